This design comes from an exercise in tuning for small area on the open sky130 flow, not from production work. The RTL was checked by simulation tests, not by an equivalence proof against the original design. Runs are listed by start time; runs that overlapped did not see each other's results, and the first one shown may already differ from the original design. Some runs may be left out. An edit can pass the tests and still lose a function that they never use. No activity file was given, so power comes from the tool's default toggle rates.

## flow/config.mk

```make
export PLATFORM = sky130hd
export DESIGN_NAME = ADD_Final_Project
export DESIGN_NICKNAME = ADD_Final_Project
export VERILOG_FILES = /design/flow/design.v
export SDC_FILE = /design/flow/constraint.sdc
export NUM_CORES = 4
export LEC_CHECK = 0
export CAP_MARGIN = 20
export CORE_MARGIN = 2
export CORE_UTILIZATION = 40
export SLEW_MARGIN = 20
```

## flow/constraint.sdc

```tcl
create_clock -name core_clock -period 10.0 [get_ports {clk}]
set_input_delay 2.0000 -clock core_clock [delete_from_list [all_inputs] [get_ports {clk}]]
set_output_delay 2.0000 -clock core_clock [all_outputs]
set_load 0.01 [all_outputs]
```

## flow/design.v

```verilog
module Authentication(clk, rst, UserDigit, UserLoad, LoggedIn, PlayerID_internal_from_pswd, logout_from_gamectrl, isGuest_from_PSWD, LoggedInLED, IDCorrect);
   input clk, rst, UserLoad; 
   input [3:0] UserDigit;
   output LoggedIn; 
   output [2:0] PlayerID_internal_from_pswd;
   input logout_from_gamectrl; 
   output isGuest_from_PSWD, LoggedInLED; 
	output IDCorrect; 
   wire matchedID;
   wire [2:0] PlayerID_internal_from_authentication; 
   wire logout;  
   wire isGuest_from_IDCheck;  
   PlayerID_Authentication PlayerID_Authentication1(clk, rst, UserDigit, UserLoad, matchedID, PlayerID_internal_from_authentication, logout, isGuest_from_IDCheck);
   PSWD_Authentication Pswd_authentication1(clk, rst, matchedID, PlayerID_internal_from_authentication, logout, isGuest_from_IDCheck, UserLoad, UserDigit, LoggedIn, PlayerID_internal_from_pswd, logout_from_gamectrl, isGuest_from_PSWD, LoggedInLED);
   assign IDCorrect = matchedID; 
endmodule
module Countto10(clk, rst, HundredmsTimeOut, OneSecTimeOut); 
   input clk, rst, HundredmsTimeOut; 
   output OneSecTimeOut; 
   reg OneSecTimeOut; 
   reg [3:0] count;
   always @ (posedge clk)
      begin
         if (rst == 1'b0) begin
            count <= 4'd0;
            OneSecTimeOut <= 1'b0;   
         end
         else begin
            if (HundredmsTimeOut == 1'b1) begin
                  count <= count + 1;
                  OneSecTimeOut <= 1'b0;
            end
            if (count == 4'b1010) begin   
               count <= 4'b0000;
               OneSecTimeOut <= 1'b1; 
            end       
            else begin
               OneSecTimeOut <= 1'b0; 
            end
         end
      end
endmodule 
module Countto100(clk, rst, enable, OnemsTimeOut, HundredmsTimeOut); 
   input clk, rst, enable, OnemsTimeOut; 
   output HundredmsTimeOut; 
   reg HundredmsTimeOut; 
   reg [6:0] count; 
   always @ (posedge clk)
      begin
         if (rst == 1'b0 || enable == 1'b0) begin
            count <= 7'd0; 
            HundredmsTimeOut <= 1'b0;
         end
         else begin
            if (OnemsTimeOut == 1'b1) begin 
                  count <= count + 1; 
                  HundredmsTimeOut <= 1'b0;
            end
            if (count == 7'd100) begin     
                  count <= 7'd0;
                  HundredmsTimeOut <= 1'b1; 
            end
            else begin
               HundredmsTimeOut <= 1'b0; 
            end
         end
      end
endmodule 
module Countto3(clk, rst, HundredmsTimeOut, ThreeSecTimeOut);  
   input clk, rst, HundredmsTimeOut; 
   output ThreeSecTimeOut; 
   reg ThreeSecTimeOut; 
   reg [3:0] count;
   always @ (posedge clk)
      begin
         if (rst == 1'b0) begin
            count <= 4'd0;
            ThreeSecTimeOut <= 1'b0;  
         end
         else begin
            if (HundredmsTimeOut == 1'b1) begin
                  count <= count + 1;
                  ThreeSecTimeOut <= 1'b0;
            end
            if (count == 4'd3) begin  
               count <= 4'b0000;
               ThreeSecTimeOut <= 1'b1; 
            end       
            else begin
               ThreeSecTimeOut <= 1'b0; 
            end
         end
      end
endmodule 
module Countto5(clk, rst, HundredmsTimeOut, FiveSecTimeOut); 
   input clk, rst, HundredmsTimeOut; 
   output FiveSecTimeOut; 
   reg FiveSecTimeOut; 
   reg [3:0] count;
   always @ (posedge clk)
      begin
         if (rst == 1'b0) begin
            count <= 4'd0;
            FiveSecTimeOut <= 1'b0;  
         end
         else begin
            if (HundredmsTimeOut == 1'b1) begin
                  count <= count + 1;
                  FiveSecTimeOut <= 1'b0;
            end
            if (count == 4'b0101) begin  
               count <= 4'b0000;
               FiveSecTimeOut <= 1'b1; 
            end       
            else begin
               FiveSecTimeOut <= 1'b0; 
            end
         end
      end
endmodule 
module DigitTimer(clk, rst, reconfig, number, BorrowUp, BorrowDn, NoBorrowUp, NoBorrowDn);
   input clk, rst, reconfig, BorrowDn, NoBorrowUp;
   output BorrowUp, NoBorrowDn; 
   reg BorrowUp, NoBorrowDn; 
   output [3:0] number; 
   reg [3:0] number; 
   always @ (posedge clk) begin
      if (rst == 1'b0) begin
         number <= 4'b0000; 
         BorrowUp <= 1'b0; 
         NoBorrowDn <= 1'b0; 
      end
      else begin
         BorrowUp <= 1'b0; 
         if (reconfig == 1'b1) begin
            number <= 4'b1010; 
            BorrowUp <= 1'b0; 
            NoBorrowDn <= 1'b0; 
         end
         else begin
            BorrowUp <= 1'b0; 
            if (BorrowDn == 1'b1) begin
               if (number == 4'b0000) begin
                  if (NoBorrowUp == 1'b0) begin
                     number <= 4'b1001;
                     BorrowUp <= 1'b1;    
                  end
                  else begin
                     NoBorrowDn <= 1'b1;
                  end
               end
               else if (number == 4'b0001) begin
                  if (NoBorrowUp == 1'b1) begin
                     NoBorrowDn <= 1'b1; 
                  end
                  number <= number - 1;
               end
               else begin
                  number <= number - 1;
               end
            end
         end
      end
  end
endmodule
module DigitTimer120(clk, rst, reconfig, number, BorrowUp, BorrowDn, NoBorrowUp, NoBorrowDn);
   input clk, rst, reconfig, BorrowDn, NoBorrowUp;
   output BorrowUp, NoBorrowDn; 
   reg BorrowUp, NoBorrowDn; 
   output [3:0] number; 
   reg [3:0] number; 
   always @ (posedge clk) begin
      if (rst == 1'b0) begin
         number <= 4'b0000; 
         BorrowUp <= 1'b0; 
         NoBorrowDn <= 1'b0; 
      end
      else begin
         BorrowUp <= 1'b0; 
         if (reconfig == 1'b1) begin
            number <= 4'b1100; 
            BorrowUp <= 1'b0; 
            NoBorrowDn <= 1'b0; 
         end
         else begin
            BorrowUp <= 1'b0; 
            if (BorrowDn == 1'b1) begin
               if (number == 4'b0000) begin
                  if (NoBorrowUp == 1'b0) begin
                     number <= 4'b1001;
                     BorrowUp <= 1'b1;    
                  end
                  else begin
                     NoBorrowDn <= 1'b1;
                  end
               end
               else if (number == 4'b0001) begin
                  if (NoBorrowUp == 1'b1) begin
                     NoBorrowDn <= 1'b1; 
                  end
                  number <= number - 1;
               end
               else begin
                  number <= number - 1;
               end
            end
         end
      end
  end
endmodule
module FiveSecTimer(clk, rst, enable, FiveSecTimeOut);
   input clk, rst, enable;
   output FiveSecTimeOut; 
   wire HundredmsTimeOut;
   wire OnemsTimeOut; 
   wire OneSec;
   wire FiveSec; 
   OnemsTimer_lfsr OnemsTimer1(clk, rst, enable, OnemsTimeOut); 
   Countto100 Countto100one(clk, rst, enable, OnemsTimeOut, HundredmsTimeOut);
   Countto10 Countto10one(clk, rst, HundredmsTimeOut, OneSec); 
   Countto5 Countto5one(clk, rst, OneSec, FiveSec); 
   assign FiveSecTimeOut = FiveSec; 
endmodule
module LFSR_number_generator(clk, rst, q); 
   input clk, rst; 
   output [3:0] q; 
   reg [3:0] q; 
   reg [15:0] LFSR;
   wire feedback = LFSR[15];
   always @(posedge clk)
   begin
      if (rst == 1'b0) begin
         LFSR <= 16'b1111111111111111; 
         q <= 4'b0000; 
      end
      else begin 
         LFSR[0] <= feedback;
         LFSR[1] <= LFSR[0];
         LFSR[2] <= LFSR[1] ^ feedback;
         LFSR[3] <= LFSR[2] ^ feedback;
         LFSR[4] <= LFSR[3];
         LFSR[5] <= LFSR[4] ^ feedback;
         LFSR[6] <= LFSR[5];
         LFSR[7] <= LFSR[6];
         LFSR[8] <= LFSR[7];
         LFSR[9] <= LFSR[8];
         LFSR[10] <= LFSR[9];
         LFSR[11] <= LFSR[10];
         LFSR[12] <= LFSR[11];
         LFSR[13] <= LFSR[12];
         LFSR[14] <= LFSR[13];
         LFSR[15] <= LFSR[14];
         q <= {LFSR[6], LFSR[8], LFSR[11], LFSR[14]};
      end  
   end
endmodule
module My7seg(num_input, num_output);
   input [3:0] num_input; 
   output [6:0] num_output; 
   reg [6:0] num_output; 
   always @ (num_input)
      begin
         case(num_input)
            4'b0000: begin num_output = 7'b1000000 ; end
            4'b0001: begin num_output = 7'b1111001 ; end
            4'b0010: begin num_output = 7'b0100100 ; end
            4'b0011: begin num_output = 7'b0110000 ; end
            4'b0100: begin num_output = 7'b0011001 ; end
            4'b0101: begin num_output = 7'b0010010 ; end
            4'b0110: begin num_output = 7'b0000010 ; end
            4'b0111: begin num_output = 7'b1111000 ; end
            4'b1000: begin num_output = 7'b0000000 ; end
            4'b1001: begin num_output = 7'b0011000 ; end
            4'b1010: begin num_output = 7'b0001000 ; end 
            4'b1011: begin num_output = 7'b0000011 ; end
            4'b1100: begin num_output = 7'b1000110 ; end
            4'b1101: begin num_output = 7'b0100001 ; end
            4'b1110: begin num_output = 7'b0000110 ; end
            4'b1111: begin num_output = 7'b0001110 ; end
            default: begin num_output = 7'b1111111 ; end
         endcase
      end
endmodule
module OnemsTimer_lfsr(clk, rst, enable, OnemsTimeOut);
   input clk, rst, enable;
   output OnemsTimeOut;
   reg OnemsTimeOut;
   reg [15:0] LFSR;
   wire feedback = LFSR[15];
   always @ (posedge clk)
      begin 
         if (rst == 1'b0 || enable == 1'b0) begin
            LFSR <= 16'd65535; 
            OnemsTimeOut <= 1'b0; 
         end
         else begin
            if (LFSR == 16'd65419) begin
               LFSR <= 16'd65535; 
               OnemsTimeOut <= 1'b1; 
            end
            else begin
               LFSR[0] <= feedback;
               LFSR[1] <= LFSR[0];
               LFSR[2] <= LFSR[1] ^ feedback;
               LFSR[3] <= LFSR[2] ^ feedback;
               LFSR[4] <= LFSR[3];
               LFSR[5] <= LFSR[4] ^ feedback;
               LFSR[6] <= LFSR[5];
               LFSR[7] <= LFSR[6];
               LFSR[8] <= LFSR[7];
               LFSR[9] <= LFSR[8];
               LFSR[10] <= LFSR[9];
               LFSR[11] <= LFSR[10];
               LFSR[12] <= LFSR[11];
               LFSR[13] <= LFSR[12];
               LFSR[14] <= LFSR[13];
               LFSR[15] <= LFSR[14];
               OnemsTimeOut <= 1'b0; 
            end
         end
      end
endmodule 
module PSWD(clk, rst, matchedID, ID_internal_from_ID, logout, isGuest_from_ID, UserLoad, UserDigit, addr, data_rom_PSWD, LoggedIn, PlayerID_internal, logout_from_gamectrl, isGuest_from_PSWD, LoggedInLED);
   input clk, rst; 
   input matchedID; 
   input [2:0] ID_internal_from_ID;
   output logout;
   input isGuest_from_ID;
   input UserLoad; 
   input [3:0] UserDigit; 
   output [4:0] addr; 
   input [23:0] data_rom_PSWD; 
   output LoggedIn; 
   output [2:0] PlayerID_internal;
   input logout_from_gamectrl; 
   output isGuest_from_PSWD;  
   output LoggedInLED; 
   reg logout;
   reg [4:0] addr;
   reg LoggedIn; 
   reg [2:0] PlayerID_internal;
   reg isGuest_from_PSWD; 
   reg [23:0] EnteredPSWD;
   reg [23:0] PSWD_from_ROM;
   reg LoggedInLED; 
   parameter INITIAL = 0, DIGIT_ONE = 1, DIGIT_TWO = 2, DIGIT_THREE = 3, DIGIT_FOUR = 4, DIGIT_FIVE = 5, DIGIT_SIX = 6,
             FETCHROM = 7, ROMCYC1 = 8, ROMCYC2 = 9, ROMCATCH = 10, COMPARE = 11, PASSED = 12, WAIT1 = 13, WAIT2 = 14;  
   reg [3:0] state;
   reg [2:0] count2; 
   reg [1:0] count3; 
   always @ (posedge clk) begin
      if (rst == 1'b0) begin
         logout <= 1'b0;
         addr <= 5'b00000;
         LoggedIn <= 1'b0;
         PlayerID_internal <= 3'b000;
         isGuest_from_PSWD <= 1'b0;
         EnteredPSWD <= 24'd0; 
         PSWD_from_ROM <= 24'd0; 
         LoggedInLED <= 1'b0; 
         count2 <= 3'b000;
         count3 <= 2'b00;
         state <= INITIAL; 
      end
      else begin
         case(state) 
            INITIAL: begin
               logout <= 1'b0;
               addr <= 5'b00000;
               LoggedIn <= 1'b0;
               PlayerID_internal <= 3'b000;
               isGuest_from_PSWD <= 1'b0;
               EnteredPSWD <= 24'd0; 
               PSWD_from_ROM <= 24'd0; 
               LoggedInLED <= 1'b0;
               count2 <= 3'b000;
               count3 <= 2'b00; 
               if (matchedID == 1'b1) begin 
                  state <= DIGIT_ONE;
               end
            end
            DIGIT_ONE: begin
               if (UserLoad == 1'b1) begin
                  EnteredPSWD[23:20] <= UserDigit;
                  state <= DIGIT_TWO;   
               end
               else begin
                  state <= DIGIT_ONE; 
               end
            end
            DIGIT_TWO: begin
               if (UserLoad == 1'b1) begin
                  EnteredPSWD[19:16] <= UserDigit;
                  state <= DIGIT_THREE;   
               end
               else begin
                  state <= DIGIT_TWO; 
               end  
            end
            DIGIT_THREE: begin
               if (UserLoad == 1'b1) begin
                  EnteredPSWD[15:12] <= UserDigit;
                  state <= DIGIT_FOUR;   
               end
               else begin
                  state <= DIGIT_THREE; 
               end  
            end
            DIGIT_FOUR: begin
               if (UserLoad == 1'b1) begin
                  EnteredPSWD[11:8] <= UserDigit;
                  state <= DIGIT_FIVE;   
               end
               else begin
                  state <= DIGIT_FOUR; 
               end  
            end
            DIGIT_FIVE: begin
               if (UserLoad == 1'b1) begin
                  EnteredPSWD[7:4] <= UserDigit;
                  state <= DIGIT_SIX;   
               end
               else begin
                  state <= DIGIT_FIVE; 
               end  
            end
            DIGIT_SIX: begin
               if (UserLoad == 1'b1) begin
                  EnteredPSWD[3:0] <= UserDigit;
                  state <= FETCHROM;   
               end
               else begin
                  state <= DIGIT_SIX; 
               end   
            end
            FETCHROM: begin
               addr <= {2'b00, ID_internal_from_ID}; 
               state <= ROMCYC1; 
            end
            ROMCYC1: begin
               state <= ROMCYC2; 
            end
            ROMCYC2: begin
               state <= ROMCATCH; 
            end
            ROMCATCH: begin
               PSWD_from_ROM <= data_rom_PSWD;
               count3 <= count3 + 1; 
               if (count3 == 2'b11) begin 
                  state <= COMPARE; 
               end
               end
            COMPARE: begin
               if (EnteredPSWD == PSWD_from_ROM) begin
                  state <= PASSED; 
               end
               else begin
                  state <= DIGIT_ONE; 
               end
            end
            PASSED: begin
               LoggedIn <= 1'b1;
               LoggedInLED <= 1'b1;  
               PlayerID_internal <= ID_internal_from_ID; 
               if (isGuest_from_ID == 1'b1) begin
                  isGuest_from_PSWD <= 1'b1; 
               end
               if (logout_from_gamectrl == 1'b1) begin
                  state <= WAIT1;
               end
               else begin 
                  state <= PASSED;
               end
            end
            WAIT1: begin
               logout <= 1'b1;
               LoggedIn <= 1'b0;
               LoggedInLED <= 1'b0;  
               state <= WAIT2; 
            end
            WAIT2: begin
               logout <= 1'b0;
               count2 <= count2 + 1;       
               if (count2 == 3'b101) begin
                  state <= INITIAL;   
               end 
            end
            default: begin
               logout <= 1'b0;
               addr <= 5'b00000;
               LoggedIn <= 1'b0;
               PlayerID_internal <= 3'b000;
               isGuest_from_PSWD <= 1'b0;
               EnteredPSWD <= 24'd0; 
               PSWD_from_ROM <= 24'd0; 
               LoggedInLED <= 1'b0;
               count2 <= 3'b000;
               state <= INITIAL;
            end
         endcase
      end
   end
endmodule
module PSWD_Authentication(clk, rst, matchedID, ID_internal_from_ID, logout, isGuest_from_ID, UserLoad, UserDigit, LoggedIn, PlayerID_internal, logout_from_gamectrl, isGuest_from_PSWD, LoggedInLED);
   input clk, rst; 
   input matchedID; 
   input [2:0] ID_internal_from_ID;
   output logout;
   input isGuest_from_ID;
   input UserLoad; 
   input [3:0] UserDigit; 
   output LoggedIn; 
   output [2:0] PlayerID_internal;
   input logout_from_gamectrl; 
   output isGuest_from_PSWD;  
   output LoggedInLED; 
   wire [4:0] addr; 
   wire [23:0] data_rom_PSWD; 
   ROM_PSWD ROM_PSWD1(addr, clk, data_rom_PSWD); 
   PSWD PSWD1(clk, rst, matchedID, ID_internal_from_ID, logout, isGuest_from_ID, UserLoad, UserDigit, addr, data_rom_PSWD, LoggedIn, PlayerID_internal, logout_from_gamectrl, isGuest_from_PSWD, LoggedInLED); 
endmodule 
module PlayerID(clk, rst, UserDigit, UserLoad, addr, data_rom_ID, matchedID, PlayerID_internal, logout, isGuest_from_IDCheck);
   input clk, rst, UserLoad;
   input [3:0] UserDigit; 
   output [4:0] addr; 
   input [15:0] data_rom_ID;
   output matchedID;
   output [2:0] PlayerID_internal; 
   input logout; 
   output isGuest_from_IDCheck; 
   reg [4:0] addr;
   reg matchedID; 
   reg [2:0] PlayerID_internal;
   reg isGuest_from_IDCheck; 
   reg [15:0] EnteredID; 
   reg [15:0] ID_from_ROM; 
   parameter INITIAL = 0, DIGIT_ONE = 1, DIGIT_TWO = 2, DIGIT_THREE = 3, DIGIT_FOUR = 4, FETCHROM = 5, ROMCYC1 = 6, ROMCYC2 = 7, 
             ROMCATCH = 8, COMPARE = 9, STATUS_CHK = 10, GUEST_CHK = 11; 
   reg [3:0] state; 
   always @ (posedge clk) begin
      if (rst == 1'b0) begin
         addr <= 5'b00000;   
         matchedID <= 1'b0;
         PlayerID_internal <= 3'b000; 
         isGuest_from_IDCheck <= 1'b0;  
         EnteredID <= 16'd0; 
         ID_from_ROM <= 16'd0; 
         state <= INITIAL; 
      end
      else begin
         case(state)
            INITIAL: begin
               addr <= 5'b00000;   
               matchedID <= 1'b0;
               PlayerID_internal <= 3'b000; 
               isGuest_from_IDCheck <= 1'b0;  
               EnteredID <= 16'd0;
               ID_from_ROM <= 16'd0;  
               state <= DIGIT_ONE;
            end
            DIGIT_ONE: begin
               if (UserLoad == 1'b1) begin
                  EnteredID[15:12] <= UserDigit;
                  state <= DIGIT_TWO;   
               end
               else begin
                  state <= DIGIT_ONE; 
               end          
            end
            DIGIT_TWO: begin
               if (UserLoad == 1'b1) begin
                  EnteredID[11:8] <= UserDigit;
                  state <= DIGIT_THREE;   
               end
               else begin
                  state <= DIGIT_TWO; 
               end  
            end
            DIGIT_THREE: begin
               if (UserLoad == 1'b1) begin
                  EnteredID[7:4] <= UserDigit;
                  state <= DIGIT_FOUR;   
               end
               else begin
                  state <= DIGIT_THREE; 
               end  
            end
            DIGIT_FOUR: begin
               if (UserLoad == 1'b1) begin
                  EnteredID[3:0] <= UserDigit;
                  state <= FETCHROM;   
               end
               else begin
                  state <= DIGIT_FOUR; 
               end  
            end
            FETCHROM: begin
               state <= ROMCYC1; 
            end
            ROMCYC1: begin
               state <= ROMCYC2; 
            end
            ROMCYC2: begin
               state <= ROMCATCH; 
            end
            ROMCATCH: begin
               ID_from_ROM <= data_rom_ID; 
               state <= COMPARE; 
            end
            COMPARE: begin
               if (EnteredID == ID_from_ROM) begin
                  state <= GUEST_CHK; 
                  matchedID <= 1'b1;
                  PlayerID_internal <= addr; 
               end
               else begin
                  state <= STATUS_CHK; 
               end
            end
            STATUS_CHK: begin
               if (ID_from_ROM == 16'b1111111111111111) begin
                  state <= INITIAL; 
               end
               else begin
                  addr <= addr + 1;
                  state <= FETCHROM;           
               end
            end
            GUEST_CHK: begin
               if (ID_from_ROM == 16'b0101100101110011) begin
                  isGuest_from_IDCheck <= 1'b1;  
               end
               if (logout == 1'b1) begin
                  state <= INITIAL;
               end
               else begin
                  state <= GUEST_CHK;
               end
            end
            default: begin
               addr <= 5'b00000;   
               matchedID <= 1'b0;
               PlayerID_internal <= 3'b000; 
               isGuest_from_IDCheck <= 1'b0;  
               EnteredID <= 16'd0; 
               ID_from_ROM <= 16'd0; 
               state <= INITIAL;   
            end
         endcase
      end
   end
endmodule
module PlayerID_Authentication(clk, rst, UserDigit, UserLoad, matchedID, PlayerID_internal_from_authentication, logout, isGuest_from_IDCheck);
   input clk, rst, UserLoad;
   input [3:0] UserDigit;  
   output matchedID;
   output [2:0] PlayerID_internal_from_authentication; 
   input logout; 
   output isGuest_from_IDCheck; 
   wire [4:0] addr; 
   wire [15:0] data_rom_ID;
   PlayerID PlayerID1(clk, rst, UserDigit, UserLoad, addr, data_rom_ID, matchedID, PlayerID_internal_from_authentication, logout, isGuest_from_IDCheck); 
   ROM_PlayerID ROM_PlayerID1(addr, clk, data_rom_ID); 
endmodule
module ROM_PSWD(address, clock, q);
   input [4:0] address;
   input clock;
   output [23:0] q;
   reg [23:0] q;
   reg [4:0] address_reg;
   reg [23:0] mem [0:31];
   initial $readmemh("PSWD_ROM_mem.hex", mem);
   always @ (posedge clock) begin
      address_reg <= address;
      q <= mem[address_reg];
   end
endmodule
module ROM_PlayerID(address, clock, q);
   input [4:0] address;
   input clock;
   output [15:0] q;
   reg [15:0] q;
   reg [4:0] address_reg;
   reg [15:0] mem [0:31];
   initial $readmemh("PlayerID_ROM_mem.hex", mem);
   always @ (posedge clock) begin
      address_reg <= address;
      q <= mem[address_reg];
   end
endmodule
module TenSecTimer(clk, rst, enable, TenSecTimeOut);
   input clk, rst, enable;
   output TenSecTimeOut; 
   wire HundredmsTimeOut; 
   wire OnemsTimeOut; 
   wire OneSec;
   wire TenSec; 
   OnemsTimer_lfsr OnemsTimer1(clk, rst, enable, OnemsTimeOut); 
   Countto100 Countto100one(clk, rst, enable, OnemsTimeOut, HundredmsTimeOut);
   Countto10 Countto10one(clk, rst, HundredmsTimeOut, OneSec); 
   Countto10 Countto10two(clk, rst, OneSec, TenSec); 
   assign TenSecTimeOut = TenSec; 
endmodule
module ThreeSecTimer(clk, rst, enable, ThreeSecTimeOut);
   input clk, rst, enable; 
   output ThreeSecTimeOut; 
   wire HundredmsTimeOut;
   wire OnemsTimeOut; 
   wire OneSec;
   wire ThreeSec; 
   OnemsTimer_lfsr OnemsTimer1(clk, rst, enable, OnemsTimeOut); 
   Countto100 Countto100one(clk, rst, enable, OnemsTimeOut, HundredmsTimeOut);
   Countto10 Countto10one(clk, rst, HundredmsTimeOut, OneSec); 
   Countto3 Countto3one(clk, rst, OneSec, ThreeSec); 
   assign ThreeSecTimeOut = ThreeSec; 
endmodule
module Timer(clk, rst, reconfig, ones, TenSecTimer, TimeOut); 
   input clk, rst, reconfig; 
   output [3:0] ones; 
   input TenSecTimer; 
   output TimeOut; 
   wire BorrowUpOnes; 
   DigitTimer Ones(clk, rst, reconfig, ones, BorrowUpOnes, TenSecTimer, 1'b1, TimeOut);
endmodule
module Timer100(clk, rst, enable, reconfig, TimeOut, ones);
   input clk, rst, enable, reconfig; 
   output TimeOut; 
   output [3:0] ones; 
   wire TenSecTimer; 
   TenSecTimer TenSecTimer1(clk, rst, enable, TenSecTimer); 
   Timer Timer1(clk, rst, reconfig, ones, TenSecTimer, TimeOut);    
endmodule
module Timer120(clk, rst, enable, reconfig, TimeOut, ones);
   input clk, rst, enable, reconfig; 
   output TimeOut; 
   output [3:0] ones; 
   wire TenSecTimer; 
   TenSecTimer TenSecTimer1(clk, rst, enable, TenSecTimer); 
   Timer_med Timer_med1(clk, rst, reconfig, ones, TenSecTimer, TimeOut);    
endmodule
module Timer_med(clk, rst, reconfig, ones, TenSecTimer, TimeOut); 
   input clk, rst, reconfig; 
   output [3:0] ones; 
   input TenSecTimer; 
   output TimeOut; 
   wire BorrowUpOnes; 
   DigitTimer120 Ones(clk, rst, reconfig, ones, BorrowUpOnes, TenSecTimer, 1'b1, TimeOut);
endmodule
module button_shaper(Button_in, Button_out, clk, rst);
   input Button_in; 
   output Button_out;
   input clk, rst; 
   reg Button_out;
   parameter INIT = 0, PULSE = 1, WAIT = 2;
   reg [1:0] State, StateNext; 
   always @ (State, Button_in) begin
      case(State)
         INIT: 
            begin
               Button_out = 1'b0;
               if (Button_in == 1'b0)
                  StateNext = PULSE;
               else
                  StateNext = INIT; 
            end
         PULSE: 
            begin
               Button_out = 1'b1; 
               StateNext = WAIT; 
            end
         WAIT: 
            begin
               Button_out = 1'b0; 
               if (Button_in == 1'b1)
                  StateNext = INIT; 
               else 
                  StateNext = WAIT; 
            end
         default: 
            begin 
               Button_out = 1'b0;
               StateNext = INIT; 
            end
      endcase
   end
   always @ (posedge clk) begin
      if (rst == 1'b0)
         State <= INIT; 
      else
         State <= StateNext; 
   end
endmodule
module difficulty_selector(LoggedIn, difficulty, LoggedIn_easy, LoggedIn_medium, LoggedIn_hard, rst, logout_easy, logout_med, logout_hard, logout, PlayerID_from_pswd);
   input LoggedIn, rst; 
   input [1:0] difficulty; 
   output LoggedIn_easy;  
   reg LoggedIn_easy; 
	output LoggedIn_medium; 
	reg LoggedIn_medium; 
	output LoggedIn_hard; 
	reg LoggedIn_hard; 
   input logout_easy;
	input logout_med;  
	input logout_hard; 
   output logout;
	input PlayerID_from_pswd;  
   reg logout;
   always @ (*) begin
      logout = 1'b0;
      if (rst == 1'b0 || LoggedIn == 1'b0) begin
         LoggedIn_easy = 1'b0; 
			LoggedIn_medium = 1'b0;
			LoggedIn_hard = 1'b0; 
      end
      else begin
            if (difficulty == 2'b00) begin
               LoggedIn_easy = 1'b0; 
					LoggedIn_medium = 1'b0; 
					LoggedIn_hard = 1'b0;
            end 
            else if (difficulty == 2'b01) begin
               LoggedIn_easy = 1'b1; 
					LoggedIn_medium = 1'b0; 
					LoggedIn_hard = 1'b0;
            end
            else if (difficulty == 2'b10) begin
               LoggedIn_easy = 1'b0;
				   LoggedIn_medium = 1'b1; 
				   LoggedIn_hard = 1'b0;	
            end
            else begin
               LoggedIn_easy = 1'b0; 
					LoggedIn_medium = 1'b0;
				   LoggedIn_hard = 1'b1;	
            end
         if (logout_easy == 1'b1 || logout_med == 1'b1 || logout_hard == 1'b1) begin
            logout = 1'b1;
         end
         else begin
            logout = 1'b0; 
         end
      end
   end
endmodule 
module gamecontrol(clk, rst, morse_number, LoggedIn, game_start, load, user_input, reconfig, enable, timeout, number, score_ones, score_tens, correct, logout, logout_from_gamecontrol); 
   input clk, rst;
   input [3:0] morse_number; 
   input LoggedIn, game_start;
   input load; 
   input [3:0] user_input;  
   output reconfig, enable;
   input timeout; 
   output [3:0] number; 
   output [3:0] score_ones; 
   output [3:0] score_tens;
   output correct; 
   input logout; 
   output logout_from_gamecontrol; 
   reg reconfig, enable; 
   reg [3:0] number; 
   reg [3:0] score_ones; 
   reg [3:0] score_tens;
   reg correct; 
   reg logout_from_gamecontrol; 
   parameter INITIAL = 0, RECONFIG = 1, WAIT1 = 2, START = 3, WAIT2 = 4, COMPARE = 5, GAME_OVER = 6;
   reg [2:0] state;
   reg [3:0] count_ones;
   reg [3:0] count_tens; 
   reg [3:0] user_entry; 
   always @ (posedge clk) begin
      if (rst == 1'b0) begin
         reconfig <= 1'b0;
         enable <= 1'b0; 
         number <= 4'b0000;
         score_ones <= 4'b0000;
         score_tens <= 4'b0000;  
         count_ones <= 4'b0000;
         count_tens <= 4'b0000;
         user_entry <= 4'b0000; 
         logout_from_gamecontrol <= 1'b0; 
         correct <= 1'b0; 
         state <= INITIAL; 
      end
      else begin
         case(state)
            INITIAL: begin
               reconfig <= 1'b0;
               enable <= 1'b0; 
               number <= 4'b0000;
               score_ones <= 4'b0000;
               score_tens <= 4'b0000;  
               count_ones <= 4'b0000;
               count_tens <= 4'b0000;
               logout_from_gamecontrol <= 1'b0; 
               correct <= 1'b0; 
               if (LoggedIn == 1'b1) begin
                   state <= RECONFIG; 
               end
               else begin
                  state <= INITIAL; 
               end
            end
            RECONFIG: begin
               reconfig <= 1'b1;
               state <= WAIT1; 
            end
            WAIT1: begin
               reconfig <= 1'b0;
               if (game_start == 1'b1) begin
                  state <= START;
               end
               else begin
                  state <= WAIT1; 
               end
            end
            START: begin
               enable <= 1'b1; 
               number <= morse_number;
               state <= WAIT2;  
            end
            WAIT2: begin
               if (timeout == 1'b1) begin
                  state <= GAME_OVER; 
               end
               if (load == 1'b1) begin
                  user_entry <= user_input; 
                  state <= COMPARE; 
               end
            end
            COMPARE: begin
               if (timeout == 1'b1) begin
                  state <= GAME_OVER; 
               end
               if (number == user_entry) begin
                  count_ones <= count_ones + 1;
                  correct <= 1'b1; 
                  if (count_ones == 4'b1010) begin
                      count_tens <= count_tens + 1;
                      count_ones <= 4'b0000; 
                  end
                  state <= START;
               end
               else begin
                  correct <= 1'b0; 
                  state <= START; 
               end
            end
            GAME_OVER: begin
               enable <= 1'b0; 
               number <= 4'b0000; 
               score_ones <= count_ones; 
               score_tens <= count_tens; 
               if (logout == 1'b1) begin
                  state <= INITIAL; 
                  logout_from_gamecontrol <= 1'b1; 
               end
               if (game_start == 1'b1) begin
                  state <= RECONFIG; 
               end
            end
            default: begin
               reconfig <= 1'b0;
               enable <= 1'b0; 
               number <= 4'b0000;
               score_ones <= 4'b0000;
               score_tens <= 4'b0000;  
               count_ones <= 4'b0000;
               count_tens <= 4'b0000;
               user_entry <= 4'b0000; 
               logout_from_gamecontrol <= 1'b0; 
               state <= INITIAL;
            end
         endcase
      end
   end
endmodule 
module gamecontrol2(clk, rst, morse_number, LoggedIn, game_start, load, user_input, reconfig, enable, timeout, number, score_ones, score_tens, correct, logout, logout_from_gamecontrol, enable5_1, enable5_2, FiveSecTimeout_1, FiveSecTimeout_2);
   input clk, rst; 
   input [3:0] morse_number;  
   input LoggedIn, game_start, load;
   input [3:0] user_input;  
   output reconfig, enable; 
   input timeout; 
   output [3:0] number; 
   output [3:0] score_ones; 
   output [3:0] score_tens;  
   output correct; 
   input logout; 
   output logout_from_gamecontrol; 
   output enable5_1, enable5_2; 
   input FiveSecTimeout_1, FiveSecTimeout_2;
   reg reconfig, enable; 
   reg [3:0] number; 
   reg [3:0] score_ones; 
   reg [3:0] score_tens; 
   reg correct; 
   reg logout_from_gamecontrol; 
   reg enable5_1, enable5_2;
   parameter INITIAL = 0, RECONFIG = 1, WAIT1 = 2, START1 = 3, BUFFER1 = 4, START2 = 5, BUFFER2 = 6, WAIT2 = 7, COMPARE1 = 8, WAIT3 = 9, COMPARE2 = 10, DECISION = 11, GAMEOVER = 12;
   reg [3:0] state;
   reg [3:0] count_ones;
   reg [3:0] count_tens; 
   reg [3:0] user_entry; 
   reg [3:0] temp1; 
   reg [3:0] temp2; 
   reg flag; 
   always @ (posedge clk) begin
      if (rst == 1'b0) begin
         reconfig <= 1'b0;
         enable <= 1'b0;
         number <= 4'b0000;
         score_ones <= 4'b0000;
         score_tens <= 4'b0000; 
         correct <= 1'b0;  
         logout_from_gamecontrol <= 1'b0; 
         enable5_1 <= 1'b0;
         enable5_2 <= 1'b0; 
         count_ones <= 4'b0000;
         count_tens <= 4'b0000;
         user_entry <= 4'b0000; 
         temp1 <= 4'b0000; 
         temp2 <= 4'b0000; 
         state <= INITIAL;  
         flag <= 1'b1;   
      end
      else begin
         case (state)
            INITIAL: begin
               reconfig <= 1'b0;
               enable <= 1'b0;
               number <= 4'b0000;
               score_ones <= 4'b0000;
               score_tens <= 4'b0000; 
               correct <= 1'b0;  
               logout_from_gamecontrol <= 1'b0; 
               enable5_1 <= 1'b0;
               enable5_2 <= 1'b0; 
               count_ones <= 4'b0000;
               count_tens <= 4'b0000;
               user_entry <= 4'b0000; 
               temp1 <= 4'b0000; 
               temp2 <= 4'b0000;  
               flag <= 1'b1;
				   if (LoggedIn == 1'b1) begin
				      state <= RECONFIG;
			      end	
            end
            RECONFIG: begin
               reconfig <= 1'b1; 
               state <= WAIT1;
            end
            WAIT1: begin
               reconfig <= 1'b0;
               if (game_start == 1'b1) begin
                  state <= START1; 
               end
               else begin 
                  state <= WAIT1; 
               end 
            end
            START1: begin
               flag <= 1'b1; 
               enable <= 1'b1; 
               enable5_1 <= 1'b1; 
               number <= morse_number; 
               temp1 <= morse_number; 
					state <= BUFFER1; 
               if (timeout == 1'b1) begin
                  state <= GAMEOVER;
               end
            end
            BUFFER1: begin
				   if (timeout == 1'b1) begin
                  state <= GAMEOVER;
               end
               if (FiveSecTimeout_1 == 1'b1) begin
					   enable5_1 <= 1'b0; 
                  state <= START2; 
               end 
               else begin
                  state <= BUFFER1; 
               end
				end
            START2: begin 
               enable5_2 <= 1'b1; 
               number <= morse_number; 
               temp2 <= morse_number; 
					state <= BUFFER2; 
               if (timeout == 1'b1) begin
                  state <= GAMEOVER;
               end
            end
            BUFFER2: begin
				   if (timeout == 1'b1) begin
                  state <= GAMEOVER;
               end
               if (FiveSecTimeout_2 == 1'b1) begin
					   enable5_2 <= 1'b0;
                  state <= WAIT2; 
               end 
               else begin
                  state <= BUFFER2; 
               end
            end
            WAIT2: begin  
				   number <= 4'b1111; 
               if (timeout == 1'b1) begin
                  state <= GAMEOVER;
               end
               if (load == 1'b1) begin
                  user_entry <= user_input; 
                  state <= COMPARE1; 
               end
            end
            COMPARE1: begin
               if (timeout == 1'b1) begin
                  state <= GAMEOVER;
               end 
               if (user_entry == temp1) begin
                  state <= WAIT3; 
               end
               else begin
                  flag <= 1'b0; 
                  state <= WAIT3; 
               end
            end
            WAIT3: begin
               if (timeout == 1'b1) begin
                  state <= GAMEOVER;
               end
               if (load == 1'b1) begin
                  user_entry <= user_input; 
                  state <= COMPARE2;  
               end
            end
            COMPARE2: begin
               if (timeout == 1'b1) begin
                  state <= GAMEOVER;
               end 
               if (user_entry == temp2) begin
                  state <= DECISION; 
               end
               else begin
                  flag <= 1'b0; 
                  state <= DECISION; 
               end
            end
            DECISION: begin
               if (timeout == 1'b1) begin
                  state <= GAMEOVER;
               end
               if (flag == 1'b1) begin
                  count_ones <= count_ones + 1; 
                  correct <= 1'b1; 
                  if (count_ones == 4'b1010) begin
                      count_tens <= count_tens + 1;
                      count_ones <= 4'b0000; 
                  end
                  state <= START1;
               end
               else begin
                  correct <= 1'b0; 
                  state <= START1; 
               end   
            end
            GAMEOVER: begin
               enable <= 1'b0; 
               number <= 4'b0000;
               temp1 <= 4'b0000;
               temp2 <= 4'b0000;  
               score_ones <= count_ones;
               score_tens <= score_tens; 
               if (game_start == 1'b1) begin
                  state <= RECONFIG; 
               end
					if (logout == 1'b1) begin
					   logout_from_gamecontrol <= 1'b1; 
						state <= INITIAL; 
					end
            end
            default: begin
               reconfig <= 1'b0;
               enable <= 1'b0;
               number <= 4'b0000;
               score_ones <= 4'b0000;
               score_tens <= 4'b0000; 
               correct <= 1'b0;  
               logout_from_gamecontrol <= 1'b0; 
               enable5_1 <= 1'b0;
               enable5_2 <= 1'b0; 
               count_ones <= 4'b0000;
               count_tens <= 4'b0000;
               user_entry <= 4'b0000; 
               temp1 <= 4'b0000; 
               temp2 <= 4'b0000; 
               state <= INITIAL;  
               flag <= 1'b1; 
            end
         endcase
      end
   end
endmodule 
module gamecontrol3(clk, rst, morse_number, LoggedIn, game_start, load, user_input, reconfig, enable, timeout, number, score_ones, score_tens, correct, logout, logout_from_gamecontrol, enable3_1, enable3_2, enable3_3, ThreeSecTimeout_1, ThreeSecTimeout_2, ThreeSecTimeout_3);
   input clk, rst;  
   input [3:0] morse_number;  
   input LoggedIn, game_start, load;
   input [3:0] user_input;  
   output reconfig, enable; 
   input timeout; 
   output [3:0] number; 
   output [3:0] score_ones; 
   output [3:0] score_tens; 
   output correct; 
   input logout; 
   output logout_from_gamecontrol; 
   output enable3_1, enable3_2, enable3_3; 
   input ThreeSecTimeout_1, ThreeSecTimeout_2, ThreeSecTimeout_3;
   reg reconfig, enable; 
   reg [3:0] number; 
   reg [3:0] score_ones; 
   reg [3:0] score_tens; 
   reg correct; 
   reg logout_from_gamecontrol; 
   reg enable3_1, enable3_2, enable3_3;
   parameter INITIAL = 0, RECONFIG = 1, WAIT1 = 2, START1 = 3, BUFFER1 = 4, START2 = 5, BUFFER2 = 6, START3 = 7, BUFFER3 = 8, WAIT2 = 9, COMPARE1 = 10, WAIT3 = 11, COMPARE2 = 12, WAIT4 = 13, COMPARE3 = 14, DECISION = 15, GAMEOVER = 16;
   reg [4:0] state;
   reg [3:0] count_ones;
   reg [3:0] count_tens; 
   reg [3:0] user_entry; 
   reg [3:0] temp1; 
   reg [3:0] temp2; 
   reg [3:0] temp3; 
   reg flag; 
   always @ (posedge clk) begin
      if (rst == 1'b0) begin
         reconfig <= 1'b0;
         enable <= 1'b0;
         number <= 4'b0000;
         score_ones <= 4'b0000;
         score_tens <= 4'b0000; 
         correct <= 1'b0;  
         logout_from_gamecontrol <= 1'b0; 
         enable3_1 <= 1'b0;
         enable3_2 <= 1'b0; 
         enable3_3 <= 1'b0; 
         count_ones <= 4'b0000;
         count_tens <= 4'b0000;
         user_entry <= 4'b0000; 
         temp1 <= 4'b0000; 
         temp2 <= 4'b0000; 
			temp3 <= 4'b0000; 
         state <= INITIAL;  
         flag <= 1'b1;   
      end
      else begin
         case (state)
            INITIAL: begin
               reconfig <= 1'b0;
               enable <= 1'b0;
               number <= 4'b0000;
               score_ones <= 4'b0000;
               score_tens <= 4'b0000; 
               correct <= 1'b0;  
               logout_from_gamecontrol <= 1'b0; 
               enable3_1 <= 1'b0;
               enable3_2 <= 1'b0; 
               count_ones <= 4'b0000;
               count_tens <= 4'b0000;
               user_entry <= 4'b0000; 
               temp1 <= 4'b0000; 
               temp2 <= 4'b0000;  
					temp3 <= 4'b0000; 
               flag <= 1'b1;
				   if (LoggedIn == 1'b1) begin
				      state <= RECONFIG;
			      end	
            end
            RECONFIG: begin
               reconfig <= 1'b1; 
               state <= WAIT1;
            end
            WAIT1: begin
               reconfig <= 1'b0;
               if (game_start == 1'b1) begin
                  state <= START1; 
               end
               else begin 
                  state <= WAIT1; 
               end 
            end
            START1: begin
               flag <= 1'b1; 
               enable <= 1'b1; 
               enable3_1 <= 1'b1; 
               number <= morse_number; 
               temp1 <= morse_number; 
					state <= BUFFER1; 
               if (timeout == 1'b1) begin
                  state <= GAMEOVER;
               end
            end
            BUFFER1: begin
				   if (timeout == 1'b1) begin
                  state <= GAMEOVER;
               end
               if (ThreeSecTimeout_1 == 1'b1) begin
					   enable3_1 <= 1'b0; 
                  state <= START2; 
               end 
               else begin
                  state <= BUFFER1; 
               end
				end
            START2: begin 
               enable3_2 <= 1'b1; 
               number <= morse_number; 
               temp2 <= morse_number; 
					state <= BUFFER2; 
               if (timeout == 1'b1) begin
                  state <= GAMEOVER;
               end
            end
            BUFFER2: begin
				   if (timeout == 1'b1) begin
                  state <= GAMEOVER;
               end
               if (ThreeSecTimeout_2 == 1'b1) begin
					   enable3_2 <= 1'b0;
                  state <= START3; 
               end 
               else begin
                  state <= BUFFER2; 
               end
            end
            START3: begin
               enable3_3 <= 1'b1; 
               number <= morse_number; 
               temp3 <= morse_number; 
					state <= BUFFER3;
               if (timeout == 1'b1) begin
                  state <= GAMEOVER;
               end
            end
            BUFFER3: begin
               if (timeout == 1'b1) begin
                  state <= GAMEOVER;
               end
               if (ThreeSecTimeout_3 == 1'b1) begin
					   enable3_3 <= 1'b0;
                  state <= WAIT2; 
               end 
               else begin
                  state <= BUFFER3; 
               end
            end
            WAIT2: begin  
				   number <= 4'b1111; 
               if (timeout == 1'b1) begin
                  state <= GAMEOVER;
               end
               if (load == 1'b1) begin
                  user_entry <= user_input; 
                  state <= COMPARE1; 
               end
            end
            COMPARE1: begin
               if (timeout == 1'b1) begin
                  state <= GAMEOVER;
               end 
               if (user_entry == temp1) begin
                  state <= WAIT3; 
               end
               else begin
                  flag <= 1'b0; 
                  state <= WAIT3; 
               end
            end
            WAIT3: begin
               if (timeout == 1'b1) begin
                  state <= GAMEOVER;
               end
               if (load == 1'b1) begin
                  user_entry <= user_input; 
                  state <= COMPARE2;  
               end
            end
            COMPARE2: begin
               if (timeout == 1'b1) begin
                  state <= GAMEOVER;
               end 
               if (user_entry == temp2) begin
                  state <= WAIT4; 
               end
               else begin
                  flag <= 1'b0; 
                  state <= WAIT4; 
               end
            end
            WAIT4: begin
               if (timeout == 1'b1) begin
                  state <= GAMEOVER;
               end
               if (load == 1'b1) begin
                  user_entry <= user_input; 
                  state <= COMPARE3;  
               end
            end
            COMPARE3: begin
               if (timeout == 1'b1) begin
                  state <= GAMEOVER;
               end 
               if (user_entry == temp3) begin
                  state <= DECISION; 
               end
               else begin
                  flag <= 1'b0; 
                  state <= DECISION; 
               end
            end
            DECISION: begin
               if (timeout == 1'b1) begin
                  state <= GAMEOVER;
               end
               if (flag == 1'b1) begin
                  count_ones <= count_ones + 1; 
                  correct <= 1'b1; 
                  if (count_ones == 4'b1010) begin
                      count_tens <= count_tens + 1;
                      count_ones <= 4'b0000; 
                  end
                  state <= START1;
               end
               else begin
                  correct <= 1'b0; 
                  state <= START1; 
               end   
            end
            GAMEOVER: begin
               enable <= 1'b0; 
               number <= 4'b0000;
               temp1 <= 4'b0000;
               temp2 <= 4'b0000; 
				   temp3 <= 4'b0000; 	
               score_ones <= count_ones;
               score_tens <= score_tens; 
               if (game_start == 1'b1) begin
                  state <= RECONFIG; 
               end
					if (logout == 1'b1) begin
					   logout_from_gamecontrol <= 1'b1; 
						state <= INITIAL; 
					end
            end
            default: begin
               reconfig <= 1'b0;
               enable <= 1'b0;
               number <= 4'b0000;
               score_ones <= 4'b0000;
               score_tens <= 4'b0000; 
               correct <= 1'b0;  
               logout_from_gamecontrol <= 1'b0; 
               enable3_1 <= 1'b0;
               enable3_2 <= 1'b0; 
               count_ones <= 4'b0000;
               count_tens <= 4'b0000;
               user_entry <= 4'b0000; 
               temp1 <= 4'b0000; 
               temp2 <= 4'b0000; 
               state <= INITIAL;  
               flag <= 1'b1; 
            end
         endcase
      end
   end
endmodule 
module gamecontrol_easy(clk, rst, LoggedIn_easy, game_start, load, user_input, reconfig, enable, timeout, number, score_ones, score_tens, correct, logout, logout_from_gamecontrol);
    input clk, rst, LoggedIn_easy, game_start, load; 
    input [3:0] user_input; 
    output reconfig, enable; 
    input timeout; 
    output [3:0] number; 
    output [3:0] score_ones;
    output [3:0] score_tens; 
    output correct; 
    input logout; 
    output logout_from_gamecontrol; 
    wire [3:0] morse_number;
    morse_number morse_number_easy(clk, rst, morse_number);
    gamecontrol gamecontrol1(clk, rst, morse_number, LoggedIn_easy, game_start, load, user_input, reconfig, enable, timeout, number, score_ones, score_tens, correct, logout, logout_from_gamecontrol); 
endmodule
module gamecontrol_hard(clk, rst, LoggedIn_hard, game_start, load, user_input, reconfig, enable, timeout, number, score_ones, score_tens, correct, logout, logout_hard);
   input clk, rst, LoggedIn_hard, game_start, load;
   input [3:0] user_input;  
   output reconfig, enable;  
   input timeout; 
   output [3:0] number; 
   output [3:0] score_ones; 
   output [3:0] score_tens; 
   output correct; 
   input logout; 
   output logout_hard; 
   wire [3:0] morse_number;
   wire enable3_1, ThreeSecTimeout_1, enable3_2, ThreeSecTimeout_2, enable3_3, ThreeSecTimeout_3; 
   morse_number_hard morse_number_hard(clk, rst, morse_number);
   ThreeSecTimer ThreeSecTimer1(clk, rst, enable3_1, ThreeSecTimeout_1); 
   ThreeSecTimer ThreeSecTimer2(clk, rst, enable3_2, ThreeSecTimeout_2); 
   ThreeSecTimer ThreeSecTimer3(clk, rst, enable3_3, ThreeSecTimeout_3); 
   gamecontrol3 gamecontrol_hard(clk, rst, morse_number, LoggedIn_hard, game_start, load, user_input, reconfig, enable, timeout, number, score_ones, score_tens, correct, logout, logout_hard, enable3_1, enable3_2, enable3_3, ThreeSecTimeout_1, ThreeSecTimeout_2, ThreeSecTimeout_3);
endmodule  
module gamecontrol_medium(clk, rst, LoggedIn_medium, game_start, load, user_input, reconfig, enable, timeout, number, score_ones, score_tens, correct, logout, logout_from_gamecontrol);
   input clk, rst, LoggedIn_medium, game_start, load;
   input [3:0] user_input;  
   output reconfig, enable; 
   input timeout;  
   output [3:0] number; 
   output [3:0] score_ones; 
   output [3:0] score_tens; 
   output correct; 
   input logout; 
   output logout_from_gamecontrol; 
   wire [3:0] morse_number;
   wire enable5_1, FiveSecTimeout_1, enable5_2, FiveSecTimeout_2; 
   morse_number morse_number_easy(clk, rst, morse_number);
   FiveSecTimer FiveSecTimer1(clk, rst, enable5_1, FiveSecTimeout_1); 
   FiveSecTimer FiveSecTimer2(clk, rst, enable5_2, FiveSecTimeout_2); 
   gamecontrol2 gamecontrol_med(clk, rst, morse_number, LoggedIn_medium, game_start, load, user_input, reconfig, enable, timeout, number, score_ones, score_tens, correct, logout, logout_from_gamecontrol, enable5_1, enable5_2, FiveSecTimeout_1, FiveSecTimeout_2);
endmodule  
module morse_number(clk, rst, morse_number);  
   input clk, rst;
   output [3:0] morse_number;
   wire [3:0] q;   
   LFSR_number_generator LFSR_number_generator1(clk, rst, q); 
   morse_number_decoder morse_number_decoder1(q, morse_number); 
endmodule 
module morse_number_decoder(q, morse_number);
   input [3:0] q;
   output [3:0] morse_number; 
   reg [3:0] morse_number;  
   always @ (q) begin
      case (q)
         4'b0000: begin morse_number = 4'b0000; end 
         4'b0001: begin morse_number = 4'b0001; end
         4'b0010: begin morse_number = 4'b0010; end 
         4'b0011: begin morse_number = 4'b0011; end
         4'b0100: begin morse_number = 4'b0100; end 
         4'b0101: begin morse_number = 4'b0101; end
         4'b0110: begin morse_number = 4'b0110; end 
         4'b0111: begin morse_number = 4'b0111; end
         4'b1000: begin morse_number = 4'b1000; end 
         4'b1001: begin morse_number = 4'b1001; end
         4'b1010: begin morse_number = 4'b0000; end 
         4'b1011: begin morse_number = 4'b0001; end
         4'b1100: begin morse_number = 4'b0010; end 
         4'b1101: begin morse_number = 4'b0011; end
         4'b1110: begin morse_number = 4'b0100; end 
         4'b1111: begin morse_number = 4'b0101; end
         default: begin morse_number = 4'b0000; end
      endcase
   end
endmodule
module morse_number_decoder_hard(q, morse_number); 
   input [3:0] q;
   output [3:0] morse_number; 
   reg [3:0] morse_number; 
   always @ (q) begin
      case (q)
         4'b0000: begin morse_number = 4'b0000; end 
         4'b0001: begin morse_number = 4'b0001; end
         4'b0010: begin morse_number = 4'b0010; end 
         4'b0011: begin morse_number = 4'b0011; end
         4'b0100: begin morse_number = 4'b0100; end 
         4'b0101: begin morse_number = 4'b0101; end
         4'b0110: begin morse_number = 4'b0110; end 
         4'b0111: begin morse_number = 4'b0111; end
         4'b1000: begin morse_number = 4'b1000; end 
         4'b1001: begin morse_number = 4'b1001; end
         4'b1010: begin morse_number = 4'b1010; end 
         4'b1011: begin morse_number = 4'b1011; end
         4'b1100: begin morse_number = 4'b1100; end 
         4'b1101: begin morse_number = 4'b1101; end
         4'b1110: begin morse_number = 4'b1110; end 
         4'b1111: begin morse_number = 4'b0000; end
         default: begin morse_number = 4'b0000; end
      endcase
   end
endmodule
module morse_number_hard(clk, rst, morse_number);  
   input clk, rst;
   output [3:0] morse_number;
   wire [3:0] q;   
   LFSR_number_generator LFSR_number_generator1(clk, rst, q); 
   morse_number_decoder_hard morse_number_decoder_hard1(q, morse_number); 
endmodule 
module number_morse_decoder(number, logout_from_gamecontrol, timeout, timeout_med, timeout_hard, rst, display0, display1, display2, display3, display4); 
   input [3:0] number;
   input logout_from_gamecontrol, timeout, timeout_med, timeout_hard, rst; 
   output [6:0] display0; 
   output [6:0] display1; 
   output [6:0] display2; 
   output [6:0] display3; 
   output [6:0] display4;  
   reg [6:0] display0; 
   reg [6:0] display1; 
   reg [6:0] display2; 
   reg [6:0] display3; 
   reg [6:0] display4;
always @ (number, logout_from_gamecontrol, timeout, timeout_med, timeout_hard, rst) begin 
      if (rst == 1'b0 || timeout == 1'b1 || timeout_med == 1'b1 || timeout_hard == 1'b1) begin 
         display0 = 7'b1111111;
         display1 = 7'b1111111;
         display2 = 7'b1111111;
         display3 = 7'b1111111;
         display4 = 7'b1111111;
      end
      else begin
         case (number)
            4'b0000: begin  
               display0 = 7'b1110111; display1 = 7'b1110111; display2 = 7'b1110111; display3 = 7'b1110111; display4 = 7'b1110111;
            end
            4'b0001: begin  
               display0 = 7'b1110111; display1 = 7'b1110111; display2 = 7'b1110111; display3 = 7'b1110111; display4 = 7'b0100011;
            end
            4'b0010: begin  
               display0 = 7'b1110111; display1 = 7'b1110111; display2 = 7'b1110111; display3 = 7'b0100011; display4 = 7'b0100011;
            end
            4'b0011: begin  
               display0 = 7'b1110111; display1 = 7'b1110111; display2 = 7'b0100011; display3 = 7'b0100011; display4 = 7'b0100011;
            end
            4'b0100: begin  
               display0 = 7'b1110111; display1 = 7'b0100011; display2 = 7'b0100011; display3 = 7'b0100011; display4 = 7'b0100011;
            end
            4'b0101: begin  
               display0 = 7'b0100011; display1 = 7'b0100011; display2 = 7'b0100011; display3 = 7'b0100011; display4 = 7'b0100011;
            end
            4'b0110: begin  
               display0 = 7'b0100011; display1 = 7'b0100011; display2 = 7'b0100011; display3 = 7'b0100011; display4 = 7'b1110111;
            end
            4'b0111: begin  
               display0 = 7'b0100011; display1 = 7'b0100011; display2 = 7'b0100011; display3 = 7'b1110111; display4 = 7'b1110111;
            end
            4'b1000: begin  
               display0 = 7'b0100011; display1 = 7'b0100011; display2 = 7'b1110111; display3 = 7'b1110111; display4 = 7'b1110111;
            end
            4'b1001: begin  
               display0 = 7'b0100011; display1 = 7'b1110111; display2 = 7'b1110111; display3 = 7'b1110111; display4 = 7'b1110111;
            end
            4'b1010: begin  
               display0 = 7'b1111111; display1 = 7'b1111111; display2 = 7'b1111111; display3 = 7'b1110111; display4 = 7'b0100011; 
            end
            4'b1011: begin  
               display0 = 7'b1111111; display1 = 7'b0100011; display2 = 7'b0100011; display3 = 7'b0100011; display4 = 7'b1110111;
            end
            4'b1100: begin  
               display0 = 7'b1111111; display1 = 7'b0100011; display2 = 7'b1110111; display3 = 7'b0100011; display4 = 7'b1110111;
            end
            4'b1101: begin  
               display0 = 7'b1111111; display1 = 7'b1111111; display2 = 7'b0100011; display3 = 7'b0100011; display4 = 7'b1110111;
            end
            4'b1110: begin  
               display0 = 7'b1111111; display1 = 7'b1111111; display2 = 7'b1111111; display3 = 7'b1111111; display4 = 7'b0100011;
            end
            4'b1111: begin  
               display0 = 7'b1111111; display1 = 7'b1111111; display2 = 7'b1111111; display3 = 7'b1111111; display4 = 7'b1111111;
            end
            default: begin
               display0 = 7'b1111111; display1 = 7'b1111111; display2 = 7'b1111111; display3 = 7'b1111111; display4 = 7'b1111111;
            end
         endcase
      end
   end
endmodule 
module signal_MUX(difficulty, signal1, signal2, signal3, signalout);
   input [1:0] difficulty; 
   input signal1, signal2, signal3; 
   output signalout; 
   reg signalout; 
   always @ (*) begin
      case (difficulty) 
         2'b00: begin
            signalout = 1'b0; 
         end
         2'b01: begin
            signalout = signal1; 
         end
         2'b10: begin
            signalout = signal2; 
         end
         2'b11: begin
            signalout = signal3; 
         end
         default: begin
            signalout = 1'b0; 
         end
      endcase 
   end
endmodule
module signal_MUX_4bit(difficulty, signal1, signal2, signal3, signalout);
   input [1:0] difficulty; 
   input [3:0] signal1;
   input [3:0] signal2;
	input [3:0] signal3; 
   output [3:0] signalout; 
   reg [3:0] signalout; 
   always @ (*) begin
      case (difficulty) 
         2'b00: begin 
            signalout = 4'b0000; 
         end
         2'b01: begin
            signalout = signal1; 
         end
         2'b10: begin
            signalout = signal2; 
         end
         2'b11: begin
            signalout = signal3; 
         end
         default: begin
            signalout = 4'b0000; 
         end
      endcase 
   end
endmodule
module ADD_Final_Project(clk, rst, UserDigit, UserLoad, LoggedInLED, difficulty, game_start, correct_final, 
logout, display0, display1, display2, display3, display4, ones_output, correctID);
   input clk, rst;
   input [3:0] UserDigit; 
   input UserLoad; 
   output LoggedInLED; 
   input [1:0] difficulty; 
   input game_start;
   output correct_final; 
   input logout; 
   output [6:0] display0; 
   output [6:0] display1; 
   output [6:0] display2;  
   output [6:0] display3; 
   output [6:0] display4; 
   output [6:0] ones_output;  
   output correctID; 
   wire LoggedIn;  
   wire [2:0] PlayerID_from_pswd;  
   wire logout_from_gamectrl;  
   wire isGuest_from_PSWD;  
   wire LoggedIn_easy;  
   wire LoggedIn_medium;  
   wire LoggedIn_hard;  
   wire logout_easy;  
   wire reconfig;  
   wire enable;  
   wire timeout;  
   wire [3:0] number;  
   wire [3:0] score_ones;  
   wire [3:0] score_tens;  
   wire [3:0] ones;  
	wire [3:0] ones_med;  
	wire [3:0] ones_hard; 
	wire [3:0] ones_final; 
	wire reconfig_med;  
	wire enable_med;  
	wire timeout_med;  
	wire logout_med;  
	wire [3:0] number_med;  
   wire [3:0] score_ones_med;  
   wire [3:0] score_tens_med;  
	wire [3:0] number_final; 
	wire correct;
	wire correct_med; 
	wire correct_hard; 
	wire reconfig_hard; 
	wire enable_hard; 
	wire timeout_hard;
	wire logout_hard; 
	wire [3:0] number_hard; 
   wire [3:0] score_ones_hard; 
   wire [3:0] score_tens_hard;
	wire timeout_final;
   button_shaper shaper1(UserLoad, Load_signal, clk, rst);
   button_shaper shaper2(game_start, start_signal, clk, rst);  
   button_shaper shaper3(logout, logout_signal, clk, rst); 	
   Authentication Authentication1(clk, rst, UserDigit, Load_signal, LoggedIn, PlayerID_from_pswd, 
	logout_from_difficulty_selector, isGuest_from_PSWD, LoggedInLED, correctID);
   difficulty_selector selector1(LoggedIn, difficulty, LoggedIn_easy, LoggedIn_medium, LoggedIn_hard, rst, 
	logout_easy, logout_med, logout_hard, logout_from_difficulty_selector, PlayerID_from_pswd);
   gamecontrol_easy gamecontrol1(clk, rst, LoggedIn_easy, start_signal, Load_signal, UserDigit, reconfig,
	enable, timeout, number, score_ones, score_tens, correct, logout_signal, logout_easy);
	gamecontrol_medium gamecontrol_med(clk, rst, LoggedIn_medium, start_signal, Load_signal, UserDigit,
	reconfig_med, enable_med, timeout_med, number_med, score_ones_med, score_tens_med, correct_med, logout_signal, logout_med);
	gamecontrol_hard gamecontrol_hard1(clk, rst, LoggedIn_hard, start_signal, Load_signal, UserDigit, reconfig_hard, 
	enable_hard, timeout_hard, number_hard, score_ones_hard, score_tens_hard, correct_hard, logout_signal, logout_hard);
   Timer100 Timer1(clk, rst, enable, reconfig, timeout, ones);
	Timer120 Timer2(clk, rst, enable_med, reconfig_med, timeout_med, ones_med); 
	Timer120 Timer3(clk, rst, enable_hard, reconfig_hard, timeout_hard, ones_hard);
	signal_MUX correct_select(difficulty, correct, correct_med, correct_hard, correct_final); 
	signal_MUX_4bit ones_select(difficulty, ones, ones_med, ones_hard, ones_final); 
	signal_MUX_4bit number_select(difficulty, number, number_med, number_hard, number_final); 
	signal_MUX timeout_select(difficulty, timeout, timeout_med, timeout_hard, timeout_final); 
   My7seg my7seg1(ones_final, ones_output); 
   number_morse_decoder decoder1(number_final, logout_easy, timeout, timeout_med, timeout_hard,
	rst, display0, display1, display2, display3, display4); 
endmodule
```

## flow/PSWD_ROM_mem.hex

```
C60E28
B70582
8957D1
59BF73
9A0C2E
A04A54
FFFFFF
FFFFFF
000000
000000
000000
000000
000000
000000
000000
000000
000000
000000
000000
000000
000000
000000
000000
000000
000000
000000
000000
000000
000000
000000
000000
000000
```

## flow/PlayerID_ROM_mem.hex

```
3848
0851
6197
6542
4565
5973
FFFF
FFFF
FFFF
FFFF
FFFF
FFFF
FFFF
FFFF
FFFF
FFFF
0000
0000
0000
0000
0000
0000
0000
0000
0000
0000
0000
0000
0000
0000
0000
0000
```

## flow/run.sh

```bash
#!/bin/bash
# synth_recipe.tcl (not shown) runs the flow's synth.tcl, then flattens the netlist and writes it again
# the make line also repeats each setting of config.mk as NAME=value (left out here)
make -C /OpenROAD-flow-scripts/flow DESIGN_CONFIG=/design/flow/config.mk WORK_HOME=/design/flow/orfs CLKGATE_MAP_FILE= SYNTH_SCRIPT=/design/flow/synth_recipe.tcl finish
```

==> key figures, run 1 <==
CTS
  • Hold Buf Count CTS: 0
  • Clk latency of the worst-skew pair: 610 ps
  • CTS tree: yes
  • CTS resizes: 0
  • CTS Sinks: 577
  • Number of CTS-inserted buffers: 59
  • CTS clock-pin slew for the worst setup and hold paths: 60 ps
  • Clock root buffer: clkbuf_16
  • Max Root-Sink Buffers: 3
  • Setup Buffers After CTS: 0
  • H-tree depth: 2

Critical path
  • CP required: 8000 ps
  • Arrival time at the worst endpoint: 5250 ps
  • Slowest-stage cell, CP: clkdlybuf4s50_1
  • Critical path buffers and inverters: 4
  • Worst path max stage delay: 790 ps
  • Startpoint Class: input pin
  • Critical path's top delay family: buffers and inverters
  • CP cell instances: clkdlybuf4s50_1, nor2b_1, a22o_1, inv_1, ha_1, inv_1, and2_1, nor2_1, o32ai_1, clkdlybuf4s50_1
  • CP endpoint kind: output port
  • CP Class: input pin to output port
  • Crit. Startpoint: difficulty[1]
  • Worst Path Max Fanout: 12

Floorplan
  • Starting Density: 40.3%
  • Die area: 61100 sq um
  • Core area: 58800 sq um
  • Row count: 89
  • Num ports: 56
  • Die X-Extent: 247 um
  • Die Ht: 247 um

Logic synthesis
  • Post-synthesis instance area: 23700 sq um
  • Cell variety after synth: 79
  • Synth top cells by count: dfxtp_1 (577), nor2_1 (343), nand2_1 (202), a21oi_1 (147), or3_1 (118)
  • Yosys reg bits: 577
  • Most common cell in the synthesized netlist: dfxtp_1
  • Synth warnings: 28
  • Post-synth EDFFs: 0
  • Leading area contributor after synthesis: dfxtp_1
  • Largest cells by area after synthesis: dfxtp_1 (49%), nor2_1 (5.4%), ha_1 (4.4%)
  • Cells after synthesis: 2590
  • Asr flop ratio synth: 0%
  • Main flop type after synthesis: dfxtp_1
  • Synth top area share: 48.8%
  • Avg Inst Size Synth: 9.14 sq um
  • Seq/Total Area, Yosys: 48.8%

STA
  • Final setup violation count: 0
  • Tightest hold margin: 357 ps
  • Final period util: 72.5%
  • Clock period minus final worst setup slack: 7250 ps
  • Fin. max-slew vios: 0
  • Final Hold Vio Count: 0
  • Layout Skew: 12.9 ps
  • Setup TNS: 0 ps
  • Slew margin rel.: 34.6%
  • Worst-Margin Slew: 980 ps
  • Max frequency: 138 MHz
  • RSZ-0062 raised after global routing: no

Place
  • Routability cong.: 0.845
  • Port bufs: 40
  • Detailed Place HPWL: 33100 um
  • Inst Count DP: 3283

Job
  • Maxcap violations: 0

Finish
  • Max reg flops: 24
  • Layout fillers: 5578
  • Final non-filler cell total: 3388
  • Area Growth Syn to Fin: 11.6%
  • Largest Register: Authentication1.Pswd_authentication1.PSWD1.EnteredPSWD
  • Largest regs: Authentication1.Pswd_authentication1.PSWD1.EnteredPSWD (24), Authentication1.Pswd_authentication1.PSWD1.PSWD_from_ROM (19), Authentication1.Pswd_authentication1.ROM_PSWD1.q (19)
  • Layout cells sized above 1: 5.66%
  • Antenna diodes: 0
  • Nets: 2665

Global route
  • Initial antenna violation count: 0
  • Vias in the first global route: 16800
  • Gr usage total: 16.2%
  • Pin count of the biggest net entering global routing: 84
  • Total gr overflow: 0
  • Global-route wire length before repair: 83000 um

Route
  • Vias post-DR: 17600
  • Met3 routed WL: 1900 um
  • Total routed wirelength: 49400 um
  • Pre-Repair DR Iteration Count: 5
  • Met1 wire length: 23500 um
  • DRT antenna net count: 0
  • Top Metal Used: met4
  • WL per Instance: 14.6 um
  • DR DRC count: 0
  • Drt via density: 5.20
  • Met2 WL: 23000 um
  • Drt first-iter violations: 973

Power
  • Leakage power: 9.44 nW
  • PD cells: 187 nW/um^2
  • Max VDD drop: 0.000136 V

Status
  • Status: no timing/DRC/antenna violations

Min path
  • Type of the tightest min-delay check: flop to flop
==> logic make-up after synthesis <==
kind of cell / after synthesis / share of synthesized area [%]
simple gates: 1030 / 21.8
compound gates: 450 / 12.2
other cells: 1 / 0.0158
flops: 577 / 48.8
xor+xnor: 201 / 7.44
buf+inv: 216 / 3.99
fa+ha+maj: 83 / 4.39
mux: 32 / 1.41
==> routing by layer <==
metal / vias up / GRT usage, %
met2: 321 / 27.2
met1: 8297 / 21.4
li1: 8906 / -
met4: 0 / 4.83
met3: 77 / 2.54
met5: - / 0
==> placed cells by master (no fill, tap or decap), types with 10 or more instances in the layout <==
cell type,count
o21ai_0,85
mux2i_1,22
a22oi_1,58
nand3b_1,12
a22o_1,13
nor2_1,343
nor4_1,16
or3_1,118
o211ai_1,12
xnor2_1,84
a21oi_1,147
clkbuf_1,18
xor2_1,117
a31oi_1,19
clkdlybuf4s50_1,39
ha_1,83
clkbuf_16,60
nand4_1,62
mux2_2,10
conb_1,15
a211oi_1,20
nand2b_1,60
and2_1,14
nand2_1,202
dfxtp_1,577
nor3_1,38
nor2b_1,21
or2_2,17
o2111ai_1,20
nand3_1,65
and3_1,13
inv_1,73
==> path summary, 6_finish.rpt <==
path               endpoint  slack (ps)  depth (start not counted)
max          ones_output[1]        2750                         10
min                    flop         360                          0
min reg2reg            flop         360                          0
max reg2reg            flop        7530                          4
==> layout make-up <==
| cell class | count | area (sq um) | area share [%] |
|---|---|---|---|
| Clock buffer | 87 | 1690 | 6.41 |
| Clock inverter | 18 | 238 | 0.900 |
| Inverter | 75 | 284 | 1.08 |
| Multi-Input combinational cell | 1811 | 11200 | 42.5 |
| Sequential cell | 577 | 11600 | 43.7 |
| Tap cell | 773 | 967 | 3.66 |
| Timing Repair Buffer | 47 | 450 | 1.71 |
==> metrics by stage <==
step	utilization [%]	area [sq um]	setup slack (ps)	power (W)
2_1_floorplan	-	23700	4140	0.00271
3_3_place_gp	41.6	24500	2960	0.00280
3_5_place_dp	41.6	24500	2770	0.00281
4_1_cts	44.9	26400	2760	0.00501
5_1_grt	44.9	26400	2490	0.00516
6_report	44.9	26400	2750	0.00495
==> worst register-to-register path: cells and delay by family, from the launching register on <==
kind               cells  cell delay, ps
AOI/OAI and AO/OA      2             610
and+or+nand+nor        2             850
DFF                    1             940
==> power breakdown <==
part / switching (W) / internal [W] / leakage [nW]
Combinational: 0.000234 / 0.000138 / 3.84
Sequential: 0.0000611 / 0.00233 / 4.66
Clock: 0.000886 / 0.00129 / 0.939
==> run 2: changes to the inputs <==
==> flow/design.v (replaced) <==
module button_shaper(Button_in, Button_out, clk, rst);
   input Button_in, clk, rst;
   output Button_out;
   reg [1:0] s;
   assign Button_out = s[0];
   always @(posedge clk) begin
      if (rst == 1'b0)
         s <= 2'b00;
      else begin
         s[0] <= ~s[0] & ~s[1] & ~Button_in;
         s[1] <= s[0] | (s[1] & ~Button_in);
      end
   end
endmodule
module ms100(clk, rst, en, tick);
   input clk, rst, en;
   output tick;
   reg [8:0] n;
   assign tick = (n == 9'd302);
   always @(posedge clk) begin
      if (rst == 1'b0 || en == 1'b0)
         n <= 9'd0;
      else if (n == 9'd302)
         n <= 9'd3;
      else
         n <= n + 9'd1;
   end
endmodule
module cnt_p(clk, rst, inc, pulse);
   parameter W = 4;
   parameter LAST = 10;
   input clk, rst, inc;
   output pulse;
   reg [W-1:0] c;
   assign pulse = (c == LAST + 1);
   always @(posedge clk) begin
      if (rst == 1'b0)
         c <= 0;
      else if (c == LAST)
         c <= LAST + 1;
      else if (inc)
         c <= pulse ? 1 : c + 1;
      else if (pulse)
         c <= 0;
   end
endmodule
module sec_timer(clk, rst, en, timeout);
   parameter W = 4;
   parameter LAST = 10;
   input clk, rst, en;
   output timeout;
   wire t100, t1s;
   ms100 m(clk, rst, en, t100);
   cnt_p #(4, 10) c1(clk, rst, t100, t1s);
   cnt_p #(W, LAST) c2(clk, rst, t1s, timeout);
endmodule
module cdown(clk, rst, reconfig, dec, d, timeout);
   parameter INIT = 10;
   input clk, rst, reconfig, dec;
   output [3:0] d;
   output timeout;
   reg [3:0] d;
   assign timeout = (d == 4'd0);
   always @(posedge clk) begin
      if (rst == 1'b0)
         d <= 4'd15;
      else if (reconfig)
         d <= INIT;
      else if (dec) begin
         if (d == 4'd15 || d == 4'd0 || d == 4'd1)
            d <= 4'd0;
         else
            d <= d - 4'd1;
      end
   end
endmodule
module ctl_easy(clk, rst, morse, LoggedIn, gs, load, uin, reconfig, enable, timeout, number, correct, logout, lo);
   input clk, rst, LoggedIn, gs, load, timeout, logout;
   input [3:0] morse, uin;
   output reconfig, enable, correct, lo;
   output [3:0] number;
   reg enable, correct, lo, match;
   reg [3:0] number;
   reg [2:0] st;
   localparam INITIAL = 0, RECONFIG = 1, WAIT1A = 2, WAIT1 = 3, START = 4, WAIT2 = 5, COMPARE = 6, GAME_OVER = 7;
   assign reconfig = (st == WAIT1A);
   always @(posedge clk) begin
      if (rst == 1'b0) begin
         st <= INITIAL; enable <= 1'b0; number <= 4'd0; correct <= 1'b0; lo <= 1'b0;
      end
      else begin
         case (st)
            INITIAL: begin
               enable <= 1'b0; number <= 4'd0; correct <= 1'b0; lo <= 1'b0;
               if (LoggedIn) st <= RECONFIG;
            end
            RECONFIG: st <= WAIT1A;
            WAIT1A, WAIT1: st <= gs ? START : WAIT1;
            START: begin
               enable <= 1'b1; number <= morse; st <= WAIT2;
            end
            WAIT2: begin
               if (load) begin
                  match <= (uin == number); st <= COMPARE;
               end
               else if (timeout) st <= GAME_OVER;
            end
            COMPARE: begin
               correct <= match; st <= START;
            end
            default: begin  
               enable <= 1'b0; number <= 4'd0;
               if (logout) lo <= 1'b1;
               if (gs) st <= RECONFIG;
               else if (logout) st <= INITIAL;
            end
         endcase
      end
   end
endmodule
module ctl_med(clk, rst, morse, LoggedIn, gs, load, uin, reconfig, enable, timeout, number, correct, logout, lo, e1, e2, f1, f2);
   input clk, rst, LoggedIn, gs, load, timeout, logout, f1, f2;
   input [3:0] morse, uin;
   output reconfig, enable, correct, lo, e1, e2;
   output [3:0] number;
   reg enable, correct, lo, e1, e2, flag;
   reg [3:0] t1, t2;
   reg [3:0] number;
   reg [3:0] st;
   localparam INITIAL = 0, RECONFIG = 1, WAIT1A = 2, WAIT1 = 3, START1 = 4, BUFFER1 = 5, START2 = 6, BUFFER2 = 7,
              WAIT2A = 8, WAIT2 = 9, COMPARE1 = 10, WAIT3 = 11, COMPARE2 = 12, DECISION = 13, GAMEOVER = 14;
   assign reconfig = (st == WAIT1A);
   always @(*) begin
      case (st)
         START1: number = enable ? 4'hF : 4'h0;
         BUFFER1, START2: number = t1;
         BUFFER2, WAIT2A: number = t2;
         WAIT2, COMPARE1, WAIT3, COMPARE2, DECISION, GAMEOVER: number = 4'hF;
         default: number = 4'h0;
      endcase
   end
   always @(posedge clk) begin
      if (rst == 1'b0) begin
         st <= INITIAL; enable <= 1'b0; correct <= 1'b0; lo <= 1'b0; e1 <= 1'b0; e2 <= 1'b0;
      end
      else begin
         case (st)
            INITIAL: begin
               enable <= 1'b0; correct <= 1'b0; lo <= 1'b0; e1 <= 1'b0; e2 <= 1'b0;
               if (LoggedIn) st <= RECONFIG;
            end
            RECONFIG: st <= WAIT1A;
            WAIT1A, WAIT1: st <= gs ? START1 : WAIT1;
            START1: begin
               enable <= 1'b1; e1 <= 1'b1; t1 <= morse;
               st <= timeout ? GAMEOVER : BUFFER1;
            end
            BUFFER1: if (f1) begin e1 <= 1'b0; st <= START2; end
            START2: begin
               e2 <= 1'b1; t2 <= morse;
               st <= timeout ? GAMEOVER : BUFFER2;
            end
            BUFFER2: if (f2) begin e2 <= 1'b0; st <= WAIT2A; end
            WAIT2A, WAIT2: begin
               if (load) begin flag <= (uin == t1); st <= COMPARE1; end
               else if (timeout) st <= GAMEOVER;
               else st <= WAIT2;
            end
            COMPARE1: st <= WAIT3;
            WAIT3: begin
               if (load) begin flag <= flag & (uin == t2); st <= COMPARE2; end
               else if (timeout) st <= GAMEOVER;
            end
            COMPARE2: st <= DECISION;
            DECISION: begin correct <= flag; st <= START1; end
            default: begin  
               enable <= 1'b0;
               if (logout) begin lo <= 1'b1; st <= INITIAL; end
               else if (gs) st <= RECONFIG;
            end
         endcase
      end
   end
endmodule
module ctl_hard(clk, rst, morse, LoggedIn, gs, load, uin, reconfig, enable, timeout, number, correct, logout, lo, e1, e2, e3, f1, f2, f3);
   input clk, rst, LoggedIn, gs, load, timeout, logout, f1, f2, f3;
   input [3:0] morse, uin;
   output reconfig, enable, correct, lo, e1, e2, e3;
   output [3:0] number;
   reg enable, correct, lo, e1, e2, e3, flag;
   reg [3:0] t1, t2, t3;
   reg [3:0] number;
   reg [4:0] st;
   localparam INITIAL = 0, RECONFIG = 1, WAIT1A = 2, WAIT1 = 3, START1 = 4, BUFFER1 = 5, START2 = 6, BUFFER2 = 7,
              START3 = 8, BUFFER3 = 9, WAIT2A = 10, WAIT2 = 11, COMPARE1 = 12, WAIT3 = 13, COMPARE2 = 14,
              WAIT4 = 15, COMPARE3 = 16, DECISION = 17, GAMEOVER = 18;
   assign reconfig = (st == WAIT1A);
   always @(*) begin
      case (st)
         START1: number = enable ? 4'hF : 4'h0;
         BUFFER1, START2: number = t1;
         BUFFER2, START3: number = t2;
         BUFFER3, WAIT2A: number = t3;
         WAIT2, COMPARE1, WAIT3, COMPARE2, WAIT4, COMPARE3, DECISION, GAMEOVER: number = 4'hF;
         default: number = 4'h0;
      endcase
   end
   always @(posedge clk) begin
      if (rst == 1'b0) begin
         st <= INITIAL; enable <= 1'b0; correct <= 1'b0; lo <= 1'b0; e1 <= 1'b0; e2 <= 1'b0; e3 <= 1'b0;
      end
      else begin
         case (st)
            INITIAL: begin
               enable <= 1'b0; correct <= 1'b0; lo <= 1'b0; e1 <= 1'b0; e2 <= 1'b0;
               if (LoggedIn) st <= RECONFIG;
            end
            RECONFIG: st <= WAIT1A;
            WAIT1A, WAIT1: st <= gs ? START1 : WAIT1;
            START1: begin
               enable <= 1'b1; e1 <= 1'b1; t1 <= morse;
               st <= timeout ? GAMEOVER : BUFFER1;
            end
            BUFFER1: if (f1) begin e1 <= 1'b0; st <= START2; end
            START2: begin
               e2 <= 1'b1; t2 <= morse;
               st <= timeout ? GAMEOVER : BUFFER2;
            end
            BUFFER2: if (f2) begin e2 <= 1'b0; st <= START3; end
            START3: begin
               e3 <= 1'b1; t3 <= morse;
               st <= timeout ? GAMEOVER : BUFFER3;
            end
            BUFFER3: if (f3) begin e3 <= 1'b0; st <= WAIT2A; end
            WAIT2A, WAIT2: begin
               if (load) begin flag <= (uin == t1); st <= COMPARE1; end
               else if (timeout) st <= GAMEOVER;
               else st <= WAIT2;
            end
            COMPARE1: st <= WAIT3;
            WAIT3: begin
               if (load) begin flag <= flag & (uin == t2); st <= COMPARE2; end
               else if (timeout) st <= GAMEOVER;
            end
            COMPARE2: st <= WAIT4;
            WAIT4: begin
               if (load) begin flag <= flag & (uin == t3); st <= COMPARE3; end
               else if (timeout) st <= GAMEOVER;
            end
            COMPARE3: st <= DECISION;
            DECISION: begin correct <= flag; st <= START1; end
            default: begin  
               enable <= 1'b0;
               if (logout) begin lo <= 1'b1; st <= INITIAL; end
               else if (gs) st <= RECONFIG;
            end
         endcase
      end
   end
endmodule
module player_id(clk, rst, d, load, logout, matchedID, k);
   input clk, rst, load, logout;
   input [3:0] d;
   output matchedID;
   output [2:0] k;
   reg [3:0] st;
   reg [2:0] addr, code;
   localparam INIT = 0, INIT_G = 1, D1 = 2, D2 = 3, D3 = 4, D4 = 5, FETCH = 6, CYC1 = 7, CYC2 = 8,
              CATCH = 9, CMP = 10, STAT = 11, GUEST = 12;
   assign matchedID = (st == GUEST) || (st == INIT_G);
   assign k = addr;
   function [3:0] idg;   
      input [2:0] i;
      input [1:0] j;
      reg [15:0] e;
      begin
         case (i)
            3'd0: e = 16'h3848;
            3'd1: e = 16'h0851;
            3'd2: e = 16'h6197;
            3'd3: e = 16'h6542;
            3'd4: e = 16'h4565;
            3'd5: e = 16'h5973;
            default: e = 16'hFFFF;
         endcase
         case (j)
            2'd0: idg = e[15:12];
            2'd1: idg = e[11:8];
            2'd2: idg = e[7:4];
            default: idg = e[3:0];
         endcase
      end
   endfunction
   always @(posedge clk) begin
      if (rst == 1'b0) begin
         st <= INIT; addr <= 3'd0;
      end
      else begin
         case (st)
            INIT, INIT_G: begin addr <= 3'd0; st <= D1; end
            D1: if (load) begin
               case (d)
                  4'h3: code <= 3'd0;
                  4'h0: code <= 3'd1;
                  4'h6: code <= 3'd2;   
                  4'h4: code <= 3'd4;
                  4'h5: code <= 3'd5;
                  4'hF: code <= 3'd6;
                  default: code <= 3'd7;
               endcase
               st <= D2;
            end
            D2: if (load) begin
               if (code == 3'd2 && d == 4'h5) code <= 3'd3;
               else if (code == 3'd7 || d != idg(code, 2'd1)) code <= 3'd7;
               st <= D3;
            end
            D3: if (load) begin
               if (code == 3'd7 || d != idg(code, 2'd2)) code <= 3'd7;
               st <= D4;
            end
            D4: if (load) begin
               if (code == 3'd7 || d != idg(code, 2'd3)) code <= 3'd7;
               st <= FETCH;
            end
            FETCH: st <= CYC1;
            CYC1: st <= CYC2;
            CYC2: st <= CATCH;
            CATCH: st <= CMP;
            CMP: st <= (code == addr) ? GUEST : STAT;
            STAT: begin
               if (addr == 3'd6) st <= INIT;
               else begin addr <= addr + 3'd1; st <= FETCH; end
            end
            GUEST: if (logout) st <= INIT_G;
            default: st <= INIT;
         endcase
      end
   end
endmodule
module pswd(clk, rst, matchedID, k, d, load, logout_gc, LoggedIn, logout);
   input clk, rst, matchedID, load, logout_gc;
   input [2:0] k;
   input [3:0] d;
   output LoggedIn, logout;
   reg [4:0] st;
   reg pf;
   localparam INIT = 0, P1 = 1, P6 = 6, FETCH = 7, CATCH3 = 13, CMP = 14, PASS0 = 15, PASS = 16, W1 = 17,
              W2_0 = 18, W2_5 = 23;
   assign LoggedIn = (st == PASS) || (st == W1);
   assign logout = (st == W2_0);
   reg [23:0] pw;
   reg [3:0] pd;
   always @(*) begin
      case (k)
         3'd0: pw = 24'hC60E28;
         3'd1: pw = 24'hB70582;
         3'd2: pw = 24'h8957D1;
         3'd3: pw = 24'h59BF73;
         3'd4: pw = 24'h9A0C2E;
         3'd5: pw = 24'hA04A54;
         default: pw = 24'hFFFFFF;
      endcase
      case (st[2:0])
         3'd1: pd = pw[23:20];
         3'd2: pd = pw[19:16];
         3'd3: pd = pw[15:12];
         3'd4: pd = pw[11:8];
         3'd5: pd = pw[7:4];
         default: pd = pw[3:0];
      endcase
   end
   always @(posedge clk) begin
      if (rst == 1'b0)
         st <= INIT;
      else begin
         if (st == INIT) begin
            if (matchedID) st <= P1;
         end
         else if (st <= P6) begin
            if (load) begin
               pf <= (st == P1 || pf) && (d == pd);
               st <= st + 5'd1;
            end
         end
         else if (st == CMP)
            st <= pf ? PASS0 : P1;
         else if (st == PASS) begin
            if (logout_gc) st <= W1;
         end
         else if (st == W2_5)
            st <= INIT;
         else
            st <= st + 5'd1;
      end
   end
endmodule
module ADD_Final_Project(clk, rst, UserDigit, UserLoad, LoggedInLED, difficulty, game_start, correct_final,
logout, display0, display1, display2, display3, display4, ones_output, correctID);
   input clk, rst;
   input [3:0] UserDigit;
   input UserLoad;
   output LoggedInLED;
   input [1:0] difficulty;
   input game_start;
   output correct_final;
   input logout;
   output [6:0] display0;
   output [6:0] display1;
   output [6:0] display2;
   output [6:0] display3;
   output [6:0] display4;
   output [6:0] ones_output;
   output correctID;
   wire Load_signal, start_signal, logout_signal;
   button_shaper shaper1(UserLoad, Load_signal, clk, rst);
   button_shaper shaper2(game_start, start_signal, clk, rst);
   button_shaper shaper3(logout, logout_signal, clk, rst);
   wire matchedID, LoggedIn, pswd_logout;
   wire [2:0] k;
   wire lo_e, lo_m, lo_h;
   player_id pid(clk, rst, UserDigit, Load_signal, pswd_logout, matchedID, k);
   pswd pw(clk, rst, matchedID, k, UserDigit, Load_signal, lo_e | lo_m | lo_h, LoggedIn, pswd_logout);
   assign correctID = matchedID;
   assign LoggedInLED = LoggedIn;
   reg [15:0] L;
   wire fb = L[15];
   always @(posedge clk) begin
      if (rst == 1'b0)
         L <= 16'hFFFF;
      else
         L <= {L[14:6], L[5] , L[4] ^ fb, L[3], L[2] ^ fb, L[1] ^ fb, L[0], fb};
   end
   wire [3:0] q = {L[7], L[9], L[12], L[15]};
   wire [3:0] morse_m = (q >= 4'd10) ? q - 4'd10 : q;
   wire [3:0] morse_h = (q == 4'd15) ? 4'd0 : q;
   wire LI_e = LoggedIn & (difficulty == 2'b01);
   wire LI_m = LoggedIn & (difficulty == 2'b10);
   wire LI_h = LoggedIn & (difficulty == 2'b11);
   wire rc_e, en_e, to_e, c_e, ts_e;
   wire [3:0] n_e, d_e;
   ctl_easy ce(clk, rst, morse_m, LI_e, start_signal, Load_signal, UserDigit, rc_e, en_e, to_e, n_e, c_e, logout_signal, lo_e);
   sec_timer #(4, 10) te(clk, rst, en_e, ts_e);
   cdown #(10) de(clk, rst, rc_e, ts_e, d_e, to_e);
   wire rc_m, en_m, to_m, c_m, ts_m, e1_m, e2_m, f1_m, f2_m;
   wire [3:0] n_m, d_m;
   ctl_med cm(clk, rst, morse_m, LI_m, start_signal, Load_signal, UserDigit, rc_m, en_m, to_m, n_m, c_m, logout_signal, lo_m,
              e1_m, e2_m, f1_m, f2_m);
   sec_timer #(4, 10) tm(clk, rst, en_m, ts_m);
   cdown #(12) dm(clk, rst, rc_m, ts_m, d_m, to_m);
   sec_timer #(3, 5) fm1(clk, rst, e1_m, f1_m);
   sec_timer #(3, 5) fm2(clk, rst, e2_m, f2_m);
   wire rc_h, en_h, to_h, c_h, ts_h, e1_h, e2_h, e3_h, f1_h, f2_h, f3_h;
   wire [3:0] n_h, d_h;
   ctl_hard ch(clk, rst, morse_h, LI_h, start_signal, Load_signal, UserDigit, rc_h, en_h, to_h, n_h, c_h, logout_signal, lo_h,
               e1_h, e2_h, e3_h, f1_h, f2_h, f3_h);
   sec_timer #(4, 10) th(clk, rst, en_h, ts_h);
   cdown #(12) dh(clk, rst, rc_h, ts_h, d_h, to_h);
   sec_timer #(3, 3) fh1(clk, rst, e1_h, f1_h);
   sec_timer #(3, 3) fh2(clk, rst, e2_h, f2_h);
   sec_timer #(3, 3) fh3(clk, rst, e3_h, f3_h);
   reg correct_final;
   reg [3:0] ones, num;
   always @(*) begin
      case (difficulty)
         2'b01: begin correct_final = c_e; ones = d_e; num = n_e; end
         2'b10: begin correct_final = c_m; ones = d_m; num = n_m; end
         2'b11: begin correct_final = c_h; ones = d_h; num = n_h; end
         default: begin correct_final = 1'b0; ones = 4'd0; num = 4'd0; end
      endcase
   end
   reg [6:0] ones_output;
   always @(*) begin
      case (ones)
         4'd0: ones_output = 7'b1000000;
         4'd1: ones_output = 7'b1111001;
         4'd2: ones_output = 7'b0100100;
         4'd3: ones_output = 7'b0110000;
         4'd4: ones_output = 7'b0011001;
         4'd5: ones_output = 7'b0010010;
         4'd6: ones_output = 7'b0000010;
         4'd7: ones_output = 7'b1111000;
         4'd8: ones_output = 7'b0000000;
         4'd9: ones_output = 7'b0011000;
         4'd10: ones_output = 7'b0001000;
         4'd11: ones_output = 7'b0000011;
         4'd12: ones_output = 7'b1000110;
         4'd13: ones_output = 7'b0100001;
         4'd14: ones_output = 7'b0000110;
         default: ones_output = 7'b1000000;  
      endcase
   end
   localparam [6:0] DA = 7'b1110111, DO = 7'b0100011, DB = 7'b1111111;
   reg [34:0] disp;
   always @(*) begin
      if (rst == 1'b0 || to_e || to_m || to_h)
         disp = {DB, DB, DB, DB, DB};
      else begin
         case (num)
            4'h0: disp = {DA, DA, DA, DA, DA};
            4'h1: disp = {DA, DA, DA, DA, DO};
            4'h2: disp = {DA, DA, DA, DO, DO};
            4'h3: disp = {DA, DA, DO, DO, DO};
            4'h4: disp = {DA, DO, DO, DO, DO};
            4'h5: disp = {DO, DO, DO, DO, DO};
            4'h6: disp = {DO, DO, DO, DO, DA};
            4'h7: disp = {DO, DO, DO, DA, DA};
            4'h8: disp = {DO, DO, DA, DA, DA};
            4'h9: disp = {DO, DA, DA, DA, DA};
            4'hA: disp = {DB, DB, DB, DA, DO};
            4'hB: disp = {DB, DO, DO, DO, DA};
            4'hC: disp = {DB, DO, DA, DO, DA};
            4'hD: disp = {DB, DB, DO, DO, DA};
            4'hE: disp = {DB, DB, DB, DB, DO};
            default: disp = {DB, DB, DB, DB, DB};
         endcase
      end
   end
   assign {display0, display1, display2, display3, display4} = disp;
endmodule
removed: flow/PSWD_ROM_mem.hex
removed: flow/PlayerID_ROM_mem.hex
==> run 2 against run 1 <==
Effect of this change:
- still clean
- synthesized cell count is 36% lower
- sequential share of layout area is 11 points lower
- hold slack better by 42 ps
- first-iteration DRC count is 33% lower
- global-route usage is 0.91 points higher
- die area is 41% lower
- worst setup slack worse by 170 ps
- combinational power is 8.6% lower
- flip-flop and latch count is 343 lower
- clock power is 55% lower
- sequential power is 57% lower
- critical path type unchanged
==> key figures, run 2 <==
Status
  • Status: no timing/DRC/antenna violations

Logic synthesis
  • Synth warnings: 13 (-54%)
  • Main flop type after synthesis: dfxtp_1
  • Largest cells by area after synthesis: dfxtp_1 (30%), ha_1 (7.7%), edfxtp_1 (5.9%)
  • Post-synthesis mux area share: 2.14% (+0.74 points)
  • Synth top area share: 30.2% (-19 points)
  • Synth top cells by count: nor2_1 (213), dfxtp_1 (207), nand2_1 (139), a21oi_1 (105)
  • Seq/Total Area, Yosys: 36.1% (-13 points)
  • Leading area contributor after synthesis: dfxtp_1
  • Yosys reg bits: 234 (-59%)
  • Post-synthesis instance area: 13700 sq um (-42%)
  • Cells after synthesis: 1670 (-36%)
  • Most common cell in the synthesized netlist: nor2_1
  • Post-Synth Adder-Cell Area: 7.66% (+3.3 points)
  • Simple-gate share of the synthesized area: 23.8% (+2.1 points)
  • Post-synth EDFFs: 27 (+27)
  • Largest family of logic cells by synthesized area: simple AND/OR/NAND/NOR gates
  • Compound-Gate Fraction of Synth Area: 17.5% (+5.3 points)
  • Avg Inst Size Synth: 8.21 sq um (-10%)
  • Xor and xnor area share after synthesis: 6.71% (-0.73 points)
  • Asr flop ratio synth: 0% (unchanged)
  • Cell variety after synth: 88 (+11%)

STA
  • Fin. max-slew vios: 0 (unchanged)
  • RSZ-0062 raised after global routing: no
  • Final Hold Vio Count: 0 (unchanged)
  • Worst-Margin Slew: 1050 ps (+65.6 ps)
  • Slew margin rel.: 30.3% (-4.3 points)
  • Final period util: 74.3% (+1.7 points)
  • Clock period minus final worst setup slack: 7430 ps (+173 ps)
  • Max frequency: 135 MHz (-2.3%)
  • Final setup violation count: 0 (unchanged)
  • Setup TNS: 0 ps (unchanged)
  • Layout Skew: 20.5 ps (+7.54 ps)

CTS
  • Setup Buffers After CTS: 0 (unchanged)
  • Max Root-Sink Buffers: 3 (unchanged)
  • CTS tree: yes
  • CTS Sinks: 234 (-59%)
  • Clock root buffer: clkbuf_16
  • Hold Buf Count CTS: 0 (unchanged)
  • CTS clock-pin slew for the worst setup and hold paths: 70 ps (about the same)
  • CTS resizes: 0 (unchanged)
  • H-tree depth: 1 (-1)
  • Number of CTS-inserted buffers: 27 (-54%)
  • Clk latency of the worst-skew pair: 550 ps (-60 ps)

Critical path
  • Worst R2R Start: ch.st[0]
  • Arrival time at the worst endpoint: 5430 ps (+180 ps)
  • Worst path max stage delay: 720 ps (-70 ps)
  • CP endpoint kind: output port
  • Crit. Startpoint: difficulty[0]
  • Slowest-stage cell, CP: nor2b_1
  • Most used cell, CP: clkdlybuf4s50_1
  • Reg2reg setup slack: 7250 ps (-280 ps)
  • CP required: 8000 ps (about the same)
  • Reg2Reg Depth: 7 (+3)
  • Worst Path Max Fanout: 13 (+1)
  • CP cell instances: clkdlybuf4s50_1, nor2b_1, and2_1, nand2_1, nand4_2, inv_1, ha_1, o21a_1, o21ai_1, clkdlybuf4s50_1
  • Critical R2R Capture: ch.flag
  • Startpoint Class: input pin
  • CP Class: input pin to output port

Finish
  • Antenna diodes: 0 (unchanged)
  • Max reg flops: 16 (-33%)
  • Most common cell after layout, fill and taps aside: nor2_1
  • Area Growth Syn to Fin: 10.4%
  • Nets: 1752 (-34%)
  • Layout cells sized above 1: 4.95% (-0.71 points)
  • Final non-filler cell total: 2125 (-37%)
  • Design area: 15100 sq um (-43%)
  • Fin util: 45.1% (+0.13 points)
  • Layout fillers: 3308 (-41%)
  • Commonest cells after routing, fill and taps aside: nor2_1 (213), dfxtp_1 (207), nand2_1 (139), a21oi_1 (105)
  • Largest Register: L

Place
  • Port bufs: 40 (unchanged)
  • Detailed Place HPWL: 21900 um (-34%)
  • Placed Area: 14300 sq um (-42%)
  • Routability cong.: 0.894 (+5.8%)
  • Inst Count DP: 2076 (-37%)

Route
  • WL per Instance: 14.6 um (about the same)
  • Total routed wirelength: 30900 um (-37%)
  • Vias post-DR: 11500 (-35%)
  • Drt first-iter violations: 650 (-33%)
  • DRT antenna net count: 0 (unchanged)
  • Drt via density: 5.40 (+3.9%)
  • DR DRC count: 0 (unchanged)
  • Pre-Repair DR Iteration Count: 5 (unchanged)

Min path
  • Worst hold endpoint: L[15]
  • Hold path startpoint: L[14]
  • Type of the tightest min-delay check: flop to flop
  • Hold depth: 1 (+1)

Floorplan
  • Row count: 67 (-25%)
  • Core area: 33600 sq um (-43%)
  • Die area: 35800 sq um (-41%)
  • Starting Density: 40.8% (+0.53 points)
  • Num ports: 56 (unchanged)
  • Die X-Extent: 189 um (-24%)
  • Die Ht: 189 um (-24%)

Global route
  • Gr usage total: 17.1% (+0.91 points)
  • Global-route wire length before repair: 52000 um (-37%)
  • Total gr overflow: 0 (unchanged)
  • Vias in the first global route: 10600 (-37%)
  • Pin count of the biggest net entering global routing: 90 (+7.1%)
  • Initial antenna violation count: 0 (unchanged)

Power
  • PD cells: 156 nW/um^2 (-17%)
  • Leakage power: 5.52 nW (-42%)
  • Max VDD drop: 0.000115 V (-15%)
  • Total Power: 0.00236 W (-52%)

Job
  • Maxcap violations: 0 (unchanged)
## run 2: cell types whose count changed after synthesis, moves of 23 or more
cell | previous run | this run
edfxtp_1 | 0 | 27
xnor2_1 | 84 | 40
nand4_1 | 62 | 28
nor2_1 | 343 | 213
a22oi_1 | 58 | 14
a21oi_1 | 147 | 105
nand2_1 | 202 | 139
or3_1 | 118 | 14
xor2_1 | 117 | 65
buf_2 | 31 | 6
nand2b_1 | 60 | 37
dfxtp_1 | 577 | 207
## run 2: metrics by stage
stage / hold slack (ps) / setup WS, ps
3_3_place_gp: 388 / 2690
5_1_grt: 429 / 2250
6_report: 399 / 2580
3_5_place_dp: 391 / 2590
4_1_cts: 406 / 2600
2_1_floorplan: 386 / 4250
## run 2: critical path: cells and delay by family
kind,cells,cell delay (ps)
compound gates,2,470
fa+ha+maj,1,210
buf+inv,3,1400
simple gates,4,1350
## run 2: routing by layer
layer  part of all wire, %  global-route usage (%)  wire length (um)
met1                    48                    23.3             14800
met4                   2.3                    4.60               697
met5                     0                       0                 0
met2                    45                    28.5             14100
met3                   4.3                    2.19              1340
## run 2: cell type report
| type | instances | area (sq um) | area share (%) |
|---|---|---|---|
| timing repair buffer | 45 | 433 | 2.86 |
| multi-input combinational | 1261 | 7990 | 52.7 |
| clock inverter | 14 | 165 | 1.09 |
| sequential | 234 | 4950 | 32.7 |
| clock buffer | 35 | 716 | 4.73 |
| inverter | 88 | 330 | 2.18 |
| tap | 448 | 561 | 3.70 |
## run 2: where the power goes
group	total, W	internal, W	leakage (nW)	switching [W]
Clock	0.000988	0.000585	0.428	0.000403
Combinational	0.000341	0.000138	3.18	0.000203
Sequential	0.00103	0.000973	1.92	0.0000589
Total	0.00236	0.00170	5.52	0.000665
## run 2: worst max path at each step
| stage | end | slack [ps] | cells past startpoint |
|---|---|---|---|
| after floorplan | display1[4] | 4250 | 9 |
| after global placement | display1[2] | 2690 | 10 |
| after detailed placement | display1[2] | 2590 | 10 |
| after CTS | display1[2] | 2600 | 10 |
| after global routing | display1[4] | 2250 | 10 |
| final | display1[2] | 2580 | 10 |
## run 2: logic make-up after synthesis
| family | Yosys count |
|---|---|
| XOR/XNOR | 105 |
| buffers and inverters | 189 |
| AND/OR/NAND/NOR | 658 |
| adder cells (fa/ha/maj) | 84 |
| multiplexers | 29 |
| AO/OA/AOI/OAI | 370 |
| flip-flops | 234 |
| other | 1 |
==> run 3: changes to the inputs <==
--- a/flow/design.v
+++ b/flow/design.v
@@ -17,29 +17,52 @@
    output tick;
-   reg [8:0] n;
-   assign tick = (n == 9'd302);
+   reg [8:0] L;
+   assign tick = L[0] & L[1] & ~L[2] & L[3] & ~L[4] & L[6] & ~L[7];
    always @(posedge clk) begin
       if (rst == 1'b0 || en == 1'b0)
-         n <= 9'd0;
-      else if (n == 9'd302)
-         n <= 9'd3;
+         L <= 9'b010010010;
       else
-         n <= n + 9'd1;
+         L <= {L[7:2], L[1] & ~tick, L[0], L[8] ^ L[3]};
    end
 endmodule
-module cnt_p(clk, rst, inc, pulse);
-   parameter W = 4;
-   parameter LAST = 10;
+module cnt10(clk, rst, inc, pulse);
    input clk, rst, inc;
    output pulse;
-   reg [W-1:0] c;
-   assign pulse = (c == LAST + 1);
+   reg [3:0] c;
+   wire adv = inc | (c[3] & c[1]);      
+   wire a0 = adv & c[0];
+   wire a1 = a0 & c[1];
+   assign pulse = c[3] & c[1] & c[0];   
    always @(posedge clk) begin
       if (rst == 1'b0)
-         c <= 0;
-      else if (c == LAST)
-         c <= LAST + 1;
-      else if (inc)
-         c <= pulse ? 1 : c + 1;
-      else if (pulse)
-         c <= 0;
+         c <= 4'd0;
+      else
+         c <= {c[3] ^ (a1 & (c[2] | c[3])), c[2] ^ (a1 & ~c[3]), c[1] ^ a0, c[0] ^ adv};
+   end
+endmodule
+module cnt5(clk, rst, inc, pulse);
+   input clk, rst, inc;
+   output pulse;
+   reg [2:0] c;
+   wire z = c[2] & c[1];                
+   wire adv = inc | (c[2] & c[0]);      
+   wire a0 = adv & c[0];
+   assign pulse = z;
+   always @(posedge clk) begin
+      if (rst == 1'b0)
+         c <= 3'd0;
+      else
+         c <= {(c[2] | (a0 & c[1])) & ~z, (c[1] ^ a0) & ~z, (c[0] ^ adv) & ~z};
+   end
+endmodule
+module cnt3(clk, rst, inc, pulse);
+   input clk, rst, inc;
+   output pulse;
+   reg [2:0] c;
+   wire adv = inc | (c[1] & c[0]);      
+   assign pulse = c[2];                 
+   always @(posedge clk) begin
+      if (rst == 1'b0)
+         c <= 3'd0;
+      else
+         c <= {c[1] & c[0], (c[1] ^ (adv & c[0])) & ~c[2], (c[0] ^ adv) & ~c[2]};
    end
@@ -47,4 +70,3 @@
 module sec_timer(clk, rst, en, timeout);
-   parameter W = 4;
-   parameter LAST = 10;
+   parameter N = 10;
    input clk, rst, en;
@@ -53,4 +75,14 @@
    ms100 m(clk, rst, en, t100);
-   cnt_p #(4, 10) c1(clk, rst, t100, t1s);
-   cnt_p #(W, LAST) c2(clk, rst, t1s, timeout);
+   cnt10 c1(clk, rst, t100, t1s);
+   generate
+      if (N == 10) begin : g10
+         cnt10 c2(clk, rst, t1s, timeout);
+      end
+      else if (N == 5) begin : g5
+         cnt5 c2(clk, rst, t1s, timeout);
+      end
+      else begin : g3
+         cnt3 c2(clk, rst, t1s, timeout);
+      end
+   endgenerate
 endmodule
@@ -81,10 +113,17 @@
    output [3:0] number;
-   reg enable, correct, lo, match;
-   reg [3:0] number;
-   reg [2:0] st;
-   localparam INITIAL = 0, RECONFIG = 1, WAIT1A = 2, WAIT1 = 3, START = 4, WAIT2 = 5, COMPARE = 6, GAME_OVER = 7;
+   reg correct, lo;
+   reg [3:0] num;
+   reg [3:0] st;
+   localparam INITIAL = 0, RECONFIG = 1, WAIT1A = 2, WAIT1 = 3, START_F = 4, START_N = 5, WAIT2 = 6,
+              COMPARE_T = 7, COMPARE_F = 8, GAME_OVER_A = 9, GAME_OVER = 10;
    assign reconfig = (st == WAIT1A);
+   assign enable = (st == START_N) || (st == WAIT2) || (st == COMPARE_T) || (st == COMPARE_F) || (st == GAME_OVER_A);
+   assign number = enable ? num : 4'd0;
+   always @(posedge clk) begin
+      if (st == START_F || st == START_N)
+         num <= morse;
+   end
    always @(posedge clk) begin
       if (rst == 1'b0) begin
-         st <= INITIAL; enable <= 1'b0; number <= 4'd0; correct <= 1'b0; lo <= 1'b0;
+         st <= INITIAL; correct <= 1'b0; lo <= 1'b0;
       end
@@ -93,3 +132,3 @@
             INITIAL: begin
-               enable <= 1'b0; number <= 4'd0; correct <= 1'b0; lo <= 1'b0;
+               correct <= 1'b0; lo <= 1'b0;
                if (LoggedIn) st <= RECONFIG;
@@ -97,17 +136,11 @@
             RECONFIG: st <= WAIT1A;
-            WAIT1A, WAIT1: st <= gs ? START : WAIT1;
-            START: begin
-               enable <= 1'b1; number <= morse; st <= WAIT2;
-            end
+            WAIT1A, WAIT1: st <= gs ? START_F : WAIT1;
+            START_F, START_N: st <= WAIT2;
             WAIT2: begin
-               if (load) begin
-                  match <= (uin == number); st <= COMPARE;
-               end
-               else if (timeout) st <= GAME_OVER;
-            end
-            COMPARE: begin
-               correct <= match; st <= START;
+               if (load) st <= (uin == num) ? COMPARE_T : COMPARE_F;
+               else if (timeout) st <= GAME_OVER_A;
             end
-            default: begin  
-               enable <= 1'b0; number <= 4'd0;
+            COMPARE_T: begin correct <= 1'b1; st <= START_N; end
+            COMPARE_F: begin correct <= 1'b0; st <= START_N; end
+            GAME_OVER_A, GAME_OVER: begin
                if (logout) lo <= 1'b1;
@@ -115,3 +148,5 @@
                else if (logout) st <= INITIAL;
+               else st <= GAME_OVER;
             end
+            default: st <= INITIAL;
          endcase
@@ -125,15 +160,18 @@
    output [3:0] number;
-   reg enable, correct, lo, e1, e2, flag;
-   reg [3:0] t1, t2;
+   reg correct, e1, e2, flag;
+   reg [3:0] A, B;
    reg [3:0] number;
-   reg [3:0] st;
-   localparam INITIAL = 0, RECONFIG = 1, WAIT1A = 2, WAIT1 = 3, START1 = 4, BUFFER1 = 5, START2 = 6, BUFFER2 = 7,
-              WAIT2A = 8, WAIT2 = 9, COMPARE1 = 10, WAIT3 = 11, COMPARE2 = 12, DECISION = 13, GAMEOVER = 14;
+   reg [4:0] st;
+   localparam INITIAL = 0, INITIAL_L = 1, RECONFIG = 2, WAIT1A = 3, WAIT1 = 4, START1F = 5, START1N = 6,
+              BUFFER1 = 7, START2 = 8, BUFFER2 = 9, WAIT2A = 10, WAIT2 = 11, COMPARE1 = 12, WAIT3 = 13,
+              COMPARE2 = 14, DECISION = 15, GAMEOVER_A = 16, GAMEOVER = 17;
    assign reconfig = (st == WAIT1A);
+   assign lo = (st == INITIAL_L);
+   assign enable = (st >= START1N && st <= GAMEOVER_A);
+   wire waitld = (st == WAIT2A || st == WAIT2 || st == WAIT3) && load;
+   wire sh = (st == START1F || st == START1N || st == START2 || waitld);
    always @(*) begin
       case (st)
-         START1: number = enable ? 4'hF : 4'h0;
-         BUFFER1, START2: number = t1;
-         BUFFER2, WAIT2A: number = t2;
-         WAIT2, COMPARE1, WAIT3, COMPARE2, DECISION, GAMEOVER: number = 4'hF;
+         START1N, WAIT2, COMPARE1, WAIT3, COMPARE2, DECISION, GAMEOVER_A, GAMEOVER: number = 4'hF;
+         BUFFER1, START2, BUFFER2, WAIT2A: number = A;
          default: number = 4'h0;
@@ -142,4 +180,8 @@
    always @(posedge clk) begin
+      if (sh) begin A <= morse; B <= A; end
+      if (waitld) flag <= (st == WAIT3 ? flag : 1'b1) & (uin == B);
+   end
+   always @(posedge clk) begin
       if (rst == 1'b0) begin
-         st <= INITIAL; enable <= 1'b0; correct <= 1'b0; lo <= 1'b0; e1 <= 1'b0; e2 <= 1'b0;
+         st <= INITIAL; correct <= 1'b0; e1 <= 1'b0; e2 <= 1'b0;
       end
@@ -147,11 +189,11 @@
          case (st)
-            INITIAL: begin
-               enable <= 1'b0; correct <= 1'b0; lo <= 1'b0; e1 <= 1'b0; e2 <= 1'b0;
-               if (LoggedIn) st <= RECONFIG;
+            INITIAL, INITIAL_L: begin
+               correct <= 1'b0; e1 <= 1'b0; e2 <= 1'b0;
+               st <= LoggedIn ? RECONFIG : INITIAL;
             end
             RECONFIG: st <= WAIT1A;
-            WAIT1A, WAIT1: st <= gs ? START1 : WAIT1;
-            START1: begin
-               enable <= 1'b1; e1 <= 1'b1; t1 <= morse;
-               st <= timeout ? GAMEOVER : BUFFER1;
+            WAIT1A, WAIT1: st <= gs ? START1F : WAIT1;
+            START1F, START1N: begin
+               e1 <= 1'b1;
+               st <= timeout ? GAMEOVER_A : BUFFER1;
             end
@@ -159,23 +201,13 @@
             START2: begin
-               e2 <= 1'b1; t2 <= morse;
-               st <= timeout ? GAMEOVER : BUFFER2;
+               e2 <= 1'b1;
+               st <= timeout ? GAMEOVER_A : BUFFER2;
             end
             BUFFER2: if (f2) begin e2 <= 1'b0; st <= WAIT2A; end
-            WAIT2A, WAIT2: begin
-               if (load) begin flag <= (uin == t1); st <= COMPARE1; end
-               else if (timeout) st <= GAMEOVER;
-               else st <= WAIT2;
-            end
+            WAIT2A, WAIT2: st <= load ? COMPARE1 : timeout ? GAMEOVER_A : WAIT2;
             COMPARE1: st <= WAIT3;
-            WAIT3: begin
-               if (load) begin flag <= flag & (uin == t2); st <= COMPARE2; end
-               else if (timeout) st <= GAMEOVER;
-            end
+            WAIT3: st <= load ? COMPARE2 : timeout ? GAMEOVER_A : WAIT3;
             COMPARE2: st <= DECISION;
-            DECISION: begin correct <= flag; st <= START1; end
-            default: begin  
-               enable <= 1'b0;
-               if (logout) begin lo <= 1'b1; st <= INITIAL; end
-               else if (gs) st <= RECONFIG;
-            end
+            DECISION: begin correct <= flag; st <= START1N; end
+            GAMEOVER_A, GAMEOVER: st <= logout ? INITIAL_L : gs ? RECONFIG : GAMEOVER;
+            default: st <= INITIAL;
          endcase
@@ -189,17 +221,19 @@
    output [3:0] number;
-   reg enable, correct, lo, e1, e2, e3, flag;
-   reg [3:0] t1, t2, t3;
+   reg correct, e1, e2, e3, flag;
+   reg [3:0] A, B, C;
    reg [3:0] number;
    reg [4:0] st;
-   localparam INITIAL = 0, RECONFIG = 1, WAIT1A = 2, WAIT1 = 3, START1 = 4, BUFFER1 = 5, START2 = 6, BUFFER2 = 7,
-              START3 = 8, BUFFER3 = 9, WAIT2A = 10, WAIT2 = 11, COMPARE1 = 12, WAIT3 = 13, COMPARE2 = 14,
-              WAIT4 = 15, COMPARE3 = 16, DECISION = 17, GAMEOVER = 18;
+   localparam INITIAL = 0, INITIAL_L = 1, RECONFIG = 2, WAIT1A = 3, WAIT1 = 4, START1F = 5, START1N = 6,
+              BUFFER1 = 7, START2 = 8, BUFFER2 = 9, START3 = 10, BUFFER3 = 11, WAIT2A = 12, WAIT2 = 13,
+              COMPARE1 = 14, WAIT3 = 15, COMPARE2 = 16, WAIT4 = 17, COMPARE3 = 18, DECISION = 19,
+              GAMEOVER_A = 20, GAMEOVER = 21;
    assign reconfig = (st == WAIT1A);
+   assign lo = (st == INITIAL_L);
+   assign enable = (st >= START1N && st <= GAMEOVER_A);
+   wire waitld = (st == WAIT2A || st == WAIT2 || st == WAIT3 || st == WAIT4) && load;
+   wire sh = (st == START1F || st == START1N || st == START2 || st == START3 || waitld);
    always @(*) begin
       case (st)
-         START1: number = enable ? 4'hF : 4'h0;
-         BUFFER1, START2: number = t1;
-         BUFFER2, START3: number = t2;
-         BUFFER3, WAIT2A: number = t3;
-         WAIT2, COMPARE1, WAIT3, COMPARE2, WAIT4, COMPARE3, DECISION, GAMEOVER: number = 4'hF;
+         START1N, WAIT2, COMPARE1, WAIT3, COMPARE2, WAIT4, COMPARE3, DECISION, GAMEOVER_A, GAMEOVER: number = 4'hF;
+         BUFFER1, START2, BUFFER2, START3, BUFFER3, WAIT2A: number = A;
          default: number = 4'h0;
@@ -208,4 +242,8 @@
    always @(posedge clk) begin
+      if (sh) begin A <= morse; B <= A; C <= B; end
+      if (waitld) flag <= ((st == WAIT3 || st == WAIT4) ? flag : 1'b1) & (uin == C);
+   end
+   always @(posedge clk) begin
       if (rst == 1'b0) begin
-         st <= INITIAL; enable <= 1'b0; correct <= 1'b0; lo <= 1'b0; e1 <= 1'b0; e2 <= 1'b0; e3 <= 1'b0;
+         st <= INITIAL; correct <= 1'b0; e1 <= 1'b0; e2 <= 1'b0; e3 <= 1'b0;
       end
@@ -213,11 +251,11 @@
          case (st)
-            INITIAL: begin
-               enable <= 1'b0; correct <= 1'b0; lo <= 1'b0; e1 <= 1'b0; e2 <= 1'b0;
-               if (LoggedIn) st <= RECONFIG;
+            INITIAL, INITIAL_L: begin
+               correct <= 1'b0; e1 <= 1'b0; e2 <= 1'b0;
+               st <= LoggedIn ? RECONFIG : INITIAL;
             end
             RECONFIG: st <= WAIT1A;
-            WAIT1A, WAIT1: st <= gs ? START1 : WAIT1;
-            START1: begin
-               enable <= 1'b1; e1 <= 1'b1; t1 <= morse;
-               st <= timeout ? GAMEOVER : BUFFER1;
+            WAIT1A, WAIT1: st <= gs ? START1F : WAIT1;
+            START1F, START1N: begin
+               e1 <= 1'b1;
+               st <= timeout ? GAMEOVER_A : BUFFER1;
             end
@@ -225,4 +263,4 @@
             START2: begin
-               e2 <= 1'b1; t2 <= morse;
-               st <= timeout ? GAMEOVER : BUFFER2;
+               e2 <= 1'b1;
+               st <= timeout ? GAMEOVER_A : BUFFER2;
             end
@@ -230,28 +268,15 @@
             START3: begin
-               e3 <= 1'b1; t3 <= morse;
-               st <= timeout ? GAMEOVER : BUFFER3;
+               e3 <= 1'b1;
+               st <= timeout ? GAMEOVER_A : BUFFER3;
             end
             BUFFER3: if (f3) begin e3 <= 1'b0; st <= WAIT2A; end
-            WAIT2A, WAIT2: begin
-               if (load) begin flag <= (uin == t1); st <= COMPARE1; end
-               else if (timeout) st <= GAMEOVER;
-               else st <= WAIT2;
-            end
+            WAIT2A, WAIT2: st <= load ? COMPARE1 : timeout ? GAMEOVER_A : WAIT2;
             COMPARE1: st <= WAIT3;
-            WAIT3: begin
-               if (load) begin flag <= flag & (uin == t2); st <= COMPARE2; end
-               else if (timeout) st <= GAMEOVER;
-            end
+            WAIT3: st <= load ? COMPARE2 : timeout ? GAMEOVER_A : WAIT3;
             COMPARE2: st <= WAIT4;
-            WAIT4: begin
-               if (load) begin flag <= flag & (uin == t3); st <= COMPARE3; end
-               else if (timeout) st <= GAMEOVER;
-            end
+            WAIT4: st <= load ? COMPARE3 : timeout ? GAMEOVER_A : WAIT4;
             COMPARE3: st <= DECISION;
-            DECISION: begin correct <= flag; st <= START1; end
-            default: begin  
-               enable <= 1'b0;
-               if (logout) begin lo <= 1'b1; st <= INITIAL; end
-               else if (gs) st <= RECONFIG;
-            end
+            DECISION: begin correct <= flag; st <= START1N; end
+            GAMEOVER_A, GAMEOVER: st <= logout ? INITIAL_L : gs ? RECONFIG : GAMEOVER;
+            default: st <= INITIAL;
          endcase
@@ -442,3 +467,3 @@
    ctl_easy ce(clk, rst, morse_m, LI_e, start_signal, Load_signal, UserDigit, rc_e, en_e, to_e, n_e, c_e, logout_signal, lo_e);
-   sec_timer #(4, 10) te(clk, rst, en_e, ts_e);
+   sec_timer #(10) te(clk, rst, en_e, ts_e);
    cdown #(10) de(clk, rst, rc_e, ts_e, d_e, to_e);
@@ -448,6 +473,6 @@
               e1_m, e2_m, f1_m, f2_m);
-   sec_timer #(4, 10) tm(clk, rst, en_m, ts_m);
+   sec_timer #(10) tm(clk, rst, en_m, ts_m);
    cdown #(12) dm(clk, rst, rc_m, ts_m, d_m, to_m);
-   sec_timer #(3, 5) fm1(clk, rst, e1_m, f1_m);
-   sec_timer #(3, 5) fm2(clk, rst, e2_m, f2_m);
+   sec_timer #(5) fm1(clk, rst, e1_m, f1_m);
+   sec_timer #(5) fm2(clk, rst, e2_m, f2_m);
    wire rc_h, en_h, to_h, c_h, ts_h, e1_h, e2_h, e3_h, f1_h, f2_h, f3_h;
@@ -456,7 +481,7 @@
                e1_h, e2_h, e3_h, f1_h, f2_h, f3_h);
-   sec_timer #(4, 10) th(clk, rst, en_h, ts_h);
+   sec_timer #(10) th(clk, rst, en_h, ts_h);
    cdown #(12) dh(clk, rst, rc_h, ts_h, d_h, to_h);
-   sec_timer #(3, 3) fh1(clk, rst, e1_h, f1_h);
-   sec_timer #(3, 3) fh2(clk, rst, e2_h, f2_h);
-   sec_timer #(3, 3) fh3(clk, rst, e3_h, f3_h);
+   sec_timer #(3) fh1(clk, rst, e1_h, f1_h);
+   sec_timer #(3) fh2(clk, rst, e2_h, f2_h);
+   sec_timer #(3) fh3(clk, rst, e3_h, f3_h);
    reg correct_final;
==> run 3 against run 2 <==
Effect of this change:
- hold slack better by 6.3 ps
- area after synthesis fell by 11%
- design area down 11%
- clock-buffer cell count unchanged
- combinational power is 19% higher
- clock power down 4.3%
- non-clock buffer count rose by 3
- register-to-register slack got worse by 30 ps
- first-iteration DRC count is 1.8% lower
==> key figures, run 3 <==
Status
  • Status: no timing/DRC/antenna violations

Logic synthesis
  • Avg Inst Size Synth: 8.83 sq um (+7.5%)
  • Synth top cells by count: dfxtp_1 (200), nor2_1 (126), a21oi_1 (86), o21ai_0 (71), ha_1 (67)
  • Asr flop ratio synth: 0% (unchanged)
  • Most common cell in the synthesized netlist: dfxtp_1
  • Seq/Total Area, Yosys: 40.4% (+4.2 points)
  • Cells after synthesis: 1376 (-18%)
  • Post-synth EDFFs: 30 (+11%)
  • Leading area contributor after synthesis: dfxtp_1
  • Synth warnings: 13 (unchanged)
  • Cell variety after synth: 98 (+11%)
  • Synth top area share: 33.0% (+2.7 points)
  • Post-synthesis instance area: 12100 sq um (-11%)
  • Yosys reg bits: 230 (-1.7%)
  • Largest cells by area after synthesis: dfxtp_1 (33%), edfxtp_1 (7.4%), ha_1 (6.9%)
  • Main flop type after synthesis: dfxtp_1

CTS
  • CTS clock-pin slew for the worst setup and hold paths: 60 ps (about the same)
  • CTS resizes: 0 (unchanged)
  • Number of CTS-inserted buffers: 27 (unchanged)
  • Setup Buffers After CTS: 0 (unchanged)
  • CTS tree: yes
  • Clk latency of the worst-skew pair: 530 ps (-20 ps)
  • CTS Sinks: 230 (-1.7%)
  • Max Root-Sink Buffers: 3 (unchanged)
  • Hold Buf Count CTS: 0 (unchanged)
  • H-tree depth: 1 (unchanged)
  • Clock root buffer: clkbuf_16

Floorplan
  • Row count: 63 (-6.0%)
  • Num ports: 56 (unchanged)
  • Die X-Extent: 178 um (-5.8%)
  • Die area: 31800 sq um (-11%)
  • Die Ht: 178 um (-5.8%)
  • Core area: 29800 sq um (-11%)
  • Starting Density: 40.8% (about the same)

Global route
  • Total gr overflow: 0 (unchanged)
  • Initial antenna violation count: 0 (unchanged)
  • Gr usage total: 16.5% (-0.64 points)
  • Pin count of the biggest net entering global routing: 67 (-26%)
  • Vias in the first global route: 8865 (-17%)
  • Global-route wire length before repair: 43800 um (-16%)

Critical path
  • Worst path max stage delay: 670 ps (-50 ps)
  • CP required: 8000 ps (about the same)
  • CP cell instances: clkdlybuf4s50_1, buf_4, nor2b_2, nor3b_1, a222oi_1, nor2b_1, ha_1, mux2_4, a211o_1, clkdlybuf4s50_1
  • CP Class: input pin to output port
  • Slowest-stage cell, CP: nor3b_1
  • Critical path buffers and inverters: 3 (unchanged)
  • Arrival time at the worst endpoint: 5590 ps (+160 ps)
  • Worst Path Max Fanout: 13 (unchanged)
  • CP endpoint kind: output port
  • Most used cell, CP: clkdlybuf4s50_1
  • Startpoint Class: input pin
  • Critical path's top delay family: simple AND/OR/NAND/NOR gates

Finish
  • Area Growth Syn to Fin: 11.0%
  • Nets: 1440 (-18%)
  • Max reg flops: 16 (unchanged)
  • Most common cell after layout, fill and taps aside: dfxtp_1
  • Commonest cells after routing, fill and taps aside: dfxtp_1 (200), nor2_1 (126), a21oi_1 (86), o21ai_0 (71), ha_1 (67)
  • Antenna diodes: 0 (unchanged)
  • Layout cells sized above 1: 7.23% (+2.3 points)
  • Largest Register: L

Route
  • Top Metal Used: met4
  • Drt via density: 5.37 (-0.61%)
  • Vias post-DR: 9516 (-17%)
  • Met2 WL: 11200 um (-20%)
  • Met1 wire length: 12700 um (-14%)
  • Total routed wirelength: 26000 um (-16%)
  • Pre-Repair DR Iteration Count: 7 (+2)
  • WL per Instance: 14.7 um (+0.60%)
  • DR DRC count: 0 (unchanged)
  • Met3 routed WL: 1180 um (-12%)
  • DRT antenna net count: 0 (unchanged)
  • Drt first-iter violations: 638 (-1.8%)

Power
  • PD cells: 177 nW/um^2 (+13%)
  • Max VDD drop: 0.000128 V (+11%)
  • Leakage power: 5.36 nW (-2.9%)

STA
  • Layout Skew: 12.3 ps (-8.12 ps)
  • Tightest hold margin: 406 ps (+6.30 ps)
  • Fin. max-slew vios: 0 (unchanged)
  • Setup TNS: 0 ps (unchanged)
  • Final period util: 75.9% (+1.6 points)
  • RSZ-0062 raised after global routing: no
  • Clock period minus final worst setup slack: 7590 ps (+164 ps)
  • Slew margin rel.: 42.0% (+12 points)
  • Final Hold Vio Count: 0 (unchanged)
  • Worst-Margin Slew: 863 ps (-183 ps)
  • Final setup violation count: 0 (unchanged)
  • Max frequency: 132 MHz (-2.2%)

Job
  • Maxcap violations: 0 (unchanged)

Place
  • Routability cong.: 0.869 (-2.8%)
  • Port bufs: 40 (unchanged)
  • Detailed Place HPWL: 18100 um (-18%)

Min path
  • Type of the tightest min-delay check: flop to flop
[run 3: stage by stage]
step	power (W)	setup slack (ps)	util, %	area, sq um	cells
final	0.00238	2410	45.3	13500	1773
after global routing	0.00250	2240	45.3	13500	1773
after floorplan	0.00136	4000	-	12200	1390
after detailed placement	0.00145	2430	42.3	12600	1723
after global placement	0.00145	2560	42.3	12600	1723
after CTS	0.00241	2430	45.3	13500	1773
[run 3: where the power goes]
group	switching, W	total, W	internal [W]
Combinational	0.000227	0.000405	0.000178
Sequential	0.0000696	0.00103	0.000962
Clock	0.000381	0.000946	0.000565
[run 3: final timing paths]
check / cells after the start / slack, ps / to / start
max reg2reg: 8 / 7220 / pw.pf / pid.addr[2]
min reg2reg: 1 / 410 / L[6] / L[5]
min: 1 / 410 / L[6] / L[5]
max: 10 / 2410 / display4[6] / difficulty[1]
[run 3: logic make-up after synthesis]
group           share of synthesized area (%)
compound gates                           17.6
xor+xnor                                 3.60
fa+ha+maj                                6.90
buf+inv                                  5.91
flops                                    40.4
mux                                      2.00
other cells                            0.0309
simple gates                             23.6
[run 3: final cells by class]
type / instances / area (sq um)
Clock buffer: 35 / 767
Clock inverter: 15 / 106
Fill cell: 2847 / 16300
Inverter: 48 / 185
Multi-Input combinational cell: 1007 / 6580
Sequential cell: 230 / 4900
Tap cell: 390 / 488
Timing Repair Buffer: 48 / 455
[run 3: metal layers]
layer	vias up	GRT usage, %
met2	210	25.3
met1	4417	23.6
met4	0	5.35
met3	49	2.54
met5	-	0
li1	4840	-
==> run 4: changes to the inputs <==
--- a/flow/design.v
+++ b/flow/design.v
@@ -17,9 +17,9 @@
    output tick;
-   reg [8:0] L;
-   assign tick = L[0] & L[1] & ~L[2] & L[3] & ~L[4] & L[6] & ~L[7];
+   reg [8:0] y;
+   assign tick = y[0] & ~y[1] & ~y[2] & ~y[3] & ~y[4] & y[6] & y[7];
    always @(posedge clk) begin
       if (rst == 1'b0 || en == 1'b0)
-         L <= 9'b010010010;
+         y <= 9'b000111000;
       else
-         L <= {L[7:2], L[1] & ~tick, L[0], L[8] ^ L[3]};
+         y <= {~y[7:3], ~y[2], ~y[1] & ~tick, ~y[0], ~(y[8] ^ y[3])};
    end
--- a/flow/config.mk
+++ b/flow/config.mk
@@ -10,2 +10,5 @@
 export CORE_UTILIZATION = 40
+export CTS_BUF_LIST = sky130_fd_sc_hd__clkbuf_8
+export CTS_CLUSTER_DIAMETER = 60
+export CTS_CLUSTER_SIZE = 16
 export SLEW_MARGIN = 20
==> run 4 against run 3 <==
Effect of this change:
- flip-flop and latch count stayed put
- critical path depth unchanged
- routed wire length decreased by 1.5%
- clock power decreased by 33%
- largest cell class unchanged
- design area fell by 4.2%
- clock skew grew 23 ps
- power decreased by 20%
- largest power group unchanged
==> key figures, run 4 <==
Min path
  • Type of the tightest min-delay check: flop to flop
  • Hold path startpoint: fh1.m.y[5]

Finish
  • Layout cells sized above 1: 4.82% (-2.4 points)
  • Design area: 12900 sq um (-4.2%)
  • Antenna diodes: 0 (unchanged)
  • Max reg flops: 16 (unchanged)
  • Most common cell after layout, fill and taps aside: dfxtp_1
  • Fin util: 43.8% (-1.4 points)
  • Commonest cells after routing, fill and taps aside: dfxtp_1 (200), nor2_1 (139), nand2_1 (104), a21oi_1 (75), o21ai_0 (67)
  • Area Growth Syn to Fin: 8.53%
  • Nets: 1426 (-0.97%)
  • Largest Register: L

Route
  • Met3 routed WL: 1050 um (-11%)
  • Total routed wirelength: 25600 um (-1.5%)
  • Vias post-DR: 9475 (-0.43%)
  • Met2 WL: 11100 um (-1.7%)
  • Pre-Repair DR Iteration Count: 4 (-3)
  • Top Metal Used: met4
  • Drt via density: 5.39 (+0.42%)
  • Met1 wire length: 12900 um (+0.87%)
  • DR DRC count: 0 (unchanged)
  • WL per Instance: 14.6 um (-0.62%)
  • DRT antenna net count: 0 (unchanged)
  • Drt first-iter violations: 639 (+0.16%)

Logic synthesis
  • Most common cell in the synthesized netlist: dfxtp_1
  • Synth top area share: 33.6% (+0.68 points)
  • Synth top cells by count: dfxtp_1 (200), nor2_1 (139), nand2_1 (104), a21oi_1 (75), o21ai_0 (67)
  • Avg Inst Size Synth: 8.72 sq um (-1.3%)
  • Asr flop ratio synth: 0% (unchanged)
  • Largest cells by area after synthesis: dfxtp_1 (34%), edfxtp_1 (7.6%), ha_1 (6.6%)
  • Leading area contributor after synthesis: dfxtp_1
  • Post-synthesis instance area: 11900 sq um (-2.0%)
  • Cells after synthesis: 1366 (-0.73%)
  • Seq/Total Area, Yosys: 41.2% (+0.83 points)
  • Post-synth EDFFs: 30 (unchanged)
  • Yosys reg bits: 230 (unchanged)
  • Main flop type after synthesis: dfxtp_1
  • Cell variety after synth: 78 (-20%)
  • Synth warnings: 13 (unchanged)

Critical path
  • Arrival time at the worst endpoint: 5220 ps (-370 ps)
  • CP endpoint kind: output port
  • Slowest-stage cell, CP: clkdlybuf4s50_1
  • CP Class: input pin to output port
  • CP required: 8000 ps (about the same)
  • Worst path max stage delay: 690 ps (+20 ps)
  • Critical path buffers and inverters: 3 (unchanged)
  • Reg2reg setup slack: 7000 ps (-220 ps)
  • Startpoint Class: input pin
  • Critical path's top delay family: compound AO/OA/AOI/OAI gates
  • Worst Path Max Fanout: 15 (+2)
  • Worst R2R Start: pid.addr[2]
  • CP cell instances: clkdlybuf4s50_1, a21o_1, a221oi_2, a21oi_1, a22oi_2, inv_1, ha_1, o211ai_1, o2111ai_1, clkdlybuf4s50_1
  • Crit. Startpoint: difficulty[0]
  • Most used cell, CP: clkdlybuf4s50_1

Place
  • DP Worst Slack: 2780 ps (+347 ps)
  • Placed Area: 12400 sq um (-1.6%)
  • Detailed Place HPWL: 17700 um (-2.2%)
  • Port bufs: 40 (unchanged)
  • Routability cong.: 0.827 (-4.8%)

Power
  • Max VDD drop: 0.0000809 V (-37%)
  • PD cells: 148 nW/um^2 (-16%)
  • Leakage power: 5.06 nW (-5.6%)
  • Total Power: 0.00192 W (-20%)

Global route
  • Pin count of the biggest net entering global routing: 77 (+15%)
  • Gr usage total: 16.2% (-0.22 points)
  • Total gr overflow: 0 (unchanged)
  • Vias in the first global route: 8733 (-1.5%)
  • Initial antenna violation count: 0 (unchanged)
  • Global-route wire length before repair: 42600 um (-2.6%)

CTS
  • Hold Buf Count CTS: 0 (unchanged)
  • CTS Sinks: 230 (unchanged)
  • Clock root buffer: clkbuf_8
  • CTS resizes: 0 (unchanged)
  • Clk latency of the worst-skew pair: 560 ps (+30 ps)
  • CTS tree: yes
  • Max Root-Sink Buffers: 3 (unchanged)
  • Number of CTS-inserted buffers: 24 (-11%)
  • CTS clock-pin slew for the worst setup and hold paths: 90 ps (+30 ps)
  • H-tree depth: 1 (unchanged)
  • Setup Buffers After CTS: 0 (unchanged)

STA
  • Final Hold Vio Count: 0 (unchanged)
  • Worst setup margin: 2780 ps (+364 ps)
  • RSZ-0062 raised after global routing: no
  • Setup TNS: 0 ps (unchanged)
  • Layout Skew: 35.7 ps (+23.4 ps)
  • Slew margin rel.: 28.0% (-14 points)
  • Final period util: 72.2% (-3.6 points)
  • Max frequency: 138 MHz (+5.0%)
  • Worst-Margin Slew: 1070 ps (+210 ps)
  • Fin. max-slew vios: 0 (unchanged)
  • Final setup violation count: 0 (unchanged)
  • Clock period minus final worst setup slack: 7220 ps (-364 ps)

Floorplan
  • Die area: 31200 sq um (-2.0%)
  • Row count: 63 (unchanged)
  • Core area: 29500 sq um (-1.1%)
  • Die Ht: 177 um (-0.99%)
  • Num ports: 56 (unchanged)
  • Die X-Extent: 177 um (-0.99%)
  • Starting Density: 40.4% (-0.39 points)

Job
  • Maxcap violations: 0 (unchanged)

Status
  • Status: no timing/DRC/antenna violations
run 4: changes by cell type after synthesis, moves of 11 or more:
cell      previous run  this run
xnor2_1             41        17
a21oi_1             86        75
xor2_1               9        30
nand2b_1            43        29
a21boi_0             2        16
and3_1              47        17
and2_1              37        49
nand2_1             65       104
nor2_1             126       139
or2_2               21         5
run 4: power by group:
group / leakage, nW / internal [W] / switching, W
clock: 0.269 / 0.000263 / 0.000368
sequential: 1.88 / 0.000953 / 0.0000408
combinational: 2.91 / 0.000129 / 0.000164
run 4: final timing paths:
kind / cells past startpoint / to
worst max-delay path: 10 / display3[6]
worst min-delay path: 1 / fh1.m.y[6]
worst max register to register: 8 / pw.pf
worst min register to register: 1 / fh1.m.y[6]
run 4: per-stage QoR:
step | std cells | hold slack (ps)
2_1_floorplan | 1380 | 358
5_1_grt | 1758 | 397
3_5_place_dp | 1716 | 372
4_1_cts | 1758 | 380
3_3_place_gp | 1716 | 365
6_report | 1758 | 379
run 4: cell type report:
cell class | count | area [sq um]
Sequential cell | 230 | 4900
Fill cell | 2922 | 16600
Inverter | 44 | 165
Multi-Input combinational cell | 1006 | 6410
Clock buffer | 26 | 358
Clock inverter | 16 | 150
Timing Repair Buffer | 46 | 443
Tap cell | 390 | 488
run 4: cell families (layout without fill, tap and decap cells):
family | after synthesis | count (layout) | share of synthesized area, %
xor gates and xnor gates | 47 | 47 | 3.46
and+or+nand+nor | 534 | 534 | 23.2
AOI/OAI and AO/OA | 332 | 332 | 18.8
other | 1 | 15 | 0.0315
DFF | 230 | 230 | 41.2
buffers and inverters | 144 | 132 | 5.38
adders and majority gates | 63 | 63 | 6.62
muxes | 15 | 15 | 1.31
run 4: layer usage:
| metal | track usage, % | up-vias |
|---|---|---|
| li1 | - | 4814 |
| met1 | 23.1 | 4446 |
| met2 | 25.7 | 174 |
| met3 | 2.37 | 41 |
| met4 | 4.34 | 0 |
| met5 | 0 | - |
==> run 5: changes to the inputs <==
--- a/flow/config.mk
+++ b/flow/config.mk
@@ -10,5 +10,5 @@
 export CORE_UTILIZATION = 40
-export CTS_BUF_LIST = sky130_fd_sc_hd__clkbuf_8
-export CTS_CLUSTER_DIAMETER = 60
-export CTS_CLUSTER_SIZE = 16
+export CTS_BUF_LIST = sky130_fd_sc_hd__clkbuf_4
+export CTS_CLUSTER_DIAMETER = 50
+export CTS_CLUSTER_SIZE = 10
 export SLEW_MARGIN = 20
==> run 5 against run 4 <==
Effect of this change:
- critical endpoint unchanged
- register-to-register slack lost 20 ps
- power shrank 2.1%
- global-route usage grew 0.15 points
- worst setup slack gained 6.5 ps
- hold slack gained 6.7 ps
- critical path depth is the same
- first-iteration DRC count grew 5.6%
- via count grew 0.35%
- sequential power is essentially flat
==> key figures, run 5 <==
STA
  • Final period util: 72.2% (about the same)
  • Worst-Margin Slew: 1050 ps (-22.8 ps)
  • Worst setup margin: 2780 ps (+6.48 ps)
  • Setup TNS: 0 ps (unchanged)
  • Layout Skew: 38.7 ps (+3.03 ps)
  • RSZ-0062 raised after global routing: no
  • Max frequency: 139 MHz (about the same)
  • Final setup violation count: 0 (unchanged)
  • Fin. max-slew vios: 0 (unchanged)
  • Slew margin rel.: 28.2% (+0.26 points)
  • Final Hold Vio Count: 0 (unchanged)
  • Clock period minus final worst setup slack: 7220 ps (-6.48 ps)

Critical path
  • CP endpoint kind: output port
  • Worst Path Max Fanout: 15 (unchanged)
  • Arrival time at the worst endpoint: 5220 ps (about the same)
  • Worst path max stage delay: 680 ps (about the same)
  • CP cell instances: clkdlybuf4s50_1, a21o_1, a221oi_2, a21oi_1, a22oi_2, inv_1, ha_1, o211ai_1, o2111ai_1, clkdlybuf4s50_1
  • Most used cell, CP: clkdlybuf4s50_1
  • CP Class: input pin to output port
  • Slowest-stage cell, CP: clkdlybuf4s50_1
  • Startpoint Class: input pin
  • CP required: 8000 ps (about the same)

Logic synthesis
  • Yosys reg bits: 230 (unchanged)
  • Synth warnings: 13 (unchanged)
  • Synth top area share: 33.6% (unchanged)
  • Seq/Total Area, Yosys: 41.2% (unchanged)
  • Largest cells by area after synthesis: dfxtp_1 (34%), edfxtp_1 (7.6%), ha_1 (6.6%)
  • Post-synthesis instance area: 11900 sq um (unchanged)
  • Asr flop ratio synth: 0% (unchanged)
  • Most common cell in the synthesized netlist: dfxtp_1
  • Post-synth EDFFs: 30 (unchanged)
  • Avg Inst Size Synth: 8.72 sq um (unchanged)
  • Cell variety after synth: 78 (unchanged)
  • Leading area contributor after synthesis: dfxtp_1
  • Main flop type after synthesis: dfxtp_1
  • Synth top cells by count: dfxtp_1 (200), nor2_1 (139), nand2_1 (104), a21oi_1 (75), o21ai_0 (67)
  • Cells after synthesis: 1366 (unchanged)

Floorplan
  • Core area: 29500 sq um (unchanged)
  • Num ports: 56 (unchanged)
  • Starting Density: 40.4% (unchanged)
  • Die area: 31200 sq um (unchanged)
  • Row count: 63 (unchanged)
  • Die Ht: 177 um (unchanged)
  • Die X-Extent: 177 um (unchanged)

Route
  • DRT antenna net count: 0 (unchanged)
  • Vias post-DR: 9508 (+0.35%)
  • Drt first-iter violations: 675 (+5.6%)
  • WL per Instance: 14.5 um (-0.26%)
  • Pre-Repair DR Iteration Count: 6 (+2)
  • Total routed wirelength: 25700 um (+0.25%)
  • DR DRC count: 0 (unchanged)
  • Drt via density: 5.38 (-0.16%)

Power
  • Leakage power: 5.03 nW (-0.46%)
  • PD cells: 146 nW/um^2 (-1.5%)
  • Max VDD drop: 0.0000654 V (-19%)

Finish
  • Commonest cells after routing, fill and taps aside: dfxtp_1 (200), nor2_1 (139), nand2_1 (104), a21oi_1 (75), o21ai_0 (67)
  • Most common cell after layout, fill and taps aside: dfxtp_1
  • Area Growth Syn to Fin: 7.88%
  • Layout fillers: 2937 (+0.51%)
  • Layout cells sized above 1: 5.45% (+0.63 points)
  • Max reg flops: 16 (unchanged)
  • Largest Register: L
  • Nets: 1433 (+0.49%)
  • Final non-filler cell total: 1767 (+0.51%)

Min path
  • Type of the tightest min-delay check: flop to flop

Global route
  • Total gr overflow: 0 (unchanged)
  • Vias in the first global route: 8774 (+0.47%)
  • Gr usage total: 16.4% (+0.15 points)
  • Initial antenna violation count: 1 (+1)
  • Global-route wire length before repair: 42900 um (+0.60%)
  • Pin count of the biggest net entering global routing: 77 (unchanged)

CTS
  • H-tree depth: 1 (unchanged)
  • Number of CTS-inserted buffers: 31 (+29%)
  • CTS Sinks: 230 (unchanged)
  • CTS resizes: 0 (unchanged)
  • Clk latency of the worst-skew pair: 700 ps (+140 ps)
  • Clock root buffer: clkbuf_4
  • Setup Buffers After CTS: 0 (unchanged)
  • Max Root-Sink Buffers: 3 (unchanged)
  • Hold Buf Count CTS: 0 (unchanged)
  • CTS tree: yes
  • CTS clock-pin slew for the worst setup and hold paths: 100 ps (about the same)

Place
  • Port bufs: 40 (unchanged)
  • DP Worst Slack: 2780 ps (unchanged)
  • Routability cong.: 0.827 (unchanged)
  • Detailed Place HPWL: 17700 um (unchanged)
  • Inst Count DP: 1716 (unchanged)

Status
  • Status: no timing/DRC/antenna violations

Job
  • Maxcap violations: 0 (unchanged)
-- run 5: worst paths after layout --
| kind | start | slack [ps] | end | cells past startpoint |
|---|---|---|---|---|
| max | difficulty[0] | 2780 | display3[6] | 10 |
| min | fh1.m.y[5] | 390 | fh1.m.y[6] | 1 |
| max reg2reg | pid.addr[2] | 6980 | pw.pf | 8 |
| min reg2reg | fh1.m.y[5] | 390 | fh1.m.y[6] | 1 |
-- run 5: cells by family (layout without fill, tap and decap cells) --
| group | count (synthesis) | count (layout) | synth area share, % |
|---|---|---|---|
| AO/OA/AOI/OAI | 332 | 332 | 18.8 |
| XOR/XNOR | 47 | 47 | 3.46 |
| adder cells (fa/ha/maj) | 63 | 63 | 6.62 |
| buffers and inverters | 144 | 140 | 5.38 |
| flip-flops | 230 | 230 | 41.2 |
| multiplexers | 15 | 15 | 1.31 |
| other | 1 | 16 | 0.0315 |
| AND/OR/NAND/NOR | 534 | 534 | 23.2 |
-- run 5: metal layers --
metal	wire [um]	up-vias	track usage (%)
met1	12700	4452	23.2
met4	592	0	4.65
met5	0	-	0
met3	1220	38	2.63
li1	-	4824	-
met2	11100	194	25.8
-- run 5: critical path, delay by kind of cell --
| kind | cells | cell delay [ps] |
|---|---|---|
| AOI/OAI and AO/OA | 6 | 1500 |
| adders and majority gates | 1 | 240 |
| buffers and inverters | 3 | 1480 |
-- run 5: where the power goes --
part / total [W] / leakage, nW / internal (W) / switching (W)
Sequential: 0.000994 / 1.88 / 0.000953 / 0.0000406
Combinational: 0.000293 / 2.91 / 0.000129 / 0.000164
Clock: 0.000589 / 0.245 / 0.000261 / 0.000329
Total: 0.00188 / 5.03 / 0.00134 / 0.000533
-- run 5: layout make-up --
class                      count  area (sq um)  share of cell area, %
timing repair buffer          46           443                   3.45
clock buffer                  38           285                   2.22
inverter                      44           165                   1.29
tap                          390           488                   3.80
sequential                   230          4900                   38.2
antenna                        1          2.50                 0.0195
multi-input combinational   1006          6410                   49.9
clock inverter                12           143                   1.11
-- run 5: stage by stage --
step	hold slack, ps	util, %	total power [W]	cell area (sq um)
after floorplan	358	-	0.00123	12000
after global placement	365	42.1	0.00130	12400
after detailed placement	372	42.1	0.00130	12400
after CTS	391	43.6	0.00190	12800
after global routing	399	43.6	0.00198	12800
final	386	43.6	0.00188	12800
==> run 6: changes to the inputs <==
==> flow/flow/run.sh (new file) <==
#!/bin/bash
set -e
cp standard.sh standard_sh.copy.log
export BUFFER_PORTS_ARGS="-buffer_cell sky130_fd_sc_hd__buf_1"
export CTS_ARGS="-sink_clustering_enable -repair_clock_nets -dont_use_dummy_load -buf_list sky130_fd_sc_hd__clkbuf_4 -sink_clustering_size 10 -sink_clustering_max_diameter 50"
bash standard.sh > standard_flow.log 2>&1
==> flow/standard.sh (new file) <==
#!/bin/bash
# synth_recipe.tcl (not shown) runs the flow's synth.tcl, then flattens the netlist and writes it again
# the make line also repeats each setting of config.mk as NAME=value (left out here)
make -C /OpenROAD-flow-scripts/flow DESIGN_CONFIG=/design/flow/config.mk WORK_HOME=/design/flow/orfs CLKGATE_MAP_FILE= SYNTH_SCRIPT=/design/flow/synth_recipe.tcl "${@:-finish}"
--- a/flow/config.mk
+++ b/flow/config.mk
@@ -10,5 +10,2 @@
 export CORE_UTILIZATION = 40
-export CTS_BUF_LIST = sky130_fd_sc_hd__clkbuf_4
-export CTS_CLUSTER_DIAMETER = 50
-export CTS_CLUSTER_SIZE = 10
 export SLEW_MARGIN = 20
removed: flow/run.sh
==> run 6 against run 5 <==
Effect of this change:
- largest cell class unchanged
- clock power fell by 29%
- worst setup slack improved by 670 ps
- still clean on timing, DRC and antenna
- clock-buffer cell count fell by 9
- via count fell by 0.49%
==> key figures, run 6 <==
Status
  • Status: no timing/DRC/antenna violations

Route
  • Pre-Repair DR Iteration Count: 5 (-1)
  • DRT antenna net count: 0 (unchanged)
  • Drt first-iter violations: 736 (+9.0%)
  • WL per Instance: 14.6 um (+0.35%)
  • Vias post-DR: 9461 (-0.49%)
  • Drt via density: 5.41 (+0.59%)
  • Total routed wirelength: 25500 um (-0.73%)
  • DR DRC count: 0 (unchanged)

CTS
  • Max Root-Sink Buffers: 3 (unchanged)
  • CTS tree: yes
  • Number of CTS-inserted buffers: 29 (-6.5%)
  • CTS clock-pin slew for the worst setup and hold paths: 100 ps (about the same)
  • Setup Buffers After CTS: 0 (unchanged)
  • CTS resizes: 0 (unchanged)
  • H-tree depth: 1 (unchanged)
  • Clock root buffer: clkbuf_4
  • Clk latency of the worst-skew pair: 680 ps (-20 ps)
  • Hold Buf Count CTS: 0 (unchanged)
  • CTS Sinks: 230 (unchanged)

Floorplan
  • Row count: 63 (unchanged)
  • Die area: 31200 sq um (unchanged)
  • Die X-Extent: 177 um (unchanged)
  • Core area: 29500 sq um (unchanged)
  • Num ports: 56 (unchanged)
  • Starting Density: 40.4% (unchanged)
  • Die Ht: 177 um (unchanged)

STA
  • Slew margin rel.: 31.3% (+3.0 points)
  • Fin. max-slew vios: 0 (unchanged)
  • Setup TNS: 0 ps (unchanged)
  • Clock period minus final worst setup slack: 6550 ps (-672 ps)
  • Worst-Margin Slew: 1020 ps (-26.4 ps)
  • Final setup violation count: 0 (unchanged)
  • Final period util: 65.5% (-6.7 points)
  • Final Hold Vio Count: 0 (unchanged)
  • Layout Skew: 53.3 ps (+14.6 ps)
  • Max frequency: 153 MHz (+10%)
  • RSZ-0062 raised after global routing: no

Logic synthesis
  • Post-synthesis instance area: 11900 sq um (unchanged)
  • Cells after synthesis: 1366 (unchanged)
  • Cell variety after synth: 78 (unchanged)
  • Synth warnings: 13 (unchanged)
  • Seq/Total Area, Yosys: 41.2% (unchanged)
  • Yosys reg bits: 230 (unchanged)
  • Avg Inst Size Synth: 8.72 sq um (unchanged)
  • Synth top area share: 33.6% (unchanged)
  • Synth top cells by count: dfxtp_1 (200), nor2_1 (139), nand2_1 (104), a21oi_1 (75), o21ai_0 (67)
  • Main flop type after synthesis: dfxtp_1
  • Most common cell in the synthesized netlist: dfxtp_1
  • Asr flop ratio synth: 0% (unchanged)
  • Post-synth EDFFs: 30 (unchanged)
  • Leading area contributor after synthesis: dfxtp_1
  • Largest cells by area after synthesis: dfxtp_1 (34%), edfxtp_1 (7.6%), ha_1 (6.6%)

Finish
  • Area Growth Syn to Fin: 4.19%
  • Final non-filler cell total: 1748 (-1.1%)
  • Layout cells sized above 1: 4.27% (-1.2 points)
  • Most common cell after layout, fill and taps aside: dfxtp_1
  • Largest Register: L
  • Nets: 1433 (unchanged)
  • Max reg flops: 16 (unchanged)
  • Commonest cells after routing, fill and taps aside: dfxtp_1 (200), nor2_1 (139), nand2_1 (104), a21oi_1 (75), o21ai_0 (67)

Critical path
  • Arrival time at the worst endpoint: 4550 ps (-670 ps)
  • Worst path max stage delay: 510 ps (-170 ps)
  • Critical path buffers and inverters: 3 (unchanged)
  • CP Class: input pin to output port
  • Reg2reg setup slack: 6960 ps (-20 ps)
  • CP required: 8000 ps (about the same)
  • Crit. Startpoint: difficulty[0]
  • CP cell instances: buf_1, a21boi_0, o21ai_0, a22oi_2, inv_1, ha_1, o211ai_1, o2111ai_1, buf_1
  • Worst R2R Start: pid.addr[2]
  • Slowest-stage cell, CP: buf_1
  • Most used cell, CP: buf_1
  • Startpoint Class: input pin
  • Critical path's top delay family: compound AO/OA/AOI/OAI gates
  • Worst Path Max Fanout: 15 (unchanged)
  • CP endpoint kind: output port

Power
  • Part of the power in registers: 58.8% (+5.8 points)
  • Switching share of power: 29.0% (+0.60 points)
  • Internal power: 0.00120 W (-11%)
  • Leakage power: 4.82 nW (-4.2%)
  • Clock power frac: 24.8% (-6.6 points)
  • Switching Power: 0.000491 W (-7.9%)
  • PD cells: 136 nW/um^2 (-6.6%)
  • Max VDD drop: 0.0000771 V (+18%)
  • Gate power share: 16.4% (+0.8 points)

Place
  • Detailed Place HPWL: 17700 um (+0.16%)
  • Inst Count DP: 1718 (+0.12%)
  • Port bufs: 40 (unchanged)
  • Routability cong.: 0.843 (+1.9%)

Global route
  • Gr usage total: 16.2% (-0.15 points)
  • Total gr overflow: 0 (unchanged)
  • Vias in the first global route: 8778 (+0.046%)
  • Initial antenna violation count: 1 (unchanged)
  • Pin count of the biggest net entering global routing: 63 (-18%)
  • Global-route wire length before repair: 42900 um (about the same)

Job
  • Maxcap violations: 0 (unchanged)

Min path
  • Hold path startpoint: fh3.m.y[0]
  • Type of the tightest min-delay check: flop to flop
## run 6: power by group through the flow
stage                     combinational, W  clock [W]  sequential [W]
final                             0.000278   0.000420        0.000994
after global routing              0.000313   0.000477         0.00100
after CTS                         0.000277   0.000446        0.000993
after detailed placement          0.000275          0         0.00101
after global placement            0.000273          0         0.00101
after floorplan                   0.000246          0        0.000988
## run 6: metrics by stage
step	hold WS (ps)	total power [W]	utilization, %	worst slack [ps]	instance area, sq um
after global routing	384	0.00179	42.1	3170	12400
after detailed placement	370	0.00129	41.3	3500	12200
final	355	0.00169	42.1	3450	12400
after floorplan	358	0.00123	-	4210	12000
after global placement	364	0.00129	41.3	3640	12200
after CTS	361	0.00172	42.1	3490	12400
## run 6: final cells by class
| type | count | area [sq um] |
|---|---|---|
| multi-input combinational | 1006 | 6410 |
| timing repair buffer | 48 | 214 |
| tap | 390 | 488 |
| antenna | 1 | 2.50 |
| clock buffer | 29 | 218 |
| sequential | 230 | 4900 |
| inverter | 44 | 165 |
| fill | 2928 | 17100 |
## run 6: worst paths after layout
check,to,depth (start not counted)
worst max-delay path,display3[6],9
worst min-delay path,fh3.m.y[1],1
worst max register to register,pw.pf,8
worst min register to register,fh3.m.y[1],1
## run 6: logic make-up after synthesis
logic type,after synthesis,share of synthesized area [%]
multiplexers,15,1.31
AO/OA/AOI/OAI,332,18.8
AND/OR/NAND/NOR,534,23.2
flip-flops,230,41.2
adder cells (fa/ha/maj),63,6.62
buffers and inverters,144,5.38
XOR/XNOR,47,3.46
other,1,0.0315
## run 6: routing by layer
layer | part of all wire (%) | vias up | GRT usage [%]
met4 | 2.3 | 0 | 3.89
met3 | 4.5 | 41 | 2.17
met1 | 49 | 4393 | 23.3
li1 | - | 4801 | -
met5 | 0 | - | 0
met2 | 44 | 226 | 25.8
==> run 7: changes to the inputs <==
--- a/flow/config.mk
+++ b/flow/config.mk
@@ -7,2 +7,3 @@
 export LEC_CHECK = 0
+export ABC_AREA = 1
 export CAP_MARGIN = 20
==> run 7 against run 6 <==
Effect of this change:
- worst setup slack gained 430 ps
- still clean
- fmax grew 7.0%
- clock skew grew 5.0 ps
- register-to-register slack gained 670 ps
- design area shrank 2.5%
- highest routed layer unchanged
- hold slack gained 1.6 ps
- die area shrank 3.4%
- core utilization grew 0.42 points
==> key figures, run 7 <==
Critical path
  • Arrival time at the worst endpoint: 4120 ps (-430 ps)
  • Reg2reg setup slack: 7630 ps (+670 ps)
  • Startpoint Class: input pin
  • Reg2Reg Depth: 9 (+1)
  • Critical Path Sink: ones_output[3]
  • CP required: 8000 ps (about the same)
  • CP Class: input pin to output port
  • Worst path max stage delay: 440 ps (-70 ps)
  • Worst Path Max Fanout: 7 (-8)
  • CP endpoint kind: output port
  • Critical R2R Capture: ch.st[1]
  • Slowest-stage cell, CP: nor2_1
  • CP cell instances: buf_1, inv_1, nor2_1, inv_1, o22ai_1, o21bai_1, inv_1, ha_1, nand2_1, nand2_1, nand2_1, o31ai_1, buf_1
  • Crit. Startpoint: difficulty[1]
  • Worst R2R Start: pw.st[0]

Floorplan
  • Die Ht: 174 um (-1.7%)
  • Die X-Extent: 174 um (-1.7%)
  • Die area: 30100 sq um (-3.4%)
  • Row count: 62 (-1.6%)
  • Starting Density: 40.4% (about the same)
  • Core area: 28500 sq um (-3.4%)
  • Num ports: 56 (unchanged)

Global route
  • Global-route wire length before repair: 42200 um (-1.7%)
  • Total gr overflow: 0 (unchanged)
  • Initial antenna violation count: 1 (unchanged)
  • Gr usage total: 16.5% (+0.26 points)
  • Vias in the first global route: 9027 (+2.8%)
  • Pin count of the biggest net entering global routing: 69 (+9.5%)

Status
  • Status: no timing/DRC/antenna violations

Place
  • Port bufs: 40 (unchanged)
  • Placed Area: 11900 sq um (-2.6%)
  • Detailed Place HPWL: 18300 um (+3.6%)
  • Routability cong.: 0.921 (+9.3%)

STA
  • Clock period minus final worst setup slack: 6120 ps (-431 ps)
  • Fin. max-slew vios: 0 (unchanged)
  • Final period util: 61.2% (-4.3 points)
  • Final setup violation count: 0 (unchanged)
  • RSZ-0062 raised after global routing: no
  • Layout Skew: 58.4 ps (+5.05 ps)
  • Worst-Margin Slew: 913 ps (-111 ps)
  • Setup TNS: 0 ps (unchanged)
  • Final Hold Vio Count: 0 (unchanged)
  • Slew margin rel.: 38.7% (+7.4 points)
  • Max frequency: 164 MHz (+7.0%)

Min path
  • Hold depth: 1 (unchanged)
  • Type of the tightest min-delay check: flop to flop
  • Hold path startpoint: fh2.m.y[2]

Logic synthesis
  • Most common cell in the synthesized netlist: nand2_1
  • Asr flop ratio synth: 0% (unchanged)
  • Synth top area share: 34.8% (+1.2 points)
  • Post-synth EDFFs: 30 (unchanged)
  • Largest cells by area after synthesis: dfxtp_1 (35%), nand2_1 (11%), edfxtp_1 (7.8%)
  • Synth top cells by count: nand2_1 (322), dfxtp_1 (200), inv_1 (196), nor2_1 (184), nand3_1 (87)
  • Cell variety after synth: 57 (-27%)
  • Leading area contributor after synthesis: dfxtp_1
  • Yosys reg bits: 230 (unchanged)
  • Post-synthesis instance area: 11500 sq um (-3.5%)
  • Synth warnings: 13 (unchanged)
  • Cells after synthesis: 1519 (+11%)
  • Main flop type after synthesis: dfxtp_1
  • Seq/Total Area, Yosys: 42.7% (+1.5 points)
  • Avg Inst Size Synth: 7.57 sq um (-13%)

Finish
  • Design area: 12100 sq um (-2.5%)
  • Max reg flops: 16 (unchanged)
  • Layout cells sized above 1: 5.80% (+1.5 points)
  • Largest Register: L
  • Area Growth Syn to Fin: 5.26%
  • FF/Latch Area: 4900 sq um (unchanged)
  • Commonest cells after routing, fill and taps aside: nand2_1 (322), dfxtp_1 (200), inv_1 (195), nor2_1 (184), nand3_1 (87)
  • Nets: 1628 (+14%)
  • Most common cell after layout, fill and taps aside: nand2_1
  • Layout fillers: 2940 (+0.41%)
  • Fin util: 42.5% (+0.42 points)
  • Combined area of the multi-input logic cells: 5540 sq um (-14%)

Route
  • Pre-Repair DR Iteration Count: 5 (unchanged)
  • Total routed wirelength: 24800 um (-2.6%)
  • Drt via density: 4.98 (-8.0%)
  • WL per Instance: 12.8 um (-12%)
  • DR DRC count: 0 (unchanged)
  • DRT antenna net count: 0 (unchanged)
  • Drt first-iter violations: 713 (-3.1%)
  • Vias post-DR: 9646 (+2.0%)

CTS
  • CTS resizes: 0 (unchanged)
  • Max Root-Sink Buffers: 3 (unchanged)
  • Hold Buf Count CTS: 0 (unchanged)
  • CTS tree: yes
  • Clk latency of the worst-skew pair: 700 ps (+20 ps)
  • H-tree depth: 1 (unchanged)
  • Number of CTS-inserted buffers: 30 (+3.4%)
  • CTS clock-pin slew for the worst setup and hold paths: 120 ps (+20 ps)
  • Clock root buffer: clkbuf_4
  • CTS Sinks: 230 (unchanged)
  • Setup Buffers After CTS: 0 (unchanged)

Power
  • Leakage power: 5.72 nW (+19%)
  • PD cells: 147 nW/um^2 (+7.5%)
  • Max VDD drop: 0.0000920 V (+19%)

Job
  • Maxcap violations: 0 (unchanged)
==> run 7: critical path: cells and delay by family <==
| family | cells | cell delay [ps] |
|---|---|---|
| buffers and inverters | 5 | 670 |
| AND/OR/NAND/NOR | 4 | 650 |
| AO/OA/AOI/OAI | 3 | 440 |
| adder cells (fa/ha/maj) | 1 | 360 |
==> run 7: logic make-up after synthesis <==
kind of cell	Yosys count	synth area share (%)
simple gates	721	27.2
flops	230	42.7
xor+xnor	32	2.44
other cells	1	0.0326
buf+inv	258	9.56
compound gates	214	11.3
fa+ha+maj	63	6.86
==> run 7: worst min-delay path by stage <==
stage and endpoint:
2_1_floorplan tm.m.y[3], 3_3_place_gp tm.m.y[3], 3_5_place_dp fh3.m.y[6], 4_1_cts fh2.m.y[3]
5_1_grt fh3.m.y[7], 6_report fh2.m.y[3]
==> run 7: layout make-up <==
| type | count | area share, % |
|---|---|---|
| multi-input cells | 1045 | 45.8 |
| diodes | 2 | 0.0414 |
| flip-flops and latches | 230 | 40.5 |
| inverters | 204 | 6.33 |
| well taps | 384 | 3.97 |
| repair buffers | 43 | 1.44 |
| clock buffers | 30 | 1.86 |
==> run 7: metrics by stage <==
stage	instances	hold slack [ps]	power (W)	worst slack [ps]
floorplan	1533	360	0.00130	4450
global placement	1906	368	0.00137	4000
detailed placement	1906	372	0.00137	3910
CTS	1936	384	0.00180	3900
global route	1938	407	0.00189	3660
finish	1938	357	0.00177	3880
==> run 7: per-layer routing <==
layer	global-route usage (%)	vias to the layer above	share of wire, %
met3	2.17	57	3.9
li1	-	5004	-
met2	27.2	205	44
met5	0	-	0
met1	22.6	4380	49
met4	4.87	0	2.4
==> run 7: where the power goes <==
part | switching (W) | internal, W | total, W
sequential | 0.0000278 | 0.000955 | 0.000983
clock | 0.000288 | 0.000137 | 0.000425
combinational | 0.000247 | 0.000119 | 0.000365
==> run 8: changes to the inputs <==
--- a/flow/design.v
+++ b/flow/design.v
@@ -450,11 +450,10 @@
    assign LoggedInLED = LoggedIn;
-   reg [15:0] L;
-   wire fb = L[15];
+   reg [15:0] y;
    always @(posedge clk) begin
       if (rst == 1'b0)
-         L <= 16'hFFFF;
+         y <= 16'h5555;    
       else
-         L <= {L[14:6], L[5] , L[4] ^ fb, L[3], L[2] ^ fb, L[1] ^ fb, L[0], fb};
+         y <= {~y[14:6], ~y[5], y[4] ^ y[15], ~y[3], y[2] ^ y[15], y[1] ^ y[15], ~y[0], ~y[15]};
    end
-   wire [3:0] q = {L[7], L[9], L[12], L[15]};
+   wire [3:0] q = {~y[7], ~y[9], y[12], ~y[15]};   
    wire [3:0] morse_m = (q >= 4'd10) ? q - 4'd10 : q;
==> run 8 against run 7 <==
Effect of this change:
- still clean
- area after synthesis shrank 0.77%
- clock-buffer cell count up 4
- clock skew is 21 ps higher
- critical path type unchanged
- highest routed layer unchanged
==> key figures, run 8 <==
Status
  • Status: no timing/DRC/antenna violations

Logic synthesis
  • Leading area contributor after synthesis: dfxtp_1
  • Asr flop ratio synth: 0% (unchanged)
  • Synth warnings: 13 (unchanged)
  • Yosys reg bits: 230 (unchanged)
  • Post-synth EDFFs: 30 (unchanged)
  • Most common cell in the synthesized netlist: nand2_1
  • Largest cells by area after synthesis: dfxtp_1 (35%), nand2_1 (10%), edfxtp_1 (7.9%)
  • Avg Inst Size Synth: 7.63 sq um (+0.82%)
  • Main flop type after synthesis: dfxtp_1
  • Synth top cells by count: nand2_1 (308), dfxtp_1 (200), inv_1 (198), nor2_1 (188), nand3_1 (84)
  • Seq/Total Area, Yosys: 43.0% (+0.33 points)
  • Cells after synthesis: 1495 (-1.6%)
  • Synth top area share: 35.1% (+0.27 points)
  • Post-synthesis instance area: 11400 sq um (-0.77%)
  • Cell variety after synth: 60 (+5.3%)

Route
  • DR DRC count: 0 (unchanged)
  • Drt first-iter violations: 602 (-16%)
  • Pre-Repair DR Iteration Count: 5 (unchanged)
  • WL per Instance: 12.8 um (about the same)
  • Drt via density: 4.94 (-0.71%)
  • DRT antenna net count: 0 (unchanged)
  • Vias post-DR: 9479 (-1.7%)
  • Total routed wirelength: 24600 um (-0.96%)

Power
  • Leakage power: 5.70 nW (-0.36%)
  • Total Power: 0.00177 W (-0.39%)
  • PD cells: 146 nW/um^2 (-0.33%)
  • Max VDD drop: 0.0000959 V (+4.3%)

Critical path
  • Arrival time at the worst endpoint: 3820 ps (-300 ps)
  • CP required: 8000 ps (about the same)
  • CP endpoint kind: output port
  • Worst Path Max Fanout: 10 (+3)
  • Startpoint Class: input pin
  • Reg2Reg Depth: 3 (-6)
  • CP Class: input pin to output port
  • Reg2reg setup slack: 7620 ps (about the same)

Floorplan
  • Die X-Extent: 173 um (-0.38%)
  • Die Ht: 173 um (-0.38%)
  • Starting Density: 40.8% (+0.46 points)
  • Row count: 61 (-1.6%)
  • Core area: 27900 sq um (-1.9%)
  • Die area: 29900 sq um (-0.75%)
  • Num ports: 56 (unchanged)

CTS
  • Clock root buffer: clkbuf_4
  • CTS Sinks: 230 (unchanged)
  • Setup Buffers After CTS: 0 (unchanged)
  • Hold Buf Count CTS: 0 (unchanged)
  • Clk latency of the worst-skew pair: 640 ps (-60 ps)
  • CTS resizes: 0 (unchanged)
  • CTS tree: yes
  • Max Root-Sink Buffers: 3 (unchanged)
  • CTS clock-pin slew for the worst setup and hold paths: 100 ps (-20 ps)
  • Number of CTS-inserted buffers: 34 (+13%)
  • H-tree depth: 2 (+1)

Global route
  • Pin count of the biggest net entering global routing: 67 (-2.9%)
  • Vias in the first global route: 8703 (-3.6%)
  • Initial antenna violation count: 1 (unchanged)
  • Global-route wire length before repair: 40900 um (-3.0%)
  • Gr usage total: 16.1% (-0.37 points)
  • Total gr overflow: 0 (unchanged)

Finish
  • Max reg flops: 16 (unchanged)
  • Commonest cells after routing, fill and taps aside: nand2_1 (308), dfxtp_1 (200), inv_1 (197), nor2_1 (188), nand3_1 (84)
  • Area Growth Syn to Fin: 6.02%
  • Fin util: 43.3% (+0.79 points)
  • Largest Register: y
  • Nets: 1620 (-0.49%)
  • Final non-filler cell total: 1918 (-1.0%)
  • Layout fillers: 2898 (-1.4%)
  • Most common cell after layout, fill and taps aside: nand2_1
  • Layout cells sized above 1: 5.26% (-0.54 points)

STA
  • Final period util: 58.2% (-2.9 points)
  • Layout Skew: 79.2 ps (+20.8 ps)
  • Final setup violation count: 0 (unchanged)
  • Fin. max-slew vios: 0 (unchanged)
  • Final Hold Vio Count: 0 (unchanged)
  • Setup TNS: 0 ps (unchanged)
  • Slew margin rel.: 45.5% (+6.9 points)
  • Clock period minus final worst setup slack: 5820 ps (-292 ps)
  • Max frequency: 172 MHz (+5.0%)
  • Worst-Margin Slew: 810 ps (-102 ps)
  • RSZ-0062 raised after global routing: no

Job
  • Maxcap violations: 0 (unchanged)

Min path
  • Type of the tightest min-delay check: flop to flop
  • Hold depth: 1 (unchanged)

Place
  • Port bufs: 40 (unchanged)
  • Detailed Place HPWL: 18000 um (-1.9%)
  • Inst Count DP: 1883 (-1.2%)
  • Routability cong.: 0.922 (+0.11%)
## run 8: worst paths after layout
check,from,to
max,difficulty[1],ones_output[1]
min,fm2.m.y[4],fm2.m.y[5]
max reg2reg,shaper1.s[0],ch.C[3]
min reg2reg,fm2.m.y[4],fm2.m.y[5]
## run 8: power breakdown
group          internal, W  switching, W
logic             0.000108      0.000221
registers         0.000955     0.0000287
clock network     0.000157      0.000296
## run 8: per-stage QoR
stage | hold WS [ps] | instance area, sq um | worst slack [ps]
after CTS | 353 | 12100 | 4190
after global routing | 361 | 12100 | 4000
after detailed placement | 358 | 11800 | 4190
after global placement | 353 | 11800 | 4230
after floorplan | 352 | 11500 | 4500
final | 349 | 12100 | 4180
## run 8: cell families after synthesis
logic type,after synthesis,share of synthesized area (%)
simple gates,691,26.3
other cells,1,0.0329
flops,230,43.0
compound gates,211,11.0
buf+inv,256,9.28
xor+xnor,37,2.84
fa+ha+maj,68,7.46
mux,1,0.0878
## run 8: per-layer routing
layer,vias to the layer above,global-route usage (%),part of all wire [%]
li1,4905,-,-
met1,4322,22.0,49
met5,-,0,0
met4,0,4.24,1.8
met3,39,2.75,4.8
met2,213,26.5,44
## run 8: cell type report
type | instances | area, sq um | area share (%)
repair buffers | 44 | 181 | 1.50
diodes | 1 | 2.50 | 0.0207
clock buffers | 34 | 255 | 2.11
multi-input cells | 1023 | 5490 | 45.4
well taps | 378 | 473 | 3.91
flip-flops and latches | 230 | 4900 | 40.6
inverters | 208 | 781 | 6.46
## run 8: critical path: stages
cell	delay, ps
buf_1	100
inv_1	70
nor2_2	360
nand2_1	80
o21ai_0	90
o21bai_1	230
inv_1	150
ha_1	250
o21ai_1	190
o311ai_0	160
buf_1	150
==> run 9: changes to the inputs <==
==> flow/flow/run.sh (replaced) <==
#!/bin/bash
set -e
cp standard.sh standard_sh.copy.log
export BUFFER_PORTS_ARGS="-buffer_cell sky130_fd_sc_hd__buf_1"
export CTS_ARGS="-sink_clustering_enable -repair_clock_nets -dont_use_dummy_load -buf_list sky130_fd_sc_hd__clkbuf_8 -sink_clustering_size 20 -sink_clustering_max_diameter 60"
bash standard.sh > standard_flow.log 2>&1
==> run 9 against run 8 <==
Effect of this change:
- still clean
- clock-buffer cell count down 13
- core utilization up 0.11 points
- clock skew down 24 ps
- die area unchanged
- register-to-register slack better by 20 ps
- sequential power about the same
- power up 1.2%
- critical path depth unchanged
- worst setup slack worse by 8.5 ps
- area after synthesis unchanged
- final cell count down 0.73%
- flip-flop and latch count unchanged
- largest cell class unchanged
==> key figures, run 9 <==
Status
  • Status: no timing/DRC/antenna violations

Finish
  • Max reg flops: 16 (unchanged)
  • Nets: 1607 (-0.80%)
  • Most common cell after layout, fill and taps aside: nand2_1
  • Layout cells sized above 1: 4.46% (-0.81 points)
  • Layout fillers: 2875 (-0.79%)
  • Combined area of the multi-input logic cells: 5490 sq um (unchanged)
  • Commonest cells after routing, fill and taps aside: nand2_1 (308), dfxtp_1 (200), inv_1 (197), nor2_1 (188), nand3_1 (84)
  • FF/Latch Area: 4900 sq um (unchanged)
  • Antenna diodes: 0 (-1)
  • Largest Register: y
  • Area Growth Syn to Fin: 6.30%
  • Design area: 12100 sq um (+0.26%)

CTS
  • Hold Buf Count CTS: 0 (unchanged)
  • CTS clock-pin slew for the worst setup and hold paths: 110 ps (about the same)
  • CTS resizes: 0 (unchanged)
  • H-tree depth: 1 (-1)
  • Max Root-Sink Buffers: 3 (unchanged)
  • Number of CTS-inserted buffers: 21 (-38%)
  • Setup Buffers After CTS: 0 (unchanged)
  • CTS tree: yes
  • CTS Sinks: 230 (unchanged)
  • Clock root buffer: clkbuf_8
  • Clk latency of the worst-skew pair: 540 ps (-100 ps)

Critical path
  • Slowest-stage cell, CP: nor2_2
  • Worst Path Max Fanout: 10 (unchanged)
  • Reg2reg setup slack: 7640 ps (+20 ps)
  • Worst path max stage delay: 370 ps (about the same)
  • CP required: 8000 ps (about the same)
  • Critical path's top delay family: compound AO/OA/AOI/OAI gates
  • CP cell instances: buf_1, inv_1, nor2_2, nand2_1, o21ai_0, o21bai_1, inv_1, ha_1, o21ai_1, o311ai_0, buf_1
  • CP Class: input pin to output port
  • CP endpoint kind: output port
  • Arrival time at the worst endpoint: 3830 ps (about the same)
  • Crit. Startpoint: difficulty[1]
  • Worst R2R Start: shaper1.s[0]
  • Critical R2R Capture: ch.C[0]
  • Critical path buffers and inverters: 4 (unchanged)
  • Startpoint Class: input pin
  • Reg2Reg Depth: 3 (unchanged)

Place
  • Port bufs: 40 (unchanged)
  • Detailed Place HPWL: 18000 um (unchanged)
  • Placed Area: 11800 sq um (unchanged)
  • Routability cong.: 0.922 (unchanged)
  • DP Worst Slack: 4190 ps (unchanged)

Floorplan
  • Die Ht: 173 um (unchanged)
  • Starting Density: 40.8% (unchanged)
  • Row count: 61 (unchanged)
  • Die area: 29900 sq um (unchanged)
  • Die X-Extent: 173 um (unchanged)
  • Core area: 27900 sq um (unchanged)
  • Num ports: 56 (unchanged)

Route
  • DRT antenna net count: 0 (unchanged)
  • Vias post-DR: 9413 (-0.70%)
  • Drt via density: 4.94 (about the same)
  • DR DRC count: 0 (unchanged)
  • Drt first-iter violations: 548 (-9.0%)
  • Pre-Repair DR Iteration Count: 5 (unchanged)
  • Total routed wirelength: 24300 um (-1.2%)
  • WL per Instance: 12.8 um (-0.43%)

STA
  • Worst setup margin: 4170 ps (-8.49 ps)
  • Setup TNS: 0 ps (unchanged)
  • Tightest hold margin: 317 ps (-32.0 ps)
  • Max frequency: 171 MHz (-0.15%)
  • Final Hold Vio Count: 0 (unchanged)
  • Final period util: 58.3% (+0.085 points)
  • Fin. max-slew vios: 0 (unchanged)
  • Clock period minus final worst setup slack: 5830 ps (+8.49 ps)
  • Layout Skew: 55.4 ps (-23.8 ps)
  • Final setup violation count: 0 (unchanged)
  • Slew margin rel.: 45.5% (about the same)
  • RSZ-0062 raised after global routing: no
  • Worst-Margin Slew: 810 ps (+0.0165 ps)

Logic synthesis
  • Synth top area share: 35.1% (unchanged)
  • Cell variety after synth: 60 (unchanged)
  • Synth top cells by count: nand2_1 (308), dfxtp_1 (200), inv_1 (198), nor2_1 (188), nand3_1 (84)
  • Avg Inst Size Synth: 7.63 sq um (unchanged)
  • Asr flop ratio synth: 0% (unchanged)
  • Yosys reg bits: 230 (unchanged)
  • Seq/Total Area, Yosys: 43.0% (unchanged)
  • Largest cells by area after synthesis: dfxtp_1 (35%), nand2_1 (10%), edfxtp_1 (7.9%)
  • Leading area contributor after synthesis: dfxtp_1
  • Cells after synthesis: 1495 (unchanged)
  • Synth warnings: 13 (unchanged)
  • Most common cell in the synthesized netlist: nand2_1
  • Post-synth EDFFs: 30 (unchanged)
  • Post-synthesis instance area: 11400 sq um (unchanged)
  • Main flop type after synthesis: dfxtp_1

Global route
  • Global-route wire length before repair: 40500 um (-0.91%)
  • Gr usage total: 15.9% (-0.27 points)
  • Initial antenna violation count: 0 (-1)
  • Pin count of the biggest net entering global routing: 67 (unchanged)
  • Vias in the first global route: 8564 (-1.6%)
  • Total gr overflow: 0 (unchanged)

Power
  • Leakage power: 5.69 nW (about the same)
  • PD cells: 147 nW/um^2 (+0.93%)
  • Total Power: 0.00179 W (+1.2%)
  • Max VDD drop: 0.0000896 V (-6.7%)

Min path
  • Worst hold endpoint: fh2.m.y[3]
  • Type of the tightest min-delay check: flop to flop
  • Hold depth: 1 (unchanged)
  • Hold path startpoint: fh2.m.y[2]

Job
  • Maxcap violations: 0 (unchanged)
run 9: cell counts after synthesis:
Identical to the previous run, type by type.
run 9: report_power, final:
part	internal, W	switching [W]
sequential	0.000955	0.0000287
clock	0.000188	0.000286
combinational	0.000108	0.000221
run 9: kinds of logic (layout without fill, tap and decap cells):
group,after synthesis,after routing,share of synthesized area (%)
flip-flops,230,230,43.0
AND/OR/NAND/NOR,691,691,26.3
other,1,15,0.0329
adder cells (fa/ha/maj),68,68,7.46
XOR/XNOR,37,37,2.84
multiplexers,1,1,0.0878
buffers and inverters,256,273,9.28
AO/OA/AOI/OAI,211,211,11.0
run 9: per-stage QoR:
stage | util, % | std cells
5_1_grt | 43.4 | 1904
6_report | 43.4 | 1904
3_3_place_gp | 42.4 | 1883
3_5_place_dp | 42.4 | 1883
4_1_cts | 43.4 | 1904
2_1_floorplan | - | 1509
run 9: area by class of cell:
cell class / count / share of cell area [%]
Clock buffer: 21 / 2.38
Tap cell: 378 / 3.90
Sequential cell: 230 / 40.5
Multi-Input combinational cell: 1023 / 45.3
Timing Repair Buffer: 44 / 1.50
Inverter: 208 / 6.44
run 9: worst max path at each step:
stage	end	slack, ps	cells after the start
after floorplan	ones_output[1]	4500	7
after global placement	ones_output[1]	4230	8
after detailed placement	ones_output[1]	4190	11
after CTS	ones_output[1]	4190	11
after global routing	ones_output[1]	4000	11
final	ones_output[1]	4170	11
run 9: per-layer routing:
metal  global-route usage, %  share of wire [%]  up-vias  routed length [um]
met5                       0                  0        -                   0
met4                    3.21                1.7        0                 410
li1                        -                  -     4876                   -
met3                    2.00                3.9       32                 945
met1                    21.9                 50     4317               12000
met2                    26.6                 45      188               10900
==> run 10: changes to the inputs <==
==> flow/flow/run.sh (replaced) <==
#!/bin/bash
set -e
cp standard.sh standard_sh.copy.log
export BUFFER_PORTS_ARGS="-buffer_cell sky130_fd_sc_hd__buf_1"
export CTS_ARGS="-sink_clustering_enable -repair_clock_nets -dont_use_dummy_load -buf_list sky130_fd_sc_hd__clkbuf_16 -sink_clustering_size 30 -sink_clustering_max_diameter 80"
bash standard.sh > standard_flow.log 2>&1
==> run 10 against run 9 <==
Effect of this change:
- clock-buffer cell count is 7 lower
- worst setup slack improved by 11 ps
- first-iteration DRC count is 4.2% higher
- area after synthesis stayed put
- core utilization grew 0.22 points
- global-route usage fell by 0.057 points
- critical path type unchanged
- critical endpoint unchanged
- highest routed layer unchanged
==> key figures, run 10 <==
Finish
  • Layout fillers: 2853 (-0.77%)
  • Design area: 12200 sq um (+0.51%)
  • Antenna diodes: 0 (unchanged)
  • Layout cells sized above 1: 4.02% (-0.44 points)
  • Max reg flops: 16 (unchanged)
  • Area Growth Syn to Fin: 6.84%
  • FF/Latch Area: 4900 sq um (unchanged)
  • Commonest cells after routing, fill and taps aside: nand2_1 (308), dfxtp_1 (200), inv_1 (197), nor2_1 (188), nand3_1 (84)
  • Most common cell after layout, fill and taps aside: nand2_1
  • Combined area of the multi-input logic cells: 5490 sq um (unchanged)
  • Nets: 1600 (-0.44%)
  • Largest Register: y

CTS
  • CTS tree: yes
  • Clk latency of the worst-skew pair: 500 ps (-40 ps)
  • Clock root buffer: clkbuf_16
  • Number of CTS-inserted buffers: 14 (-33%)
  • H-tree depth: 1 (unchanged)
  • Max Root-Sink Buffers: 3 (unchanged)
  • CTS Sinks: 230 (unchanged)
  • Hold Buf Count CTS: 0 (unchanged)
  • CTS clock-pin slew for the worst setup and hold paths: 110 ps (about the same)
  • Setup Buffers After CTS: 0 (unchanged)
  • CTS resizes: 0 (unchanged)

STA
  • Final period util: 58.2% (-0.11 points)
  • Worst-Margin Slew: 812 ps (+2.16 ps)
  • Clock period minus final worst setup slack: 5820 ps (-10.7 ps)
  • Fin. max-slew vios: 0 (unchanged)
  • Max frequency: 172 MHz (+0.18%)
  • Layout Skew: 63.2 ps (+7.82 ps)
  • RSZ-0062 raised after global routing: no
  • Final Hold Vio Count: 0 (unchanged)
  • Slew margin rel.: 45.4% (-0.14 points)
  • Worst setup margin: 4180 ps (+10.7 ps)
  • Setup TNS: 0 ps (unchanged)
  • Final setup violation count: 0 (unchanged)
  • Tightest hold margin: 356 ps (+38.3 ps)

Min path
  • Type of the tightest min-delay check: flop to flop

Logic synthesis
  • Post-synthesis instance area: 11400 sq um (unchanged)
  • Cells after synthesis: 1495 (unchanged)
  • Cell variety after synth: 60 (unchanged)
  • Leading area contributor after synthesis: dfxtp_1
  • Synth top area share: 35.1% (unchanged)
  • Largest cells by area after synthesis: dfxtp_1 (35%), nand2_1 (10%), edfxtp_1 (7.9%)
  • Seq/Total Area, Yosys: 43.0% (unchanged)
  • Avg Inst Size Synth: 7.63 sq um (unchanged)
  • Main flop type after synthesis: dfxtp_1
  • Synth top cells by count: nand2_1 (308), dfxtp_1 (200), inv_1 (198), nor2_1 (188), nand3_1 (84)
  • Asr flop ratio synth: 0% (unchanged)
  • Synth warnings: 13 (unchanged)
  • Yosys reg bits: 230 (unchanged)
  • Post-synth EDFFs: 30 (unchanged)
  • Most common cell in the synthesized netlist: nand2_1

Power
  • Clock power frac: 29.1% (+2.6 points)
  • Leakage power: 5.71 nW (+0.38%)
  • Gate power share: 17.8% (-0.6 points)
  • PD cells: 152 nW/um^2 (+3.2%)
  • Total Power: 0.00185 W (+3.7%)
  • Part of the power in registers: 53.1% (-2.0 points)
  • Max VDD drop: 0.0000887 V (-0.91%)
  • Switching Power: 0.000539 W (+0.54%)
  • Internal power: 0.00131 W (+5.0%)
  • Switching share of power: 29.1% (-0.91 points)

Route
  • Pre-Repair DR Iteration Count: 5 (unchanged)
  • Drt via density: 4.94 (about the same)
  • DRT antenna net count: 0 (unchanged)
  • DR DRC count: 0 (unchanged)
  • Drt first-iter violations: 571 (+4.2%)
  • WL per Instance: 12.8 um (+0.18%)
  • Total routed wirelength: 24200 um (-0.19%)
  • Vias post-DR: 9372 (-0.44%)

Global route
  • Gr usage total: 15.8% (-0.057 points)
  • Total gr overflow: 0 (unchanged)
  • Pin count of the biggest net entering global routing: 67 (unchanged)
  • Initial antenna violation count: 0 (unchanged)
  • Vias in the first global route: 8558 (-0.070%)
  • Global-route wire length before repair: 40400 um (-0.29%)

Critical path
  • Arrival time at the worst endpoint: 3820 ps (about the same)
  • CP Class: input pin to output port
  • CP endpoint kind: output port
  • Worst Path Max Fanout: 10 (unchanged)
  • Startpoint Class: input pin
  • CP required: 8000 ps (about the same)

Floorplan
  • Die X-Extent: 173 um (unchanged)
  • Num ports: 56 (unchanged)
  • Die Ht: 173 um (unchanged)
  • Row count: 61 (unchanged)
  • Die area: 29900 sq um (unchanged)
  • Core area: 27900 sq um (unchanged)
  • Starting Density: 40.8% (unchanged)

Place
  • Placed Area: 11800 sq um (unchanged)
  • DP Worst Slack: 4190 ps (unchanged)
  • Detailed Place HPWL: 18000 um (unchanged)
  • Port bufs: 40 (unchanged)
  • Routability cong.: 0.922 (unchanged)

Job
  • Maxcap violations: 0 (unchanged)

Status
  • Status: no timing/DRC/antenna violations
## run 10: cell counts after synthesis
Identical to the previous run, type by type.
## run 10: power by group through the flow
stage | clock network [W] | registers [W] | logic, W
CTS | 0.000565 | 0.000984 | 0.000327
floorplan | 0 | 0.000995 | 0.000257
global placement | 0 | 0.00100 | 0.000324
global route | 0.000594 | 0.000989 | 0.000378
finish | 0.000540 | 0.000984 | 0.000329
detailed placement | 0 | 0.00101 | 0.000325
## run 10: final cells by class
type / count / share of cell area (%)
multi-input combinational: 1023 / 45.1
sequential: 230 / 40.3
inverter: 208 / 6.41
tap: 378 / 3.88
clock buffer: 14 / 2.88
timing repair buffer: 44 / 1.49
## run 10: through the flow
step                cells  utilization (%)
floorplan            1509                -
global placement     1883             42.4
detailed placement   1883             42.4
CTS                  1897             43.6
global route         1897             43.6
finish               1897             43.6
## run 10: per-layer routing
layer  track usage [%]  part of all wire, %  up-vias
met2              26.8                   45      191
li1                  -                    -     4877
met5                 0                    0        -
met3              1.87                  4.2       24
met1              21.8                   49     4280
met4              2.82                  1.6        0
## run 10: worst paths after layout
path,start,endpoint,slack (ps),depth (start not counted)
worst min-delay path,fh2.m.y[0],fh2.m.y[1],360,1
worst max register to register,shaper1.s[0],ch.C[0],7600,3
worst min register to register,fh2.m.y[0],fh2.m.y[1],360,1
worst max-delay path,difficulty[1],ones_output[1],4180,11
## run 10: critical path, stage by stage
cell	delay (ps)
buf_1	100
inv_1	70
nor2_2	350
nand2_1	80
o21ai_0	90
o21bai_1	230
inv_1	150
ha_1	250
o21ai_1	200
o311ai_0	160
buf_1	150
## run 10: kinds of logic after synthesis
kind of cell | after synthesis | share of synthesized area [%]
AOI/OAI and AO/OA | 211 | 11.0
xor gates and xnor gates | 37 | 2.84
adders and majority gates | 68 | 7.46
buffers and inverters | 256 | 9.28
DFF | 230 | 43.0
muxes | 1 | 0.0878
other | 1 | 0.0329
and+or+nand+nor | 691 | 26.3
==> run 11: changes to the inputs <==
==> flow/flow/run.sh (replaced) <==
#!/bin/bash
set -e
cp standard.sh standard_sh.copy.log
export BUFFER_PORTS_ARGS="-buffer_cell sky130_fd_sc_hd__buf_1"
export CTS_ARGS="-sink_clustering_enable -repair_clock_nets -dont_use_dummy_load -buf_list sky130_fd_sc_hd__clkbuf_4 -sink_clustering_size 10 -sink_clustering_max_diameter 50"
bash standard.sh > standard_flow.log 2>&1
--- a/flow/config.mk
+++ b/flow/config.mk
@@ -8,5 +8,5 @@
 export ABC_AREA = 1
-export CAP_MARGIN = 20
+export CAP_MARGIN = 0
 export CORE_MARGIN = 2
 export CORE_UTILIZATION = 40
-export SLEW_MARGIN = 20
+export SLEW_MARGIN = 0
==> run 11 against run 10 <==
Effect of this change:
- power decreased by 4.7%
- combinational power about the same
- sequential power hardly changed
- clock skew rose by 16 ps
==> key figures, run 11 <==
STA
  • Clock period minus final worst setup slack: 5820 ps (+2.26 ps)
  • Layout Skew: 79.2 ps (+16.0 ps)
  • Max frequency: 172 MHz (about the same)
  • Final period util: 58.2% (about the same)
  • Setup TNS: 0 ps (unchanged)
  • Final Hold Vio Count: 0 (unchanged)
  • Fin. max-slew vios: 0 (unchanged)
  • Slew margin rel.: 45.5% (+0.15 points)
  • Final setup violation count: 0 (unchanged)
  • Worst setup margin: 4180 ps (-2.26 ps)
  • Worst-Margin Slew: 810 ps (-2.17 ps)
  • RSZ-0062 raised after global routing: no

Place
  • Routability cong.: 0.922 (unchanged)
  • Placed Area: 11800 sq um (unchanged)
  • Detailed Place HPWL: 18000 um (unchanged)
  • DP Worst Slack: 4190 ps (unchanged)
  • Port bufs: 40 (unchanged)
  • Inst Count DP: 1883 (unchanged)

Logic synthesis
  • Largest cells by area after synthesis: dfxtp_1 (35%), nand2_1 (10%), edfxtp_1 (7.9%)
  • Post-Synth Adder-Cell Area: 7.46% (unchanged)
  • Post-synthesis mux area share: 0.0878% (unchanged)
  • Asr flop ratio synth: 0% (unchanged)
  • Post-synth EDFFs: 30 (unchanged)
  • Leading area contributor after synthesis: dfxtp_1
  • Xor and xnor area share after synthesis: 2.84% (unchanged)
  • Simple-gate share of the synthesized area: 26.3% (unchanged)
  • Compound-Gate Fraction of Synth Area: 11.0% (unchanged)
  • Main flop type after synthesis: dfxtp_1
  • Cells after synthesis: 1495 (unchanged)
  • Synth top cells by count: nand2_1 (308), dfxtp_1 (200), inv_1 (198), nor2_1 (188), nand3_1 (84)
  • Avg Inst Size Synth: 7.63 sq um (unchanged)
  • Most common cell in the synthesized netlist: nand2_1
  • Synth top area share: 35.1% (unchanged)
  • Cell variety after synth: 60 (unchanged)
  • Yosys reg bits: 230 (unchanged)
  • Seq/Total Area, Yosys: 43.0% (unchanged)
  • Post-synthesis instance area: 11400 sq um (unchanged)
  • Largest family of logic cells by synthesized area: simple AND/OR/NAND/NOR gates
  • Synth warnings: 13 (unchanged)

Job
  • Maxcap violations: 0 (unchanged)

CTS
  • Clock root buffer: clkbuf_4
  • Setup Buffers After CTS: 0 (unchanged)
  • CTS tree: yes
  • H-tree depth: 2 (+1)
  • CTS resizes: 0 (unchanged)
  • Max Root-Sink Buffers: 3 (unchanged)
  • Hold Buf Count CTS: 0 (unchanged)
  • CTS clock-pin slew for the worst setup and hold paths: 100 ps (about the same)
  • Number of CTS-inserted buffers: 34 (+20)
  • Clk latency of the worst-skew pair: 640 ps (+140 ps)
  • CTS Sinks: 230 (unchanged)

Critical path
  • Critical R2R Capture: ch.C[3]
  • Arrival time at the worst endpoint: 3820 ps (about the same)
  • CP Class: input pin to output port
  • Reg2Reg Depth: 3 (unchanged)
  • Worst R2R Start: shaper1.s[0]
  • Startpoint Class: input pin
  • Worst Path Max Fanout: 10 (unchanged)
  • CP endpoint kind: output port
  • Reg2reg setup slack: 7620 ps (+20 ps)
  • CP required: 8000 ps (about the same)

Min path
  • Type of the tightest min-delay check: flop to flop
  • Worst hold endpoint: fm2.m.y[5]
  • Hold depth: 1 (unchanged)
  • Hold path startpoint: fm2.m.y[4]

Finish
  • Max reg flops: 16 (unchanged)
  • Commonest cells after routing, fill and taps aside: nand2_1 (308), dfxtp_1 (200), inv_1 (197), nor2_1 (188), nand3_1 (84)
  • Final non-filler cell total: 1918 (+1.1%)
  • Area Growth Syn to Fin: 6.02%
  • Design area: 12100 sq um (-0.76%)
  • Nets: 1620 (+1.3%)
  • Most common cell after layout, fill and taps aside: nand2_1
  • Layout cells sized above 1: 5.26% (+1.2 points)
  • Largest Register: y

Route
  • WL per Instance: 12.8 um (+0.24%)
  • Drt via density: 4.94 (about the same)
  • Pre-Repair DR Iteration Count: 5 (unchanged)
  • Vias post-DR: 9479 (+1.1%)
  • DRT antenna net count: 0 (unchanged)
  • Drt first-iter violations: 602 (+5.4%)
  • Total routed wirelength: 24600 um (+1.4%)
  • DR DRC count: 0 (unchanged)

Power
  • Gate power share: 18.6% (+0.8 points)
  • Leakage power: 5.70 nW (-0.28%)
  • Max VDD drop: 0.0000959 V (+8.1%)
  • PD cells: 146 nW/um^2 (-4.0%)
  • Switching Power: 0.000546 W (+1.3%)
  • Switching share of power: 30.9% (+1.8 points)
  • Total Power: 0.00177 W (-4.7%)
  • Internal power: 0.00122 W (-7.2%)
  • Part of the power in registers: 55.7% (+2.6 points)
  • Clock power frac: 25.7% (-3.4 points)

Floorplan
  • Die X-Extent: 173 um (unchanged)
  • Core area: 27900 sq um (unchanged)
  • Die Ht: 173 um (unchanged)
  • Row count: 61 (unchanged)
  • Starting Density: 40.8% (unchanged)
  • Num ports: 56 (unchanged)
  • Die area: 29900 sq um (unchanged)

Global route
  • Pin count of the biggest net entering global routing: 67 (unchanged)
  • Vias in the first global route: 8703 (+1.7%)
  • Initial antenna violation count: 1 (+1)
  • Global-route wire length before repair: 40900 um (+1.2%)
  • Gr usage total: 16.1% (+0.33 points)
  • Total gr overflow: 0 (unchanged)

Status
  • Status: no timing/DRC/antenna violations
==> run 11: changes by cell type in the layout (fill, tap and decap cells not counted) <==
| cell | delta |
|---|---|
| clkbuf_16 | -14 |
| clkbuf_4 | +34 |
| diode_2 | +1 |
==> run 11: logic make-up after synthesis <==
group                    count (synthesis)
AND/OR/NAND/NOR                        691
buffers and inverters                  256
flip-flops                             230
AO/OA/AOI/OAI                          211
adder cells (fa/ha/maj)                 68
XOR/XNOR                                37
other                                    1
multiplexers                             1
==> run 11: critical path, stage by stage <==
cell,delay [ps]
buf_1,100
inv_1,70
nor2_2,360
nand2_1,80
o21ai_0,90
o21bai_1,230
inv_1,150
ha_1,250
o21ai_1,190
o311ai_0,160
buf_1,150
==> run 11: stage by stage <==
| stage | hold WS, ps | util, % |
|---|---|---|
| detailed placement | 358 | 42.4 |
| global placement | 353 | 42.4 |
| floorplan | 352 | - |
| CTS | 353 | 43.3 |
| finish | 349 | 43.3 |
| global route | 361 | 43.3 |
==> run 11: how the worst max path moves through the flow <==
stage	from	to	slack [ps]	depth (start not counted)
floorplan	difficulty[1]	ones_output[1]	4500	7
global placement	difficulty[1]	ones_output[1]	4230	8
detailed placement	difficulty[1]	ones_output[1]	4190	11
CTS	difficulty[1]	ones_output[1]	4190	11
global route	difficulty[1]	ones_output[1]	4000	11
finish	difficulty[1]	ones_output[1]	4180	11
==> run 11: metal layers <==
metal,GRT usage [%],vias up,part of all wire (%)
li1,-,4905,-
met1,22.0,4322,49
met2,26.5,213,44
met3,2.75,39,4.8
met4,4.24,0,1.8
met5,0,-,0
==> run 11: power groups by stage <==
stage          logic, W  clock network (W)  registers (W)
2_1_floorplan  0.000257                  0       0.000995
3_5_place_dp   0.000325                  0        0.00101
4_1_cts        0.000327           0.000482       0.000984
5_1_grt        0.000378           0.000519       0.000989
6_report       0.000329           0.000453       0.000984
3_3_place_gp   0.000324                  0        0.00100
==> run 11: cell type report <==
| class | count | area, sq um |
|---|---|---|
| diodes | 1 | 2.50 |
| clock buffers | 34 | 255 |
| well taps | 378 | 473 |
| flip-flops and latches | 230 | 4900 |
| inverters | 208 | 781 |
| repair buffers | 44 | 181 |
| multi-input cells | 1023 | 5490 |
| fillers | 2898 | 15800 |
==> run 12: changes to the inputs <==
==> flow/flow/run.sh (replaced) <==
#!/bin/bash
set -e
cp standard.sh standard_sh.copy.log
export BUFFER_PORTS_ARGS="-buffer_cell sky130_fd_sc_hd__buf_1"
export CTS_ARGS="-sink_clustering_enable -repair_clock_nets -dont_use_dummy_load -buf_list sky130_fd_sc_hd__clkbuf_4 -sink_clustering_size 8 -sink_clustering_max_diameter 40"
bash standard.sh > standard_flow.log 2>&1
--- a/flow/config.mk
+++ b/flow/config.mk
@@ -8,5 +8,6 @@
 export ABC_AREA = 1
-export CAP_MARGIN = 0
+export CAP_MARGIN = 20
 export CORE_MARGIN = 2
-export CORE_UTILIZATION = 40
-export SLEW_MARGIN = 0
+export CORE_UTILIZATION = 65
+export PLACE_DENSITY = 0.75
+export SLEW_MARGIN = 20
==> run 12 against run 11 <==
Effect of this change:
- routed wire length is 4.3% lower
- die area fell by 38%
- critical path depth is 5 lower
- global-route usage is 9.5 points higher
- via count is 0.14% higher
- first-iteration DRC count is 11% higher
- register-to-register slack improved by 110 ps
- clock power grew 2%
==> key figures, run 12 <==
Job
  • Maxcap violations: 0 (unchanged)

Finish
  • Area Growth Syn to Fin: 4.41%
  • Nets: 1621 (+0.062%)
  • Largest Register: y
  • Layout fillers: 1506 (-48%)
  • FF/Latch Area: 4900 sq um (unchanged)
  • Most common cell after layout, fill and taps aside: nand2_1
  • Commonest cells after routing, fill and taps aside: nand2_1 (308), dfxtp_1 (200), inv_1 (197), nor2_1 (188), nand3_1 (84)
  • Max reg flops: 16 (unchanged)
  • Layout cells sized above 1: 5.32% (+0.062 points)
  • Combined area of the multi-input logic cells: 5490 sq um (unchanged)
  • Design area: 11900 sq um (-1.5%)

Route
  • WL per Instance: 13.3 um (+3.9%)
  • Pre-Repair DR Iteration Count: 5 (unchanged)
  • Drt first-iter violations: 667 (+11%)
  • DR DRC count: 0 (unchanged)
  • DRT antenna net count: 0 (unchanged)
  • Total routed wirelength: 23500 um (-4.3%)
  • Drt via density: 5.37 (+8.8%)
  • Vias post-DR: 9492 (+0.14%)

Critical path
  • Worst Path Max Fanout: 66 (+56)
  • CP required: 8000 ps (about the same)
  • Reg2reg setup slack: 7730 ps (+110 ps)
  • CP endpoint kind: output port
  • CP Class: input pin to output port
  • Worst R2R Start: shaper1.s[0]
  • Reg2Reg Depth: 3 (unchanged)
  • Critical R2R Capture: ch.B[2]
  • Arrival time at the worst endpoint: 3950 ps (+130 ps)
  • Startpoint Class: input pin

Global route
  • Pin count of the biggest net entering global routing: 67 (unchanged)
  • Initial antenna violation count: 1 (unchanged)
  • Gr usage total: 25.6% (+9.5 points)
  • Vias in the first global route: 8686 (-0.20%)
  • Total gr overflow: 0 (unchanged)
  • Global-route wire length before repair: 39200 um (-4.2%)

CTS
  • Setup Buffers After CTS: 0 (unchanged)
  • Clock root buffer: clkbuf_4
  • Max Root-Sink Buffers: 3 (unchanged)
  • CTS tree: yes
  • Number of CTS-inserted buffers: 37 (+8.8%)
  • Clk latency of the worst-skew pair: 630 ps (about the same)
  • CTS resizes: 0 (unchanged)
  • CTS clock-pin slew for the worst setup and hold paths: 80 ps (-20 ps)
  • CTS Sinks: 230 (unchanged)
  • Hold Buf Count CTS: 0 (unchanged)
  • H-tree depth: 2 (unchanged)

Floorplan
  • Num ports: 56 (unchanged)
  • Die X-Extent: 136 um (-21%)
  • Die Ht: 136 um (-21%)
  • Die area: 18600 sq um (-38%)
  • Core area: 17200 sq um (-38%)
  • Row count: 48 (-21%)
  • Starting Density: 66.2% (+25 points)

Logic synthesis
  • Largest cells by area after synthesis: dfxtp_1 (35%), nand2_1 (10%), edfxtp_1 (7.9%)
  • Synth top area share: 35.1% (unchanged)
  • Synth warnings: 13 (unchanged)
  • Synth top cells by count: nand2_1 (308), dfxtp_1 (200), inv_1 (198), nor2_1 (188), nand3_1 (84)
  • Main flop type after synthesis: dfxtp_1
  • Seq/Total Area, Yosys: 43.0% (unchanged)
  • Post-synthesis instance area: 11400 sq um (unchanged)
  • Asr flop ratio synth: 0% (unchanged)
  • Post-synth EDFFs: 30 (unchanged)
  • Avg Inst Size Synth: 7.63 sq um (unchanged)
  • Most common cell in the synthesized netlist: nand2_1
  • Leading area contributor after synthesis: dfxtp_1
  • Cell variety after synth: 60 (unchanged)
  • Cells after synthesis: 1495 (unchanged)
  • Yosys reg bits: 230 (unchanged)

STA
  • Setup TNS: 0 ps (unchanged)
  • Final period util: 59.5% (+1.2 points)
  • Slew margin rel.: 44.0% (-1.6 points)
  • Final Hold Vio Count: 0 (unchanged)
  • Layout Skew: 59.2 ps (-20.1 ps)
  • RSZ-0062 raised after global routing: no
  • Clock period minus final worst setup slack: 5950 ps (+123 ps)
  • Worst-Margin Slew: 834 ps (+23.6 ps)
  • Max frequency: 168 MHz (-2.1%)
  • Final setup violation count: 0 (unchanged)
  • Fin. max-slew vios: 0 (unchanged)

Min path
  • Type of the tightest min-delay check: flop to flop
  • Hold path startpoint: fh2.m.y[2]
  • Hold depth: 1 (unchanged)
  • Worst hold endpoint: fh2.m.y[3]

Place
  • Routability cong.: 0.932 (+1.1%)
  • Placed Area: 11600 sq um (-1.7%)
  • Detailed Place HPWL: 17200 um (-4.2%)
  • Port bufs: 40 (unchanged)

Power
  • Switching share of power: 30.2% (-0.72 points)
  • PD cells: 148 nW/um^2 (+1.5%)
  • Max VDD drop: 0.000105 V (+9.8%)
  • Internal power: 0.00123 W (+1.0%)
  • Gate power share: 18.1% (-0.5 points)
  • Leakage power: 5.70 nW (about the same)
  • Clock power frac: 26.3% (+0.6 points)
  • Part of the power in registers: 55.6% (about the same)
  • Switching Power: 0.000533 W (-2.3%)

Status
  • Status: no timing/DRC/antenna violations
run 12: final cells by class:
type / count / area share, %
Antenna cell: 1 / 0.0210
Sequential cell: 230 / 41.2
Multi-Input combinational cell: 1023 / 46.1
Timing Repair Buffer: 42 / 1.40
Inverter: 208 / 6.56
Clock buffer: 37 / 2.33
Tap cell: 225 / 2.36
run 12: power by group through the flow:
stage | sequential, W | combinational [W] | clock, W
CTS | 0.000982 | 0.000318 | 0.000484
detailed placement | 0.00100 | 0.000317 | 0
global route | 0.000987 | 0.000375 | 0.000518
floorplan | 0.000995 | 0.000257 | 0
finish | 0.000983 | 0.000319 | 0.000464
global placement | 0.00100 | 0.000313 | 0
run 12: worst max-delay path by stage:
stage | cells past startpoint | start | slack, ps | to
detailed placement | 6 | rst | 4000 | display4[6]
floorplan | 7 | difficulty[1] | 4500 | ones_output[1]
finish | 6 | rst | 4050 | display4[6]
CTS | 6 | rst | 4010 | display4[6]
global placement | 6 | rst | 4090 | display2[4]
global route | 6 | rst | 3820 | display3[4]
run 12: worst max-delay path, stage by stage:
cell	delay [ps]
clkbuf_2	80
buf_4	570
inv_2	90
nor4_2	770
nand3_1	220
buf_1	180
run 12: per-stage QoR:
stage / utilization [%] / hold WS [ps] / worst slack [ps] / instances / power [W]
6_report: 69.1 / 365 / 4050 / 1766 / 0.00177
5_1_grt: 69.1 / 380 / 3820 / 1766 / 0.00188
4_1_cts: 69.1 / 376 / 4010 / 1765 / 0.00178
3_5_place_dp: 67.5 / 358 / 4000 / 1728 / 0.00132
3_3_place_gp: 67.5 / 354 / 4090 / 1728 / 0.00132
2_1_floorplan: - / 352 / 4500 / 1509 / 0.00125
run 12: logic make-up (layout without fill, tap and decap cells):
logic type / count (synthesis) / in the layout / share of synthesized area (%)
DFF: 230 / 230 / 43.0
AOI/OAI and AO/OA: 211 / 211 / 11.0
muxes: 1 / 1 / 0.0878
buffers and inverters: 256 / 287 / 9.28
other: 1 / 16 / 0.0329
xor gates and xnor gates: 37 / 37 / 2.84
adders and majority gates: 68 / 68 / 7.46
and+or+nand+nor: 691 / 691 / 26.3
run 12: metal layers:
layer / global-route usage [%] / part of all wire, % / vias to the layer above
li1: - / - / 4926
met1: 33.3 / 45 / 4229
met2: 42.4 / 46 / 283
met3: 4.70 / 5.9 / 54
met4: 9.72 / 2.9 / 0
met5: 0 / 0 / -
==> run 13: changes to the inputs <==
==> flow/flow/run.sh (replaced) <==
#!/bin/bash
set -e
cp standard.sh standard_sh.copy.log
export BUFFER_PORTS_ARGS="-buffer_cell sky130_fd_sc_hd__buf_1"
export CTS_ARGS="-sink_clustering_enable -repair_clock_nets -dont_use_dummy_load -buf_list sky130_fd_sc_hd__clkbuf_4 -sink_clustering_size 10 -sink_clustering_max_diameter 50"
bash standard.sh > standard_flow.log 2>&1
--- a/flow/config.mk
+++ b/flow/config.mk
@@ -10,4 +10,4 @@
 export CORE_MARGIN = 2
-export CORE_UTILIZATION = 65
-export PLACE_DENSITY = 0.75
+export CORE_UTILIZATION = 75
+export PLACE_DENSITY = 0.85
 export SLEW_MARGIN = 20
==> run 13 against run 12 <==
Effect of this change:
- non-clock buffer count grew 1
- design area shrank 0.96%
- sequential share of layout area grew 0.40 points
- worst setup slack gained 18 ps
- clock skew grew 26 ps
- final cell count shrank 2.6%
- routed wire length grew 1.4%
- via count grew 1.8%
- area after synthesis is the same
==> key figures, run 13 <==
Status
  • Status: no timing/DRC/antenna violations

CTS
  • CTS Sinks: 230 (unchanged)
  • Clock root buffer: clkbuf_4
  • CTS clock-pin slew for the worst setup and hold paths: 100 ps (+20 ps)
  • Number of CTS-inserted buffers: 27 (-27%)
  • Max Root-Sink Buffers: 3 (unchanged)
  • Clk latency of the worst-skew pair: 660 ps (+30 ps)
  • Hold Buf Count CTS: 0 (unchanged)
  • H-tree depth: 1 (-1)
  • CTS tree: yes
  • Setup Buffers After CTS: 0 (unchanged)
  • CTS resizes: 0 (unchanged)

Logic synthesis
  • Synth warnings: 13 (unchanged)
  • Largest family of logic cells by synthesized area: simple AND/OR/NAND/NOR gates
  • Main flop type after synthesis: dfxtp_1
  • Cell variety after synth: 60 (unchanged)
  • Synth top area share: 35.1% (unchanged)
  • Leading area contributor after synthesis: dfxtp_1
  • Post-synth EDFFs: 30 (unchanged)
  • Post-Synth Adder-Cell Area: 7.46% (unchanged)
  • Largest cells by area after synthesis: dfxtp_1 (35%), nand2_1 (10%), edfxtp_1 (7.9%)
  • Xor and xnor area share after synthesis: 2.84% (unchanged)
  • Compound-Gate Fraction of Synth Area: 11.0% (unchanged)
  • Post-synthesis mux area share: 0.0878% (unchanged)
  • Yosys reg bits: 230 (unchanged)
  • Post-synthesis instance area: 11400 sq um (unchanged)
  • Cells after synthesis: 1495 (unchanged)
  • Avg Inst Size Synth: 7.63 sq um (unchanged)
  • Asr flop ratio synth: 0% (unchanged)
  • Most common cell in the synthesized netlist: nand2_1
  • Synth top cells by count: nand2_1 (308), dfxtp_1 (200), inv_1 (198), nor2_1 (188), nand3_1 (84)
  • Seq/Total Area, Yosys: 43.0% (unchanged)
  • Simple-gate share of the synthesized area: 26.3% (unchanged)

Job
  • Maxcap violations: 0 (unchanged)

Finish
  • Max reg flops: 16 (unchanged)
  • Layout cells sized above 1: 4.77% (-0.56 points)
  • Area Growth Syn to Fin: 3.41%
  • Design area: 11800 sq um (-0.96%)
  • Layout fillers: 1130 (-25%)
  • Nets: 1612 (-0.56%)
  • Largest Register: y
  • Commonest cells after routing, fill and taps aside: nand2_1 (308), dfxtp_1 (200), inv_1 (197), nor2_1 (188), nand3_1 (84)
  • Most common cell after layout, fill and taps aside: nand2_1

Min path
  • Hold depth: 1 (unchanged)
  • Type of the tightest min-delay check: flop to flop

Critical path
  • Crit. Startpoint: rst
  • Startpoint Class: input pin
  • Worst Path Max Fanout: 66 (unchanged)
  • Arrival time at the worst endpoint: 3930 ps (-20 ps)
  • Critical R2R Capture: ch.C[3]
  • CP Class: input pin to output port
  • CP cell instances: clkbuf_2, buf_4, inv_2, nor4_2, nand3_1, buf_1
  • Reg2reg setup slack: 7680 ps (-50 ps)
  • CP endpoint kind: output port
  • CP required: 8000 ps (about the same)
  • Critical Path Sink: display2[6]
  • Slowest-stage cell, CP: nor4_2
  • Worst R2R Start: shaper1.s[0]
  • Worst path max stage delay: 760 ps (about the same)
  • Reg2Reg Depth: 3 (unchanged)

Floorplan
  • Die X-Extent: 127 um (-6.7%)
  • Row count: 45 (-6.3%)
  • Die area: 16200 sq um (-13%)
  • Starting Density: 75.9% (+9.7 points)
  • Core area: 15000 sq um (-13%)
  • Die Ht: 127 um (-6.7%)
  • Num ports: 56 (unchanged)

STA
  • Layout Skew: 84.7 ps (+25.5 ps)
  • Final period util: 59.3% (-0.18 points)
  • Max frequency: 169 MHz (+0.30%)
  • RSZ-0062 raised after global routing: no
  • Clock period minus final worst setup slack: 5930 ps (-18.0 ps)
  • Setup TNS: 0 ps (unchanged)
  • Final Hold Vio Count: 0 (unchanged)
  • Fin. max-slew vios: 0 (unchanged)
  • Slew margin rel.: 44.6% (+0.67 points)
  • Final setup violation count: 0 (unchanged)
  • Worst-Margin Slew: 824 ps (-10.0 ps)

Global route
  • Vias in the first global route: 9004 (+3.7%)
  • Gr usage total: 29.5% (+3.9 points)
  • Global-route wire length before repair: 40000 um (+2.2%)
  • Pin count of the biggest net entering global routing: 67 (unchanged)
  • Initial antenna violation count: 1 (unchanged)
  • Total gr overflow: 0 (unchanged)

Route
  • Drt first-iter violations: 738 (+11%)
  • WL per Instance: 13.9 um (+4.1%)
  • Vias post-DR: 9663 (+1.8%)
  • Drt via density: 5.62 (+4.5%)
  • Pre-Repair DR Iteration Count: 5 (unchanged)
  • DRT antenna net count: 0 (unchanged)
  • Total routed wirelength: 23800 um (+1.4%)
  • DR DRC count: 0 (unchanged)

Place
  • Port bufs: 40 (unchanged)
  • Routability cong.: 0.974 (+4.5%)
  • Placed Area: 11600 sq um (-0.33%)
  • Detailed Place HPWL: 17700 um (+2.8%)

Power
  • Switching Power: 0.000516 W (-3.2%)
  • Part of the power in registers: 57.7% (+2.1 points)
  • Gate power share: 19.0% (+0.9 points)
  • Leakage power: 5.66 nW (-0.71%)
  • Switching share of power: 30.3% (+0.13 points)
  • Internal power: 0.00119 W (-3.8%)
  • PD cells: 144 nW/um^2 (-2.7%)
  • Clock power frac: 23.2% (-3.1 points)
  • Total Power: 0.00170 W (-3.6%)
  • Max VDD drop: 0.000135 V (+29%)
[run 13: cell counts after synthesis]
No cell type changed its count.
[run 13: kinds of logic after synthesis]
group	Yosys count
compound gates	211
xor+xnor	37
fa+ha+maj	68
buf+inv	256
flops	230
mux	1
other cells	1
simple gates	691
[run 13: worst max-delay path, delay by kind of cell]
kind,cells,cell delay [ps]
buffers and inverters,4,900
and+or+nand+nor,2,990
[run 13: cell type report]
| class | instances | area (sq um) | share of cell area, % |
|---|---|---|---|
| Multi-Input combinational cell | 1023 | 5490 | 46.6 |
| Sequential cell | 230 | 4900 | 41.6 |
| Inverter | 208 | 781 | 6.62 |
| Clock buffer | 27 | 203 | 1.72 |
| Antenna cell | 1 | 2.50 | 0.0212 |
| Timing Repair Buffer | 43 | 174 | 1.47 |
| Tap cell | 188 | 235 | 1.99 |
[run 13: how the worst min path moves through the flow]
stage,slack [ps],endpoint,from
floorplan,350,y[12],y[11]
global placement,360,y[14],y[13]
detailed placement,360,y[4],y[3]
CTS,390,y[1],y[0]
global route,390,y[6],y[5]
finish,380,y[1],y[0]
[run 13: stage by stage]
step | utilization [%] | hold WS [ps] | setup WS [ps] | instances
finish | 78.5 | 384 | 4070 | 1720
CTS | 78.4 | 388 | 4040 | 1719
detailed placement | 77.1 | 362 | 4040 | 1692
global route | 78.5 | 390 | 3900 | 1720
floorplan | - | 352 | 4500 | 1509
global placement | 77.1 | 360 | 4110 | 1692
[run 13: layer usage]
metal,part of all wire [%],GRT usage (%)
met1,44,39.2
met2,47,51.1
met3,6.2,3.81
met4,2.3,8.47
met5,0,0
[run 13: power by group through the flow]
stage	combinational, W	sequential, W	clock, W
after global routing	0.000370	0.000987	0.000439
after global placement	0.000312	0.00100	0
after floorplan	0.000257	0.000995	0
after CTS	0.000319	0.000983	0.000405
after detailed placement	0.000317	0.00100	0
final	0.000324	0.000983	0.000395
==> run 14: changes to the inputs <==
--- a/flow/config.mk
+++ b/flow/config.mk
@@ -10,4 +10,4 @@
 export CORE_MARGIN = 2
-export CORE_UTILIZATION = 75
-export PLACE_DENSITY = 0.85
+export CORE_UTILIZATION = 65
+export PLACE_DENSITY = 0.75
 export SLEW_MARGIN = 20
==> run 14 against run 13 <==
Effect of this change:
- hold slack lost 41 ps
- area after synthesis did not move
- die area increased by 15%
- critical path depth did not move
- still clean on timing, DRC and antenna
==> key figures, run 14 <==
CTS
  • CTS clock-pin slew for the worst setup and hold paths: 110 ps (about the same)
  • Hold Buf Count CTS: 0 (unchanged)
  • CTS resizes: 0 (unchanged)
  • CTS Sinks: 230 (unchanged)
  • CTS tree: yes
  • Setup Buffers After CTS: 0 (unchanged)
  • Number of CTS-inserted buffers: 28 (+3.7%)
  • Max Root-Sink Buffers: 3 (unchanged)
  • H-tree depth: 1 (unchanged)
  • Clk latency of the worst-skew pair: 660 ps (about the same)
  • Clock root buffer: clkbuf_4

Finish
  • Fin util: 68.7% (-9.8 points)
  • Largest Register: y
  • Most common cell after layout, fill and taps aside: nand2_1
  • Layout cells sized above 1: 4.77% (unchanged)
  • Max reg flops: 16 (unchanged)
  • Area Growth Syn to Fin: 3.82%
  • Commonest cells after routing, fill and taps aside: nand2_1 (308), dfxtp_1 (200), inv_1 (197), nor2_1 (188), nand3_1 (84)
  • Nets: 1612 (unchanged)

Critical path
  • Arrival time at the worst endpoint: 3990 ps (+60 ps)
  • Slowest-stage cell, CP: nor4_2
  • CP Class: input pin to output port
  • Startpoint Class: input pin
  • Worst path max stage delay: 810 ps (+50 ps)
  • Critical path's top delay family: simple AND/OR/NAND/NOR gates
  • CP endpoint kind: output port
  • CP required: 8000 ps (about the same)
  • Worst Path Max Fanout: 66 (unchanged)
  • CP cell instances: clkbuf_2, buf_4, inv_2, nor4_2, nand3_1, buf_1
  • Critical path buffers and inverters: 4 (unchanged)

STA
  • Slew margin rel.: 40.8% (-3.9 points)
  • Final Hold Vio Count: 0 (unchanged)
  • Layout Skew: 52.2 ps (-32.5 ps)
  • Clock period minus final worst setup slack: 5990 ps (+60.4 ps)
  • Final setup violation count: 0 (unchanged)
  • Worst-Margin Slew: 881 ps (+57.7 ps)
  • Max frequency: 167 MHz (-1.0%)
  • Fin. max-slew vios: 0 (unchanged)
  • Setup TNS: 0 ps (unchanged)
  • Final period util: 59.9% (+0.60 points)
  • RSZ-0062 raised after global routing: no

Global route
  • Gr usage total: 25.0% (-4.5 points)
  • Pin count of the biggest net entering global routing: 67 (unchanged)
  • Total gr overflow: 0 (unchanged)
  • Vias in the first global route: 8587 (-4.6%)
  • Global-route wire length before repair: 38600 um (-3.5%)
  • Initial antenna violation count: 1 (unchanged)

Logic synthesis
  • Synth top area share: 35.1% (unchanged)
  • Main flop type after synthesis: dfxtp_1
  • Synth top cells by count: nand2_1 (308), dfxtp_1 (200), inv_1 (198), nor2_1 (188), nand3_1 (84)
  • Post-synthesis instance area: 11400 sq um (unchanged)
  • Most common cell in the synthesized netlist: nand2_1
  • Seq/Total Area, Yosys: 43.0% (unchanged)
  • Post-synth EDFFs: 30 (unchanged)
  • Asr flop ratio synth: 0% (unchanged)
  • Leading area contributor after synthesis: dfxtp_1
  • Largest cells by area after synthesis: dfxtp_1 (35%), nand2_1 (10%), edfxtp_1 (7.9%)
  • Yosys reg bits: 230 (unchanged)
  • Synth warnings: 13 (unchanged)
  • Avg Inst Size Synth: 7.63 sq um (unchanged)
  • Cell variety after synth: 60 (unchanged)
  • Cells after synthesis: 1495 (unchanged)

Place
  • Detailed Place HPWL: 17200 um (-2.7%)
  • Port bufs: 40 (unchanged)
  • Routability cong.: 0.932 (-4.3%)

Power
  • PD cells: 144 nW/um^2 (-0.13%)
  • Max VDD drop: 0.000103 V (-24%)
  • Total Power: 0.00171 W (+0.26%)
  • Leakage power: 5.66 nW (about the same)

Floorplan
  • Core area: 17200 sq um (+15%)
  • Starting Density: 66.2% (-9.7 points)
  • Num ports: 56 (unchanged)
  • Die area: 18600 sq um (+15%)
  • Die Ht: 136 um (+7.2%)
  • Die X-Extent: 136 um (+7.2%)
  • Row count: 48 (+6.7%)

Status
  • Status: no timing/DRC/antenna violations

Route
  • Total routed wirelength: 23200 um (-2.6%)
  • WL per Instance: 13.2 um (-4.6%)
  • Vias post-DR: 9489 (-1.8%)
  • Drt via density: 5.40 (-3.9%)
  • Pre-Repair DR Iteration Count: 5 (unchanged)
  • DR DRC count: 0 (unchanged)
  • DRT antenna net count: 0 (unchanged)
  • Drt first-iter violations: 621 (-16%)

Job
  • Maxcap violations: 0 (unchanged)

Min path
  • Type of the tightest min-delay check: flop to flop
run 14: cell count changes in the layout (fill, tap and decap cells not counted), sizes merged:
| cell | change |
|---|---|
| buf | -1 |
| clkbuf | +1 |
run 14: worst reg2reg max path: stages (launching register included):
cell	delay [ps]
dfxtp_1	650
clkinv_1	470
a21oi_1	310
nand3b_1	530
run 14: area by class of cell:
| type | instances | area (sq um) |
|---|---|---|
| well taps | 225 | 282 |
| inverters | 208 | 781 |
| diodes | 1 | 2.50 |
| clock buffers | 28 | 210 |
| multi-input cells | 1023 | 5490 |
| fillers | 1515 | 5400 |
| flip-flops and latches | 230 | 4900 |
| repair buffers | 42 | 166 |
run 14: cells by family after synthesis:
logic type	synth area share, %
and+or+nand+nor	26.3
buffers and inverters	9.28
DFF	43.0
AOI/OAI and AO/OA	11.0
adders and majority gates	7.46
xor gates and xnor gates	2.84
other	0.0329
muxes	0.0878
run 14: layer usage:
layer / part of all wire (%) / GRT usage (%) / vias to the layer above
met5: 0 / 0 / -
met3: 5.9 / 3.69 / 55
li1: - / - / 4904
met4: 2.9 / 8.45 / 0
met2: 46 / 42.1 / 272
met1: 45 / 33.0 / 4258
run 14: stage by stage:
step                      hold slack (ps)  instances  area [sq um]  setup slack, ps
final                                 343       1757         11800             4010
after CTS                             347       1756         11800             4010
after global routing                  360       1757         11800             3820
after detailed placement              358       1728         11600             4000
after global placement                354       1728         11600             4090
after floorplan                       352       1509         11500             4500
run 14: worst paths after layout:
| check | from | endpoint | slack (ps) | cells past startpoint |
|---|---|---|---|---|
| min reg2reg | fm1.m.y[6] | fm1.m.y[7] | 340 | 1 |
| min | fm1.m.y[6] | fm1.m.y[7] | 340 | 1 |
| max | rst | display2[6] | 4010 | 6 |
| max reg2reg | shaper1.s[0] | ch.C[3] | 7700 | 3 |
run 14: report_power, final:
part	internal (W)	switching [W]	leakage [nW]
clock	0.000128	0.000276	0.129
combinational	0.000107	0.000213	3.65
sequential	0.000955	0.0000278	1.88

[what the ideal ports hide]
No port has a modelled driver above. Below, the same layouts with a new extraction and two added sets of constraints. Step 1 (the two cells are an assumption about what drives the block):
set clk [get_ports {clk}]
set_driving_cell -lib_cell sky130_fd_sc_hd__clkbuf_16 $clk
set_driving_cell -lib_cell sky130_fd_sc_hd__buf_2 [delete_from_list [all_inputs] $clk]
Step 2, shift: input delay + t, output delay - t, t = (earliest + latest rising clock arrival at the registers) / 2. This alone moves slack from input paths to output paths. Slacks: ideal ports / drivers / drivers and shift; pairs: ideal ports / drivers.
run | t, ns | setup slack, ns | clock arrival spread, ns | slew at the worst register clock pin (ns) | cell pins on the clock port's net
run 1 | 0.666 | 2.748 / 2.713 / 2.713 | 0.017 / 0.018 | 0.07 / 0.07 | 1
run 2 | 0.583 | 2.575 / 2.549 / 2.549 | 0.022 / 0.022 | 0.07 / 0.07 | 1
run 3 | 0.573 | 2.411 / 2.384 / 2.384 | 0.016 / 0.016 | 0.06 / 0.06 | 1
run 4 | 0.583 | 2.776 / 2.713 / 2.713 | 0.041 / 0.041 | 0.10 / 0.10 | 1
run 5 | 0.722 | 2.782 / 2.717 / 2.717 | 0.042 / 0.042 | 0.12 / 0.12 | 1
run 6 | 0.694 | 3.454 / 3.370 / 3.370 | 0.056 / 0.057 | 0.11 / 0.11 | 1
run 7 | 0.704 | 3.885 / 3.860 / 3.860 | 0.072 / 0.072 | 0.12 / 0.12 | 1
run 8 | 0.645 | 4.177 / 4.152 / 4.152 | 0.081 / 0.081 | 0.11 / 0.11 | 1
run 9 | 0.557 | 4.168 / 4.143 / 4.143 | 0.056 / 0.056 | 0.11 / 0.11 | 1
run 10 | 0.514 | 4.179 / 4.154 / 4.154 | 0.064 / 0.063 | 0.11 / 0.11 | 1
run 11 | 0.645 | 4.177 / 4.152 / 4.152 | 0.081 / 0.081 | 0.11 / 0.11 | 1
run 12 | 0.627 | 4.054 / 4.032 / 4.032 | 0.068 / 0.069 | 0.09 / 0.09 | 1
run 13 | 0.657 | 4.072 / 4.049 / 4.049 | 0.085 / 0.085 | 0.12 / 0.12 | 1
run 14 | 0.673 | 4.012 / 3.989 / 3.989 | 0.052 / 0.052 | 0.11 / 0.11 | 1
After both steps every run listed still meets setup and hold. For run 6, which loses most, drivers alone change the setup slack by -0.084 ns; drivers and shift together by -0.084 ns.
